Source: an optimization exercise on an open RTL-to-GDS flow (aim: small area and a short achievable clock period). Production flows keep margins and buffers that such runs may drop. At most, simulation tests tie the RTL to the original design; equivalence was not proved. Runs are listed by start time; runs that overlapped did not see each other's results, and the first one shown may already differ from the original design. Some runs may be left out. An edit can pass the tests and still lose a function that they never use. No functional check of the RTL was part of runs 2 to 4, 10 to 12, 16, 18 and 22. Power and IR drop assume default switching activity.

$ cat run.sh
#!/bin/bash
# synth_recipe.tcl (not shown) runs the flow's synth.tcl, then flattens the netlist and writes it again
# the make line also repeats each setting of config.mk as NAME=value (left out here)
make -C /OpenROAD-flow-scripts/flow DESIGN_CONFIG=/design/flow/config.mk WORK_HOME=/design/flow/orfs CLKGATE_MAP_FILE= SYNTH_SCRIPT=/design/flow/synth_recipe.tcl finish
$ cat constraint.sdc
create_clock -name core_clock -period 8.0 [get_ports {HCLK}]
set_input_delay 1.6000 -clock core_clock [delete_from_list [all_inputs] [get_ports {HCLK}]]
set_output_delay 1.6000 -clock core_clock [all_outputs]
set_load 0.01 [all_outputs]
$ cat design.v
module flop 
#(parameter WIDTH = 8)
(input              	clk,
 input  	[WIDTH-1:0] d,
 output reg [WIDTH-1:0] q
);
  always@(posedge clk)
    q <= d;
endmodule
module ahb_decoder(
	input  [31:0] HADDR,
    output [3:0]  HSEL
);
  assign HSEL[0] = (HADDR[31:16] == 16'h0000);  
  assign HSEL[1] = (HADDR[31:17] == 15'h0001);  
  assign HSEL[2] = (HADDR[31:4]  == 28'h2020000);  
  assign HSEL[3] = (HADDR[31:8]  == 24'h200030);   
endmodule
module ahb_mux(
	input  [3:0]  HSEL,
    input  [31:0] HRDATA0, HRDATA1, HRDATA2, HRDATA3,
	output reg [31:0] HRDATA
);
  always@(*)
    casez(HSEL)
      4'b???1: HRDATA = HRDATA0;
      4'b??10: HRDATA = HRDATA1;
      4'b?100: HRDATA = HRDATA2;
      4'b1000: HRDATA = HRDATA3;
      default: HRDATA = 32'b0;
    endcase
endmodule
module ahb_rom(
	input         HCLK,
    input         HSEL,
    input  [15:2] HADDR,
    output [31:0] HRDATA
);
  reg [31:0] rom[63:0];  
  initial
      $readmemh("rom_contents.dat",rom);
  assign HRDATA = rom[HADDR[7:2]];
endmodule
module ahb_ram(
	input         HCLK,
    input         HSEL,
    input  [16:2] HADDR,
    input         HWRITE,
    input  [31:0] HWDATA,
	output [31:0] HRDATA
);
  reg [31:0] ram[15:0];  
  assign HRDATA = ram[HADDR[5:2]];
  always@(posedge HCLK)
    if (HWRITE & HSEL) ram[HADDR[5:2]] <= HWDATA;
endmodule
module ahb_gpio(input  logic        HCLK,
                input  logic        HRESETn,
                input  logic        HSEL,
                input  logic        HADDR,
                input  logic        HWRITE,
                input  logic [31:0] HWDATA,
                output logic [31:0] HRDATA,
                input  logic [31:0] pins_in,
                output logic [31:0] pins_out,
                output logic [31:0] pins_dir);
  logic [31:0] gpio[1:0];      
  logic [31:0] pins;           
  always_ff @(posedge HCLK or negedge HRESETn)
    if (~HRESETn) begin
      gpio[0] <= 32'b0;   
      gpio[1] <= 32'b0;   
    end else if (HWRITE & HSEL)
      gpio[HADDR] <= HWDATA;
  assign HRDATA = HADDR ? gpio[1] : pins;
  assign pins_out = gpio[0];
  assign pins_dir = gpio[1];
  genvar i;
  generate
    for (i=0; i<32; i=i+1) begin: pinloop
      assign pins[i] = gpio[1][i] ? gpio[0][i] : pins_in[i];
    end
  endgenerate
endmodule
module ahb_timer(
	input         HCLK,
    input         HRESETn,
    input         HSEL,
    input  [4:2]  HADDR,
    input         HWRITE,
    input  [31:0] HWDATA,
    output [31:0] HRDATA
);
  reg  [31:0] timers[6:0];      
  wire [31:0] chi, clo;         
  wire [3:0]  match, clr;       
  always@(posedge HCLK or negedge HRESETn)
    if (~HRESETn) begin
      timers[0] <= 32'b0;   
      timers[1] <= 32'b0;   
      timers[2] <= 32'b0;   
      timers[3] <= 32'b0;   
      timers[4] <= 32'b0;   
      timers[5] <= 32'b0;   
      timers[6] <= 32'b0;   
    end 
	else begin
      timers[0] <= {28'b0, match};
      timers[1] <= (HWRITE & HSEL & HADDR == 3'b001) ? HWDATA : clo;
      timers[2] <= (HWRITE & HSEL & HADDR == 3'b010) ? HWDATA : chi;
      if (HWRITE & HSEL & HADDR == 3'b011) timers[3] <= HWDATA;
      if (HWRITE & HSEL & HADDR == 3'b100) timers[4] <= HWDATA;
      if (HWRITE & HSEL & HADDR == 3'b101) timers[5] <= HWDATA;
      if (HWRITE & HSEL & HADDR == 3'b110) timers[6] <= HWDATA;
    end    
  assign HRDATA = (HADDR == 3'b111) ? 32'b0 : timers[HADDR];
  assign {chi, clo} = {timers[2], timers[1]} + 1;
  assign clr = {4{HWRITE & HSEL & HADDR == 3'b000}} & HWDATA[3:0];
  assign match[0] = ~clr[0] & (timers[0][0] | (timers[1] == timers[3]));
  assign match[1] = ~clr[1] & (timers[0][1] | (timers[1] == timers[4]));
  assign match[2] = ~clr[2] & (timers[0][2] | (timers[1] == timers[5]));
  assign match[3] = ~clr[3] & (timers[0][3] | (timers[1] == timers[6]));
endmodule
module ahb_lite(
	input        HCLK,
    input        HRESETn,
    input [31:0] HADDR,
    input        HWRITE,
    input [31:0] HWDATA,
    output[31:0] HRDATA,
    input [31:0] pins_in,
    output[31:0] pins_out,
    output[31:0] pins_dir
);
  wire [3:0] HSEL;
  wire [31:0] HRDATA0, HRDATA1, HRDATA2, HRDATA3;
  wire [31:0] HADDRDEL;
  wire        HWRITEDEL;
  flop #(32)  adrreg(HCLK, HADDR, HADDRDEL);
  flop #(1)   writereg(HCLK, HWRITE, HWRITEDEL);
  ahb_decoder dec(HADDRDEL, HSEL);
  ahb_mux     mux(HSEL, HRDATA0, HRDATA1, HRDATA2, HRDATA3, HRDATA);
  ahb_rom     rom  (HCLK, HSEL[0], HADDRDEL[15:2], HRDATA0);
  ahb_ram     ram  (HCLK, HSEL[1], HADDRDEL[16:2], HWRITEDEL, HWDATA, HRDATA1);
  ahb_gpio    gpio (HCLK, HRESETn, HSEL[2], HADDRDEL[2], HWRITEDEL, HWDATA, HRDATA2, pins_in, pins_out, pins_dir);
  ahb_timer   timer(HCLK, HRESETn, HSEL[3], HADDRDEL[4:2], HWRITEDEL, HWDATA, HRDATA3);
endmodule
$ cat config.mk
export PLATFORM = sky130hd
export DESIGN_NAME = ahb_lite
export DESIGN_NICKNAME = ahb_lite
export VERILOG_FILES = /design/flow/design.v
export SDC_FILE = /design/flow/constraint.sdc
export NUM_CORES = 4
export LEC_CHECK = 0
export CAP_MARGIN = 20
export CORE_MARGIN = 2
export CORE_UTILIZATION = 40
export SLEW_MARGIN = 20
$ cat rom_contents.dat
7857DD86
22222222
BA6F875C
940EEE3C
4DC2A627
33406BC4
E325FAA6
B938451E
68FB90D7
C1D8FAC1
B7740A63
C2354E2B
43E58844
887E8400
3EC33DD6
A2DA95A8
12345678
23456789
7F90ADE7
5AAB0A37
6A769806
86FF0DE2
BA4E6C36
9D9B532A
F6978770
37D72E4A
4F3D4E7B
8B389064
B43D4318
548A84A5
84F42B4B
131DB618
BB3A6A06
C63D5F77
FFE9EC11
DDFA7FA4
34D57084
B070E384
C0A9C8BE
BA49C19F
77F1CAF0
ECB736D8
B5834F4C
D4DD79D3
DF354788
A70B967A
25FBAB1B
88177ABD
366DADC0
DE11EE00
6972F683
FAACED22
0EF8E010
C54BE01C
597538CB
A0F09780
6AA45FE0
7744001A
1FCA7DA2
B9AE5C8F
BE564059
2393446A
C34797C4
53BDF64D
==> results.txt, run 1 <==
synthesized net count=3,029; Tmin final=6.489 ns; RSZ-0062 raised after global routing=false; slowest library cell on the worst path=nor2b_2; YS warnings=9; synthesized cell area=0.03895 mm^2; Critical Path Stages=9; clk sink count=835; final cycle utilization of the critical path=0.8111; drt wl/cell=31.45 um; CTS buffer count=88; vias in the first global route=26,430; post-cts sizing count=0; max-slew violations=0; crit-path max FO=35; top-count cell post-synth=edfxtp_1; post-synthesis sequential area ratio=0.5941; layout cell share with drive strength beyond 1=0.1940; crit-path cells=buf_4 > nor2b_2 > buf_4 > nand2_1 > o211a_1 > nor4_1 > a21oi_1 > a21oi_1 > clkdlybuf4s50_1; TritonCTS clock tree=built; required time worst endpoint=6.40 ns; count of cell types in the netlist=72; cell family with most CP delay=buffers and inverters; Synth top cells by count=edfxtp_1, dfrtp_1, mux2_2; Synth Register Bits=835; crit path capture=HRDATA[17]; R2R Path End=ram.ram[9][4]$_DFFE_PP_; largest net degree at the start of global routing=152; FP Rows=114; post-synth top area share=0.3947; Avg Synthesized Cell Area=13.39 um^2; Peak VDD IR=0.1550 mV; CP startpoint=gpio.HADDR$_DFF_P_; Critical Path Start Type=register; reg2reg start=gpio.HADDR$_DFF_P_; largest area contributor in the netlist=edfxtp_1; final net count=3,161; GPL Wtd Cong=0.9962; Slew Limit Headroom=0.2172; status=finished clean; Cells after Synth=2,910; die area=0.09989 mm^2; CP Capture Type=output pin; clock root buffer=clkbuf_16; hold slack=0.5252 ns; clk slew on worst S/H paths=0.07 ns; first-pass GRT wire length=196,600 um; Final Hold Viols=0; PortBufs=192; final setup violation count=0; Non-Filler Instances=4,396; Async SR Flop Fraction=0.3114; Max clock buf depth=3; Bufs and invs on worst path=3; DRC=0; total track usage=0.2757; number of nets with antenna violations after routing=0; Post-synth EDFFs=512; die width=316.1 um; Top FF cell, synth=edfxtp_1; max cap viols=0; Core ar.=0.09657 mm^2; via count=26,930; Register-to-Register Path Depth=6; flop2flop setup slack=3.90 ns; kind of critical path=register to output pin; Filler Cell Count=8,493; I/O Pins=195; LEAKAGE=15.86 nW; initial antenna violation count=11; DP Cell Count=4,228; Avg Vias per Cell=6.127; H-tree Lvls=3; fmax=154.1 MHz; CP Data Arrival Time=4.89 ns; cts hold-fix bufs=0; initial core utilization=0.4034; Largest stage delay, worst path=0.82 ns; Final Total Pwr=0.01026 W; drt first pass iters=7; skew final=0.03797 ns; Final HPWL DP=92,310 um; postcts setup bufs=0; top cells by area, synth=edfxtp_1, dfrtp_1, mux4_2, mux2_2, xnor2_1; Slew @ Worst Pin=1.171 ns; drt total wl=138,300 um; initial drt markers=3,914; worst hold path class=register to register; Total Neg Setup Slack=0 ns; Pwr Density=226.8 mW/mm^2; final global-route overflow total=0; Worst-Skew Late Latency=0.68 ns; Area growth, synth to finish=16.16%; chip height=316.1 um
[cell usage in the layout (no fill, tap or decap), types with 10 or more instances in the layout]
master,count
clkbuf_1,18
clkbuf_16,90
and4_1,13
clkinv_1,10
xor2_1,39
nor2b_1,11
clkinv_2,16
nand2b_1,43
mux2i_1,77
dfrtp_1,260
a22oi_1,32
edfxtp_1,512
clkdlybuf4s50_1,178
a221oi_1,36
bufinv_16,12
nand2_1,138
buf_4,77
a211oi_1,22
nor4_1,18
o211ai_1,25
xnor2_1,153
buf_2,12
mux2_2,208
a21oi_1,178
a221o_1,11
nor2_1,168
nand3_1,58
nor3_1,29
nand4_1,52
dfxtp_1,59
o21ai_0,145
a31oi_1,36
mux2_1,41
inv_1,20
ha_1,20
a222oi_1,23
nor2_4,13
mux4_2,115
and3_1,14
[metrics by stage]
stage	cell area, um^2	utilization	setup slack [ns]
6_report	45250	0.4686	1.511
5_1_grt	45240	0.4685	1.286
4_1_cts	45290	0.4690	1.469
3_5_place_dp	42240	0.4374	2.198
3_3_place_gp	42220	0.4372	2.245
2_1_floorplan	38950	-	3.747
[cells by family (layout without fill, tap and decap cells)]
group	count (synthesis)	after routing	synth area share
AND/OR/NAND/NOR	607	607	0.07803
buffers and inverters	252	460	0.02881
adder cells (fa/ha/maj)	20	20	0.006424
other	0	2	0
multiplexers	441	441	0.1583
AO/OA/AOI/OAI	563	563	0.09116
XOR/XNOR	192	192	0.04317
flip-flops	835	835	0.5941
[power breakdown]
group | internal [W] | switching, W
clock network | 0.00254 | 0.00176
registers | 0.00468 | 0.000191
logic | 0.000433 | 0.000654
[worst min path at each step]
| stage | startpoint | to | slack, ns | depth (start not counted) |
|---|---|---|---|---|
| after floorplan | timer.timers[0][2]$_DFF_PN0_ | timer.timers[0][2]$_DFF_PN0_ | 0.49 | 2 |
| after global placement | gpio.gpio[0][2]$_DFFE_PN0P_ | gpio.gpio[0][2]$_DFFE_PN0P_ | 0.50 | 1 |
| after detailed placement | gpio.gpio[0][5]$_DFFE_PN0P_ | gpio.gpio[0][5]$_DFFE_PN0P_ | 0.51 | 1 |
| after CTS | gpio.gpio[0][2]$_DFFE_PN0P_ | gpio.gpio[0][2]$_DFFE_PN0P_ | 0.53 | 1 |
| after global routing | gpio.gpio[0][6]$_DFFE_PN0P_ | gpio.gpio[0][6]$_DFFE_PN0P_ | 0.56 | 1 |
| final | gpio.gpio[0][2]$_DFFE_PN0P_ | gpio.gpio[0][2]$_DFFE_PN0P_ | 0.53 | 1 |
[state kept, by name, indices dropped and copies added, names as in the netlist]
signal,cells
mux.HRDATA0,32
timer.timers,196
adrreg.q,29
ram.ram,512
gpio.gpio,64
writereg.q,1
gpio.HADDR,1
[routing by layer]
metal	track usage	routed length (um)	vias up
met4	0.09102	4502	0
li1	-	-	11360
met3	0.05389	13400	227
met2	0.4149	62070	1424
met5	0	0	-
met1	0.4014	58280	13930
[cell type report]
class | instances | area, um^2 | share of cell area
Tap cell | 1276 | 1597 | 0.03529
Clock inverter | 49 | 610.6 | 0.01349
Clock buffer | 117 | 2435 | 0.05381
Antenna cell | 2 | 5.005 | 0.0001106
Inverter | 21 | 78.83 | 0.001742
Multi-Input combinational cell | 1823 | 14840 | 0.3279
Sequential cell | 835 | 23150 | 0.5118
Timing Repair Buffer | 273 | 2530 | 0.05592
==> inputs of run 2 (changes only) <==
==> design.v (replaced) <==
module flop 
#(parameter WIDTH = 8)
(input              	clk,
 input  	[WIDTH-1:0] d,
 output reg [WIDTH-1:0] q
);
  always@(posedge clk)
    q <= d;
endmodule
module ahb_decoder(
	input  [31:0] HADDR,
    output [3:0]  HSEL
);
  assign HSEL[0] = (HADDR[31:16] == 16'h0000);     
  assign HSEL[1] = (HADDR[31:17] == 15'h0001);     
  assign HSEL[2] = (HADDR[31:4]  == 28'h2020000);  
  assign HSEL[3] = (HADDR[31:8]  == 24'h200030);   
endmodule
module ahb_mux(
	input  [3:0]  HSEL,
    input  [31:0] HRDATA0, HRDATA1, HRDATA2, HRDATA3,
	output [31:0] HRDATA
);
  assign HRDATA = ({32{HSEL[0]}} & HRDATA0) |
                  ({32{HSEL[1]}} & HRDATA1) |
                  ({32{HSEL[2]}} & HRDATA2) |
                  ({32{HSEL[3]}} & HRDATA3);
endmodule
module ahb_rom(
    input  [7:2]  HADDR,
    output [31:0] HRDATA
);
  reg [31:0] rom[63:0];  
  initial
      $readmemh("rom_contents.dat",rom);
  assign HRDATA = rom[HADDR[7:2]];
endmodule
module ahb_ram(
	input         HCLK,
    input         WE,         
    input  [3:0]  WADDR,      
    input  [31:0] HWDATA,
    input  [3:0]  RADDR,      
	output [31:0] RDATA       
);
  reg [31:0] ram[15:0];  
  wire [15:0] rsel = 16'b1 << RADDR;
  reg  [31:0] rd;
  integer i;
  always@(*) begin
    rd = 32'b0;
    for (i = 0; i < 16; i = i + 1)
      rd = rd | ({32{rsel[i]}} & ram[i]);
  end
  assign RDATA = (WE & (WADDR == RADDR)) ? HWDATA : rd;
  always@(posedge HCLK)
    if (WE) ram[WADDR] <= HWDATA;
endmodule
module ahb_gpio(input  logic        HCLK,
                input  logic        HRESETn,
                input  logic        WE,       
                input  logic        WADDR,    
                input  logic [31:0] HWDATA,
                input  logic        RADDR,    
                output logic [31:0] RDATA,    
                output logic [31:0] pins_out,
                output logic [31:0] pins_dir);
  logic [31:0] port_d, dir_d;
  assign port_d = (WE & ~WADDR) ? HWDATA : pins_out;
  assign dir_d  = (WE &  WADDR) ? HWDATA : pins_dir;
  always_ff @(posedge HCLK or negedge HRESETn)
    if (~HRESETn) begin
      pins_out <= 32'b0;   
      pins_dir <= 32'b0;   
    end else begin
      pins_out <= port_d;
      pins_dir <= dir_d;
    end
  assign RDATA = RADDR ? dir_d : (dir_d & port_d);
endmodule
module ahb_timer(
	input         HCLK,
    input         HRESETn,
    input         WE,          
    input  [2:0]  WADDR,       
    input  [31:0] HWDATA,
    input  [2:0]  RADDR,       
    output [31:0] RDATA
);
  reg  [3:0]  cs;
  reg  [31:0] clo, chi;
  reg  [31:0] c0, c1, c2, c3;
  wire [31:0] clo_d, chi_d, c0_d, c1_d, c2_d, c3_d;
  wire [3:0]  match, clr;
  wire [7:0]  wsel = {8{WE}} & (8'b1 << WADDR);
  wire [31:0] clo_inc = clo + 1;
  wire [31:0] chi_inc = chi + (&clo);
  assign clo_d = wsel[1] ? HWDATA : clo_inc;
  assign chi_d = wsel[2] ? HWDATA : chi_inc;
  assign c0_d  = wsel[3] ? HWDATA : c0;
  assign c1_d  = wsel[4] ? HWDATA : c1;
  assign c2_d  = wsel[5] ? HWDATA : c2;
  assign c3_d  = wsel[6] ? HWDATA : c3;
  assign clr = {4{wsel[0]}} & HWDATA[3:0];
  assign match[0] = ~clr[0] & (cs[0] | (clo == c0));
  assign match[1] = ~clr[1] & (cs[1] | (clo == c1));
  assign match[2] = ~clr[2] & (cs[2] | (clo == c2));
  assign match[3] = ~clr[3] & (cs[3] | (clo == c3));
  always@(posedge HCLK or negedge HRESETn)
    if (~HRESETn) begin
      cs  <= 4'b0;    
      clo <= 32'b0;   
      chi <= 32'b0;   
      c0  <= 32'b0;   
      c1  <= 32'b0;   
      c2  <= 32'b0;   
      c3  <= 32'b0;   
    end 
	else begin
      cs  <= match;
      clo <= clo_d;
      chi <= chi_d;
      c0  <= c0_d;
      c1  <= c1_d;
      c2  <= c2_d;
      c3  <= c3_d;
    end    
  wire [7:0] rsel = 8'b1 << RADDR;
  assign RDATA = ({32{rsel[0]}} & {28'b0, match}) |
                 ({32{rsel[1]}} & clo_d) |
                 ({32{rsel[2]}} & chi_d) |
                 ({32{rsel[3]}} & c0_d) |
                 ({32{rsel[4]}} & c1_d) |
                 ({32{rsel[5]}} & c2_d) |
                 ({32{rsel[6]}} & c3_d);
endmodule
module ahb_lite(
	input        HCLK,
    input        HRESETn,
    input [31:0] HADDR,
    input        HWRITE,
    input [31:0] HWDATA,
    output[31:0] HRDATA,
    input [31:0] pins_in,
    output[31:0] pins_out,
    output[31:0] pins_dir
);
  wire [3:0]  HSEL;
  wire [31:0] RD0, RD1, RD2, RD3, RDNEXT;
  wire [31:0] RDDEL;
  wire [2:0]  WSEL, WSELDEL;
  wire [3:0]  WADDRDEL;
  wire        PINSELDEL;
  ahb_decoder dec(HADDR, HSEL);
  assign WSEL = {3{HWRITE}} & HSEL[3:1];
  flop #(3)   wselreg(HCLK, WSEL, WSELDEL);
  flop #(4)   waddrreg(HCLK, HADDR[5:2], WADDRDEL);
  ahb_rom     rom  (HADDR[7:2], RD0);
  ahb_ram     ram  (HCLK, WSELDEL[0], WADDRDEL, HWDATA, HADDR[5:2], RD1);
  ahb_gpio    gpio (HCLK, HRESETn, WSELDEL[1], WADDRDEL[0], HWDATA, HADDR[2], RD2, pins_out, pins_dir);
  ahb_timer   timer(HCLK, HRESETn, WSELDEL[2], WADDRDEL[2:0], HWDATA, HADDR[4:2], RD3);
  ahb_mux     mux(HSEL, RD0, RD1, RD2, RD3, RDNEXT);
  flop #(32)  rdreg(HCLK, RDNEXT, RDDEL);
  flop #(1)   pinselreg(HCLK, HSEL[2] & ~HADDR[2], PINSELDEL);
  assign HRDATA = RDDEL | ({32{PINSELDEL}} & ~pins_dir & pins_in);
endmodule
==> results.txt, run 2 <==
mux cell area share after synthesis=0.06940; Slew @ Worst Pin=1.295 ns; Total Neg Setup Slack=0 ns; CP Data Arrival Time=6.43 ns; Tmin final=5.890 ns; postcts setup bufs=0; Placed Area=0.04114 mm^2; GRT busiest layer=met2; drt first pass iters=8; Avg Vias per Cell=6.361; PortBufs=192; post-synthesis xor/xnor area fraction=0.04446; synthesized net count=3,197; total track usage=0.3047; Post-synth EDFFs=512; Async SR Flop Fraction=0.3202; Hold Path Cell Cnt=1; met3 Track Usage GR=0.06465; vias in the first global route=28,290; Slew Limit Headroom=0.1365; final setup violation count=0; TritonCTS clock tree=built; Pwr Density=227.6 mW/mm^2; final global-route overflow total=0; layout cell share with drive strength beyond 1=0.1584; top cells by area, synth=edfxtp_1, dfrtp_1, mux2_2, xnor2_1, a22oi_1; first-pass GRT wire length=211,900 um; commonest cells after routing, fill and taps aside=edfxtp_1, dfrtp_1, nand2_1, mux2_2, clkdlybuf4s50_1; chip height=310.7 um; Register-to-Register Path Depth=15; via count=28,810; largest net degree at the start of global routing=147; synthesized cell area=0.03762 mm^2; GPL Wtd Cong=1.026; I/O Pins=195; Synth Area in Compound Gates=0.1493; skew final=0.02897 ns; Synth Area in Adders=0.005321; FP Rows=112; Core ar.=0.09333 mm^2; clk slew on worst S/H paths=0.06 ns; Synth top cells by count=edfxtp_1, dfrtp_1, clkbuf_1; max cap viols=0; Design Area, Final=0.04407 mm^2; Synth Register Bits=812; post-synthesis sequential area ratio=0.6029; crit-path max FO=24; die area=0.09653 mm^2; drt total wl=150,800 um; LEAKAGE=15.24 nW; drt wl/cell=33.29 um; post-synth top area share=0.4086; final net count=3,316; Worst-Skew Late Latency=0.66 ns; max FFs per register=512; top-count cell post-synth=edfxtp_1; RSZ-0062 raised after global routing=false; final cycle utilization of the critical path=0.7362; initial core utilization=0.4031; worst hold path class=register to register; CP Capture Type=register; die width=310.7 um; YS warnings=8; H-tree Lvls=3; max-slew violations=0; Filler Cell Count=8,379; DRC=0; post-cts sizing count=0; initial antenna violation count=12; Area growth, synth to finish=17.14%; Avg Synthesized Cell Area=12.21 um^2; status=finished clean; Peak VDD IR=0.1723 mV; largest area contributor in the netlist=edfxtp_1; fmax=169.8 MHz; Simple-Gate Fraction of Synth Area=0.09847; GR Layer Usage met1=0.4161; kind of critical path=input port to register; initial drt markers=3,805; clk sink count=812; largest family of logic cells by synthesized area=compound AO/OA/AOI/OAI gates; required time worst endpoint=8.54 ns; Final Hold Viols=0; cts hold-fix bufs=0; met2 usage in global routing=0.4550; number of nets with antenna violations after routing=0; count of cell types in the netlist=84; Critical Path Start Type=input port; CTS buffer count=86; clock root buffer=clkbuf_16; Cells after Synth=3,082; Top FF cell, synth=edfxtp_1; Max clock buf depth=3; most common cell after layout, fill and taps aside=edfxtp_1; Final HPWL DP=96,980 um
==> run 2: cell count changes after synthesis, moves of 28 or more <==
cell / previous run / this run
mux4_2: 115 / 5
mux2_1: 41 / 0
clkbuf_1: 116 / 210
nand2_1: 139 / 206
o21bai_1: 0 / 35
a22oi_1: 32 / 145
mux2i_1: 77 / 28
nand4_1: 52 / 81
a21oi_1: 179 / 127
a22o_1: 6 / 56
nand3_1: 58 / 96
xnor2_1: 153 / 125
buf_2: 79 / 21
==> run 2: final timing paths <==
kind,endpoint,slack (ns),start
worst max-delay path,rdreg.q[12]$_DFF_P_,2.11,HADDR[3]
worst min-delay path,timer.cs[0]$_DFF_PN0_,0.50,timer.cs[0]$_DFF_PN0_
worst max register to register,rdreg.q[26]$_DFF_P_,2.48,timer.clo[0]$_DFF_PN0_
worst min register to register,timer.cs[0]$_DFF_PN0_,0.50,timer.cs[0]$_DFF_PN0_
max in group asynchronous,gpio.pins_dir[20]$_DFF_PN0_,5.56,HRESETn
min in group asynchronous,gpio.pins_dir[28]$_DFF_PN0_,0.97,HRESETn
==> run 2: layout make-up <==
class,instances,area (um^2),area share
clock inverters,50,595.6,0.01351
repair buffers,308,2803,0.06359
multi-input cells,1978,14040,0.3186
inverters,15,56.30,0.001278
well taps,1254,1569,0.03560
clock buffers,107,2311,0.05243
flip-flops and latches,812,22680,0.5147
diodes,5,12.51,0.0002839
==> run 2: kinds of logic (layout without fill, tap and decap cells) <==
kind of cell,Yosys count,after routing
multiplexers,230,230
buffers and inverters,292,480
AO/OA/AOI/OAI,791,791
adder cells (fa/ha/maj),16,16
XOR/XNOR,191,191
AND/OR/NAND/NOR,750,750
other,0,5
flip-flops,812,812
==> run 2: worst max-delay path: stages <==
cell             delay (ns)
clkdlybuf4s50_1        1.08
inv_1                  0.44
ha_1                   0.54
nand2b_1               0.66
nor2_2                 0.08
buf_4                  0.34
a22oi_1                0.25
nand4_1                0.18
nor3_1                 0.57
nor3_1                 0.24
a2111o_1               0.43
==> run 2: metrics by stage <==
| stage | total power (W) | hold WS (ns) | util | instances | worst slack [ns] |
|---|---|---|---|---|---|
| 2_1_floorplan | 0.005392 | 0.4647 | - | 3082 | 3.677 |
| 3_3_place_gp | 0.005954 | 0.4736 | 0.4407 | 4366 | 1.287 |
| 3_5_place_dp | 0.005963 | 0.4887 | 0.4408 | 4367 | 1.669 |
| 4_1_cts | 0.01004 | 0.5010 | 0.4719 | 4524 | 2.322 |
| 5_1_grt | 0.01029 | 0.5352 | 0.4721 | 4524 | 2.094 |
| 6_report | 0.01003 | 0.5016 | 0.4722 | 4529 | 2.110 |
==> run 2: power by group <==
part | switching [W] | leakage (nW) | internal [W]
clock network | 0.00172 | 1.41 | 0.00239
registers | 0.000193 | 7.97 | 0.00455
logic | 0.000756 | 5.86 | 0.000424
==> run 2: routing by layer <==
metal  vias to the layer above  share of wire
met3                       347           0.10
met5                         -        0.00025
met1                     14620           0.40
li1                      12040              -
met2                      1791           0.44
met4                         6          0.058
==> inputs of run 3 (changes only) <==
--- a/config.mk
+++ b/config.mk
@@ -9,3 +9,4 @@
 export CORE_MARGIN = 2
-export CORE_UTILIZATION = 40
+export CORE_UTILIZATION = 60
+export SETUP_SLACK_MARGIN = 4.5
 export SLEW_MARGIN = 20
==> results.txt, run 3 <==
Final Hold Viols=0; Post-synth EDFFs=512; Final Total Pwr=0.01013 W; clk slew on worst S/H paths=0.06 ns; first-pass GRT wire length=203,900 um; Synth top cells by count=edfxtp_1, dfrtp_1, clkbuf_1; Top FF cell, synth=edfxtp_1; Critical Path Start Type=register; drt wl/cell=34.96 um; die width=254.4 um; routed length on met2=64,900 um; largest net degree at the start of global routing=176; worst hold path class=register to register; Core ar.=0.06183 mm^2; drt total wl=147,800 um; clock root buffer=clkbuf_16; Top Metal Used=met5; number of nets with antenna violations after routing=0; RSZ-0062 raised after global routing=true; FP Rows=91; CP Capture Type=register; Async SR Flop Fraction=0.3202; required time worst endpoint=8.53 ns; Cells after Synth=3,082; Avg Vias per Cell=7.242; DRT met1 WL=50,310 um; Slew Limit Headroom=0.1553; Area growth, synth to finish=22.28%; CP startpoint=timer.clo[3]$_DFF_PN0_; commonest cells after routing, fill and taps aside=edfxtp_1, dfrtp_1, mux2_2, buf_4, nand2_1; count of cell types in the netlist=84; Slew @ Worst Pin=1.267 ns; chip height=254.4 um; Peak VDD IR=0.2985 mV; kind of critical path=register to register; drt first pass iters=7; final net count=3,439; Tmin final=3.763 ns; Synth Register Bits=812; post-synthesis sequential area ratio=0.6029; final global-route overflow total=0; I/O Pins=195; reg2reg start=timer.clo[3]$_DFF_PN0_; final core occ=0.7442; top cells by area, synth=edfxtp_1, dfrtp_1, mux2_2, xnor2_1, a22oi_1; LEAKAGE=16.38 nW; max cap viols=0; total track usage=0.4438; Placed Area=0.04069 mm^2; final cycle utilization of the critical path=0.4704; Worst-Skew Late Latency=0.68 ns; layout cell share with drive strength beyond 1=0.2662; DR WL met3=19,940 um; max FFs per register=512; CP Data Arrival Time=4.29 ns; initial antenna violation count=4; vias in the first global route=29,200; crit-path max FO=7; synthesized net count=3,197; Final HPWL DP=87,160 um; top-count cell post-synth=edfxtp_1; DRC=0; PortBufs=192; CTS buffer count=83; Filler Cell Count=4,048; via count=30,620; Max clock buf depth=3; GPL Wtd Cong=1.056; status=finished clean; Design Area, Final=0.04601 mm^2; TritonCTS clock tree=built; H-tree Lvls=3; Total Neg Setup Slack=0 ns; final setup violation count=0; fmax=265.7 MHz; most common cell after layout, fill and taps aside=edfxtp_1; YS warnings=8; post-synth top area share=0.4086; die area=0.06472 mm^2; largest area contributor in the netlist=edfxtp_1; synthesized cell area=0.03762 mm^2; clk sink count=812; max-slew violations=0; initial core utilization=0.6085; initial drt markers=5,295; Pwr Density=220.3 mW/mm^2; hold_sp=timer.cs[0]$_DFF_PN0_; Avg Synthesized Cell Area=12.21 um^2; skew final=0.04238 ns
## run 3: cells by family after synthesis
group | Yosys count | share of synthesized area
compound gates | 791 | 0.1493
buf+inv | 292 | 0.03023
fa+ha+maj | 16 | 0.005321
xor+xnor | 191 | 0.04446
flops | 812 | 0.6029
mux | 230 | 0.06940
simple gates | 750 | 0.09847
## run 3: metal layers
metal / track usage / vias to the layer above
li1: - / 12260
met1: 0.5625 / 15100
met2: 0.6635 / 2543
met3: 0.1277 / 703
met4: 0.3039 / 8
met5: 0 / -
## run 3: timing repair
action | CTS | global route
pin swaps | 82 | 100
endpoints found under the setup margin | 94 | 69
resized for setup | 473 | 153
hold buffers | 0 | 0
setup buffers | 73 | 57
gates cloned | 3 | 6
## run 3: area by class of cell
type | instances | area (um^2) | area share
clock inverters | 37 | 508.0 | 0.01104
well taps | 837 | 1047 | 0.02276
flip-flops and latches | 812 | 22710 | 0.4937
clock buffers | 113 | 2291 | 0.04979
diodes | 2 | 5.005 | 0.0001088
repair buffers | 432 | 4149 | 0.09018
multi-input cells | 1980 | 15220 | 0.3308
inverters | 15 | 76.32 | 0.001659
## run 3: path summary, 6_finish.rpt
check                                               to  slack (ns)  depth (start not counted)
min in group asynchronous  gpio.pins_out[13]$_DFF_PN0_        0.96                          1
min reg2reg                      timer.cs[0]$_DFF_PN0_        0.52                          1
max                                rdreg.q[30]$_DFF_P_        4.24                         15
max in group asynchronous       timer.clo[6]$_DFF_PN0_        5.37                          2
max reg2reg                        rdreg.q[30]$_DFF_P_        4.24                         15
min                              timer.cs[0]$_DFF_PN0_        0.52                          1
## run 3: stage by stage
step	instances	setup slack (ns)	hold WS, ns
2_1_floorplan	3082	4.312	0.4647
3_3_place_gp	3937	2.199	0.4748
3_5_place_dp	3937	2.204	0.5061
4_1_cts	4163	4.319	0.5190
5_1_grt	4226	4.199	0.5361
6_report	4228	4.237	0.5164
## run 3: critical path, stage by stage (launching register included)
cell and delay [ns]:
dfrtp_2 0.48, nand3_2 0.22, nor4_4 0.40, nand2_2 0.21, nor3_4 0.30, ha_4 0.21
ha_4 0.13, nand4_1 0.10, buf_6 0.17, buf_4 0.13, nor2_4 0.19, and4_4 0.33
nand2_4 0.09, xor2_4 0.19, o221ai_2 0.12, a221o_1 0.37
## run 3: where the power goes
group	internal, W	switching (W)	leakage, nW
clock	0.00226	0.00171	1.34
combinational	0.000576	0.000880	7.09
sequential	0.00456	0.000149	7.95
total	0.00740	0.00274	16.4
==> inputs of run 4 (changes only) <==
--- a/config.mk
+++ b/config.mk
@@ -9,3 +9,3 @@
 export CORE_MARGIN = 2
-export CORE_UTILIZATION = 60
+export CORE_UTILIZATION = 40
 export SETUP_SLACK_MARGIN = 4.5
==> results.txt, run 4 <==
worst setup slack after layout=4.239 ns; Final Hold Viols=0; largest family of logic cells by synthesized area=compound AO/OA/AOI/OAI gates; Synth Area in Adders=0.005321; LEAKAGE=16.45 nW; most common cell after layout, fill and taps aside=edfxtp_1; largest area contributor in the netlist=edfxtp_1; Setup WS pre-CTS=2.270 ns; Hold EP=timer.cs[0]$_DFF_PN0_; Area growth, synth to finish=23.83%; clk sink count=812; drt first pass iters=6; top-count cell post-synth=edfxtp_1; clk slew on worst S/H paths=0.06 ns; CP Data Arrival Time=2.16 ns; post-synth top area share=0.4086; via count=29,980; Avg Synthesized Cell Area=12.21 um^2; Pwr Density=218.8 mW/mm^2; initial core utilization=0.4031; Final HPWL DP=96,540 um; Tmin final=3.761 ns; max-slew violations=0; Total Neg Setup Slack=0 ns; Design Area, Final=0.04659 mm^2; final net count=3,441; required time worst endpoint=6.40 ns; die area=0.09653 mm^2; die width=310.7 um; CP startpoint=pins_in[27]; Slew Limit Headroom=0.2510; Synth Register Bits=812; Placed Area=0.04127 mm^2; Peak VDD IR=0.1944 mV; Hold Path Cell Cnt=1; initial drt markers=4,738; DRC=0; first-pass GRT wire length=220,200 um; status=finished clean; CTS buffer count=86; flop2flop setup slack=4.48 ns; DR WL met3=17,110 um; max cap viols=0; synthesized cell area=0.03762 mm^2; Simple-Gate Fraction of Synth Area=0.09847; FP Rows=112; YS warnings=8; skew final=0.04079 ns; ant diodes=0; number of nets with antenna violations after routing=0; drt wl/cell=34.30 um; fmax=265.9 MHz; Top Metal Used=met5; Synth top cells by count=edfxtp_1, dfrtp_1, clkbuf_1; Synth Area in Compound Gates=0.1493; final setup violation count=0; routed length on met2=70,260 um; kind of critical path=input port to output pin; hold slack=0.5065 ns; DRT met1 WL=63,460 um; TritonCTS clock tree=built; initial antenna violation count=6; Critical Path Start Type=input port; Post-synth EDFFs=512; I/O Pins=195; worst hold path class=register to register; post-synthesis xor/xnor area fraction=0.04446; Max clock buf depth=3; final global-route overflow total=0; largest net degree at the start of global routing=118; Final Total Pwr=0.01019 W; H-tree Lvls=3; CP Capture Type=output pin; count of cell types in the netlist=84; drt total wl=159,500 um; R2R Path End=rdreg.q[31]$_DFF_P_; total track usage=0.3191; clock root buffer=clkbuf_16; Register-to-Register Path Depth=16; synthesized net count=3,197; vias in the first global route=28,330; Slew @ Worst Pin=1.123 ns; RSZ-0062 raised after global routing=true; chip height=310.7 um; hold_sp=timer.cs[0]$_DFF_PN0_; reg2reg start=timer.clo[16]$_DFF_PN0_; Cells after Synth=3,082; layout cell share with drive strength beyond 1=0.2609; cts hold-fix bufs=0; PortBufs=192; commonest cells after routing, fill and taps aside=edfxtp_1, dfrtp_1, mux2_2, buf_4, nand2_1; crit-path max FO=1; post-synthesis sequential area ratio=0.6029; mux cell area share after synthesis=0.06940; Top FF cell, synth=edfxtp_1; Avg Vias per Cell=6.447; Core ar.=0.09333 mm^2; top cells by area, synth=edfxtp_1, dfrtp_1, mux2_2, xnor2_1, a22oi_1; GPL Wtd Cong=0.9805; final cycle utilization of the critical path=0.4701; Async SR Flop Fraction=0.3202; Worst-Skew Late Latency=0.68 ns; max FFs per register=512
-- run 4: worst max path at each step --
stage                                endpoint  slack [ns]  depth (start not counted)
after global placement    rdreg.q[22]$_DFF_P_        2.33                         10
final                              HRDATA[27]        4.24                          4
after detailed placement  rdreg.q[22]$_DFF_P_        2.27                         10
after floorplan           rdreg.q[15]$_DFF_P_        4.31                         11
after global routing               HRDATA[27]        4.25                          4
after CTS                          HRDATA[27]        4.26                          4
-- run 4: power by group --
| part | total [W] | internal [W] | switching, W |
|---|---|---|---|
| combinational | 0.00140 | 0.000534 | 0.000869 |
| sequential | 0.00471 | 0.00456 | 0.000145 |
| clock | 0.00408 | 0.00233 | 0.00175 |
-- run 4: area by class of cell --
cell class,instances,area (um^2)
clock buffers,116,2335
repair buffers,430,4238
multi-input cells,1981,15110
inverters,15,73.82
fillers,8166,46740
well taps,1254,1569
clock inverters,42,546.8
flip-flops and latches,812,22720
-- run 4: repair_timing --
| item | CTS | global route |
|---|---|---|
| setup buffers | 74 | 46 |
| cloned | 9 | 2 |
| pin swaps | 86 | 82 |
| resized for setup | 522 | 83 |
| setup endpoints to repair | 92 | 64 |
| hold endpoints to repair | 0 | 0 |
-- run 4: worst max-delay path, cell delays in order --
cell	delay (ns)
buf_12	0.09
nand2_4	0.06
o21bai_4	0.25
buf_6	0.15
-- run 4: metrics by stage --
step           instances    util
2_1_floorplan       3082       -
3_3_place_gp        4361  0.4422
3_5_place_dp        4361  0.4422
4_1_cts             4602  0.4910
5_1_grt             4650  0.4992
6_report            4650  0.4992
-- run 4: per-layer routing --
layer	track usage	vias to the layer above
met5	0	-
met4	0.1470	4
met3	0.07225	334
met2	0.4787	2000
met1	0.4405	15340
li1	-	12300
-- run 4: logic make-up (layout without fill, tap and decap cells) --
logic type,after synthesis,after routing
DFF,812,812
muxes,230,230
AOI/OAI and AO/OA,791,791
xor gates and xnor gates,191,191
adders and majority gates,16,16
buffers and inverters,292,603
and+or+nand+nor,750,753
==> inputs of run 5 (changes only) <==
--- a/design.v
+++ b/design.v
@@ -92,2 +92,3 @@
   reg  [31:0] c0, c1, c2, c3;
+  reg         clo_max;          
   wire [31:0] clo_d, chi_d, c0_d, c1_d, c2_d, c3_d;
@@ -96,3 +97,3 @@
   wire [31:0] clo_inc = clo + 1;
-  wire [31:0] chi_inc = chi + (&clo);
+  wire [31:0] chi_inc = chi + clo_max;
   assign clo_d = wsel[1] ? HWDATA : clo_inc;
@@ -111,2 +112,3 @@
       cs  <= 4'b0;    
+      clo_max <= 1'b0;
       clo <= 32'b0;   
@@ -121,2 +123,3 @@
       clo <= clo_d;
+      clo_max <= &clo_d;
       chi <= chi_d;
==> flow/run.sh (new file) <==
#!/bin/bash
# Standard layout, with small port buffers and the pins_in/HRDATA pins paired.
set -euo pipefail
here=$(pwd)
export BUFFER_PORTS_ARGS="-buffer_cell sky130_fd_sc_hd__buf_1"
export PRE_IO_PLACEMENT_TCL=$here/flow/io.tcl
bash standard.sh > $here/standard.log 2>&1
==> flow/io.tcl (new file) <==
# keep each pins_in bit beside the HRDATA bit it feeds
set_io_pin_constraint -group -order -pin_names {pins_in[0] HRDATA[0] pins_in[1] HRDATA[1] pins_in[2] HRDATA[2] pins_in[3] HRDATA[3] pins_in[4] HRDATA[4] pins_in[5] HRDATA[5] pins_in[6] HRDATA[6] pins_in[7] HRDATA[7] pins_in[8] HRDATA[8] pins_in[9] HRDATA[9] pins_in[10] HRDATA[10] pins_in[11] HRDATA[11] pins_in[12] HRDATA[12] pins_in[13] HRDATA[13] pins_in[14] HRDATA[14] pins_in[15] HRDATA[15] pins_in[16] HRDATA[16] pins_in[17] HRDATA[17] pins_in[18] HRDATA[18] pins_in[19] HRDATA[19] pins_in[20] HRDATA[20] pins_in[21] HRDATA[21] pins_in[22] HRDATA[22] pins_in[23] HRDATA[23] pins_in[24] HRDATA[24] pins_in[25] HRDATA[25] pins_in[26] HRDATA[26] pins_in[27] HRDATA[27] pins_in[28] HRDATA[28] pins_in[29] HRDATA[29] pins_in[30] HRDATA[30] pins_in[31] HRDATA[31]}
==> standard.sh (new file) <==
#!/bin/bash
# synth_recipe.tcl (not shown) runs the flow's synth.tcl, then flattens the netlist and writes it again
# the make line also repeats each setting of config.mk as NAME=value (left out here)
make -C /OpenROAD-flow-scripts/flow DESIGN_CONFIG=/design/flow/config.mk WORK_HOME=/design/flow/orfs CLKGATE_MAP_FILE= SYNTH_SCRIPT=/design/flow/synth_recipe.tcl "${@:-finish}"
--- a/config.mk
+++ b/config.mk
@@ -9,3 +9,5 @@
 export CORE_MARGIN = 2
-export CORE_UTILIZATION = 40
+export CORE_UTILIZATION = 45
+export CTS_CLUSTER_DIAMETER = 100
+export CTS_CLUSTER_SIZE = 20
 export SETUP_SLACK_MARGIN = 4.5
removed: run.sh
==> results.txt, run 5 <==
PortBufs=192; reg2reg start=timer.clo[3]$_DFF_PN0_; crit-path max FO=1; Critical Path Start Type=input port; Final Total Pwr=0.008668 W; clk slew on worst S/H paths=0.08 ns; die area=0.08615 mm^2; crit path capture=HRDATA[1]; clock root buffer=clkbuf_16; Final HPWL DP=100,500 um; Max clock buf depth=3; drt first pass iters=9; largest net degree at the start of global routing=78; max FFs per register=512; crit-path cells=buf_1 > nand2_2 > o21bai_4 > buf_6; skew final=0.04748 ns; Critical Path Stages=4; layout cell share with drive strength beyond 1=0.2002; count of cell types in the netlist=84; flop2flop setup slack=4.51 ns; first-pass GRT wire length=219,000 um; chip height=293.5 um; worst setup slack after layout=4.181 ns; Pwr Density=201.0 mW/mm^2; H-tree Lvls=2; YS warnings=8; Async SR Flop Fraction=0.3210; Peak VDD IR=0.1547 mV; Avg Synthesized Cell Area=12.35 um^2; Avg Vias per Cell=6.840; GPL Wtd Cong=0.9765; status=finished clean; Setup WS pre-CTS=2.319 ns; via count=29,730; synthesized net count=3,170; CTS buffer count=47; final cycle utilization of the critical path=0.4773; worst hold path class=register to register; Slew @ Worst Pin=1.055 ns; max-slew violations=0; Total Neg Setup Slack=0 ns; final global-route overflow total=0; LEAKAGE=14.95 nW; DRC=0; Worst-Skew Late Latency=0.65 ns; drt wl/cell=36.97 um; initial core utilization=0.4528; CP Data Arrival Time=2.22 ns; final setup violation count=0; top cells by area, synth=edfxtp_1, dfrtp_1, mux2_2, xnor2_1, a22oi_1; final core occ=0.5179; max cap viols=0; Bufs and invs on worst path=2; commonest cells after routing, fill and taps aside=edfxtp_1, dfrtp_1, nand2_1, mux2_2, xnor2_1; drt total wl=160,700 um; Final Hold Viols=0; cell family with most CP delay=compound AO/OA/AOI/OAI gates; required time worst endpoint=6.40 ns; Filler Cell Count=7,141; Cells after Synth=3,055; total track usage=0.3614; RSZ-0062 raised after global routing=true; Slew Limit Headroom=0.2785; Synth top cells by count=edfxtp_1, dfrtp_1, nand2_1; vias in the first global route=27,820; fmax=261.9 MHz; most common cell after layout, fill and taps aside=edfxtp_1; TritonCTS clock tree=built; I/O Pins=195; slowest library cell on the worst path=o21bai_4; Area growth, synth to finish=14.36%; CP startpoint=pins_in[1]; hold slack=0.5367 ns; initial antenna violation count=14; final net count=3,337; Register-to-Register Path Depth=7; initial drt markers=4,917; top-count cell post-synth=edfxtp_1; number of nets with antenna violations after routing=0; synthesized cell area=0.03772 mm^2; Top FF cell, synth=edfxtp_1; post-synth top area share=0.4076; Largest stage delay, worst path=0.25 ns; kind of critical path=input port to output pin; largest area contributor in the netlist=edfxtp_1; clk sink count=813; Synth Register Bits=813; die width=293.5 um; FP Rows=106; Post-synth EDFFs=512; Core ar.=0.08329 mm^2; post-synthesis sequential area ratio=0.6020; R2R Path End=timer.clo_max$_DFF_PN0_; Tmin final=3.819 ns; CP Capture Type=output pin
[run 5: routing by layer]
layer,vias to the layer above,routed length [um],GRT usage
li1,12040,-,-
met1,15180,61670,0.4951
met2,2109,70580,0.5420
met3,387,18060,0.07648
met4,14,10280,0.1893
met5,-,79,0
[run 5: how the worst min path moves through the flow]
stage	endpoint	slack, ns	start	cells past startpoint
after global routing	gpio.pins_out[15]$_DFF_PN0_	0.55	gpio.pins_out[15]$_DFF_PN0_	1
after CTS	gpio.pins_out[7]$_DFF_PN0_	0.54	gpio.pins_out[7]$_DFF_PN0_	1
after detailed placement	gpio.pins_out[7]$_DFF_PN0_	0.51	gpio.pins_out[7]$_DFF_PN0_	1
after floorplan	timer.cs[1]$_DFF_PN0_	0.48	timer.cs[1]$_DFF_PN0_	2
final	gpio.pins_out[13]$_DFF_PN0_	0.54	gpio.pins_out[13]$_DFF_PN0_	1
after global placement	gpio.pins_out[14]$_DFF_PN0_	0.51	gpio.pins_out[14]$_DFF_PN0_	2
[run 5: cells by family after synthesis]
logic type	synth area share
buffers and inverters	0.03211
xor gates and xnor gates	0.04273
adders and majority gates	0.005308
muxes	0.07278
DFF	0.6020
and+or+nand+nor	0.09640
AOI/OAI and AO/OA	0.1486
[run 5: layout make-up]
cell class              instances  area, um^2  share of cell area
flip-flops and latches        813       22710              0.5264
multi-input cells            1950       14680              0.3404
repair buffers                385        2860             0.06631
well taps                    1080        1351             0.03133
clock buffers                  83        1311             0.03040
inverters                      25       111.4            0.002582
clock inverters                 5       98.84            0.002292
diodes                          5       12.51           0.0002901
[run 5: power by group]
part	total, W	switching [W]	internal, W
logic	0.00131	0.000848	0.000459
clock network	0.00260	0.00146	0.00114
registers	0.00476	0.000217	0.00455
[run 5: repair_timing]
item,in CTS,in global routing
pin swaps,33,24
hold buffers,0,0
cloned,6,4
setup endpoints to repair,66,58
setup buffers,43,31
gates resized for setup,200,56
[run 5: per-stage QoR]
stage | cells | area (um^2)
floorplan | 3055 | 38030
global placement | 4168 | 39860
detailed placement | 4169 | 39860
CTS | 4306 | 42540
global route | 4341 | 43120
finish | 4346 | 43130
==> inputs of run 6 (changes only) <==
==> run.sh (new file) <==
#!/bin/bash
# synth_recipe.tcl (not shown) runs the flow's synth.tcl, then flattens the netlist and writes it again
# the make line also repeats each setting of config.mk as NAME=value (left out here)
make -C /OpenROAD-flow-scripts/flow DESIGN_CONFIG=/design/flow/config.mk WORK_HOME=/design/flow/orfs CLKGATE_MAP_FILE= SYNTH_SCRIPT=/design/flow/synth_recipe.tcl finish
--- a/config.mk
+++ b/config.mk
@@ -10,4 +10,2 @@
 export CORE_UTILIZATION = 45
-export CTS_CLUSTER_DIAMETER = 100
-export CTS_CLUSTER_SIZE = 20
 export SETUP_SLACK_MARGIN = 4.5
removed: flow/run.sh
removed: flow/io.tcl
removed: standard.sh
==> results.txt, run 6 <==
DRC=0; drt first pass iters=8; clk slew on worst S/H paths=0.05 ns; Register-to-Register Path Depth=7; number of nets with antenna violations after routing=0; Worst-Skew Late Latency=0.68 ns; FP Rows=106; fmax=274.1 MHz; LEAKAGE=16.04 nW; Slew Limit Headroom=0.2412; kind of critical path=input port to output pin; Final Hold Viols=0; Avg Vias per Cell=6.685; status=finished clean; Area growth, synth to finish=20.16%; Synth top cells by count=edfxtp_1, dfrtp_1, nand2_1; clock root buffer=clkbuf_16; CP Capture Type=output pin; die area=0.08615 mm^2; Slew @ Worst Pin=1.129 ns; CP Data Arrival Time=2.05 ns; drt wl/cell=34.90 um; post-synth top area share=0.4076; largest net degree at the start of global routing=187; Design Area, Final=0.04532 mm^2; total track usage=0.3500; vias in the first global route=28,340; Total Neg Setup Slack=0 ns; clk sink count=813; register area=0.02271 mm^2; Max clock buf depth=3; initial antenna violation count=11; initial core utilization=0.4528; layout cell share with drive strength beyond 1=0.2252; H-tree Lvls=3; top-count cell post-synth=edfxtp_1; Placed Area=0.04103 mm^2; final setup violation count=0; initial drt markers=4,317; Multi-input gate area=0.01467 mm^2; Critical Path Start Type=input port; Post-synth EDFFs=512; YS warnings=8; GPL Wtd Cong=1.036; worst hold path class=register to register; Cells after Synth=3,055; PortBufs=192; max-slew violations=0; I/O Pins=195; most common cell after layout, fill and taps aside=edfxtp_1; final net count=3,357; RSZ-0062 raised after global routing=true; top cells by area, synth=edfxtp_1, dfrtp_1, mux2_2, xnor2_1, a22oi_1; drt total wl=153,600 um; synthesized net count=3,170; synthesized cell area=0.03772 mm^2; largest area contributor in the netlist=edfxtp_1; via count=29,410; CTS buffer count=88; Top FF cell, synth=edfxtp_1; crit-path max FO=1; Synth Register Bits=813; max cap viols=0; max FFs per register=512; final global-route overflow total=0; worst setup slack after layout=4.352 ns; Pwr Density=226.4 mW/mm^2; count of cell types in the netlist=84; Setup WS pre-CTS=2.202 ns; required time worst endpoint=6.40 ns; Final HPWL DP=95,780 um; cts hold-fix bufs=0; Tmin final=3.648 ns; Async SR Flop Fraction=0.3210; Peak VDD IR=0.2414 mV; final cycle utilization of the critical path=0.4560; Avg Synthesized Cell Area=12.35 um^2; TritonCTS clock tree=built; Final Total Pwr=0.01026 W; commonest cells after routing, fill and taps aside=edfxtp_1, dfrtp_1, nand2_1, mux2_2, xnor2_1; Filler Cell Count=6,986; Hold Path Cell Cnt=1; post-synthesis sequential area ratio=0.6020; chip height=293.5 um; Core ar.=0.08329 mm^2; die width=293.5 um; skew final=0.05877 ns; first-pass GRT wire length=214,500 um
## run 6: cells by family after synthesis
kind of cell	after synthesis	share of synthesized area
adders and majority gates	16	0.005308
AOI/OAI and AO/OA	786	0.1486
xor gates and xnor gates	184	0.04273
DFF	813	0.6020
buffers and inverters	295	0.03211
muxes	236	0.07278
and+or+nand+nor	725	0.09640
## run 6: path summary, 6_finish.rpt
path	from	end	slack (ns)
max	pins_in[0]	HRDATA[0]	4.35
min	gpio.pins_out[13]$_DFF_PN0_	gpio.pins_out[13]$_DFF_PN0_	0.52
max reg2reg	timer.clo[9]$_DFF_PN0_	timer.clo_max$_DFF_PN0_	4.57
min reg2reg	gpio.pins_out[13]$_DFF_PN0_	gpio.pins_out[13]$_DFF_PN0_	0.52
max in group asynchronous	HRESETn	gpio.pins_out[4]$_DFF_PN0_	5.60
min in group asynchronous	HRESETn	gpio.pins_out[0]$_DFF_PN0_	0.93
## run 6: power by group
group / internal, W / switching [W] / leakage (nW) / total, W
logic: 0.000503 / 0.000855 / 6.65 / 0.00136
clock network: 0.00242 / 0.00174 / 1.44 / 0.00416
registers: 0.00456 / 0.000189 / 7.96 / 0.00474
## run 6: routing by layer
layer / vias up / GRT usage / wire (um)
met5: - / 0 / 193
met1: 14860 / 0.4798 / 59330
met2: 2000 / 0.5265 / 67680
met3: 401 / 0.07700 / 17280
li1: 12140 / - / -
met4: 12 / 0.1741 / 9082
## run 6: what timing repair did
| action | in CTS | in global routing |
|---|---|---|
| setup buffers | 45 | 11 |
| cloned | 4 | 5 |
| gates resized for setup | 392 | 67 |
| setup endpoints to repair | 67 | 65 |
| pin swaps | 51 | 52 |
## run 6: stage by stage
step                std cells  hold slack, ns  utilization
floorplan                3055          0.4780            -
global placement         4166          0.5048       0.4927
detailed placement       4166          0.5033       0.4927
CTS                      4380          0.5165       0.5379
global route             4397          0.5402       0.5440
finish                   4400          0.5205       0.5441
## run 6: critical path, cell delays in order
cell and delay [ns]:
buf_8 0.08, nand2_8 0.06, o21bai_1 0.16, buf_2 0.14
## run 6: final cells by class
| cell class | count | share of cell area |
|---|---|---|
| multi-input cells | 1951 | 0.3238 |
| repair buffers | 363 | 0.07733 |
| inverters | 25 | 0.002429 |
| flip-flops and latches | 813 | 0.5011 |
| diodes | 3 | 0.0001656 |
| clock buffers | 120 | 0.05301 |
| clock inverters | 45 | 0.01240 |
| well taps | 1080 | 0.02982 |
==> inputs of run 7 (changes only) <==
--- a/config.mk
+++ b/config.mk
@@ -10,2 +10,4 @@
 export CORE_UTILIZATION = 45
+export CTS_CLUSTER_DIAMETER = 100
+export CTS_CLUSTER_SIZE = 20
 export SETUP_SLACK_MARGIN = 4.5
==> results.txt, run 7 <==
chip height=293.5 um; Total Neg Setup Slack=0 ns; drt wl/cell=35.50 um; fmax=274.7 MHz; mux cell area share after synthesis=0.07278; worst hold path class=register to register; final net count=3,323; Simple-Gate Fraction of Synth Area=0.09640; max-slew violations=0; largest family of logic cells by synthesized area=compound AO/OA/AOI/OAI gates; largest net degree at the start of global routing=187; required time worst endpoint=6.40 ns; Worst-Skew Late Latency=0.65 ns; Post-synth EDFFs=512; Pwr Density=198.3 mW/mm^2; max cap viols=0; LEAKAGE=15.32 nW; die width=293.5 um; CTS buffer count=47; drt first pass iters=6; Synth top cells by count=edfxtp_1, dfrtp_1, nand2_1; Hold Path Cell Cnt=2; Slew Limit Headroom=0.2302; count of cell types in the netlist=84; I/O Pins=195; Tmin final=3.641 ns; total track usage=0.3485; synthesized cell area=0.03772 mm^2; post-synthesis xor/xnor area fraction=0.04273; Avg Synthesized Cell Area=12.35 um^2; via count=29,230; hold_sp=timer.cs[1]$_DFF_PN0_; Synth Register Bits=813; DP Cell Count=4,166; H-tree Lvls=2; Avg Vias per Cell=6.754; DRC=0; R2R Path End=timer.clo_max$_DFF_PN0_; initial core utilization=0.4528; Area growth, synth to finish=16.19%; initial drt markers=4,482; Synth Area in Compound Gates=0.1486; flop2flop setup slack=4.58 ns; Hold EP=timer.cs[1]$_DFF_PN0_; top cells by area, synth=edfxtp_1, dfrtp_1, mux2_2, xnor2_1, a22oi_1; crit-path max FO=1; vias in the first global route=27,970; Final HPWL DP=95,780 um; final global-route overflow total=0; Filler Cell Count=7,143; RSZ-0062 raised after global routing=true; status=finished clean; Peak VDD IR=0.1748 mV; final setup violation count=0; clk sink count=813; Top FF cell, synth=edfxtp_1; TritonCTS clock tree=built; Async SR Flop Fraction=0.3210; layout cell share with drive strength beyond 1=0.2051; kind of critical path=input port to output pin; Critical Path Start Type=input port; Final Hold Viols=0; drt total wl=153,600 um; CP Capture Type=output pin; initial antenna violation count=7; CP Data Arrival Time=2.04 ns; skew final=0.02748 ns; YS warnings=8; clk slew on worst S/H paths=0.09 ns; Cells after Synth=3,055; max FFs per register=512; reg2reg start=timer.clo[9]$_DFF_PN0_; post-synth top area share=0.4076; GPL Wtd Cong=1.036; Synth Area in Adders=0.005308; Slew @ Worst Pin=1.145 ns; final cycle utilization of the critical path=0.4551; cts hold-fix bufs=0; synthesized net count=3,170; Register-to-Register Path Depth=7; PortBufs=192; clock root buffer=clkbuf_16; Non-Filler Instances=4,328; top-count cell post-synth=edfxtp_1; die area=0.08615 mm^2; FP Rows=106; largest area contributor in the netlist=edfxtp_1; Core ar.=0.08329 mm^2; first-pass GRT wire length=213,800 um; commonest cells after routing, fill and taps aside=edfxtp_1, dfrtp_1, nand2_1, mux2_2, xnor2_1; post-synthesis sequential area ratio=0.6020; number of nets with antenna violations after routing=0; most common cell after layout, fill and taps aside=edfxtp_1; Max clock buf depth=3
[run 7: cell count changes in the layout (fill, tap and decap cells not counted), sizes merged]
cell      delta
inv          -1
clkinvlp     -3
clkinv      -27
bufinv       -9
bufbuf       +1
clkbuf      -36
diode        -2
buf          +5
[run 7: final cells by class]
| class | count | area (um^2) | area share |
|---|---|---|---|
| repair buffers | 370 | 3611 | 0.08240 |
| diodes | 1 | 2.502 | 0.00005710 |
| inverters | 25 | 112.6 | 0.002570 |
| multi-input cells | 1951 | 14620 | 0.3336 |
| flip-flops and latches | 813 | 22710 | 0.5182 |
| clock buffers | 83 | 1333 | 0.03041 |
| well taps | 1080 | 1351 | 0.03084 |
| clock inverters | 5 | 83.83 | 0.001913 |
[run 7: kinds of logic (layout without fill, tap and decap cells)]
logic type / count (synthesis) / after routing
fa+ha+maj: 16 / 16
buf+inv: 295 / 483
compound gates: 786 / 786
mux: 236 / 236
simple gates: 725 / 729
other cells: 0 / 1
flops: 813 / 813
xor+xnor: 184 / 184
[run 7: repair_timing]
item                                    in CTS  in global routing
pin swaps                                   52                 48
buffers inserted                            44                 17
gates resized for setup                    403                 46
endpoints found under the setup margin      67                 65
cloned                                       5                  6
[run 7: how the worst max path moves through the flow]
stage | startpoint | endpoint | depth (start not counted)
floorplan | HADDR[2] | rdreg.q[21]$_DFF_P_ | 12
global placement | HADDR[3] | rdreg.q[27]$_DFF_P_ | 11
detailed placement | HADDR[3] | rdreg.q[27]$_DFF_P_ | 11
CTS | pins_in[0] | HRDATA[0] | 4
global route | pins_in[13] | HRDATA[13] | 4
finish | pins_in[14] | HRDATA[14] | 4
[run 7: metrics by stage]
step | utilization | hold WS [ns] | area [um^2] | setup slack, ns | total power, W
2_1_floorplan | - | 0.4780 | 38030 | 4.360 | 0.005477
3_3_place_gp | 0.4927 | 0.5048 | 41030 | 2.229 | 0.006031
3_5_place_dp | 0.4927 | 0.5033 | 41030 | 2.202 | 0.006038
4_1_cts | 0.5200 | 0.5239 | 43310 | 4.328 | 0.008618
5_1_grt | 0.5261 | 0.5483 | 43820 | 4.324 | 0.008914
6_report | 0.5261 | 0.5259 | 43820 | 4.359 | 0.008688
[run 7: routing by layer]
metal	up-vias	wire (um)	global-route usage
met1	14850	60320	0.4834
met3	358	16500	0.06815
li1	12040	-	-
met2	1977	68000	0.5238
met5	-	41	0
met4	8	8767	0.1740
[run 7: report_power, final]
part | switching (W) | internal (W) | leakage (nW)
clock network | 0.00144 | 0.00116 | 0.670
registers | 0.000190 | 0.00455 | 7.96
logic | 0.000852 | 0.000502 | 6.70
[run 7: worst max-delay path, cell delays in order]
cell and delay (ns):
buf_6 0.07, nand2_1 0.05, o21bai_1 0.16, buf_2 0.16
==> inputs of run 8 (changes only) <==
--- a/design.v
+++ b/design.v
@@ -65,2 +65,3 @@
                 output logic [31:0] RDATA,    
+                output logic [31:0] INDIR,    
                 output logic [31:0] pins_out,
@@ -79,2 +80,3 @@
   assign RDATA = RADDR ? dir_d : (dir_d & port_d);
+  assign INDIR = ~dir_d;
 endmodule
@@ -155,3 +157,3 @@
   wire [3:0]  WADDRDEL;
-  wire        PINSELDEL;
+  wire [31:0] INDIR, PINSELDEL;
   ahb_decoder dec(HADDR, HSEL);
@@ -162,3 +164,3 @@
   ahb_ram     ram  (HCLK, WSELDEL[0], WADDRDEL, HWDATA, HADDR[5:2], RD1);
-  ahb_gpio    gpio (HCLK, HRESETn, WSELDEL[1], WADDRDEL[0], HWDATA, HADDR[2], RD2, pins_out, pins_dir);
+  ahb_gpio    gpio (HCLK, HRESETn, WSELDEL[1], WADDRDEL[0], HWDATA, HADDR[2], RD2, INDIR, pins_out, pins_dir);
   ahb_timer   timer(HCLK, HRESETn, WSELDEL[2], WADDRDEL[2:0], HWDATA, HADDR[4:2], RD3);
@@ -166,4 +168,4 @@
   flop #(32)  rdreg(HCLK, RDNEXT, RDDEL);
-  flop #(1)   pinselreg(HCLK, HSEL[2] & ~HADDR[2], PINSELDEL);
-  assign HRDATA = RDDEL | ({32{PINSELDEL}} & ~pins_dir & pins_in);
+  flop #(32)  pinselreg(HCLK, {32{HSEL[2] & ~HADDR[2]}} & INDIR, PINSELDEL);
+  assign HRDATA = RDDEL | (PINSELDEL & pins_in);
 endmodule
==> flow/run.sh (new file) <==
#!/bin/bash
# Standard layout, with small port buffers and the pins_in/HRDATA pins paired.
set -euo pipefail
here=$(pwd)
export BUFFER_PORTS_ARGS="-buffer_cell sky130_fd_sc_hd__buf_1"
export PRE_IO_PLACEMENT_TCL=$here/flow/io.tcl
bash standard.sh > $here/standard.log 2>&1
==> flow/io.tcl (new file) <==
# keep each pins_in bit beside the HRDATA bit it feeds
set_io_pin_constraint -group -order -pin_names {pins_in[0] HRDATA[0] pins_in[1] HRDATA[1] pins_in[2] HRDATA[2] pins_in[3] HRDATA[3] pins_in[4] HRDATA[4] pins_in[5] HRDATA[5] pins_in[6] HRDATA[6] pins_in[7] HRDATA[7] pins_in[8] HRDATA[8] pins_in[9] HRDATA[9] pins_in[10] HRDATA[10] pins_in[11] HRDATA[11] pins_in[12] HRDATA[12] pins_in[13] HRDATA[13] pins_in[14] HRDATA[14] pins_in[15] HRDATA[15] pins_in[16] HRDATA[16] pins_in[17] HRDATA[17] pins_in[18] HRDATA[18] pins_in[19] HRDATA[19] pins_in[20] HRDATA[20] pins_in[21] HRDATA[21] pins_in[22] HRDATA[22] pins_in[23] HRDATA[23] pins_in[24] HRDATA[24] pins_in[25] HRDATA[25] pins_in[26] HRDATA[26] pins_in[27] HRDATA[27] pins_in[28] HRDATA[28] pins_in[29] HRDATA[29] pins_in[30] HRDATA[30] pins_in[31] HRDATA[31]}
==> standard.sh (new file) <==
#!/bin/bash
# synth_recipe.tcl (not shown) runs the flow's synth.tcl, then flattens the netlist and writes it again
# the make line also repeats each setting of config.mk as NAME=value (left out here)
make -C /OpenROAD-flow-scripts/flow DESIGN_CONFIG=/design/flow/config.mk WORK_HOME=/design/flow/orfs CLKGATE_MAP_FILE= SYNTH_SCRIPT=/design/flow/synth_recipe.tcl "${@:-finish}"
--- a/config.mk
+++ b/config.mk
@@ -12,3 +12,3 @@
 export CTS_CLUSTER_SIZE = 20
-export SETUP_SLACK_MARGIN = 4.5
+export SETUP_SLACK_MARGIN = 4.4
 export SLEW_MARGIN = 20
removed: run.sh
==> results.txt, run 8 <==
status=finished clean; final cycle utilization of the critical path=0.4678; TritonCTS clock tree=built; CP Capture Type=register; Max clock buf depth=3; first-pass GRT wire length=210,000 um; required time worst endpoint=8.53 ns; top-count cell post-synth=edfxtp_1; final net count=3,361; Synth top cells by count=edfxtp_1, dfrtp_1, clkbuf_1; Post-synth EDFFs=512; Non-Filler Instances=4,410; Total Neg Setup Slack=0 ns; max cap viols=0; Final HPWL DP=97,870 um; flop2flop setup slack=4.52 ns; chip height=295.6 um; Synth Register Bits=844; kind of critical path=input port to register; number of nets with antenna violations after routing=0; Top FF cell, synth=edfxtp_1; Tmin final=3.743 ns; GPL Wtd Cong=0.9654; final global-route overflow total=0; skew final=0.06010 ns; LEAKAGE=15.13 nW; PortBufs=192; initial drt markers=4,261; clk slew on worst S/H paths=0.09 ns; post-synthesis sequential area ratio=0.6099; Design Area, Final=0.04313 mm^2; Avg Synthesized Cell Area=12.25 um^2; fmax=267.2 MHz; layout cell share with drive strength beyond 1=0.1704; CP Data Arrival Time=4.27 ns; most common cell after layout, fill and taps aside=edfxtp_1; max-slew violations=0; vias in the first global route=27,420; drt wl/cell=34.23 um; Worst-Skew Late Latency=0.68 ns; Area growth, synth to finish=12.75%; Critical Path Start Type=input port; worst hold path class=register to register; synthesized cell area=0.03825 mm^2; Hold Path Cell Cnt=1; initial antenna violation count=8; Final Hold Viols=0; Pwr Density=202.4 mW/mm^2; largest net degree at the start of global routing=161; Cells after Synth=3,122; Placed Area=0.04044 mm^2; drt first pass iters=6; DRC=0; Avg Vias per Cell=6.566; final core occ=0.5137; FP Rows=106; count of cell types in the netlist=83; crit-path max FO=7; largest area contributor in the netlist=edfxtp_1; RSZ-0062 raised after global routing=true; initial core utilization=0.4556; YS warnings=7; Slew @ Worst Pin=1.060 ns; CTS buffer count=49; clk sink count=844; via count=28,960; commonest cells after routing, fill and taps aside=edfxtp_1, dfrtp_1, nand2_1, mux2_2, buf_1; Core ar.=0.08395 mm^2; die width=295.6 um; synthesized net count=3,237; top cells by area, synth=edfxtp_1, dfrtp_1, mux2_2, dfxtp_1, xnor2_1; drt total wl=150,900 um; Async SR Flop Fraction=0.3092; final setup violation count=0; Peak VDD IR=0.1943 mV; total track usage=0.3406; Register-to-Register Path Depth=8; post-synth top area share=0.4019; max FFs per register=512; die area=0.08735 mm^2; Slew Limit Headroom=0.2933; H-tree Lvls=2; DP Cell Count=4,289; clock root buffer=clkbuf_16; I/O Pins=195
[run 8: changes by cell type in the layout (fill, tap and decap cells not counted), moves of 26 or more]
cell	change
a21o_1	+36
a22oi_1	+26
buf_1	+182
buf_2	-34
buf_4	-32
buf_6	-26
clkdlybuf4s50_1	-118
dfxtp_1	+32
nor2_1	+38
o21bai_1	-29
[run 8: kinds of logic (layout without fill, tap and decap cells)]
| family | Yosys count | in the layout | synth area share |
|---|---|---|---|
| xor+xnor | 183 | 183 | 0.04190 |
| mux | 218 | 218 | 0.06719 |
| other cells | 0 | 1 | 0 |
| fa+ha+maj | 16 | 16 | 0.005234 |
| compound gates | 768 | 768 | 0.1412 |
| flops | 844 | 844 | 0.6099 |
| simple gates | 797 | 797 | 0.1036 |
| buf+inv | 296 | 449 | 0.03101 |
[run 8: final timing paths]
path / start / end
max in group asynchronous: HRESETn / gpio.pins_dir[13]$_DFF_PN0_
worst max register to register: waddrreg.q[0]$_DFF_P_ / rdreg.q[3]$_DFF_P_
worst min-delay path: gpio.pins_out[11]$_DFF_PN0_ / gpio.pins_out[11]$_DFF_PN0_
min in group asynchronous: HRESETn / timer.c3[10]$_DFF_PN0_
worst max-delay path: HADDR[3] / rdreg.q[15]$_DFF_P_
worst min register to register: gpio.pins_out[11]$_DFF_PN0_ / gpio.pins_out[11]$_DFF_PN0_
[run 8: per-layer routing]
metal  GRT usage  vias to the layer above  share of wire
met4      0.1502                        0          0.052
li1            -                    12090              -
met1      0.4699                    14750           0.40
met2      0.5227                     1797           0.44
met3     0.06856                      310           0.10
met5           0                        -              0
[run 8: through the flow]
stage          hold WS [ns]  total power [W]  setup WS (ns)
6_report             0.5315         0.008730          4.257
5_1_grt              0.5372         0.008971          4.339
4_1_cts              0.5315         0.008710          4.333
3_5_place_dp         0.5114         0.006043          2.582
3_3_place_gp         0.5024         0.006035          2.617
2_1_floorplan        0.4782         0.005553          4.295
[run 8: repair_timing]
action / in CTS / in global routing
pin swaps: 15 / 15
setup buffers: 17 / 12
hold buffers: 0 / 0
endpoints found under the setup margin: 65 / 35
gates resized for setup: 132 / 38
endpoints found under the hold margin: 0 / 0
cloned: 7 / 3
[run 8: final cells by class]
cell class	count	area, um^2
Fill cell	7370	40830
Antenna cell	1	2.502
Timing Repair Buffer	342	2342
Multi-Input combinational cell	1982	14450
Timing Repair inverter	1	5.005
Sequential cell	844	23330
Clock inverter	9	152.6
Clock buffer	71	1309
Inverter	26	120.1
Tap cell	1134	1419
[run 8: critical path, cell delays in order]
cell      delay (ns)
buf_8           0.10
buf_12          0.14
inv_8           0.05
ha_4            0.16
buf_6           0.13
and3_4          0.21
buf_8           0.14
a22o_1          0.26
a221oi_4        0.30
nand4_1         0.43
mux2i_1         0.37
o221ai_1        0.15
a21o_1          0.20
[run 8: power by group]
group | switching [W] | leakage [nW] | internal [W]
logic | 0.000791 | 6.23 | 0.000405
registers | 0.000162 | 8.19 | 0.00469
clock network | 0.00149 | 0.698 | 0.00119
total | 0.00244 | 15.1 | 0.00629
==> inputs of run 9 (changes only) <==
--- a/config.mk
+++ b/config.mk
@@ -12,3 +12,3 @@
 export CTS_CLUSTER_SIZE = 20
-export SETUP_SLACK_MARGIN = 4.4
+export SETUP_SLACK_MARGIN = 4.5
 export SLEW_MARGIN = 20
==> results.txt, run 9 <==
status=finished clean; synthesized cell area=0.03825 mm^2; YS warnings=7; kind of critical path=input port to output pin; final setup violation count=0; Hold Path Cell Cnt=1; die area=0.08735 mm^2; LEAKAGE=15.39 nW; Comb pwr share=0.138; Max clock buf depth=3; CP Data Arrival Time=1.97 ns; crit-path cells=buf_1 > a21o_1 > buf_6; Design Area, Final=0.04363 mm^2; initial drt markers=3,978; CP startpoint=pins_in[11]; initial core utilization=0.4556; PortBufs=192; flop2flop setup slack=4.59 ns; Peak VDD IR=0.2067 mV; post-synth top area share=0.4019; clk sink count=844; R2R Path End=timer.clo_max$_DFF_PN0_; CP Capture Type=output pin; skew final=0.03444 ns; Area growth, synth to finish=14.06%; Placed Area=0.04051 mm^2; Slew @ Worst Pin=1.037 ns; fmax=279.8 MHz; clk slew on worst S/H paths=0.08 ns; Critical Path Start Type=input port; crit-path max FO=1; Final Hold Viols=0; top cells by area, synth=edfxtp_1, dfrtp_1, mux2_2, dfxtp_1, xnor2_1; count of cell types in the netlist=83; net switching power=0.002449 W; Core ar.=0.08395 mm^2; required time worst endpoint=6.40 ns; number of nets with antenna violations after routing=0; initial antenna violation count=6; Cells after Synth=3,122; Register-to-Register Path Depth=7; drt first pass iters=8; hold slack=0.5234 ns; GPL Wtd Cong=0.9774; chip height=295.6 um; total track usage=0.3429; RSZ-0062 raised after global routing=true; Async SR Flop Fraction=0.3092; CTS buffer count=49; Final HPWL DP=97,860 um; reg2reg start=timer.clo[7]$_DFF_PN0_; max cap viols=0; Hold EP=gpio.pins_out[13]$_DFF_PN0_; TritonCTS clock tree=built; Avg Vias per Cell=6.585; Tmin final=3.574 ns; Avg Synthesized Cell Area=12.25 um^2; largest area contributor in the netlist=edfxtp_1; die width=295.6 um; drt total wl=153,000 um; Top FF cell, synth=edfxtp_1; max FFs per register=512; Largest stage delay, worst path=0.17 ns; drt wl/cell=34.41 um; max-slew violations=0; via count=29,290; Final Total Pwr=0.008761 W; Post-synth EDFFs=512; clock root buffer=clkbuf_16; I/O Pins=195; commonest cells after routing, fill and taps aside=edfxtp_1, dfrtp_1, nand2_1, mux2_2, a22oi_1; Synth Register Bits=844; H-tree Lvls=2; synthesized net count=3,237; top-count cell post-synth=edfxtp_1; Clk network pwr share=0.307; slowest library cell on the worst path=a21o_1; first-pass GRT wire length=211,100 um; Slew Limit Headroom=0.3086; sw frac=0.2795; Worst-Skew Late Latency=0.66 ns; Seq pwr share=0.555; hold_sp=gpio.pins_out[13]$_DFF_PN0_; post-synthesis sequential area ratio=0.6099; Pwr Density=200.8 mW/mm^2; DRC=0; final cycle utilization of the critical path=0.4467; final global-route overflow total=0; Internal Power=0.006312 W; cts hold-fix bufs=0; Total Neg Setup Slack=0 ns; layout cell share with drive strength beyond 1=0.1966; FP Rows=106; Synth top cells by count=edfxtp_1, dfrtp_1, clkbuf_1; worst hold path class=register to register; final net count=3,386; worst setup slack after layout=4.426 ns; largest net degree at the start of global routing=154; most common cell after layout, fill and taps aside=edfxtp_1; Setup WS pre-CTS=2.266 ns; vias in the first global route=27,370
## run 9: cell count changes in the layout (fill, tap and decap cells not counted), moves of 12 or more
cell,delta
buf_1,-30
buf_4,+28
clkbuf_2,+23
a221oi_1,-13
a221oi_2,+12
clkbuf_1,+12
## run 9: how the worst max path moves through the flow
stage	endpoint	slack [ns]	cells past startpoint
2_1_floorplan	rdreg.q[14]$_DFF_P_	4.30	12
3_3_place_gp	rdreg.q[20]$_DFF_P_	2.28	10
3_5_place_dp	rdreg.q[16]$_DFF_P_	2.27	9
4_1_cts	HRDATA[11]	4.42	3
5_1_grt	HRDATA[11]	4.41	3
6_report	HRDATA[11]	4.43	3
## run 9: power by group through the flow
stage	sequential (W)	combinational (W)	clock [W]
after global routing	0.00487	0.00126	0.00287
final	0.00486	0.00121	0.00269
after detailed placement	0.00495	0.00108	0
after global placement	0.00495	0.00108	0
after floorplan	0.00483	0.000728	0
after CTS	0.00486	0.00114	0.00271
## run 9: cells by family after synthesis
kind of cell,Yosys count,synth area share
AND/OR/NAND/NOR,797,0.1036
multiplexers,218,0.06719
XOR/XNOR,183,0.04190
adder cells (fa/ha/maj),16,0.005234
AO/OA/AOI/OAI,768,0.1412
buffers and inverters,296,0.03101
flip-flops,844,0.6099
## run 9: layout make-up
cell class              count  area (um^2)
clock buffers              85         1381
well taps                1134         1419
repair buffers            366         2591
inverters                  26        120.1
clock inverters             7        96.34
diodes                      2        5.005
multi-input cells        1984        14680
fillers                  7278        40330
flip-flops and latches    844        23330
## run 9: repair_timing
action                     4_1_cts  5_1_grt
gates cloned                     5        3
pin swaps                       12       26
buffers inserted                26       31
setup endpoints to repair       97       63
resized for setup              167       96
## run 9: critical path: cells and delay by family
kind                   cells  cell delay, ns
buffers and inverters      2            0.20
AO/OA/AOI/OAI              1            0.17
## run 9: through the flow
step           utilization  std cells
6_report            0.5197       4448
5_1_grt             0.5196       4446
4_1_cts             0.5123       4412
3_5_place_dp        0.4825       4289
3_3_place_gp        0.4825       4289
2_1_floorplan            -       3122
## run 9: metal layers
| layer | part of all wire | up-vias | global-route usage |
|---|---|---|---|
| met1 | 0.40 | 14900 | 0.4738 |
| met4 | 0.049 | 2 | 0.1405 |
| met2 | 0.45 | 1904 | 0.5313 |
| li1 | - | 12180 | - |
| met3 | 0.10 | 300 | 0.06736 |
| met5 | 0.000085 | - | 0 |
==> inputs of run 10 (changes only) <==
--- a/design.v
+++ b/design.v
@@ -43,3 +43,4 @@
     input  [3:0]  RADDR,      
-	output [31:0] RDATA       
+	output [31:0] RDATA,      
+    output        FWD         
 );
@@ -54,3 +55,4 @@
   end
-  assign RDATA = (WE & (WADDR == RADDR)) ? HWDATA : rd;
+  assign RDATA = rd;
+  assign FWD   = WE & (WADDR == RADDR);
   always@(posedge HCLK)
@@ -89,3 +91,4 @@
     input  [2:0]  RADDR,       
-    output [31:0] RDATA
+    output [31:0] RDATA,
+    output        FWD          
 );
@@ -93,5 +96,7 @@
   reg  [31:0] clo, chi;
-  reg  [31:0] c0, c1, c2, c3;
-  reg         clo_max;          
-  wire [31:0] clo_d, chi_d, c0_d, c1_d, c2_d, c3_d;
+  reg  [31:0] c0r, c1r, c2r, c3r;   
+  reg  [3:0]  cv;                   
+  reg         clo_max;              
+  wire [31:0] clo_d, chi_d;
+  wire [31:0] c0, c1, c2, c3;
   wire [3:0]  match, clr;
@@ -102,11 +107,12 @@
   assign chi_d = wsel[2] ? HWDATA : chi_inc;
-  assign c0_d  = wsel[3] ? HWDATA : c0;
-  assign c1_d  = wsel[4] ? HWDATA : c1;
-  assign c2_d  = wsel[5] ? HWDATA : c2;
-  assign c3_d  = wsel[6] ? HWDATA : c3;
+  assign c0 = {32{cv[0]}} & c0r;
+  assign c1 = {32{cv[1]}} & c1r;
+  assign c2 = {32{cv[2]}} & c2r;
+  assign c3 = {32{cv[3]}} & c3r;
+  wire clo_zero = (clo == 32'b0);
   assign clr = {4{wsel[0]}} & HWDATA[3:0];
-  assign match[0] = ~clr[0] & (cs[0] | (clo == c0));
-  assign match[1] = ~clr[1] & (cs[1] | (clo == c1));
-  assign match[2] = ~clr[2] & (cs[2] | (clo == c2));
-  assign match[3] = ~clr[3] & (cs[3] | (clo == c3));
+  assign match[0] = ~clr[0] & (cs[0] | (cv[0] ? (clo == c0r) : clo_zero));
+  assign match[1] = ~clr[1] & (cs[1] | (cv[1] ? (clo == c1r) : clo_zero));
+  assign match[2] = ~clr[2] & (cs[2] | (cv[2] ? (clo == c2r) : clo_zero));
+  assign match[3] = ~clr[3] & (cs[3] | (cv[3] ? (clo == c3r) : clo_zero));
   always@(posedge HCLK or negedge HRESETn)
@@ -114,9 +120,6 @@
       cs  <= 4'b0;    
-      clo_max <= 1'b0;
       clo <= 32'b0;   
       chi <= 32'b0;   
-      c0  <= 32'b0;   
-      c1  <= 32'b0;   
-      c2  <= 32'b0;   
-      c3  <= 32'b0;   
+      cv  <= 4'b0;    
+      clo_max <= 1'b0;
     end 
@@ -125,17 +128,21 @@
       clo <= clo_d;
+      chi <= chi_d;
+      cv  <= cv | wsel[6:3];
       clo_max <= &clo_d;
-      chi <= chi_d;
-      c0  <= c0_d;
-      c1  <= c1_d;
-      c2  <= c2_d;
-      c3  <= c3_d;
     end    
+  always@(posedge HCLK) begin
+    if (wsel[3]) c0r <= HWDATA;
+    if (wsel[4]) c1r <= HWDATA;
+    if (wsel[5]) c2r <= HWDATA;
+    if (wsel[6]) c3r <= HWDATA;
+  end
   wire [7:0] rsel = 8'b1 << RADDR;
+  assign FWD   = WE & (WADDR == RADDR) & (RADDR != 3'd0) & (RADDR != 3'd7);
   assign RDATA = ({32{rsel[0]}} & {28'b0, match}) |
-                 ({32{rsel[1]}} & clo_d) |
-                 ({32{rsel[2]}} & chi_d) |
-                 ({32{rsel[3]}} & c0_d) |
-                 ({32{rsel[4]}} & c1_d) |
-                 ({32{rsel[5]}} & c2_d) |
-                 ({32{rsel[6]}} & c3_d);
+                  ({32{rsel[1]}} & clo_inc) |
+                  ({32{rsel[2]}} & chi_inc) |
+                  ({32{rsel[3]}} & c0) |
+                  ({32{rsel[4]}} & c1) |
+                  ({32{rsel[5]}} & c2) |
+                  ({32{rsel[6]}} & c3);
 endmodule
@@ -153,3 +160,4 @@
   wire [3:0]  HSEL;
-  wire [31:0] RD0, RD1, RD2, RD3, RDNEXT;
+  wire [31:0] RD0, RD1, RD2, RD3, RDSEL, RDNEXT;
+  wire        FWD1, FWD3;
   wire [31:0] RDDEL;
@@ -163,6 +171,7 @@
   ahb_rom     rom  (HADDR[7:2], RD0);
-  ahb_ram     ram  (HCLK, WSELDEL[0], WADDRDEL, HWDATA, HADDR[5:2], RD1);
+  ahb_ram     ram  (HCLK, WSELDEL[0], WADDRDEL, HWDATA, HADDR[5:2], RD1, FWD1);
   ahb_gpio    gpio (HCLK, HRESETn, WSELDEL[1], WADDRDEL[0], HWDATA, HADDR[2], RD2, INDIR, pins_out, pins_dir);
-  ahb_timer   timer(HCLK, HRESETn, WSELDEL[2], WADDRDEL[2:0], HWDATA, HADDR[4:2], RD3);
-  ahb_mux     mux(HSEL, RD0, RD1, RD2, RD3, RDNEXT);
+  ahb_timer   timer(HCLK, HRESETn, WSELDEL[2], WADDRDEL[2:0], HWDATA, HADDR[4:2], RD3, FWD3);
+  ahb_mux     mux(HSEL, RD0, RD1, RD2, RD3, RDSEL);
+  assign RDNEXT = ((HSEL[1] & FWD1) | (HSEL[3] & FWD3)) ? HWDATA : RDSEL;
   flop #(32)  rdreg(HCLK, RDNEXT, RDDEL);
==> results.txt, run 10 <==
clk sink count=848; RSZ-0062 raised after global routing=true; met3 Track Usage GR=0.05295; Setup WS pre-CTS=2.590 ns; layout cell share with drive strength beyond 1=0.1912; Total Neg Setup Slack=0 ns; post-synth top area share=0.5097; die area=0.08612 mm^2; commonest cells after routing, fill and taps aside=edfxtp_1, nor2_1, buf_1, xor2_1, dfrtp_1; Final Hold Viols=0; Synth Register Bits=848; Avg Synthesized Cell Area=12.79 um^2; Avg Vias per Cell=6.750; mux cell area share after synthesis=0.03216; met2 usage in global routing=0.5149; post-synthesis sequential area ratio=0.6383; largest net degree at the start of global routing=76; via count=28,700; Synth top cells by count=edfxtp_1, nor2_1, clkbuf_1; Critical Path Start Type=input port; max FFs per register=512; final global-route overflow total=0; net switching power=0.002231 W; Max clock buf depth=3; final cycle utilization of the critical path=0.4571; DRC=0; Tmin final=3.657 ns; drt total wl=150,800 um; clock root buffer=clkbuf_16; synthesized net count=3,064; top-count cell post-synth=edfxtp_1; TritonCTS clock tree=built; initial drt markers=4,319; required time worst endpoint=8.50 ns; final net count=3,266; top cells by area, synth=edfxtp_1, dfrtp_1, dfxtp_1, xor2_1, a22oi_1; vias in the first global route=26,470; Async SR Flop Fraction=0.1616; die width=293.5 um; GPL Wtd Cong=1.005; crit-path max FO=6; LEAKAGE=15.09 nW; fmax=273.5 MHz; GRT busiest layer=met2; largest area contributor in the netlist=edfxtp_1; GR Layer Usage met1=0.4822; post-synthesis xor/xnor area fraction=0.04414; Synth Area in Adders=0.005641; Filler Cell Count=7,085; count of cell types in the netlist=85; Final HPWL DP=91,190 um; initial antenna violation count=6; Multi-input gate area=0.01373 mm^2; Top FF cell, synth=edfxtp_1; skew final=0.05250 ns; clk slew on worst S/H paths=0.09 ns; Simple-Gate Fraction of Synth Area=0.09810; largest family of logic cells by synthesized area=compound AO/OA/AOI/OAI gates; Seq pwr share=0.581; Peak VDD IR=0.2021 mV; Pwr Density=193.0 mW/mm^2; Area growth, synth to finish=16.51%; max-slew violations=0; Slew Limit Headroom=0.3457; CP Data Arrival Time=4.15 ns; Internal Power=0.006250 W; register area=0.02407 mm^2; I/O Pins=195; drt first pass iters=8; YS warnings=7; worst setup slack after layout=4.343 ns; PortBufs=192; Synth Area in Compound Gates=0.1538; synthesized cell area=0.03770 mm^2; total track usage=0.3393; CP Capture Type=register; chip height=293.5 um; most common cell after layout, fill and taps aside=edfxtp_1; drt wl/cell=35.46 um; Post-synth EDFFs=640; sw frac=0.2630; number of nets with antenna violations after routing=0; Core ar.=0.08329 mm^2; status=finished clean; Cells after Synth=2,948; final setup violation count=0; Worst-Skew Late Latency=0.68 ns; kind of critical path=input port to register; FP Rows=106; worst hold path class=register to register; Slew @ Worst Pin=0.9815 ns; initial core utilization=0.4527; max cap viols=0; Comb pwr share=0.110; H-tree Lvls=2; first-pass GRT wire length=206,600 um; CTS buffer count=49; Clk network pwr share=0.309
-- run 10: cell count changes in the layout (fill, tap and decap cells not counted), moves of 34 or more --
cell      previous run  this run
a221oi_2            21        61
nor4_1              17        51
nand2_1            201       115
xnor2_1            152        46
dfrtp_1            259       135
edfxtp_1           512       640
a22oi_1            174       118
mux2_2             190        74
xor2_1              31       144
a22o_1              38        83
-- run 10: final cells by class --
type	instances	area share
Sequential cell	848	0.5480
Antenna cell	2	0.0001139
Timing Repair Buffer	393	0.07420
Clock buffer	63	0.02934
Multi-Input combinational cell	1839	0.3127
Tap cell	1080	0.03076
Clock inverter	7	0.002649
Inverter	19	0.002336
-- run 10: worst paths after layout --
path | slack (ns) | start | endpoint | depth (start not counted)
max | 4.34 | HADDR[3] | rdreg.q[31]$_DFF_P_ | 14
min | 0.53 | gpio.pins_out[11]$_DFF_PN0_ | gpio.pins_out[11]$_DFF_PN0_ | 1
max reg2reg | 4.60 | timer.clo[0]$_DFF_PN0_ | rdreg.q[30]$_DFF_P_ | 8
min reg2reg | 0.53 | gpio.pins_out[11]$_DFF_PN0_ | gpio.pins_out[11]$_DFF_PN0_ | 1
max in group asynchronous | 6.05 | HRESETn | timer.chi[24]$_DFF_PN0_ | 2
min in group asynchronous | 0.78 | HRESETn | timer.clo[6]$_DFF_PN0_ | 1
-- run 10: worst max-delay path, stage by stage --
cell      delay, ns
buf_8          0.10
buf_12         0.14
buf_8          0.12
ha_4           0.16
buf_12         0.13
and3b_4        0.22
buf_6          0.14
buf_12         0.14
a22oi_2        0.15
nand3_1        0.11
a21oi_2        0.13
nand4_1        0.38
a221oi_2       0.43
a41oi_2        0.17
-- run 10: power groups by stage --
stage	Sequential, W	Combinational (W)	Clock, W
after global placement	0.00501	0.000794	0
after CTS	0.00492	0.000877	0.00266
after floorplan	0.00491	0.000501	0
final	0.00493	0.000932	0.00262
after global routing	0.00493	0.000965	0.00280
after detailed placement	0.00501	0.000799	0
-- run 10: cell families after synthesis --
family	Yosys count
simple gates	719
mux	99
flops	848
buf+inv	262
fa+ha+maj	17
xor+xnor	190
compound gates	813
-- run 10: metal layers --
layer | up-vias | part of all wire
met5 | - | 0
met4 | 0 | 0.053
met3 | 321 | 0.10
met2 | 1936 | 0.44
met1 | 14580 | 0.40
li1 | 11860 | -
-- run 10: what timing repair did --
item | in CTS | in global routing
endpoints found under the setup margin | 97 | 67
resized for setup | 191 | 122
cloned | 14 | 5
hold buffers | 0 | 0
pin swaps | 37 | 66
hold endpoints to repair | 0 | 0
buffers inserted | 46 | 31
-- run 10: stage by stage --
stage,instance area (um^2),instances,hold WS (ns),utilization,power [W]
detailed placement,40060,4083,0.5103,0.4809,0.005812
CTS,43080,4213,0.5297,0.5173,0.008448
global placement,40060,4083,0.5034,0.4809,0.005804
finish,43930,4251,0.5340,0.5274,0.008480
floorplan,38240,2948,0.4720,-,0.005414
global route,43920,4249,0.5509,0.5274,0.008693
==> inputs of run 11 (changes only) <==
--- a/config.mk
+++ b/config.mk
@@ -10,4 +10,5 @@
 export CORE_UTILIZATION = 45
-export CTS_CLUSTER_DIAMETER = 100
-export CTS_CLUSTER_SIZE = 20
+export CTS_BUF_LIST = sky130_fd_sc_hd__clkbuf_8
+export CTS_CLUSTER_DIAMETER = 80
+export CTS_CLUSTER_SIZE = 14
 export SETUP_SLACK_MARGIN = 4.5
==> results.txt, run 11 <==
top cells by area, synth=edfxtp_1, dfrtp_1, dfxtp_1, xor2_1, a22oi_1; final global-route overflow total=0; YS warnings=7; CP Capture Type=register; Final HPWL DP=91,190 um; die width=293.5 um; final net count=3,264; skew final=0.04405 ns; Critical Path Start Type=input port; die area=0.08612 mm^2; Max clock buf depth=3; slowest library cell on the worst path=nand4_1; Peak VDD IR=0.1669 mV; most common cell after layout, fill and taps aside=edfxtp_1; largest area contributor in the netlist=edfxtp_1; crit-path max FO=8; most used cell, CP=buf_12; post-synth top area share=0.5097; CTS buffer count=72; drt total wl=150,300 um; drt first pass iters=8; largest net degree at the start of global routing=76; LEAKAGE=14.92 nW; worst setup slack after layout=4.356 ns; Cells after Synth=2,948; final cycle utilization of the critical path=0.4555; Total Neg Setup Slack=0 ns; vias in the first global route=26,660; H-tree Lvls=3; Async SR Flop Fraction=0.1616; GPL Wtd Cong=1.005; Slew @ Worst Pin=0.9511 ns; I/O Pins=195; Final Hold Viols=0; cell family with most CP delay=compound AO/OA/AOI/OAI gates; cts hold-fix bufs=0; Synth Register Bits=848; flop2flop setup slack=4.64 ns; chip height=293.5 um; RSZ-0062 raised after global routing=true; initial antenna violation count=5; max-slew violations=0; Bufs and invs on worst path=6; Slew Limit Headroom=0.3659; first-pass GRT wire length=206,100 um; Worst-Skew Late Latency=0.71 ns; Tmin final=3.644 ns; PortBufs=192; Top FF cell, synth=edfxtp_1; Largest stage delay, worst path=0.41 ns; initial drt markers=4,180; initial core utilization=0.4527; final setup violation count=0; top-count cell post-synth=edfxtp_1; Avg Synthesized Cell Area=12.79 um^2; synthesized net count=3,064; via count=28,600; DRC=0; status=finished clean; drt wl/cell=35.31 um; worst hold path class=register to register; Setup WS pre-CTS=2.590 ns; clk slew on worst S/H paths=0.11 ns; FP Rows=106; commonest cells after routing, fill and taps aside=edfxtp_1, nor2_1, buf_1, xor2_1, dfrtp_1; clk sink count=848; Synth top cells by count=edfxtp_1, nor2_1, clkbuf_1; CP Data Arrival Time=4.26 ns; number of nets with antenna violations after routing=0; Post-synth EDFFs=640; layout cell share with drive strength beyond 1=0.1840; Core ar.=0.08329 mm^2; TritonCTS clock tree=built; Area growth, synth to finish=14.95%; kind of critical path=input port to register; required time worst endpoint=8.62 ns; max FFs per register=512; total track usage=0.3391; max cap viols=0; crit-path cells=buf_8 > buf_12 > buf_6 > ha_4 > buf_12 > and3b_4 > buf_12 > buf_12 > a22o_1 > a221oi_2 > nand4_1 > a21oi_1 > o2111ai_1 > o21a_1; synthesized cell area=0.03770 mm^2; Avg Vias per Cell=6.721; count of cell types in the netlist=85; clock root buffer=clkbuf_8; post-synthesis sequential area ratio=0.6383; fmax=274.4 MHz; Pwr Density=189.5 mW/mm^2
## run 11: path summary, 6_finish.rpt
path	from	to	depth (start not counted)
max	HADDR[3]	rdreg.q[13]$_DFF_P_	14
min	gpio.pins_out[11]$_DFF_PN0_	gpio.pins_out[11]$_DFF_PN0_	1
max reg2reg	timer.clo[1]$_DFF_PN0_	rdreg.q[30]$_DFF_P_	8
min reg2reg	gpio.pins_out[11]$_DFF_PN0_	gpio.pins_out[11]$_DFF_PN0_	1
max in group asynchronous	HRESETn	gpio.pins_dir[15]$_DFF_PN0_	2
min in group asynchronous	HRESETn	timer.clo[6]$_DFF_PN0_	1
## run 11: what timing repair did
action | in CTS | in global routing
resized for setup | 167 | 107
setup buffers | 35 | 18
endpoints found under the hold margin | 0 | 0
setup endpoints to repair | 96 | 64
pin swaps | 36 | 52
cloned | 13 | 5
## run 11: area by class of cell
cell class / count / area (um^2)
fill: 7207 / 39950
sequential: 848 / 24070
multi-input combinational: 1838 / 13610
timing repair buffer: 369 / 3000
tap: 1080 / 1351
clock buffer: 75 / 1032
clock inverter: 25 / 170.2
inverter: 19 / 102.6
antenna: 2 / 5.005
## run 11: metrics by stage
step	area, um^2	std cells	total power (W)	util	hold WS, ns
2_1_floorplan	38240	2948	0.005414	-	0.4720
3_3_place_gp	40060	4083	0.005804	0.4809	0.5034
3_5_place_dp	40060	4083	0.005812	0.4809	0.5103
4_1_cts	42650	4231	0.008172	0.5120	0.5310
5_1_grt	43340	4255	0.008428	0.5203	0.5522
6_report	43340	4256	0.008212	0.5203	0.5320
## run 11: layer usage
metal	global-route usage	up-vias	part of all wire
li1	-	11850	-
met1	0.4790	14550	0.40
met2	0.5101	1894	0.44
met3	0.05734	313	0.10
met4	0.1633	0	0.052
met5	0	-	0
## run 11: power breakdown
part | switching, W | internal [W]
sequential | 0.000148 | 0.00478
clock | 0.00147 | 0.000903
combinational | 0.000604 | 0.000312
## run 11: kinds of logic after synthesis
logic type	synth area share
XOR/XNOR	0.04414
multiplexers	0.03216
AND/OR/NAND/NOR	0.09810
buffers and inverters	0.02778
adder cells (fa/ha/maj)	0.005641
AO/OA/AOI/OAI	0.1538
flip-flops	0.6383
==> inputs of run 12 (changes only) <==
--- a/design.v
+++ b/design.v
@@ -43,4 +43,3 @@
     input  [3:0]  RADDR,      
-	output [31:0] RDATA,      
-    output        FWD         
+	output [31:0] RDATA       
 );
@@ -55,4 +54,3 @@
   end
-  assign RDATA = rd;
-  assign FWD   = WE & (WADDR == RADDR);
+  assign RDATA = (WE & (WADDR == RADDR)) ? HWDATA : rd;
   always@(posedge HCLK)
@@ -91,4 +89,3 @@
     input  [2:0]  RADDR,       
-    output [31:0] RDATA,
-    output        FWD          
+    output [31:0] RDATA
 );
@@ -139,4 +136,5 @@
   wire [7:0] rsel = 8'b1 << RADDR;
-  assign FWD   = WE & (WADDR == RADDR) & (RADDR != 3'd0) & (RADDR != 3'd7);
-  assign RDATA = ({32{rsel[0]}} & {28'b0, match}) |
+  wire       fwd  = WE & (WADDR == RADDR) & (RADDR != 3'd0) & (RADDR != 3'd7);
+  assign RDATA = fwd ? HWDATA :
+                 (({32{rsel[0]}} & {28'b0, match}) |
                   ({32{rsel[1]}} & clo_inc) |
@@ -146,3 +144,3 @@
                   ({32{rsel[5]}} & c2) |
-                  ({32{rsel[6]}} & c3);
+                  ({32{rsel[6]}} & c3));
 endmodule
@@ -160,4 +158,3 @@
   wire [3:0]  HSEL;
-  wire [31:0] RD0, RD1, RD2, RD3, RDSEL, RDNEXT;
-  wire        FWD1, FWD3;
+  wire [31:0] RD0, RD1, RD2, RD3, RDNEXT;
   wire [31:0] RDDEL;
@@ -171,7 +168,6 @@
   ahb_rom     rom  (HADDR[7:2], RD0);
-  ahb_ram     ram  (HCLK, WSELDEL[0], WADDRDEL, HWDATA, HADDR[5:2], RD1, FWD1);
+  ahb_ram     ram  (HCLK, WSELDEL[0], WADDRDEL, HWDATA, HADDR[5:2], RD1);
   ahb_gpio    gpio (HCLK, HRESETn, WSELDEL[1], WADDRDEL[0], HWDATA, HADDR[2], RD2, INDIR, pins_out, pins_dir);
-  ahb_timer   timer(HCLK, HRESETn, WSELDEL[2], WADDRDEL[2:0], HWDATA, HADDR[4:2], RD3, FWD3);
-  ahb_mux     mux(HSEL, RD0, RD1, RD2, RD3, RDSEL);
-  assign RDNEXT = ((HSEL[1] & FWD1) | (HSEL[3] & FWD3)) ? HWDATA : RDSEL;
+  ahb_timer   timer(HCLK, HRESETn, WSELDEL[2], WADDRDEL[2:0], HWDATA, HADDR[4:2], RD3);
+  ahb_mux     mux(HSEL, RD0, RD1, RD2, RD3, RDNEXT);
   flop #(32)  rdreg(HCLK, RDNEXT, RDDEL);
--- a/config.mk
+++ b/config.mk
@@ -10,5 +10,4 @@
 export CORE_UTILIZATION = 45
-export CTS_BUF_LIST = sky130_fd_sc_hd__clkbuf_8
-export CTS_CLUSTER_DIAMETER = 80
-export CTS_CLUSTER_SIZE = 14
+export CTS_CLUSTER_DIAMETER = 100
+export CTS_CLUSTER_SIZE = 20
 export SETUP_SLACK_MARGIN = 4.5
==> results.txt, run 12 <==
clk sink count=848; Max clock buf depth=3; count of cell types in the netlist=81; Area growth, synth to finish=15.47%; clock root buffer=clkbuf_16; CP startpoint=HADDR[3]; GPL Wtd Cong=0.9767; CTS buffer count=49; synthesized cell area=0.03778 mm^2; via count=28,640; post-synthesis sequential area ratio=0.6370; most common cell after layout, fill and taps aside=edfxtp_1; largest net degree at the start of global routing=94; total track usage=0.3402; drt wl/cell=35.44 um; Top FF cell, synth=edfxtp_1; top cells by area, synth=edfxtp_1, dfrtp_1, dfxtp_1, a22oi_1, xor2_1; Critical Path Start Type=input port; layout cell share with drive strength beyond 1=0.1756; hold_sp=gpio.pins_out[15]$_DFF_PN0_; die width=293.8 um; FP Rows=106; max-slew violations=0; Worst-Skew Late Latency=0.67 ns; PortBufs=192; fmax=271.5 MHz; Core ar.=0.08342 mm^2; I/O Pins=195; post-synth top area share=0.5087; final setup violation count=0; largest area contributor in the netlist=edfxtp_1; H-tree Lvls=2; final global-route overflow total=0; drt total wl=151,000 um; Avg Synthesized Cell Area=12.86 um^2; final net count=3,262; crit-path max FO=7; Setup WS pre-CTS=2.589 ns; Peak VDD IR=0.1911 mV; status=finished clean; die area=0.08629 mm^2; initial core utilization=0.4529; worst setup slack after layout=4.317 ns; Final Hold Viols=0; chip height=293.8 um; initial drt markers=4,290; final cycle utilization of the critical path=0.4604; drt first pass iters=6; CP Data Arrival Time=4.23 ns; max FFs per register=512; Tmin final=3.683 ns; Synth top cells by count=edfxtp_1, nor2_1, clkbuf_1; required time worst endpoint=8.54 ns; initial antenna violation count=12; top-count cell post-synth=edfxtp_1; TritonCTS clock tree=built; Total Neg Setup Slack=0 ns; Post-synth EDFFs=640; CP Capture Type=register; first-pass GRT wire length=207,200 um; vias in the first global route=26,670; clk slew on worst S/H paths=0.09 ns; reg2reg start=timer.clo[0]$_DFF_PN0_; Cells after Synth=2,937; worst hold path class=register to register; Slew @ Worst Pin=1.170 ns; cts hold-fix bufs=0; Synth Register Bits=848; Slew Limit Headroom=0.2180; commonest cells after routing, fill and taps aside=edfxtp_1, nor2_1, a22oi_1, buf_1, buf_4; Async SR Flop Fraction=0.1616; synthesized net count=3,053; skew final=0.05336 ns; RSZ-0062 raised after global routing=true; kind of critical path=input port to register; Pwr Density=197.2 mW/mm^2; number of nets with antenna violations after routing=0; Avg Vias per Cell=6.720; max cap viols=0; YS warnings=7; Final HPWL DP=94,330 um; LEAKAGE=14.80 nW; DRC=0
-- run 12: changes by cell type after synthesis, moves of 23 or more --
cell	delta
o2111ai_1	+32
o211ai_1	+27
xnor2_1	+31
xor2_1	-32
a22oi_1	+28
a22o_1	-23
-- run 12: metal layers --
layer  wire length, um  track usage  vias up  share of wire
li1                  -            -    11890              -
met1             59230       0.4672    14470           0.39
met2             68230       0.5310     1983           0.45
met3             16310      0.06715      285           0.11
met4              7187       0.1400        4          0.048
met5                35            0        -        0.00023
-- run 12: stage by stage --
| stage | hold slack (ns) | utilization | total power, W | instance area, um^2 | cells |
|---|---|---|---|---|---|
| 6_report | 0.5333 | 0.5229 | 0.008601 | 43620 | 4261 |
| 5_1_grt | 0.5476 | 0.5228 | 0.008803 | 43620 | 4258 |
| 4_1_cts | 0.5298 | 0.5148 | 0.008545 | 42940 | 4222 |
| 3_5_place_dp | 0.5102 | 0.4778 | 0.005865 | 39860 | 4077 |
| 3_3_place_gp | 0.4984 | 0.4775 | 0.005860 | 39840 | 4076 |
| 2_1_floorplan | 0.4759 | - | 0.005451 | 37970 | 2937 |
-- run 12: timing repair --
item / CTS / global route
resized for setup: 176 / 99
setup buffers: 48 / 31
endpoints found under the setup margin: 96 / 66
pin swaps: 32 / 52
cloned: 14 / 3
-- run 12: worst paths after layout --
check	depth (start not counted)	to	slack, ns
max	13	rdreg.q[22]$_DFF_P_	4.32
min	1	gpio.pins_out[15]$_DFF_PN0_	0.53
max reg2reg	8	rdreg.q[20]$_DFF_P_	4.69
min reg2reg	1	gpio.pins_out[15]$_DFF_PN0_	0.53
max in group asynchronous	2	timer.cv[0]$_DFF_PN0_	5.85
min in group asynchronous	1	gpio.pins_dir[30]$_DFF_PN0_	0.90
-- run 12: cells by family (layout without fill, tap and decap cells) --
group,after synthesis,count (layout),synth area share
DFF,848,848,0.6370
AOI/OAI and AO/OA,824,824,0.1565
and+or+nand+nor,701,702,0.09548
buffers and inverters,259,499,0.03017
xor gates and xnor gates,189,189,0.04381
muxes,99,99,0.03136
adders and majority gates,17,17,0.005630
other,0,3,0
-- run 12: area by class of cell --
type	instances	area, um^2
fill	7121	39800
sequential	848	24070
multi-input combinational	1831	13520
timing repair buffer	393	3082
clock buffer	77	1363
tap	1080	1351
clock inverter	6	116.4
inverter	23	112.6
antenna	3	7.507
-- run 12: worst max-delay path, stage by stage --
cell and delay [ns]:
buf_8 0.08, buf_12 0.13, inv_12 0.04, ha_4 0.20, nor3b_4 0.18, buf_12 0.14
buf_12 0.15, a22o_1 0.24, a221oi_4 0.22, nand4_1 0.51, mux2_4 0.49, a21oi_4 0.16
o21ai_1 0.08
-- run 12: where the power goes --
part	switching [W]	internal [W]
Sequential	0.000144	0.00478
Combinational	0.000646	0.000335
Clock	0.00150	0.00120
==> inputs of run 13 (changes only) <==
==> design.v: back to that of run 8 <==
--- a/config.mk
+++ b/config.mk
@@ -10,4 +10,5 @@
 export CORE_UTILIZATION = 45
-export CTS_CLUSTER_DIAMETER = 100
-export CTS_CLUSTER_SIZE = 20
+export CTS_BUF_LIST = sky130_fd_sc_hd__clkbuf_8
+export CTS_CLUSTER_DIAMETER = 80
+export CTS_CLUSTER_SIZE = 14
 export SETUP_SLACK_MARGIN = 4.5
==> results.txt, run 13 <==
count of cell types in the netlist=83; I/O Pins=195; most common cell after layout, fill and taps aside=edfxtp_1; Setup WS pre-CTS=2.266 ns; status=finished clean; synthesized cell area=0.03825 mm^2; GRT busiest layer=met2; reg2reg start=timer.clo[12]$_DFF_PN0_; Pwr Density=195.5 mW/mm^2; Area growth, synth to finish=12.55%; top cells by area, synth=edfxtp_1, dfrtp_1, mux2_2, dfxtp_1, xnor2_1; largest net degree at the start of global routing=154; worst hold path class=register to register; DRC=0; Max clock buf depth=3; Tmin final=3.600 ns; TritonCTS clock tree=built; kind of critical path=input port to register; CTS buffer count=71; met3 Track Usage GR=0.07292; max-slew violations=0; Final HPWL DP=97,860 um; final global-route overflow total=0; hold_sp=gpio.pins_out[6]$_DFF_PN0_; final net count=3,391; GR Layer Usage met1=0.4671; RSZ-0062 raised after global routing=true; FP Rows=106; skew final=0.04623 ns; flop2flop setup slack=4.60 ns; vias in the first global route=27,480; max cap viols=0; CP Capture Type=register; PortBufs=192; layout cell share with drive strength beyond 1=0.1910; drt total wl=152,700 um; Avg Synthesized Cell Area=12.25 um^2; Core ar.=0.08395 mm^2; Worst-Skew Late Latency=0.75 ns; Synth top cells by count=edfxtp_1, dfrtp_1, clkbuf_1; Peak VDD IR=0.1651 mV; initial drt markers=3,977; hold slack=0.5292 ns; YS warnings=7; LEAKAGE=15.29 nW; clock root buffer=clkbuf_8; Critical Path Start Type=input port; Total Neg Setup Slack=0 ns; final setup violation count=0; clk sink count=844; met2 usage in global routing=0.5231; final cycle utilization of the critical path=0.4500; Slew @ Worst Pin=1.046 ns; drt wl/cell=34.32 um; initial core utilization=0.4556; Async SR Flop Fraction=0.3092; die area=0.08735 mm^2; via count=29,040; number of nets with antenna violations after routing=0; clk slew on worst S/H paths=0.10 ns; max FFs per register=512; Hold Path Cell Cnt=1; H-tree Lvls=3; die width=295.6 um; worst setup slack after layout=4.400 ns; Synth Register Bits=844; CP Data Arrival Time=4.27 ns; Slew Limit Headroom=0.3028; largest area contributor in the netlist=edfxtp_1; Avg Vias per Cell=6.525; synthesized net count=3,237; post-synthesis sequential area ratio=0.6099; Hold EP=gpio.pins_out[6]$_DFF_PN0_; total track usage=0.3400; cts hold-fix bufs=0; Register-to-Register Path Depth=7; drt first pass iters=8; Final Hold Viols=0; commonest cells after routing, fill and taps aside=edfxtp_1, dfrtp_1, nand2_1, mux2_2, a22oi_1; Post-synth EDFFs=512; R2R Path End=timer.clo_max$_DFF_PN0_; initial antenna violation count=5; crit-path max FO=13; Filler Cell Count=7,340; fmax=277.8 MHz; top-count cell post-synth=edfxtp_1; GPL Wtd Cong=0.9774; Top FF cell, synth=edfxtp_1; required time worst endpoint=8.67 ns; chip height=295.6 um; Cells after Synth=3,122; first-pass GRT wire length=209,100 um; post-synth top area share=0.4019
==> run 13: cell types whose count changed after synthesis, moves of 29 or more <==
cell / change
clkbuf_1: +54
xor2_1: -81
nand2_1: +100
o2111ai_1: -35
xnor2_1: +75
edfxtp_1: -128
nand3_1: +29
dfrtp_1: +124
mux2_2: +116
==> run 13: what timing repair did <==
item	CTS	global route
resized for setup	127	93
cloned	2	5
endpoints found under the setup margin	68	58
pin swaps	5	10
buffers inserted	7	34
==> run 13: metrics by stage <==
step | utilization | power (W) | instance area (um^2) | cells
3_3_place_gp | 0.4825 | 0.006026 | 40510 | 4289
5_1_grt | 0.5128 | 0.008651 | 43050 | 4449
2_1_floorplan | - | 0.005560 | 38650 | 3122
4_1_cts | 0.5046 | 0.008356 | 42360 | 4409
3_5_place_dp | 0.4825 | 0.006037 | 40510 | 4289
6_report | 0.5128 | 0.008417 | 43050 | 4450
==> run 13: layout make-up <==
| class | count | area (um^2) | share of cell area |
|---|---|---|---|
| inverter | 26 | 120.1 | 0.002790 |
| tap | 1134 | 1419 | 0.03296 |
| timing repair buffer | 349 | 2409 | 0.05595 |
| multi-input combinational | 1984 | 14540 | 0.3377 |
| clock buffer | 73 | 1005 | 0.02334 |
| clock inverter | 38 | 222.7 | 0.005173 |
| antenna | 2 | 5.005 | 0.0001163 |
| sequential | 844 | 23330 | 0.5420 |
==> run 13: cells by family (layout without fill, tap and decap cells) <==
kind of cell    after synthesis  after routing  share of synthesized area
compound gates              768            768                     0.1412
xor+xnor                    183            183                    0.04190
fa+ha+maj                    16             16                   0.005234
buf+inv                     296            486                    0.03101
flops                       844            844                     0.6099
mux                         218            218                    0.06719
other cells                   0              2                          0
simple gates                797            799                     0.1036
==> run 13: worst max path at each step <==
| stage | from | end | slack [ns] | depth (start not counted) |
|---|---|---|---|---|
| 2_1_floorplan | HADDR[2] | rdreg.q[14]$_DFF_P_ | 4.30 | 12 |
| 3_3_place_gp | HADDR[3] | rdreg.q[20]$_DFF_P_ | 2.28 | 10 |
| 3_5_place_dp | HADDR[3] | rdreg.q[16]$_DFF_P_ | 2.27 | 9 |
| 4_1_cts | pins_in[11] | HRDATA[11] | 4.42 | 3 |
| 5_1_grt | pins_in[11] | HRDATA[11] | 4.41 | 3 |
| 6_report | HADDR[2] | rdreg.q[14]$_DFF_P_ | 4.40 | 11 |
==> run 13: report_power, final <==
group          internal [W]  total (W)  switching [W]  leakage [nW]
clock network      0.000872    0.00236        0.00149         0.734
logic              0.000406    0.00119       0.000786          6.36
registers           0.00470    0.00486       0.000166          8.19
==> run 13: critical path, cell delays in order <==
cell and delay, ns:
clkbuf_16 0.16, inv_8 0.09, ha_4 0.19, buf_4 0.22, nor2b_1 0.82, a22o_1 0.27
a222oi_1 0.08, o2111ai_1 0.14, nor3_1 0.09, nor3_1 0.41, or4_1 0.18
==> run 13: layer usage <==
| metal | wire (um) | part of all wire |
|---|---|---|
| met4 | 7396 | 0.048 |
| met5 | 25 | 0.00016 |
| met3 | 15510 | 0.10 |
| met2 | 68410 | 0.45 |
| met1 | 61400 | 0.40 |
==> inputs of run 14 (changes only) <==
--- a/config.mk
+++ b/config.mk
@@ -13,2 +13,3 @@
 export CTS_CLUSTER_SIZE = 14
+export GPL_TIMING_DRIVEN = 0
 export SETUP_SLACK_MARGIN = 4.5
==> results.txt, run 14 <==
total track usage=0.4179; largest net degree at the start of global routing=32; final setup violation count=0; Avg Vias per Cell=6.757; Design Area, Final=0.04640 mm^2; CP Data Arrival Time=4.50 ns; layout cell share with drive strength beyond 1=0.2588; count of cell types in the netlist=83; max FFs per register=512; Final HPWL DP=132,600 um; H-tree Lvls=3; final core occ=0.5527; PortBufs=190; TritonCTS clock tree=built; Area growth, synth to finish=21.31%; Slew Limit Headroom=0.07433; hold_sp=gpio.pins_out[17]$_DFF_PN0_; crit-path max FO=8; reg2reg start=wselreg.q[2]$_DFF_P_; Max clock buf depth=3; clock root buffer=clkbuf_8; final cycle utilization of the critical path=0.4902; post-synth top area share=0.4019; post-synthesis sequential area ratio=0.6099; Setup WS pre-CTS=1.568 ns; Core ar.=0.08395 mm^2; initial drt markers=4,936; Worst-Skew Late Latency=0.81 ns; worst setup slack after layout=4.078 ns; initial antenna violation count=11; skew final=0.08161 ns; CP startpoint=HADDR[2]; top-count cell post-synth=edfxtp_1; chip height=295.6 um; FP Rows=106; die area=0.08735 mm^2; Slew @ Worst Pin=1.389 ns; initial core utilization=0.4556; Synth Register Bits=844; most common cell after layout, fill and taps aside=edfxtp_1; first-pass GRT wire length=248,100 um; synthesized cell area=0.03825 mm^2; GPL Wtd Cong=1.067; drt first pass iters=8; clk sink count=844; I/O Pins=195; Pwr Density=187.9 mW/mm^2; synthesized net count=3,237; commonest cells after routing, fill and taps aside=edfxtp_1, dfrtp_1, nand2_1, mux2_2, nor2_1; clk slew on worst S/H paths=0.09 ns; final global-route overflow total=0; die width=295.6 um; largest area contributor in the netlist=edfxtp_1; Peak VDD IR=0.1859 mV; via count=31,780; cts hold-fix bufs=0; Synth top cells by count=edfxtp_1, dfrtp_1, clkbuf_1; top cells by area, synth=edfxtp_1, dfrtp_1, mux2_2, dfxtp_1, xnor2_1; vias in the first global route=29,910; Post-synth EDFFs=512; DRC=0; final net count=3,655; kind of critical path=input port to register; Async SR Flop Fraction=0.3092; CTS buffer count=73; number of nets with antenna violations after routing=0; YS warnings=7; required time worst endpoint=8.58 ns; Final Hold Viols=0; max-slew violations=0; RSZ-0062 raised after global routing=true; worst hold path class=register to register; Critical Path Start Type=input port; Cells after Synth=3,122; Avg Synthesized Cell Area=12.25 um^2; CP Capture Type=register; Placed Area=0.04191 mm^2; Top FF cell, synth=edfxtp_1; hold slack=0.5316 ns; LEAKAGE=16.77 nW; drt wl/cell=39.42 um; Tmin final=3.922 ns; drt total wl=185,400 um; status=finished clean; max cap viols=0; fmax=255.0 MHz
-- run 14: cell count changes in the layout (fill, tap and decap cells not counted), sizes merged --
cell | before | now
clkinvlp | 2 | 4
and3 | 21 | 20
and3b | 9 | 8
clkbuf | 106 | 307
bufbuf | 2 | 0
buf | 314 | 378
clkdlybuf4s15 | 0 | 2
clkinv | 2 | 7
inv | 60 | 43
-- run 14: worst max-delay path, stage by stage --
cell       delay (ns)
buf_12           0.08
clkbuf_16        0.14
clkbuf_16        0.14
inv_12           0.05
ha_4             0.15
clkbuf_16        0.15
and3b_2          0.22
clkbuf_16        0.17
a22o_4           0.23
a221oi_4         0.23
nand4_1          0.41
mux2i_1          0.33
o221ai_2         0.18
a211o_1          0.40
-- run 14: cells by family (layout without fill, tap and decap cells) --
kind of cell / count (synthesis) / count (layout) / synth area share
compound gates: 768 / 768 / 0.1412
xor+xnor: 183 / 183 / 0.04190
fa+ha+maj: 16 / 16 / 0.005234
other cells: 0 / 2 / 0
simple gates: 797 / 797 / 0.1036
mux: 218 / 218 / 0.06719
flops: 844 / 844 / 0.6099
buf+inv: 296 / 741 / 0.03101
-- run 14: timing repair --
action / 4_1_cts / 5_1_grt
endpoints found under the setup margin: 99 / 65
cloned: 2 / 2
buffers inserted: 73 / 33
gates resized for setup: 480 / 192
pin swaps: 83 / 88
-- run 14: worst paths after layout --
kind / slack, ns / cells after the start / end
max: 4.08 / 14 / rdreg.q[23]$_DFF_P_
min: 0.53 / 1 / gpio.pins_out[17]$_DFF_PN0_
max reg2reg: 4.42 / 9 / rdreg.q[30]$_DFF_P_
min reg2reg: 0.53 / 1 / gpio.pins_out[17]$_DFF_PN0_
max in group asynchronous: 5.73 / 5 / gpio.pins_dir[23]$_DFF_PN0_
min in group asynchronous: 0.89 / 1 / timer.c3[24]$_DFF_PN0_
-- run 14: power by group --
part | switching (W) | internal, W
Clock | 0.00153 | 0.000882
Combinational | 0.00105 | 0.000510
Sequential | 0.0000439 | 0.00470
Total | 0.00263 | 0.00609
-- run 14: final cells by class --
| cell class | count | area [um^2] |
|---|---|---|
| Fill cell | 7121 | 37550 |
| Sequential cell | 844 | 23330 |
| Multi-Input combinational cell | 1982 | 15170 |
| Timing Repair Buffer | 343 | 2828 |
| Buffer | 270 | 2287 |
| Tap cell | 1134 | 1419 |
| Clock buffer | 74 | 1018 |
| Clock inverter | 28 | 215.2 |
| Inverter | 26 | 128.9 |
| Antenna cell | 2 | 5.005 |
-- run 14: layer usage --
| metal | up-vias | GRT usage | part of all wire |
|---|---|---|---|
| met2 | 2414 | 0.6262 | 0.43 |
| met1 | 16100 | 0.5492 | 0.38 |
| met5 | - | 0 | 0.00036 |
| met3 | 557 | 0.1164 | 0.12 |
| li1 | 12700 | - | - |
| met4 | 10 | 0.2312 | 0.070 |
-- run 14: stage by stage --
step / std cells / TNS, ns / power [W]
after global routing: 4702 / 0 / 0.008913
after detailed placement: 4488 / 0 / 0.006194
after CTS: 4665 / 0 / 0.008628
after floorplan: 3122 / 0 / 0.005560
after global placement: 4446 / -2172.94 / 0.006177
final: 4703 / 0 / 0.008720
==> inputs of run 15 (changes only) <==
--- a/config.mk
+++ b/config.mk
@@ -10,6 +10,5 @@
 export CORE_UTILIZATION = 45
-export CTS_BUF_LIST = sky130_fd_sc_hd__clkbuf_8
-export CTS_CLUSTER_DIAMETER = 80
-export CTS_CLUSTER_SIZE = 14
-export GPL_TIMING_DRIVEN = 0
+export CTS_CLUSTER_DIAMETER = 100
+export CTS_CLUSTER_SIZE = 20
+export PLACE_DENSITY = 0.75
 export SETUP_SLACK_MARGIN = 4.5
==> results.txt, run 15 <==
worst hold path class=register to register; Tmin final=3.699 ns; crit-path cells=clkbuf_16 > buf_16 > ha_4 > and3b_1 > buf_8 > a22o_1 > a221oi_2 > nand4_1 > mux2i_1 > o221ai_1 > a21o_1; status=finished clean; Synth Area in Adders=0.005234; drt total wl=146,100 um; Setup WS pre-CTS=2.420 ns; drt wl/cell=32.97 um; Avg Synthesized Cell Area=12.25 um^2; top cells by area, synth=edfxtp_1, dfrtp_1, mux2_2, dfxtp_1, xnor2_1; Total Neg Setup Slack=0 ns; Design Area, Final=0.04360 mm^2; post-synthesis xor/xnor area fraction=0.04190; H-tree Lvls=2; Pwr Density=198.4 mW/mm^2; Synth Area in Compound Gates=0.1412; kind of critical path=input port to register; first-pass GRT wire length=203,700 um; synthesized cell area=0.03825 mm^2; fmax=270.3 MHz; via count=29,660; Slew @ Worst Pin=1.216 ns; CP Capture Type=register; post-synth top area share=0.4019; total track usage=0.3271; Post-synth EDFFs=512; CP Data Arrival Time=4.24 ns; Placed Area=0.04048 mm^2; Top Metal Used=met5; PortBufs=192; final global-route overflow total=0; Worst-Skew Late Latency=0.66 ns; crit-path max FO=29; number of nets with antenna violations after routing=0; TritonCTS clock tree=built; RSZ-0062 raised after global routing=true; Avg Vias per Cell=6.693; clk slew on worst S/H paths=0.08 ns; DP Cell Count=4,283; vias in the first global route=27,850; Simple-Gate Fraction of Synth Area=0.1036; CTS buffer count=48; Final HPWL DP=91,320 um; chip height=295.6 um; Synth Register Bits=844; Peak VDD IR=0.1541 mV; worst setup slack after layout=4.301 ns; final cycle utilization of the critical path=0.4624; mux cell area share after synthesis=0.06719; Top FF cell, synth=edfxtp_1; I/O Pins=195; Non-Filler Instances=4,431; commonest cells after routing, fill and taps aside=edfxtp_1, dfrtp_1, nand2_1, mux2_2, a22oi_1; max FFs per register=512; Bufs and invs on worst path=3; initial drt markers=4,609; flop2flop setup slack=4.52 ns; drt first pass iters=7; YS warnings=7; count of cell types in the netlist=83; die area=0.08735 mm^2; max-slew violations=0; clk sink count=844; slowest library cell on the worst path=nand4_1; final net count=3,389; routed length on met2=62,130 um; Area growth, synth to finish=14.00%; final setup violation count=0; clock root buffer=clkbuf_16; largest net degree at the start of global routing=113; most common cell after layout, fill and taps aside=edfxtp_1; Max clock buf depth=3; DR WL met3=20,630 um; Cells after Synth=3,122; required time worst endpoint=8.54 ns; initial antenna violation count=7; cell family with most CP delay=compound AO/OA/AOI/OAI gates; synthesized net count=3,237; largest area contributor in the netlist=edfxtp_1; Largest stage delay, worst path=0.49 ns; skew final=0.03480 ns; layout cell share with drive strength beyond 1=0.1952; max cap viols=0; largest family of logic cells by synthesized area=compound AO/OA/AOI/OAI gates; GPL Wtd Cong=1.020; die width=295.6 um; hold slack=0.5271 ns; Core ar.=0.08395 mm^2; Synth top cells by count=edfxtp_1, dfrtp_1, clkbuf_1; Async SR Flop Fraction=0.3092; LEAKAGE=15.44 nW; FP Rows=106; DRT met1 WL=53,810 um; initial core utilization=0.4556; Final Hold Viols=0; Slew Limit Headroom=0.1891; Filler Cell Count=7,061; top-count cell post-synth=edfxtp_1; DRC=0; Critical Path Start Type=input port; post-synthesis sequential area ratio=0.6099
## run 15: repair_timing
action / in CTS / in global routing
pin swaps: 19 / 25
gates resized for setup: 159 / 91
endpoints found under the setup margin: 97 / 65
setup buffers: 42 / 21
hold buffers: 0 / 0
cloned: 11 / 1
## run 15: report_power, final
group / internal [W] / switching (W)
logic: 0.000424 / 0.000798
registers: 0.00469 / 0.000164
clock network: 0.00114 / 0.00143
total: 0.00626 / 0.00239
## run 15: final cells by class
| cell class | count | area (um^2) | area share |
|---|---|---|---|
| flip-flops and latches | 844 | 23330 | 0.5350 |
| multi-input cells | 1983 | 14610 | 0.3350 |
| repair buffers | 370 | 2740 | 0.06284 |
| well taps | 1134 | 1419 | 0.03254 |
| clock buffers | 64 | 1271 | 0.02915 |
| inverters | 26 | 123.9 | 0.002841 |
| clock inverters | 6 | 101.3 | 0.002324 |
| diodes | 3 | 7.507 | 0.0001722 |
| repair inverters | 1 | 5.005 | 0.0001148 |
## run 15: routing by layer
metal / vias up / global-route usage
li1: 12150 / -
met1: 14660 / 0.4338
met2: 2367 / 0.4747
met3: 470 / 0.1064
met4: 6 / 0.1794
met5: - / 0
## run 15: kinds of logic (layout without fill, tap and decap cells)
family | after synthesis | in the layout
multiplexers | 218 | 218
AND/OR/NAND/NOR | 797 | 798
adder cells (fa/ha/maj) | 16 | 16
other | 0 | 3
buffers and inverters | 296 | 467
XOR/XNOR | 183 | 183
AO/OA/AOI/OAI | 768 | 768
flip-flops | 844 | 844
## run 15: worst paths after layout
check / startpoint / endpoint / cells past startpoint
setup / recovery: HADDR[2] / rdreg.q[15]$_DFF_P_ / 11
hold reg to reg: gpio.pins_out[10]$_DFF_PN0_ / gpio.pins_out[10]$_DFF_PN0_ / 1
setup reg to reg: timer.clo[0]$_DFF_PN0_ / timer.clo_max$_DFF_PN0_ / 8
hold / removal: gpio.pins_out[10]$_DFF_PN0_ / gpio.pins_out[10]$_DFF_PN0_ / 1
max in group asynchronous: HRESETn / gpio.pins_dir[5]$_DFF_PN0_ / 2
min in group asynchronous: HRESETn / timer.c0[25]$_DFF_PN0_ / 1
## run 15: per-stage QoR
step / util / total power [W]
2_1_floorplan: - / 0.005560
3_3_place_gp: 0.4821 / 0.006008
3_5_place_dp: 0.4821 / 0.006019
4_1_cts: 0.5141 / 0.008562
5_1_grt: 0.5193 / 0.008860
6_report: 0.5194 / 0.008651
==> inputs of run 16 (changes only) <==
==> design.v: back to that of run 12 <==
--- a/config.mk
+++ b/config.mk
@@ -10,5 +10,5 @@
 export CORE_UTILIZATION = 45
-export CTS_CLUSTER_DIAMETER = 100
-export CTS_CLUSTER_SIZE = 20
-export PLACE_DENSITY = 0.75
+export CTS_BUF_LIST = sky130_fd_sc_hd__clkbuf_8
+export CTS_CLUSTER_DIAMETER = 80
+export CTS_CLUSTER_SIZE = 14
 export SETUP_SLACK_MARGIN = 4.5
==> results.txt, run 16 <==
FP Rows=106; status=finished clean; vias in the first global route=26,790; drt wl/cell=34.61 um; TritonCTS clock tree=built; required time worst endpoint=8.60 ns; Multi-input gate area=0.01342 mm^2; CP Data Arrival Time=4.34 ns; R2R Path End=rdreg.q[26]$_DFF_P_; crit-path cells=buf_8 > buf_12 > inv_16 > ha_4 > buf_12 > nor3b_2 > buf_12 > a22o_1 > a221oi_4 > nand4_1 > mux2_4 > a21oi_4 > o21ai_1; Total Neg Setup Slack=0 ns; via count=28,440; top cells by area, synth=edfxtp_1, dfrtp_1, dfxtp_1, a22oi_1, xor2_1; top-count cell post-synth=edfxtp_1; initial drt markers=4,240; Max clock buf depth=3; Cells after Synth=2,937; final core occ=0.5150; Synth top cells by count=edfxtp_1, nor2_1, clkbuf_1; CTS buffer count=71; Synth Register Bits=848; Worst-Skew Late Latency=0.72 ns; initial antenna violation count=11; reg2reg start=timer.clo[0]$_DFF_PN0_; post-synth top area share=0.5087; post-synthesis sequential area ratio=0.6370; DRC=0; max-slew violations=0; drt first pass iters=8; die width=293.8 um; Hold EP=gpio.pins_out[15]$_DFF_PN0_; PortBufs=192; number of nets with antenna violations after routing=0; largest net degree at the start of global routing=94; max FFs per register=512; commonest cells after routing, fill and taps aside=edfxtp_1, nor2_1, a22oi_1, buf_1, dfrtp_1; most common cell after layout, fill and taps aside=edfxtp_1; I/O Pins=195; LEAKAGE=14.63 nW; Tmin final=3.738 ns; crit-path max FO=29; RSZ-0062 raised after global routing=true; total track usage=0.3364; final setup violation count=0; Final HPWL DP=94,330 um; Top FF cell, synth=edfxtp_1; CP Capture Type=register; first-pass GRT wire length=205,100 um; hold slack=0.5334 ns; GPL Wtd Cong=0.9767; flop2flop setup slack=4.57 ns; most used cell, CP=buf_12; Hold Path Cell Cnt=1; Peak VDD IR=0.1931 mV; drt total wl=147,600 um; synthesized net count=3,053; initial core utilization=0.4529; clock root buffer=clkbuf_8; slowest library cell on the worst path=nand4_1; final net count=3,264; die area=0.08629 mm^2; kind of critical path=input port to register; register area=0.02407 mm^2; Area growth, synth to finish=13.72%; count of cell types in the netlist=81; Avg Vias per Cell=6.669; Slew Limit Headroom=0.2468; layout cell share with drive strength beyond 1=0.1707; YS warnings=7; Filler Cell Count=7,215; Final Hold Viols=0; Avg Synthesized Cell Area=12.86 um^2; hold_sp=gpio.pins_out[15]$_DFF_PN0_; Core ar.=0.08342 mm^2; largest area contributor in the netlist=edfxtp_1; final global-route overflow total=0; Post-synth EDFFs=640; synthesized cell area=0.03778 mm^2; Slew @ Worst Pin=1.127 ns; Critical Path Start Type=input port; Register-to-Register Path Depth=8; H-tree Lvls=3; chip height=293.8 um; max cap viols=0; worst hold path class=register to register; skew final=0.03248 ns; fmax=267.5 MHz; Async SR Flop Fraction=0.1616; clk sink count=848; clk slew on worst S/H paths=0.10 ns; Largest stage delay, worst path=0.51 ns; final cycle utilization of the critical path=0.4673; Pwr Density=191.4 mW/mm^2
## run 16: timing repair
item,4_1_cts,5_1_grt
resized for setup,151,93
hold buffers,0,0
pin swaps,28,46
gates cloned,9,2
setup buffers,40,25
endpoints found under the setup margin,96,64
## run 16: metal layers
layer	track usage	vias to the layer above	routed length, um	part of all wire
met5	0	-	49	0.00033
met4	0.1431	8	7047	0.048
met3	0.06896	296	15270	0.10
met2	0.5184	1865	66430	0.45
met1	0.4641	14380	58780	0.40
li1	-	11890	-	-
## run 16: layout make-up
class / instances / share of cell area
antenna: 3 / 0.0001747
clock buffer: 72 / 0.02306
clock inverter: 34 / 0.004980
inverter: 23 / 0.002650
multi-input combinational: 1831 / 0.3125
sequential: 848 / 0.5602
tap: 1080 / 0.03145
timing repair buffer: 373 / 0.06503
## run 16: report_power, final
part	internal, W	total [W]	switching (W)
combinational	0.000326	0.000961	0.000635
sequential	0.00478	0.00492	0.000142
clock	0.000882	0.00234	0.00146
total	0.00599	0.00823	0.00224
## run 16: critical path, delay by kind of cell
| family | cells | cell delay [ns] |
|---|---|---|
| AOI/OAI and AO/OA | 4 | 0.77 |
| adders and majority gates | 1 | 0.16 |
| buffers and inverters | 5 | 0.60 |
| muxes | 1 | 0.49 |
| and+or+nand+nor | 2 | 0.67 |
## run 16: how the worst max path moves through the flow
stage	slack, ns	cells past startpoint	start	endpoint
4_1_cts	4.34	3	pins_in[4]	HRDATA[4]
2_1_floorplan	4.49	12	HADDR[3]	rdreg.q[28]$_DFF_P_
3_3_place_gp	2.60	13	HADDR[3]	rdreg.q[10]$_DFF_P_
5_1_grt	4.31	14	HADDR[3]	rdreg.q[22]$_DFF_P_
6_report	4.26	13	HADDR[3]	rdreg.q[22]$_DFF_P_
3_5_place_dp	2.59	11	HADDR[3]	rdreg.q[28]$_DFF_P_
## run 16: logic make-up after synthesis
| logic type | synth area share |
|---|---|
| and+or+nand+nor | 0.09548 |
| buffers and inverters | 0.03017 |
| xor gates and xnor gates | 0.04381 |
| DFF | 0.6370 |
| muxes | 0.03136 |
| AOI/OAI and AO/OA | 0.1565 |
| adders and majority gates | 0.005630 |
## run 16: metrics by stage
stage	instance area (um^2)	instances	power, W	worst slack, ns
6_report	42960	4264	0.008225	4.262
2_1_floorplan	37970	2937	0.005451	4.493
3_5_place_dp	39860	4077	0.005865	2.589
3_3_place_gp	39840	4076	0.005860	2.598
5_1_grt	42960	4262	0.008448	4.307
4_1_cts	42340	4232	0.008192	4.343
==> inputs of run 17 (changes only) <==
==> design.v: back to that of run 8 <==
--- a/config.mk
+++ b/config.mk
@@ -10,6 +10,6 @@
 export CORE_UTILIZATION = 45
-export CTS_BUF_LIST = sky130_fd_sc_hd__clkbuf_8
-export CTS_CLUSTER_DIAMETER = 80
-export CTS_CLUSTER_SIZE = 14
+export CTS_CLUSTER_DIAMETER = 100
+export CTS_CLUSTER_SIZE = 20
 export SETUP_SLACK_MARGIN = 4.5
 export SLEW_MARGIN = 20
+export TNS_END_PERCENT = 30
==> results.txt, run 17 <==
FP Rows=106; max cap viols=0; largest area contributor in the netlist=edfxtp_1; required time worst endpoint=8.59 ns; CP Data Arrival Time=4.24 ns; Critical Path Start Type=input port; top-count cell post-synth=edfxtp_1; total track usage=0.3448; post-synth top area share=0.4019; YS warnings=7; Synth Register Bits=844; Final HPWL DP=99,150 um; clock root buffer=clkbuf_16; synthesized cell area=0.03825 mm^2; status=finished clean; Max clock buf depth=3; drt total wl=153,500 um; layout cell share with drive strength beyond 1=0.1840; cts hold-fix bufs=0; drt wl/cell=34.54 um; GPL Wtd Cong=1.009; Async SR Flop Fraction=0.3092; max FFs per register=512; R2R Path End=timer.clo_max$_DFF_PN0_; commonest cells after routing, fill and taps aside=edfxtp_1, dfrtp_1, nand2_1, mux2_2, buf_1; final net count=3,384; first-pass GRT wire length=211,700 um; LEAKAGE=15.22 nW; Peak VDD IR=0.1928 mV; Post-synth EDFFs=512; Core ar.=0.08395 mm^2; CTS buffer count=48; crit-path max FO=7; worst hold path class=register to register; chip height=295.6 um; number of nets with antenna violations after routing=0; largest net degree at the start of global routing=157; Avg Synthesized Cell Area=12.25 um^2; drt first pass iters=6; Pwr Density=200.8 mW/mm^2; TritonCTS clock tree=built; Largest stage delay, worst path=0.49 ns; hold slack=0.5250 ns; vias in the first global route=27,490; initial core utilization=0.4556; Cells after Synth=3,122; final cycle utilization of the critical path=0.4555; RSZ-0062 raised after global routing=true; most common cell after layout, fill and taps aside=edfxtp_1; Top FF cell, synth=edfxtp_1; count of cell types in the netlist=83; PortBufs=192; CP Capture Type=register; Tmin final=3.644 ns; crit path capture=rdreg.q[14]$_DFF_P_; via count=29,130; die area=0.08735 mm^2; Synth top cells by count=edfxtp_1, dfrtp_1, clkbuf_1; clk sink count=844; slowest library cell on the worst path=nor2b_2; flop2flop setup slack=4.56 ns; final global-route overflow total=0; I/O Pins=195; Bufs and invs on worst path=5; die width=295.6 um; DRC=0; CP startpoint=HADDR[3]; final setup violation count=0; initial drt markers=4,132; top cells by area, synth=edfxtp_1, dfrtp_1, mux2_2, dfxtp_1, xnor2_1; synthesized net count=3,237; register area=0.02333 mm^2; skew final=0.03481 ns; Filler Cell Count=7,348; H-tree Lvls=2; Final Hold Viols=0; crit-path cells=buf_8 > buf_12 > inv_6 > ha_4 > buf_4 > buf_4 > nor2b_2 > a22o_1 > a222oi_1 > o2111ai_1 > nor3_1 > nor3_1 > or4_1; Worst-Skew Late Latency=0.66 ns; fmax=274.4 MHz; post-synthesis sequential area ratio=0.6099; Area growth, synth to finish=13.38%; reg2reg start=timer.clo[0]$_DFF_PN0_; initial antenna violation count=6; Total Neg Setup Slack=0 ns; Slew @ Worst Pin=1.057 ns; clk slew on worst S/H paths=0.09 ns; cell family with most CP delay=simple AND/OR/NAND/NOR gates; Register-to-Register Path Depth=8; Avg Vias per Cell=6.554; kind of critical path=input port to register; Multi-input gate area=0.01466 mm^2; Critical Path Stages=13; Slew Limit Headroom=0.2939; max-slew violations=0
==> run 17: cell types whose count changed in the layout (fill, tap and decap cells not counted), sizes merged, moves of 35 or more <==
cell	previous run	this run
mux2	75	190
edfxtp	640	512
xor2	112	31
dfrtp	137	261
o2111ai	39	4
xnor2	77	152
nand2	104	204
==> run 17: how the worst min path moves through the flow <==
stage	depth (start not counted)	startpoint	slack, ns	endpoint
6_report	1	gpio.pins_out[3]$_DFF_PN0_	0.52	gpio.pins_out[3]$_DFF_PN0_
5_1_grt	1	gpio.pins_out[8]$_DFF_PN0_	0.53	gpio.pins_out[8]$_DFF_PN0_
4_1_cts	1	gpio.pins_out[5]$_DFF_PN0_	0.53	gpio.pins_out[5]$_DFF_PN0_
3_5_place_dp	1	gpio.pins_out[8]$_DFF_PN0_	0.51	gpio.pins_out[8]$_DFF_PN0_
3_3_place_gp	2	gpio.pins_out[26]$_DFF_PN0_	0.50	gpio.pins_out[26]$_DFF_PN0_
2_1_floorplan	2	timer.cs[0]$_DFF_PN0_	0.48	timer.cs[0]$_DFF_PN0_
==> run 17: repair_timing <==
item                       CTS  global route
pin swaps                   19            25
gates resized for setup    139            65
buffers inserted            39            12
gates cloned                 5             3
setup endpoints to repair   97            96
==> run 17: logic make-up (layout without fill, tap and decap cells) <==
logic type                 count (synthesis)  in the layout  share of synthesized area
adders and majority gates                 16             16                   0.005234
and+or+nand+nor                          797            799                     0.1036
buffers and inverters                    296            481                    0.03101
DFF                                      844            844                     0.6099
other                                      0              1                          0
AOI/OAI and AO/OA                        768            768                     0.1412
muxes                                    218            218                    0.06719
xor gates and xnor gates                 183            183                    0.04190
==> run 17: per-stage QoR <==
step | total power (W) | worst slack, ns | instance area, um^2 | utilization | cells
finish | 0.008707 | 4.356 | 43370 | 0.5166 | 4444
CTS | 0.008662 | 4.408 | 42990 | 0.5121 | 4428
global route | 0.008934 | 4.349 | 43370 | 0.5166 | 4443
floorplan | 0.005557 | 4.295 | 38590 | - | 3122
detailed placement | 0.006042 | 2.554 | 40530 | 0.4828 | 4294
global placement | 0.006033 | 2.599 | 40530 | 0.4828 | 4294
==> run 17: layer usage <==
layer	GRT usage	wire length, um	vias up
met3	0.07563	16410	304
met4	0.1515	7573	6
met2	0.5207	68000	1785
met5	0	47	-
met1	0.4791	61460	14860
li1	-	-	12170
==> run 17: final cells by class <==
class / count / area share
Tap cell: 1134 / 0.03272
Antenna cell: 1 / 0.00005770
Clock buffer: 85 / 0.03139
Inverter: 26 / 0.002770
Timing Repair Buffer: 364 / 0.05536
Clock inverter: 5 / 0.001587
Timing Repair inverter: 1 / 0.0001154
Sequential cell: 844 / 0.5379
Multi-Input combinational cell: 1984 / 0.3381
==> run 17: worst register-to-register path: stages, from the launching register on <==
cell and delay, ns:
dfrtp_2 0.51, ha_1 0.24, nand3_1 0.22, or4_4 0.69, or3_1 0.41, a31oi_2 0.39
nand4b_1 0.22, nor4b_1 0.37, and4_1 0.31
==> run 17: report_power, final <==
| part | switching, W | internal [W] | leakage [nW] |
|---|---|---|---|
| Combinational | 0.000795 | 0.000414 | 6.35 |
| Sequential | 0.000165 | 0.00469 | 8.19 |
| Clock | 0.00147 | 0.00117 | 0.677 |
==> inputs of run 18 (changes only) <==
==> design.v: back to that of run 12 <==
--- a/config.mk
+++ b/config.mk
@@ -12,4 +12,3 @@
 export CTS_CLUSTER_SIZE = 20
-export SETUP_SLACK_MARGIN = 4.5
+export SETUP_SLACK_MARGIN = 5.0
 export SLEW_MARGIN = 20
-export TNS_END_PERCENT = 30
==> results.txt, run 18 <==
die width=293.8 um; first-pass GRT wire length=218,400 um; synthesized cell area=0.03778 mm^2; Bufs and invs on worst path=4; total track usage=0.3623; crit-path max FO=7; CP Capture Type=register; PortBufs=192; post-synthesis xor/xnor area fraction=0.04381; required time worst endpoint=8.52 ns; Avg Vias per Cell=6.873; drt first pass iters=9; synthesized net count=3,053; RSZ-0062 raised after global routing=true; TritonCTS clock tree=built; via count=29,720; Peak VDD IR=0.1800 mV; Top FF cell, synth=edfxtp_1; Max clock buf depth=3; Non-Filler Instances=4,325; max-slew violations=0; mux cell area share after synthesis=0.03136; DRC=0; Synth Register Bits=848; register area=0.02410 mm^2; Core ar.=0.08342 mm^2; H-tree Lvls=2; final global-route overflow total=0; final setup violation count=0; vias in the first global route=27,630; clk sink count=848; number of nets with antenna violations after routing=0; Multi-input gate area=0.01410 mm^2; Synth Area in Compound Gates=0.1565; Synth Area in Adders=0.005630; initial antenna violation count=11; Total Neg Setup Slack=0 ns; final cycle utilization of the critical path=0.4665; Pwr Density=190.4 mW/mm^2; initial core utilization=0.4529; largest family of logic cells by synthesized area=compound AO/OA/AOI/OAI gates; LEAKAGE=15.53 nW; Design Area, Final=0.04522 mm^2; drt total wl=160,700 um; kind of critical path=input port to register; Avg Synthesized Cell Area=12.86 um^2; GPL Wtd Cong=0.9596; most common cell after layout, fill and taps aside=edfxtp_1; chip height=293.8 um; largest net degree at the start of global routing=73; fmax=268.0 MHz; count of cell types in the netlist=81; post-synth top area share=0.5087; cts hold-fix bufs=0; die area=0.08629 mm^2; Tmin final=3.732 ns; FP Rows=106; Post-synth EDFFs=640; initial drt markers=4,032; skew final=0.06095 ns; worst hold path class=register to register; final net count=3,341; top-count cell post-synth=edfxtp_1; Final Hold Viols=0; largest area contributor in the netlist=edfxtp_1; worst setup slack after layout=4.268 ns; DP Cell Count=4,076; Critical Path Start Type=input port; Worst-Skew Late Latency=0.67 ns; Cells after Synth=2,937; commonest cells after routing, fill and taps aside=edfxtp_1, buf_4, nor2_1, a22oi_1, buf_1; Register-to-Register Path Depth=8; Simple-Gate Fraction of Synth Area=0.09548; layout cell share with drive strength beyond 1=0.2304; post-synthesis sequential area ratio=0.6370; cell family with most CP delay=compound AO/OA/AOI/OAI gates; Setup WS pre-CTS=2.397 ns; max cap viols=0; clk slew on worst S/H paths=0.09 ns; Critical Path Stages=11; Largest stage delay, worst path=0.51 ns; Hold Path Cell Cnt=1; Slew Limit Headroom=0.3494; Area growth, synth to finish=19.70%; Final HPWL DP=97,100 um; drt wl/cell=37.16 um; clock root buffer=clkbuf_16; I/O Pins=195; CTS buffer count=48; slowest library cell on the worst path=nand4_1; Async SR Flop Fraction=0.1616; Synth top cells by count=edfxtp_1, nor2_1, clkbuf_1; CP Data Arrival Time=4.25 ns; crit-path cells=clkbuf_16 > buf_16 > ha_4 > buf_6 > and3b_2 > buf_12 > a22o_1 > a221oi_1 > nand4_1 > o211ai_1 > o2111ai_1; top cells by area, synth=edfxtp_1, dfrtp_1, dfxtp_1, a22oi_1, xor2_1; Placed Area=0.04014 mm^2; YS warnings=7; Slew @ Worst Pin=0.9685 ns; status=finished clean; Filler Cell Count=6,915; max FFs per register=512
==> run 18: routing by layer <==
metal	share of wire	routed length [um]	GRT usage	vias to the layer above
met5	0.00030	49	0	-
met4	0.067	10770	0.1930	6
met3	0.13	20180	0.08603	416
met2	0.43	69800	0.5463	2296
met1	0.37	59910	0.4867	14940
li1	-	-	-	12070
==> run 18: cells by family (layout without fill, tap and decap cells) <==
kind of cell | Yosys count | in the layout
AOI/OAI and AO/OA | 824 | 824
buffers and inverters | 259 | 561
xor gates and xnor gates | 189 | 189
adders and majority gates | 17 | 17
other | 0 | 3
muxes | 99 | 99
and+or+nand+nor | 701 | 704
DFF | 848 | 848
==> run 18: power breakdown <==
group          total [W]  internal (W)  leakage [nW]  switching (W)
Combinational    0.00111      0.000403          6.97       0.000706
Clock            0.00258       0.00112         0.649        0.00146
Sequential       0.00493       0.00478          7.91       0.000142
Total            0.00861       0.00630          15.5        0.00231
==> run 18: what timing repair did <==
item,CTS,global route
gates cloned,21,3
setup buffers,128,25
resized for setup,323,111
pin swaps,102,63
setup endpoints to repair,98,143
==> run 18: worst reg2reg max path, cell delays in order, from the launching register on <==
cell	delay [ns]
dfrtp_2	0.51
ha_1	0.28
and4_1	0.33
nand3_4	0.20
nor4_4	0.37
xnor2_1	0.31
o2111ai_1	0.42
o221ai_1	0.33
o2111ai_1	0.15
==> run 18: area by class of cell <==
class / instances / share of cell area
flip-flops and latches: 848 / 0.5328
inverters: 23 / 0.002794
repair buffers: 471 / 0.09282
multi-input cells: 1833 / 0.3117
clock buffers: 62 / 0.02772
clock inverters: 5 / 0.002075
diodes: 3 / 0.0001660
well taps: 1080 / 0.02988
==> run 18: final timing paths <==
| kind | from | endpoint | slack [ns] |
|---|---|---|---|
| min | gpio.pins_out[20]$_DFF_PN0_ | gpio.pins_out[20]$_DFF_PN0_ | 0.53 |
| max reg2reg | timer.clo[1]$_DFF_PN0_ | rdreg.q[20]$_DFF_P_ | 4.94 |
| min reg2reg | gpio.pins_out[20]$_DFF_PN0_ | gpio.pins_out[20]$_DFF_PN0_ | 0.53 |
| max | HADDR[2] | rdreg.q[20]$_DFF_P_ | 4.27 |
| min in group asynchronous | HRESETn | timer.cs[1]$_DFF_PN0_ | 0.81 |
| max in group asynchronous | HRESETn | gpio.pins_dir[5]$_DFF_PN0_ | 5.43 |
==> run 18: stage by stage <==
stage                 util  hold WS [ns]  power [W]
floorplan                -        0.4783   0.005468
CTS                 0.5338        0.5289   0.008535
global placement    0.4805        0.5060   0.005878
global route        0.5421        0.5428   0.008807
finish              0.5421        0.5298   0.008613
detailed placement  0.4812        0.5096   0.005885
==> inputs of run 19 (changes only) <==
==> design.v: back to that of run 8 <==
==> results.txt, run 19 <==
final setup violation count=0; Core ar.=0.08395 mm^2; CP startpoint=pins_in[11]; number of nets with antenna violations after routing=0; top cells by area, synth=edfxtp_1, dfrtp_1, mux2_2, dfxtp_1, xnor2_1; Slew @ Worst Pin=1.014 ns; Cells after Synth=3,122; most common cell after layout, fill and taps aside=edfxtp_1; Worst-Skew Late Latency=0.66 ns; via count=30,140; die width=295.6 um; die area=0.08735 mm^2; required time worst endpoint=6.40 ns; max-slew violations=0; count of cell types in the netlist=83; kind of critical path=input port to output pin; drt first pass iters=8; LEAKAGE=16.50 nW; final cycle utilization of the critical path=0.4486; Slew Limit Headroom=0.3167; Synth Register Bits=844; Final Total Pwr=0.008945 W; cts hold-fix bufs=0; Tmin final=3.589 ns; clk sink count=844; Max clock buf depth=3; FP Rows=106; vias in the first global route=28,570; Top FF cell, synth=edfxtp_1; post-synth top area share=0.4019; post-synthesis sequential area ratio=0.6099; synthesized cell area=0.03825 mm^2; initial core utilization=0.4556; Filler Cell Count=6,983; Critical Path Start Type=input port; drt total wl=159,000 um; largest area contributor in the netlist=edfxtp_1; I/O Pins=195; fmax=278.6 MHz; Avg Vias per Cell=6.599; total track usage=0.3579; initial antenna violation count=4; Synth top cells by count=edfxtp_1, dfrtp_1, clkbuf_1; Avg Synthesized Cell Area=12.25 um^2; first-pass GRT wire length=219,500 um; initial drt markers=4,375; Final HPWL DP=97,700 um; largest net degree at the start of global routing=145; drt wl/cell=34.81 um; status=finished clean; layout cell share with drive strength beyond 1=0.2635; CP Data Arrival Time=1.99 ns; CTS buffer count=49; Async SR Flop Fraction=0.3092; final global-route overflow total=0; GPL Wtd Cong=0.9878; clock root buffer=clkbuf_16; Total Neg Setup Slack=0 ns; max cap viols=0; Post-synth EDFFs=512; chip height=295.6 um; max FFs per register=512; PortBufs=192; YS warnings=7; Pwr Density=193.1 mW/mm^2; TritonCTS clock tree=built; CP Capture Type=output pin; Area growth, synth to finish=21.08%; top-count cell post-synth=edfxtp_1; RSZ-0062 raised after global routing=true; skew final=0.04571 ns; DRC=0; commonest cells after routing, fill and taps aside=edfxtp_1, dfrtp_1, nand2_1, mux2_2, buf_4; reg2reg start=waddrreg.q[0]$_DFF_P_; clk slew on worst S/H paths=0.08 ns; H-tree Lvls=2; Final Hold Viols=0; worst hold path class=register to register; hold_sp=gpio.pins_out[13]$_DFF_PN0_; Peak VDD IR=0.2310 mV; final net count=3,505; crit-path max FO=1; synthesized net count=3,237
-- run 19: cell count changes after synthesis, moves of 54 or more --
cell,delta
edfxtp_1,-128
mux2_2,+116
xor2_1,-81
xnor2_1,+75
dfrtp_1,+124
nand2_1,+100
clkbuf_1,+54
-- run 19: final timing paths --
kind | endpoint | slack, ns | cells past startpoint
max in group asynchronous | gpio.pins_out[26]$_DFF_PN0_ | 5.67 | 2
min in group asynchronous | timer.c3[10]$_DFF_PN0_ | 1.02 | 1
hold / removal | gpio.pins_out[13]$_DFF_PN0_ | 0.53 | 1
hold reg to reg | gpio.pins_out[13]$_DFF_PN0_ | 0.53 | 1
setup reg to reg | rdreg.q[10]$_DFF_P_ | 4.64 | 8
setup / recovery | HRDATA[11] | 4.41 | 3
-- run 19: cell type report --
cell class	count	area [um^2]	area share
inverter	26	126.4	0.002729
timing repair buffer	486	4324	0.09337
clock inverter	6	78.83	0.001702
multi-input combinational	1983	15620	0.3372
tap	1134	1419	0.03064
sequential	844	23350	0.5041
clock buffer	86	1396	0.03015
antenna	2	5.005	0.0001081
-- run 19: metal layers --
| metal | up-vias | GRT usage | share of wire |
|---|---|---|---|
| met2 | 2036 | 0.5447 | 0.44 |
| met3 | 439 | 0.07119 | 0.10 |
| met4 | 0 | 0.1834 | 0.062 |
| met5 | - | 0 | 0 |
| met1 | 15250 | 0.4880 | 0.39 |
| li1 | 12410 | - | - |
-- run 19: per-stage QoR --
stage	setup WS [ns]	util	hold slack, ns	cells	instance area, um^2
5_1_grt	4.401	0.5516	0.5409	4565	46310
6_report	4.411	0.5516	0.5288	4567	46310
3_5_place_dp	2.509	0.4832	0.5071	4291	40560
4_1_cts	4.411	0.5398	0.5257	4523	45320
3_3_place_gp	2.527	0.4832	0.5034	4291	40560
2_1_floorplan	4.295	-	0.4782	3122	38660
-- run 19: where the power goes --
part | leakage (nW) | switching [W] | internal (W) | total [W]
Clock | 0.701 | 0.00148 | 0.00121 | 0.00269
Combinational | 7.62 | 0.000929 | 0.000526 | 0.00145
Sequential | 8.18 | 0.000103 | 0.00470 | 0.00480
Total | 16.5 | 0.00251 | 0.00643 | 0.00894
-- run 19: cells by family after synthesis --
group / Yosys count / synth area share
adders and majority gates: 16 / 0.005234
xor gates and xnor gates: 183 / 0.04190
muxes: 218 / 0.06719
buffers and inverters: 296 / 0.03101
and+or+nand+nor: 797 / 0.1036
AOI/OAI and AO/OA: 768 / 0.1412
DFF: 844 / 0.6099
-- run 19: critical path, stage by stage --
cell,delay (ns)
buf_1,0.09
a21o_1,0.17
clkbuf_2,0.13
-- run 19: timing repair --
action | CTS | global route
cloned | 20 | 3
setup buffers | 120 | 39
endpoints found under the setup margin | 100 | 97
pin swaps | 126 | 106
gates resized for setup | 417 | 136
==> inputs of run 20 (changes only) <==
--- a/flow/run.sh
+++ b/flow/run.sh
@@ -6,2 +6,3 @@
 export PRE_IO_PLACEMENT_TCL=$here/flow/io.tcl
+export RECOVER_POWER=20
 bash standard.sh > $here/standard.log 2>&1
--- a/config.mk
+++ b/config.mk
@@ -12,3 +12,3 @@
 export CTS_CLUSTER_SIZE = 20
-export SETUP_SLACK_MARGIN = 5.0
+export SETUP_SLACK_MARGIN = 4.5
 export SLEW_MARGIN = 20
==> results.txt, run 20 <==
status=complete, but fails checks; Failing Checks=capacitance limit, slew limit; Avg Vias per Cell=6.593; final cycle utilization of the critical path=0.6177; crit-path cells=clkbuf_16 > clkbuf_1 > ha_2 > nor2b_2 > nor2_1 > mux4_2 > a21oi_1 > o22ai_1 > a221o_1; initial core utilization=0.4556; required time worst endpoint=8.55 ns; Avg Synthesized Cell Area=12.25 um^2; Max clock buf depth=3; LEAKAGE=15.30 nW; I/O Pins=195; final global-route overflow total=0; max cap viols=18; Core ar.=0.08395 mm^2; final setup violation count=0; Seq pwr share=0.555; max FFs per register=512; Total Neg Setup Slack=0 ns; net switching power=0.002451 W; synthesized cell area=0.03825 mm^2; top cells by area, synth=edfxtp_1, dfrtp_1, mux2_2, dfxtp_1, xnor2_1; Pwr Density=201.2 mW/mm^2; largest area contributor in the netlist=edfxtp_1; synthesized net count=3,237; Tmin final=4.941 ns; slowest library cell on the worst path=clkbuf_1; CP Capture Type=register; worst hold path class=register to register; top-count cell post-synth=edfxtp_1; total track usage=0.3429; Post-synth EDFFs=512; via count=29,340; max-slew violations=508; clock root buffer=clkbuf_16; Slew @ Worst Pin=2.285 ns; drt first pass iters=6; DP Cell Count=4,289; RSZ-0062 raised after global routing=true; fmax=202.4 MHz; PortBufs=192; YS warnings=7; CTS buffer count=49; drt total wl=153,300 um; die area=0.08735 mm^2; H-tree Lvls=2; Final HPWL DP=97,860 um; cell family with most CP delay=buffers and inverters; clk slew on worst S/H paths=0.10 ns; Critical Path Start Type=input port; most common cell after layout, fill and taps aside=edfxtp_1; Synth Register Bits=844; commonest cells after routing, fill and taps aside=edfxtp_1, dfrtp_1, nand2_1, mux2_2, a22oi_1; Comb pwr share=0.138; Clk network pwr share=0.307; vias in the first global route=27,370; Async SR Flop Fraction=0.3092; final core occ=0.5185; crit-path max FO=36; kind of critical path=input port to register; sw frac=0.2798; initial antenna violation count=6; skew final=0.03657 ns; post-synthesis sequential area ratio=0.6099; TritonCTS clock tree=built; die width=295.6 um; Non-Filler Instances=4,450; drt wl/cell=34.44 um; final net count=3,386; Largest stage delay, worst path=1.50 ns; Final Hold Viols=0; Cells after Synth=3,122; clk sink count=844; Top FF cell, synth=edfxtp_1; post-synth top area share=0.4019; first-pass GRT wire length=211,100 um; Area growth, synth to finish=13.81%; Peak VDD IR=0.2062 mV; CP Data Arrival Time=5.49 ns; Slew Limit Headroom=-0.5233; Internal Power=0.006309 W; GPL Wtd Cong=0.9774; initial drt markers=4,061; DRC=0; layout cell share with drive strength beyond 1=0.1893; Synth top cells by count=edfxtp_1, dfrtp_1, clkbuf_1; Worst-Skew Late Latency=0.66 ns; count of cell types in the netlist=83; Bufs and invs on worst path=2; chip height=295.6 um; FP Rows=106; number of nets with antenna violations after routing=0; largest net degree at the start of global routing=154
[run 20: cell counts after synthesis]
Identical to the previous run, type by type.
[run 20: logic make-up (layout without fill, tap and decap cells)]
kind of cell    count (synthesis)  count (layout)  synth area share
compound gates                768             768            0.1412
xor+xnor                      183             183           0.04190
fa+ha+maj                      16              16          0.005234
buf+inv                       296             484           0.03101
flops                         844             844            0.6099
mux                           218             218           0.06719
other cells                     0               4                 0
simple gates                  797             799            0.1036
[run 20: worst reg2reg max path: stages (launching register included)]
cell and delay (ns):
dfrtp_1 0.66, nand4_4 0.21, or4_4 0.65, or4_1 0.50, a31oi_1 0.39, nand2_1 0.12, a2111oi_2 0.47, and4_1 0.32
[run 20: what timing repair did]
| action | 4_1_cts | 5_1_grt |
|---|---|---|
| pin swaps | 12 | 26 |
| resized for setup | 167 | 96 |
| hold buffers | 0 | 0 |
| setup endpoints to repair | 97 | 63 |
| setup buffers | 26 | 31 |
| gates cloned | 5 | 3 |
[run 20: stage by stage]
stage / hold slack [ns] / worst slack, ns / total power (W) / cell area (um^2)
final: 0.5260 / 3.059 / 0.008760 / 43530
after global routing: 0.5440 / 3.084 / 0.008999 / 43520
after CTS: 0.5228 / 4.423 / 0.008706 / 43010
after detailed placement: 0.5049 / 2.266 / 0.006037 / 40510
after global placement: 0.5020 / 2.281 / 0.006026 / 40510
after floorplan: 0.4782 / 4.295 / 0.005560 / 38650
[run 20: layer usage]
metal | up-vias | track usage | share of wire | routed length [um]
li1 | 12190 | - | - | -
met1 | 15010 | 0.4738 | 0.40 | 61660
met2 | 1806 | 0.5313 | 0.45 | 68430
met3 | 330 | 0.06736 | 0.10 | 15290
met4 | 2 | 0.1405 | 0.051 | 7880
met5 | - | 0 | 0.000085 | 13
[run 20: cell type report]
type,instances,area (um^2)
Antenna cell,4,10.01
Clock buffer,85,1381
Clock inverter,7,96.34
Fill cell,7279,40420
Inverter,26,120.1
Multi-Input combinational cell,1984,14680
Sequential cell,844,23330
Tap cell,1134,1419
Timing Repair Buffer,366,2492
[run 20: worst paths after layout]
kind,start,slack (ns),depth (start not counted),to
worst min register to register,gpio.pins_out[10]$_DFF_PN0_,0.53,1,gpio.pins_out[10]$_DFF_PN0_
worst min-delay path,gpio.pins_out[10]$_DFF_PN0_,0.53,1,gpio.pins_out[10]$_DFF_PN0_
max in group asynchronous,HRESETn,4.31,2,gpio.pins_dir[10]$_DFF_PN0_
worst max register to register,timer.clo[8]$_DFF_PN0_,4.59,7,timer.clo_max$_DFF_PN0_
min in group asynchronous,HRESETn,1.62,1,timer.c0[8]$_DFF_PN0_
worst max-delay path,HADDR[2],3.06,9,rdreg.q[16]$_DFF_P_
[run 20: power groups by stage]
stage / logic, W / clock network (W) / registers, W
2_1_floorplan: 0.000728 / 0 / 0.00483
3_3_place_gp: 0.00108 / 0 / 0.00495
3_5_place_dp: 0.00108 / 0 / 0.00495
4_1_cts: 0.00114 / 0.00271 / 0.00486
5_1_grt: 0.00125 / 0.00287 / 0.00487
6_report: 0.00121 / 0.00269 / 0.00486
==> inputs of run 21 (changes only) <==
==> flow/run.sh (replaced) <==
#!/bin/bash
# Standard layout, with small port buffers.
set -euo pipefail
here=$(pwd)
export BUFFER_PORTS_ARGS="-buffer_cell sky130_fd_sc_hd__buf_1"
bash standard.sh > $here/standard.log 2>&1
removed: flow/io.tcl
==> results.txt, run 21 <==
status=finished clean; Design Area, Final=0.04432 mm^2; kind of critical path=input port to register; sw frac=0.2795; crit-path max FO=5; drt wl/cell=34.29 um; clock root buffer=clkbuf_16; CP Data Arrival Time=4.22 ns; GPL Wtd Cong=0.9712; largest area contributor in the netlist=edfxtp_1; crit-path cells=buf_12 > buf_12 > inv_8 > ha_4 > buf_6 > and3b_4 > buf_6 > a22o_1 > a221oi_4 > nand4_1 > mux2i_1 > o221ai_2 > a211o_1; RSZ-0062 raised after global routing=true; Total Neg Setup Slack=0 ns; Synth top cells by count=edfxtp_1, dfrtp_1, clkbuf_1; final cycle utilization of the critical path=0.4579; Clk network pwr share=0.306; synthesized cell area=0.03825 mm^2; CP Capture Type=register; final setup violation count=0; chip height=295.6 um; commonest cells after routing, fill and taps aside=edfxtp_1, dfrtp_1, nand2_1, mux2_2, a22oi_1; skew final=0.02895 ns; Post-synth EDFFs=512; top-count cell post-synth=edfxtp_1; final global-route overflow total=0; routed length on met2=67,600 um; max FFs per register=512; PortBufs=192; Peak VDD IR=0.2158 mV; via count=29,530; net switching power=0.002458 W; Internal Power=0.006336 W; clk slew on worst S/H paths=0.09 ns; Filler Cell Count=7,120; slowest library cell on the worst path=nand4_1; Non-Filler Instances=4,492; final net count=3,428; Final Hold Viols=0; Avg Synthesized Cell Area=12.25 um^2; drt first pass iters=6; TritonCTS clock tree=built; H-tree Lvls=2; initial antenna violation count=12; number of nets with antenna violations after routing=0; I/O Pins=195; DR WL met3=16,340 um; DRT met1 WL=61,420 um; Core ar.=0.08395 mm^2; fmax=273.0 MHz; max cap viols=0; Top Metal Used=met5; initial drt markers=4,254; Slew Limit Headroom=0.3259; Final HPWL DP=96,010 um; Max clock buf depth=3; Cells after Synth=3,122; Setup WS pre-CTS=2.177 ns; die width=295.6 um; max-slew violations=0; Worst-Skew Late Latency=0.66 ns; synthesized net count=3,237; total track usage=0.3470; Seq pwr share=0.553; drt total wl=154,000 um; Pwr Density=198.4 mW/mm^2; Slew @ Worst Pin=1.011 ns; vias in the first global route=28,120; worst setup slack after layout=4.337 ns; clk sink count=844; LEAKAGE=15.75 nW; Tmin final=3.663 ns; YS warnings=7; Async SR Flop Fraction=0.3092; Area growth, synth to finish=15.86%; Synth Register Bits=844; Comb pwr share=0.141; most common cell after layout, fill and taps aside=edfxtp_1; die area=0.08735 mm^2; worst hold path class=register to register; top cells by area, synth=edfxtp_1, dfrtp_1, mux2_2, dfxtp_1, xnor2_1; post-synth top area share=0.4019; CTS buffer count=49; first-pass GRT wire length=214,000 um; Critical Path Start Type=input port; layout cell share with drive strength beyond 1=0.2051; initial core utilization=0.4556; FP Rows=106; Avg Vias per Cell=6.573; count of cell types in the netlist=83; DP Cell Count=4,295; Placed Area=0.04056 mm^2; DRC=0; required time worst endpoint=8.56 ns; Top FF cell, synth=edfxtp_1; Largest stage delay, worst path=0.47 ns; post-synthesis sequential area ratio=0.6099; largest net degree at the start of global routing=140
## run 21: changes by cell type in the layout (fill, tap and decap cells not counted), sizes merged
cell,previous run,this run
inv,29,26
clkbuf,141,120
clkinvlp,2,4
bufbuf,3,9
clkinv,2,3
and3b,9,10
buf,307,363
## run 21: area by class of cell
type	instances	area, um^2	share of cell area
sequential	844	23330	0.5264
multi-input combinational	1985	14680	0.3312
timing repair buffer	406	3261	0.07357
tap	1134	1419	0.03202
clock buffer	86	1375	0.03103
inverter	26	127.6	0.002880
clock inverter	6	108.9	0.002456
antenna	4	10.01	0.0002259
timing repair inverter	1	7.507	0.0001694
## run 21: what timing repair did
item                                    CTS  global route
gates cloned                             13             1
hold buffers                              0             0
endpoints found under the setup margin   96            82
pin swaps                                25            35
gates resized for setup                 197            86
buffers inserted                         68            19
## run 21: final timing paths
| kind | slack (ns) | endpoint | depth (start not counted) | startpoint |
|---|---|---|---|---|
| min in group asynchronous | 1.06 | timer.c2[15]$_DFF_PN0_ | 1 | HRESETn |
| setup reg to reg | 4.44 | timer.clo_max$_DFF_PN0_ | 8 | timer.clo[0]$_DFF_PN0_ |
| hold reg to reg | 0.53 | gpio.pins_out[15]$_DFF_PN0_ | 1 | gpio.pins_out[15]$_DFF_PN0_ |
| hold / removal | 0.53 | gpio.pins_out[15]$_DFF_PN0_ | 1 | gpio.pins_out[15]$_DFF_PN0_ |
| setup / recovery | 4.34 | rdreg.q[23]$_DFF_P_ | 13 | HADDR[3] |
| max in group asynchronous | 5.48 | gpio.pins_dir[12]$_DFF_PN0_ | 2 | HRESETn |
## run 21: worst max-delay path, delay by kind of cell
| kind | cells | cell delay (ns) |
|---|---|---|
| compound gates | 4 | 0.83 |
| simple gates | 2 | 0.70 |
| buf+inv | 5 | 0.52 |
| mux | 1 | 0.37 |
| fa+ha+maj | 1 | 0.17 |
## run 21: power by group through the flow
stage / clock network [W] / logic [W] / registers (W)
final: 0.00269 / 0.00124 / 0.00486
after CTS: 0.00272 / 0.00117 / 0.00486
after global placement: 0 / 0.00107 / 0.00495
after detailed placement: 0 / 0.00108 / 0.00495
after floorplan: 0 / 0.000728 / 0.00483
after global routing: 0.00286 / 0.00129 / 0.00487
## run 21: per-layer routing
metal / vias to the layer above / global-route usage
met4: 8 / 0.1660
met5: - / 0
met2: 1819 / 0.5200
met1: 15050 / 0.4757
met3: 374 / 0.08247
li1: 12280 / -
## run 21: cell families (layout without fill, tap and decap cells)
group           count (synthesis)  count (layout)  share of synthesized area
compound gates                768             768                     0.1412
xor+xnor                      183             183                    0.04190
fa+ha+maj                      16              16                   0.005234
buf+inv                       296             525                    0.03101
flops                         844             844                     0.6099
mux                           218             218                    0.06719
other cells                     0               4                          0
simple gates                  797             800                     0.1036
## run 21: per-stage QoR
stage	total power (W)	util	hold WS (ns)
2_1_floorplan	0.005560	-	0.4782
3_3_place_gp	0.006019	0.4831	0.5034
3_5_place_dp	0.006031	0.4831	0.5080
4_1_cts	0.008744	0.5220	0.5275
5_1_grt	0.009015	0.5278	0.5341
6_report	0.008794	0.5279	0.5279
==> inputs of run 22 (changes only) <==
==> design.v: back to that of run 12 <==
==> results.txt, run 22 <==
H-tree Lvls=2; TritonCTS clock tree=built; GR Layer Usage met1=0.4721; Top FF cell, synth=edfxtp_1; Synth Register Bits=848; clk sink count=848; kind of critical path=input port to output pin; GRT busiest layer=met2; Core ar.=0.08342 mm^2; Avg Synthesized Cell Area=12.86 um^2; cts hold-fix bufs=0; Register-to-Register Path Depth=7; initial drt markers=4,463; Slew Limit Headroom=0.2946; clk slew on worst S/H paths=0.08 ns; Avg Vias per Cell=6.828; max-slew violations=0; Filler Cell Count=7,120; Post-synth EDFFs=640; Multi-input gate area=0.01333 mm^2; max cap viols=0; met2 usage in global routing=0.5108; Slew @ Worst Pin=1.057 ns; drt first pass iters=7; FP Rows=106; commonest cells after routing, fill and taps aside=edfxtp_1, nor2_1, a22oi_1, buf_1, dfrtp_1; CP Data Arrival Time=2.05 ns; Tmin final=3.648 ns; Placed Area=0.03989 mm^2; Final Hold Viols=0; final setup violation count=0; skew final=0.03360 ns; Area growth, synth to finish=14.04%; final cycle utilization of the critical path=0.4560; top-count cell post-synth=edfxtp_1; Critical Path Start Type=input port; drt wl/cell=35.75 um; die area=0.08629 mm^2; chip height=293.8 um; final net count=3,226; GPL Wtd Cong=1.016; first-pass GRT wire length=204,200 um; Max clock buf depth=3; final global-route overflow total=0; status=finished clean; RSZ-0062 raised after global routing=true; post-synth top area share=0.5087; Design Area, Final=0.04309 mm^2; most common cell after layout, fill and taps aside=edfxtp_1; fmax=274.1 MHz; layout cell share with drive strength beyond 1=0.1589; initial antenna violation count=5; Async SR Flop Fraction=0.1616; synthesized cell area=0.03778 mm^2; clock root buffer=clkbuf_16; CTS buffer count=49; required time worst endpoint=6.40 ns; met3 Track Usage GR=0.05242; Total Neg Setup Slack=0 ns; PortBufs=192; register area=0.02407 mm^2; top cells by area, synth=edfxtp_1, dfrtp_1, dfxtp_1, a22oi_1, xor2_1; largest net degree at the start of global routing=69; crit-path max FO=1; Pwr Density=197.6 mW/mm^2; Cells after Synth=2,937; Hold Path Cell Cnt=1; Worst-Skew Late Latency=0.66 ns; total track usage=0.3329; initial core utilization=0.4529; count of cell types in the netlist=81; YS warnings=7; Final HPWL DP=92,070 um; worst hold path class=register to register; max FFs per register=512; number of nets with antenna violations after routing=0; via count=28,740; vias in the first global route=26,920; die width=293.8 um; CP Capture Type=output pin; synthesized net count=3,053; post-synthesis sequential area ratio=0.6370; drt total wl=150,500 um; Peak VDD IR=0.1565 mV; I/O Pins=195; Synth top cells by count=edfxtp_1, nor2_1, clkbuf_1; LEAKAGE=14.55 nW; largest area contributor in the netlist=edfxtp_1; DRC=0
-- run 22: cell types whose count changed in the layout (fill, tap and decap cells not counted), moves of 28 or more --
cell	delta
buf_4	-42
dfrtp_1	-123
edfxtp_1	+128
mux2_2	-117
nand2_1	-98
nand3_1	-29
nor4_1	+28
o2111ai_1	+32
xnor2_1	-75
xor2_1	+81
-- run 22: where the power goes --
| group | internal (W) | switching, W | total, W |
|---|---|---|---|
| Clock | 0.00114 | 0.00149 | 0.00263 |
| Sequential | 0.00478 | 0.000150 | 0.00493 |
| Combinational | 0.000326 | 0.000627 | 0.000953 |
-- run 22: area by class of cell --
type | instances | share of cell area
multi-input cells | 1832 | 0.3094
inverters | 23 | 0.002556
repair buffers | 356 | 0.06549
flip-flops and latches | 848 | 0.5586
well taps | 1080 | 0.03136
clock buffers | 61 | 0.02950
clock inverters | 7 | 0.002846
diodes | 3 | 0.0001742
-- run 22: worst paths after layout --
path	start	to	slack (ns)
worst max-delay path	pins_in[0]	HRDATA[0]	4.35
worst min-delay path	gpio.pins_out[3]$_DFF_PN0_	gpio.pins_out[3]$_DFF_PN0_	0.53
worst max register to register	timer.clo[14]$_DFF_PN0_	timer.clo_max$_DFF_PN0_	4.67
worst min register to register	gpio.pins_out[3]$_DFF_PN0_	gpio.pins_out[3]$_DFF_PN0_	0.53
max in group asynchronous	HRESETn	gpio.pins_dir[15]$_DFF_PN0_	5.16
min in group asynchronous	HRESETn	timer.chi[28]$_DFF_PN0_	0.94
-- run 22: metrics by stage --
step,power (W),cells,hold slack (ns),utilization,setup slack [ns]
3_5_place_dp,0.005852,4078,0.5103,0.4781,2.554
6_report,0.008512,4210,0.5293,0.5165,4.352
5_1_grt,0.008719,4208,0.5504,0.5164,4.354
2_1_floorplan,0.005451,2937,0.4759,-,4.493
3_3_place_gp,0.005843,4077,0.5017,0.4778,2.540
4_1_cts,0.008460,4171,0.5291,0.5071,4.342
-- run 22: cell families (layout without fill, tap and decap cells) --
group                    after synthesis  in the layout  synth area share
AO/OA/AOI/OAI                        824            824            0.1565
buffers and inverters                259            447           0.03017
AND/OR/NAND/NOR                      701            703           0.09548
other                                  0              3                 0
flip-flops                           848            848            0.6370
adder cells (fa/ha/maj)               17             17          0.005630
XOR/XNOR                             189            189           0.04381
multiplexers                          99             99           0.03136
-- run 22: critical path: stages --
cell	delay, ns
buf_1	0.07
a21o_1	0.21
buf_2	0.16
-- run 22: metal layers --
layer / vias up / part of all wire
li1: 11810 / -
met1: 14490 / 0.39
met2: 2133 / 0.45
met3: 312 / 0.11
met4: 0 / 0.048
met5: - / 0
-- run 22: timing repair --
item / in CTS / in global routing
buffers inserted: 17 / 23
pin swaps: 20 / 32
endpoints found under the setup margin: 97 / 62
gates cloned: 8 / 11
gates resized for setup: 148 / 81
endpoints found under the hold margin: 0 / 0

-- static timing again, ports no longer ideal --
The results above use ideal ports. As a check the final layouts listed here were re-extracted and re-timed, cells and wires unchanged.
Step 1 (the two cells are an assumption about what drives the block):
set clk [get_ports {HCLK}]
set_driving_cell -lib_cell sky130_fd_sc_hd__clkbuf_16 $clk
set_driving_cell -lib_cell sky130_fd_sc_hd__buf_2 [delete_from_list [all_inputs] $clk]
Step 2, shift: input delay + t, output delay - t, t = (earliest + latest rising clock arrival at the registers) / 2. This alone moves slack from input paths to output paths.
Slacks: ideal ports / drivers / drivers and shift; pairs: ideal ports / drivers.
run | t (ns) | slack for setup (ns) | slew at the worst register clock pin (ns) | cell pins on the clock port's net
run 1 | 0.732 | 1.511 / 1.439 / 2.115 | 0.07 / 0.07 | 1
run 2 | 0.716 | 2.110 / 2.154 / 1.439 | 0.07 / 0.07 | 1
run 3 | 0.722 | 4.237 / 4.237 / 3.534 | 0.07 / 0.07 | 1
run 4 | 0.730 | 4.239 / 4.164 / 3.525 | 0.07 / 0.07 | 1
run 5 | 0.707 | 4.181 / 4.128 / 3.534 | 0.10 / 0.10 | 1
run 6 | 0.720 | 4.352 / 4.229 / 3.735 | 0.07 / 0.07 | 1
run 7 | 0.710 | 4.359 / 4.237 / 3.765 | 0.10 / 0.10 | 1
run 8 | 0.718 | 4.257 / 4.271 / 3.553 | 0.10 / 0.10 | 1
run 9 | 0.705 | 4.426 / 4.356 / 3.651 | 0.10 / 0.10 | 1
run 10 | 0.721 | 4.343 / 4.368 / 3.653 | 0.10 / 0.10 | 1
run 11 | 0.754 | 4.356 / 4.369 / 3.625 | 0.11 / 0.11 | 1
run 12 | 0.705 | 4.317 / 4.324 / 3.619 | 0.10 / 0.10 | 1
run 13 | 0.792 | 4.400 / 4.386 / 3.621 | 0.11 / 0.11 | 1
run 14 | 0.836 | 4.078 / 4.083 / 3.247 | 0.11 / 0.11 | 1
run 15 | 0.708 | 4.301 / 4.320 / 3.613 | 0.10 / 0.10 | 1
run 16 | 0.763 | 4.262 / 4.272 / 3.509 | 0.11 / 0.11 | 1
run 17 | 0.708 | 4.356 / 4.334 / 3.626 | 0.10 / 0.10 | 1
run 18 | 0.714 | 4.268 / 4.285 / 3.572 | 0.10 / 0.10 | 1
run 19 | 0.707 | 4.411 / 4.378 / 3.684 | 0.10 / 0.10 | 1
run 20 | 0.706 | 3.059 / 2.994 / 2.288 | 0.10 / 0.10 | 1
run 21 | 0.712 | 4.337 / 4.303 / 3.619 | 0.10 / 0.10 | 1
run 22 | 0.710 | 4.352 / 4.315 / 3.709 | 0.10 / 0.10 | 1
For run 14, which loses most, drivers alone change the setup slack by +0.005 ns; drivers and shift together by -0.831 ns.
